Background: an optimization exercise with open tools, aiming at small area. Do not read the settings as production practice.
RTL that was checked went through simulation tests only; none was proved equivalent to the original.
The runs stand in the order in which they began. Some may have run side by side, so a run need not build on the results above it, and the first need not be the original design.
Not every run is shown, and edits may drop behaviour that the tests do not exercise.
Only the layout flow was run in runs 5 and 6; the RTL was not checked for function there.
Power and IR drop assume default switching activity.

===== design/flow/design.v =====
`timescale 1ns/1ps
module uart_tx (output reg uart_txd,             
                output reg tx_done,              
                input wire clk,                  
                input wire rst_n,                
                input wire tx_enable,            
                input wire [7:0] uart_data_in);  
    parameter CLK_F    = 50_000_000;        
    parameter UART_BPS = 115200;            
    parameter CLK_GOAL = CLK_F / UART_BPS;  
    reg tx_enable_0;       
    reg tx_enable_1;       
    reg [31:0] clk_count;  
    reg [3:0] tx_count;    
    reg [7:0] tx_data;     
    reg tx_flag;           
    wire start_flag;  
    assign start_flag = (~tx_enable_1) & tx_enable_0;
    always @(posedge clk or negedge rst_n) begin
        if (!rst_n) begin
            tx_enable_0 <= 1'b0;
            tx_enable_1 <= 1'b0;
        end
        else begin
            tx_enable_0 <= tx_enable;
            tx_enable_1 <= tx_enable_0;
        end
    end
    always @(posedge clk or negedge rst_n) begin
        if (!rst_n) begin
            tx_flag <= 1'b0;
            tx_data <= 8'd0;
        end
        else begin
            if (start_flag) begin         
                tx_flag <= 1'b1;          
                tx_data <= uart_data_in;  
            end
            else if (tx_count == 4'd10) begin  
                tx_flag  <= 1'b0;              
                tx_data	 <= 8'd0;              
            end
            else begin
                tx_flag  <= tx_flag;
                tx_data	 <= tx_data;
            end
        end
    end
    always @(posedge clk or negedge rst_n) begin
        if (!rst_n) begin
            clk_count <= 32'd0;
            tx_count  <= 4'd0;
        end
        else if (tx_flag) begin                    
            if (clk_count < (CLK_GOAL - 1)) begin  
                clk_count <= clk_count + 1'b1;
                tx_count  <= tx_count;
            end
            else begin                         
                clk_count <= 32'd0;            
                tx_count  <= tx_count + 1'b1;  
            end
        end
        else begin  
            clk_count <= 32'd0;
            tx_count  <= 4'd0;
        end
    end
    always @(posedge clk or negedge rst_n) begin
        if (!rst_n) begin
            uart_txd <= 1'b1;
        end
        else if (tx_flag) begin  
            case (tx_count)      
                4'd0:
                uart_txd <= 1'b0;  
                4'd1:
                uart_txd <= tx_data[0];  
                4'd2:
                uart_txd <= tx_data[1];
                4'd3:
                uart_txd <= tx_data[2];
                4'd4:
                uart_txd <= tx_data[3];
                4'd5:
                uart_txd <= tx_data[4];
                4'd6:
                uart_txd <= tx_data[5];
                4'd7:
                uart_txd <= tx_data[6];
                4'd8:
                uart_txd <= tx_data[7];  
                default:
                uart_txd <= 1'b1;  
            endcase
        end
        else begin             
            uart_txd <= 1'b1;  
        end
    end
    always @(posedge clk or negedge rst_n) begin
        if (!rst_n) begin
            tx_done <= 1'b0;
        end
        else if (tx_count == 4'd10) begin  
            tx_done <= 1'b1;               
        end
        else begin
            tx_done <= 1'b0;
        end
    end
endmodule  
`timescale 1ns/1ps
module uart_rx (output reg [7:0] uart_data_out,  
                output reg uart_done,            
                input wire clk,                  
                input wire rst_n,                
                input wire uart_rxd);            
parameter CLK_F    = 50_000_000;        
parameter UART_BPS = 115200;            
parameter CLK_GOAL = CLK_F / UART_BPS;  
reg uart_rxd_1;        
reg [31:0] clk_count;  
reg [3:0] rx_count;    
reg [7:0] rx_data;     
reg rx_flag;           
wire start_flag;  
assign start_flag = uart_rxd_1 & (~uart_rxd);
always @(posedge clk or negedge rst_n) begin
    if (!rst_n) begin
        uart_rxd_1 <= 1'b1;
    end
    else begin
        uart_rxd_1 <= uart_rxd;
    end
end
always @(posedge clk or negedge rst_n) begin
    if (!rst_n) begin
        rx_flag <= 1'b0;
    end
    else begin
        if (start_flag) begin  
            rx_flag <= 1'b1;   
        end
        else if (rx_count == 4'd10) begin  
            rx_flag <= 1'b0;               
        end
        else begin
            rx_flag <= rx_flag;
        end
    end
end
always @(posedge clk or negedge rst_n) begin
    if (!rst_n) begin
        clk_count <= 32'd0;
        rx_count  <= 4'd0;
    end
    else if (rx_flag) begin                    
        if (clk_count < (CLK_GOAL - 1)) begin  
            clk_count <= clk_count + 1'b1;
            rx_count  <= rx_count;
        end
        else begin                         
            clk_count <= 32'd0;            
            rx_count  <= rx_count + 1'b1;  
        end
    end
    else begin  
        clk_count <= 32'd0;
        rx_count  <= 4'd0;
    end
end
always @(posedge clk or negedge rst_n) begin
    if (!rst_n) begin
        rx_data <= 8'd0;
    end
    else if (rx_flag) begin                     
        if (clk_count == (CLK_GOAL / 2)) begin  
            case (rx_count)
                4'd1:
                rx_data[0] <= uart_rxd;  
                4'd2:
                rx_data[1] <= uart_rxd;
                4'd3:
                rx_data[2] <= uart_rxd;
                4'd4:
                rx_data[3] <= uart_rxd;
                4'd5:
                rx_data[4] <= uart_rxd;
                4'd6:
                rx_data[5] <= uart_rxd;
                4'd7:
                rx_data[6] <= uart_rxd;
                4'd8:
                rx_data[7] <= uart_rxd;  
                default:
                rx_data <= rx_data;
            endcase
        end
        else begin  
            rx_data <= rx_data;
        end
    end
    else begin  
        rx_data <= 8'd0;
    end
end
always @(posedge clk or negedge rst_n) begin
    if (!rst_n) begin
        uart_data_out <= 8'd0;
        uart_done     <= 1'b0;
    end
    else if (rx_count == 4'd10) begin  
        uart_data_out <= rx_data;      
        uart_done     <= 1'b1;         
    end
    else begin
        uart_data_out <= uart_data_out;
        uart_done     <= 1'b0;
    end
end
endmodule  
`timescale 1ns/1ps
module data_in_64_to_8 (output reg [7:0] data_8,    
                        output reg tx_enable,       
                        input wire clk,             
                        input wire rst_n,           
                        input wire [63:0] data_64,  
                        input wire data_in_enable,  
                        input wire manual_start);   
reg [63:0] data;       
reg [3:0] state;       
reg data_in_enable_1;  
reg manual_start_1;    
wire start_flag;  
assign start_flag = (((~data_in_enable_1) & data_in_enable) || ((~manual_start_1) & manual_start));
always @(posedge clk or negedge rst_n) begin
    if (!rst_n) begin
        data_in_enable_1 <= 1'b0;
        manual_start_1   <= 1'b0;
    end
    else begin
        data_in_enable_1 <= data_in_enable;
        manual_start_1   <= manual_start;
    end
end
always @(posedge clk or negedge rst_n) begin
    if (!rst_n) begin
        state <= 4'd8;
        data  <= 64'd0;
    end
    else if (start_flag) begin   
        if (state > 4'd6) begin  
            state <= 4'd0;       
            data  <= data_64;    
        end
        else begin
            state <= state + 1'b1;  
            data  <= data;
        end
    end
    else begin  
        state <= state;
        data  <= data;
    end
end
always @(posedge clk or negedge rst_n) begin
    if (!rst_n) begin
        data_8 <= 8'd0;
    end
    else begin
        case (state)  
            4'd0:
            data_8 <= data[7:0];  
            4'd1:
            data_8 <= data[15:8];
            4'd2:
            data_8 <= data[23:16];
            4'd3:
            data_8 <= data[31:24];
            4'd4:
            data_8 <= data[39:32];
            4'd5:
            data_8 <= data[47:40];
            4'd6:
            data_8 <= data[55:48];
            4'd7:
            data_8 <= data[63:56];  
            default:
            data_8 <= 8'd0;
        endcase
    end
end
always @(posedge clk or negedge rst_n)  begin
    if (!rst_n) begin
        tx_enable <= 1'b0;
    end
    else if (start_flag) begin  
        tx_enable <= 1'b1;      
    end
    else begin
        tx_enable <= 1'b0;
    end
end
endmodule  
`timescale 1ns/1ps
module data_out_8_to_64 (output reg [63:0] data_64,    
                         output reg data_out_done,     
                         input wire clk,               
                         input wire rst_n,             
                         input wire [7:0] data_8,      
                         input wire data_out_enable);  
reg [7:0] data_in;      
reg [63:0] data_out;    
reg [3:0] state;        
reg data_out_enable_1;  
wire start_flag;  
assign start_flag = (~data_out_enable_1) & data_out_enable;
always @(posedge clk or negedge rst_n) begin
    if (!rst_n) begin
        data_out_enable_1 <= 1'b0;
    end
    else begin
        data_out_enable_1 <= data_out_enable;
    end
end
always @(posedge clk or negedge rst_n) begin
    if (!rst_n) begin
        state   <= 4'd8;
        data_in <= 8'd0;
    end
    else if (start_flag) begin   
        data_in <= data_8;       
        if (state > 4'd6) begin  
            state <= 4'd0;       
        end
        else begin
            state <= state + 1'b1;  
        end
    end
    else begin  
        state   <= state;
        data_in <= data_in;
    end
end
always @(posedge clk or negedge rst_n) begin
    if (!rst_n) begin
        data_out <= 64'd0;
    end
    else begin
        case (state)  
            4'd0:
            data_out[7:0] <= data_in;  
            4'd1:
            data_out[15:8] <= data_in;
            4'd2:
            data_out[23:16] <= data_in;
            4'd3:
            data_out[31:24] <= data_in;
            4'd4:
            data_out[39:32] <= data_in;
            4'd5:
            data_out[47:40] <= data_in;
            4'd6:
            data_out[55:48] <= data_in;
            4'd7:
            data_out[63:56] <= data_in;  
            default:
            data_out <= 64'd0;
        endcase
    end
end
always @(posedge clk or negedge rst_n) begin
    if (!rst_n) begin
        data_out_done <= 1'd0;
    end
    else if (state == 4'd7) begin  
        data_out_done <= 1'd1;     
    end
    else begin
        data_out_done <= 1'd0;
    end
end
always @(posedge clk or negedge rst_n) begin
    if (!rst_n) begin
        data_64 <= 64'd0;
    end
    else if (data_out_done == 1'd1) begin  
        data_64 <= data_out;               
    end
    else begin
        data_64 <= data_64;
    end
end
endmodule  
`timescale 1ns/1ps
module top_in (output wire uart_txd,       
               input wire clk,             
               input wire rst_n,           
               input wire [63:0] data_64,  
               input wire manual_start);   
    parameter CLK_F    = 50_000_000      ;
    parameter UART_BPS = 115200          ;
    parameter CLK_GOAL = CLK_F / UART_BPS;
    wire [7:0] data_8;  
    wire tx_done;       
    wire tx_enable;     
    data_in_64_to_8  u_data_in_64_to_8 (
    .clk                     (clk),
    .rst_n                   (rst_n),
    .data_64                 (data_64),
    .data_in_enable          (tx_done),
    .manual_start            (manual_start),
    .data_8                  (data_8),
    .tx_enable               (tx_enable)
    );
    uart_tx #(
    .CLK_F    (CLK_F),
    .UART_BPS (UART_BPS),
    .CLK_GOAL (CLK_F / UART_BPS))
    u_uart_tx (
    .clk                     (clk),
    .rst_n                   (rst_n),
    .tx_enable               (tx_enable),
    .uart_data_in            (data_8),
    .uart_txd                (uart_txd),
    .tx_done                 (tx_done)
    );
endmodule  
`timescale 1ns/1ps
module top_out (output wire [63:0] data_64,  
                output wire data_out_done,   
                input wire clk,              
                input wire rst_n,            
                input wire uart_rxd);        
parameter CLK_F    = 50_000_000      ;
parameter UART_BPS = 115200          ;
parameter CLK_GOAL = CLK_F / UART_BPS;
wire [7:0] uart_data_out;  
wire uart_done;            
uart_rx #(
.CLK_F    (CLK_F),
.UART_BPS (UART_BPS),
.CLK_GOAL (CLK_F / UART_BPS))
u_uart_rx (
.clk                     (clk),
.rst_n                   (rst_n),
.uart_rxd                (uart_rxd),
.uart_data_out           (uart_data_out),
.uart_done               (uart_done)
);
data_out_8_to_64  u_data_out_8_to_64 (
.clk                     (clk),
.rst_n                   (rst_n),
.data_8                  (uart_data_out),
.data_out_enable         (uart_done),
.data_64                 (data_64),
.data_out_done           (data_out_done)
);
endmodule  
`timescale 1ns/1ps
module top (output wire uart_txd,            
            output wire [63:0] data_out_64,  
            output wire data_out_done,       
            input wire clk,                  
            input wire rst_n,                
            input wire [63:0] data_in_64,    
            input wire manual_start,         
            input wire uart_rxd);            
    parameter CLK_F    = 50_000_000      ;
    parameter UART_BPS = 115200          ;
    parameter CLK_GOAL = CLK_F / UART_BPS;
    top_in #(
    .CLK_F    (CLK_F),
    .UART_BPS (UART_BPS),
    .CLK_GOAL (CLK_F / UART_BPS))
    u_top_in (
    .clk                     (clk),
    .rst_n                   (rst_n),
    .data_64                 (data_in_64),
    .manual_start            (manual_start),
    .uart_txd                (uart_txd)
    );
    top_out #(
    .CLK_F    (CLK_F),
    .UART_BPS (UART_BPS),
    .CLK_GOAL (CLK_F / UART_BPS))
    u_top_out (
    .clk                     (clk),
    .rst_n                   (rst_n),
    .uart_rxd                (uart_rxd),
    .data_64                 (data_out_64),
    .data_out_done           (data_out_done)
    );
endmodule  

===== design/flow/run.sh =====
#!/bin/bash
# synth_recipe.tcl (not shown) runs the flow's synth.tcl, then flattens the netlist and writes it again
# the make line also repeats each setting of config.mk as NAME=value (left out here)
make -C /OpenROAD-flow-scripts/flow DESIGN_CONFIG=/design/flow/config.mk WORK_HOME=/design/flow/orfs CLKGATE_MAP_FILE= SYNTH_SCRIPT=/design/flow/synth_recipe.tcl finish

===== design/flow/config.mk =====
export PLATFORM = sky130hd
export DESIGN_NAME = top
export DESIGN_NICKNAME = top
export VERILOG_FILES = /design/flow/design.v
export SDC_FILE = /design/flow/constraint.sdc
export NUM_CORES = 4
export LEC_CHECK = 0
export CAP_MARGIN = 20
export CORE_MARGIN = 2
export CORE_UTILIZATION = 40
export SLEW_MARGIN = 20

===== design/flow/constraint.sdc =====
create_clock -name core_clock -period 20.0 [get_ports {clk}]
set_input_delay 4.0000 -clock core_clock [delete_from_list [all_inputs] [get_ports {clk}]]
set_output_delay 4.0000 -clock core_clock [all_outputs]
set_load 0.01 [all_outputs]

==> results by group, run 1 <==
Setup path
  – Critical path's top delay family: buffers and inverters
  – Reg-to-reg endpoint: u_top_in.u_data_in_64_to_8.data[62]$_DFFE_PN0P_
  – Crit path cell chain: clkdlybuf4s50_1 > inv_1 > o22a_1 > inv_1 > o21ai_4 > buf_4 > mux2_2
  – R2R Setup Slk: 17.16 ns
  – CP arrival: 6.02 ns
  – CP max stage cell: buf_4
  – Critical Path Source Type: primary input
  – Most frequent CP cell: inv_1
  – Largest stage delay, worst path: 0.66 ns
  – Path length in cells of the critical path: 7
  – Worst setup EP type: flip-flop
  – Worst reg-to-reg path cell count: 6
  – CP Max Fanout: 64
  – Worst path bufs/invs: 4
  – CP Class: primary input to flip-flop
  – CP required: 20.38 ns
  – R2R Path Start: u_top_in.u_data_in_64_to_8.state[0]$_DFFE_PN0N_

Synthesis
  – Syn Std Cell Area: 0.0130 mm^2
  – Multiplexer share of the synthesized area: 13.1%
  – Top_reg_cell synth: dfrtp_1
  – XOR/XNOR Fraction of Synth Area: 1.01%
  – Post-synth EDFFs: 0
  – Adder-Cell Fraction of Synth Area: 2.03%
  – Async S/R FF share, synth: 100%
  – Syn_area_per_cell: 12.1 um^2
  – Synth Area in Compound Gates: 7.30%
  – YS warnings: 4
  – Main combinational cell family by area after synthesis: multiplexers
  – Synth Instances: 1075
  – Synth unique cells: 54
  – Register bit count reported by yosys: 325
  – Post-synthesis simple-gate area fraction: 11.3%
  – Post-synthesis sequential area ratio: 62.7%

Floorplan
  – Core Footprint: 0.0317 mm^2
  – Die width: 184 um
  – Core Rows: 65
  – Initial core utilization: 40.9%
  – Die Area: 0.0339 mm^2
  – Boundary pin count: 134
  – Die Ht: 184 um

Power
  – Worst vdd ir: 0.0532 mV
  – Gate power share: 22.5%
  – P_int: 1.31 mW
  – Pwr dens: 117 mW/mm^2
  – Sw frac: 30.0%
  – Seq pwr share: 44.6%
  – Power share of the clock group: 33.0%
  – Sw power: 0.560 mW
  – Leakage: 7.15 nW
  – Power Total: 1.87 mW

STA
  – Fmax: 177 MHz
  – Rel. slew slack: 33.1%
  – # setup viols final: 0
  – Minimum clock period: 5.64 ns
  – Worst-Margin Slew: 1.00 ns
  – Fin. Hold Viols: 0
  – Fin crit share: 28.2%
  – Max Slew Vio Count: 0
  – Clock skew: 0.0263 ns
  – Setup tns final: 0 ns
  – RSZ-0062 raised after global routing: false

Clock tree
  – CTS tree: built
  – Post-CTS Resized: 0
  – # clock sinks: 325
  – CTS root buf: clkbuf_16
  – Clock latency at the later pin of the worst-skew pair: 0.51 ns
  – CTS Hold Bufs: 0
  – H-tree Lvls: 2
  – Setup bufs post-CTS: 0
  – Clock-pin slew on the worst setup and hold paths: 0.06 ns
  – Clock Tree Buf Depth: 3
  – Total CTS buffers: 35

Global routing
  – Largest net degree at the start of global routing: 157
  – Initial antenna violation count: 0
  – First-pass GRT wire length: 44.6 mm
  – Global Route Usage Sum: 16.4%
  – Number of global-route vias before repair: 8256
  – Total global routing overflow: 0

Final layout
  – Multi-input logic area: 0.00470 mm^2
  – Area Growth Syn to Fin: 22.7%
  – Filler instances: 2832
  – Layout cell share with drive strength beyond 1: 16.9%
  – Fin area: 0.0159 mm^2
  – Ant diodes: 0
  – Final Net Count: 1330
  – Post-layout util: 50.2%
  – Seq. cell area: 0.00814 mm^2

Placed design
  – GPL Wtd Cong: 0.768
  – HPWL Detailed: 17.3 mm
  – I/O Buffers: 133
  – Placed cell areas: 0.0148 mm^2

Routing
  – DRC Markers: 0
  – 1st-iter DRT viols: 507
  – Vias/cell: 4.90
  – Vias: 8158
  – Drt pass-1 iters: 5
  – Routed WL: 26.6 mm
  – Drt wl/cell: 16.0 um
  – Final ANT Viol Nets: 0

Min path
  – Worst Hold Launch: u_top_in.u_data_in_64_to_8.tx_enable$_DFF_PN0_
  – Worst Hold End: u_top_in.u_uart_tx.tx_enable_0$_DFF_PN0_
  – Hold Path Depth: 0
  – Hold WC Path Type: flip-flop to flip-flop

Status
  – Status: complete, no violations

Run
  – Max_cap viols: 0
## cell families after synthesis
group	Yosys count
simple gates	326
flops	325
compound gates	155
mux	153
buf+inv	79
fa+ha+maj	21
xor+xnor	15
other cells	1
## cell usage in the layout (no fill, tap or decap), types with 9 or more instances in the layout
master           netlist  final
a22oi_1               10     10
ha_1                  21     21
nand3_1               17     17
nor2_1                34     34
a21oi_1               16     13
nor4_1                10     10
mux2i_1               15     15
inv_1                 24     24
o21ai_0               85     85
nand2_1              207    207
nand2b_1              12     12
nor3_1                11     11
clkbuf_16              0     37
xnor2_1                9      9
dfrtp_1              321    320
mux2_2               138    138
clkdlybuf4s50_1        0    132
clkbuf_1              31     13
conb_1                 1     46
## registers in the layout (all words and copies together), names as in the netlist, 4 cells and up
signal,cells
u_top_in.u_data_in_64_to_8.data,64
u_top_out.u_data_out_8_to_64.data_64,64
u_top_out.u_data_out_8_to_64.data_out,64
u_top_in.u_uart_tx.clk_count,32
u_top_out.u_uart_rx.clk_count,32
u_top_in.u_data_in_64_to_8.data_8,8
u_top_in.u_uart_tx.tx_data,8
u_top_out.u_data_out_8_to_64.data_in,8
u_top_out.u_uart_rx.rx_data,8
u_top_out.u_uart_rx.uart_data_out,8
u_top_in.u_data_in_64_to_8.state,4
u_top_in.u_uart_tx.tx_count,4
u_top_out.u_data_out_8_to_64.state,4
u_top_out.u_uart_rx.rx_count,4
## power groups by stage
stage               registers (mW)  logic (mW)  clock network, mW
CTS                          0.832       0.422              0.633
floorplan                    0.816       0.317                  0
global route                 0.845       0.473              0.666
detailed placement           0.843       0.419                  0
global placement             0.841       0.411                  0
finish                       0.832       0.420              0.616
## Yosys cell counts (2+ instances only)
library cell  count  area share [%]
buf_1            15            0.43
dfstp_2           4            0.81
a21oi_1          16            0.62
ha_1             21             2.0
buf_2             2           0.077
xnor2_1           9            0.61
and3_1            3            0.14
a22o_1            3            0.20
nand2_1         207             6.0
a222oi_1          6            0.46
and2_1            8            0.39
o22ai_1           5            0.24
nor4_4            2            0.33
o21ai_0          85             3.3
o31ai_1           2            0.12
or3_2             2            0.12
mux2i_1          15             1.2
a22oi_1          10            0.58
a21boi_0          3            0.17
nor4_1           10            0.48
nor3_2            2            0.15
nand4_1           3            0.14
and3_2            2            0.12
nor2b_1           5            0.24
nor4b_1           2            0.14
o211ai_1          5            0.29
mux2_2          138              12
nor2_1           34            0.98
nor3_1           11            0.42
xor2_1            6            0.41
a32oi_1           4            0.27
dfrtp_1         321              62
nand2b_1         12            0.58
a31oi_1           7            0.34
nand3_1          17            0.66
buf_4             7            0.41
clkbuf_1         31            0.90
inv_1            24            0.69
## worst max-delay path by stage
stage                                                       endpoint         start  slack (ns)
2_1_floorplan        u_top_in.u_data_in_64_to_8.data[10]$_DFFE_PN0P_  manual_start       14.85
3_3_place_gp              u_top_out.u_uart_rx.rx_data[3]$_DFFE_PN0P_         rst_n       13.81
3_5_place_dp              u_top_out.u_uart_rx.rx_data[3]$_DFFE_PN0P_         rst_n       13.77
4_1_cts          u_top_out.u_data_out_8_to_64.data_in[4]$_DFFE_PN0P_         rst_n       14.31
5_1_grt        u_top_out.u_data_out_8_to_64.data_out[34]$_DFFE_PN0N_         rst_n       14.01
6_report             u_top_in.u_data_in_64_to_8.data[62]$_DFFE_PN0P_  manual_start       14.36
## final cells by class
| class | count | area share (%) |
|---|---|---|
| clock buffer | 55 | 6.55 |
| clock inverter | 4 | 0.322 |
| inverter | 24 | 0.566 |
| multi-input combinational | 716 | 29.5 |
| sequential | 325 | 51.1 |
| tap | 402 | 3.16 |
| timing repair buffer | 139 | 8.75 |
## worst reg2reg max path, cell delays in order (launching register included)
cell	delay (ns)
dfrtp_1	0.45
inv_1	0.11
ha_1	0.73
nor3_2	0.17
o21ai_4	0.16
buf_4	0.66
mux2_2	0.47
## layer usage
layer / routed length, um / track usage [%] / part of all wire [%]
met5: 0 / 0 / 0
met1: 13300 / 25.0 / 50
met3: 1220 / 3.30 / 4.6
met4: 453 / 3.97 / 1.7
met2: 11600 / 24.0 / 44
## per-stage QoR
stage | instances | hold WS [ns] | setup slack (ns)
floorplan | 1120 | 0.331 | 14.85
global placement | 1606 | 0.333 | 13.81
detailed placement | 1606 | 0.335 | 13.77
CTS | 1665 | 0.361 | 14.31
global route | 1665 | 0.396 | 14.01
finish | 1665 | 0.361 | 14.36
==> run 2, diff against run 1 <==
==> design/flow/design.v (replaced) <==
`timescale 1ns/1ps
module top (output reg         uart_txd,
            output reg  [63:0] data_out_64,
            output reg         data_out_done,
            input  wire        clk,
            input  wire        rst_n,
            input  wire [63:0] data_in_64,
            input  wire        manual_start,
            input  wire        uart_rxd);
    parameter CLK_F    = 50_000_000;
    parameter UART_BPS = 115200;
    parameter CLK_GOAL = CLK_F / UART_BPS;     
    localparam [8:0] LAST   = CLK_GOAL - 1;
    localparam [8:0] SAMPLE = CLK_GOAL / 2;
    reg        ms_1;         
    reg  [2:0] t_state;      
    reg [63:0] t_word;       
    reg  [7:0] t_byte;       
    reg        t_en, t_en0, t_en1;
    reg        t_flag;
    reg  [8:0] t_clk;
    reg  [3:0] t_cnt;
    reg  [7:0] t_data;
    wire t_next  = (t_cnt == 4'd10 && t_clk == 9'd1) || (manual_start && !ms_1);
    wire t_start = t_en0 && !t_en1;
    always @(posedge clk or negedge rst_n)
        if (!rst_n) begin
            ms_1    <= 1'b0;
            t_state <= 3'd7;
            t_en    <= 1'b0;
            t_en0   <= 1'b0;
            t_en1   <= 1'b0;
            t_flag  <= 1'b0;
            t_clk   <= 9'd0;
            t_cnt   <= 4'd0;
            uart_txd <= 1'b1;
        end else begin
            ms_1  <= manual_start;
            t_en  <= t_next;
            t_en0 <= t_en;
            t_en1 <= t_en0;
            if (t_next)
                t_state <= t_state + 3'd1;
            if (t_start)
                t_flag <= 1'b1;
            else if (t_cnt == 4'd10)
                t_flag <= 1'b0;
            if (!t_flag) begin
                t_clk <= 9'd0;
                t_cnt <= 4'd0;
            end else if (t_clk != LAST) begin
                t_clk <= t_clk + 9'd1;
            end else begin
                t_clk <= 9'd0;
                t_cnt <= t_cnt + 4'd1;
            end
            if (!t_flag)
                uart_txd <= 1'b1;
            else case (t_cnt)
                4'd0: uart_txd <= 1'b0;
                4'd1: uart_txd <= t_data[0];
                4'd2: uart_txd <= t_data[1];
                4'd3: uart_txd <= t_data[2];
                4'd4: uart_txd <= t_data[3];
                4'd5: uart_txd <= t_data[4];
                4'd6: uart_txd <= t_data[5];
                4'd7: uart_txd <= t_data[6];
                4'd8: uart_txd <= t_data[7];
                default: uart_txd <= 1'b1;
            endcase
        end
    always @(posedge clk) begin
        if (t_next && t_state == 3'd7)
            t_word <= data_in_64;
        t_byte <= t_word[t_state*8 +: 8];
        if (t_start)
            t_data <= t_byte;
    end
    reg        rxd_1;
    reg        r_flag;
    reg  [8:0] r_clk;
    reg  [3:0] r_cnt;
    reg [63:0] r_shift;      
    reg  [3:0] r_state;      
    reg        done_1;       
    wire r_sample = r_clk == SAMPLE && r_cnt >= 4'd1 && r_cnt <= 4'd8;
    wire r_byte   = r_cnt == 4'd10 && r_clk == 9'd1;    
    always @(posedge clk or negedge rst_n)
        if (!rst_n) begin
            rxd_1   <= 1'b1;
            r_flag  <= 1'b0;
            r_clk   <= 9'd0;
            r_cnt   <= 4'd0;
            r_state <= 4'd8;
            data_out_done <= 1'b0;
            done_1  <= 1'b0;
            data_out_64 <= 64'd0;
        end else begin
            rxd_1 <= uart_rxd;
            if (rxd_1 && !uart_rxd)
                r_flag <= 1'b1;
            else if (r_cnt == 4'd10)
                r_flag <= 1'b0;
            if (!r_flag) begin
                r_clk <= 9'd0;
                r_cnt <= 4'd0;
            end else if (r_clk != LAST) begin
                r_clk <= r_clk + 9'd1;
            end else begin
                r_clk <= 9'd0;
                r_cnt <= r_cnt + 4'd1;
            end
            if (r_byte)
                r_state <= (r_state[3] || r_state[2:0] == 3'd7) ? 4'd0 : r_state + 4'd1;
            data_out_done <= r_state == 4'd7;
            done_1 <= data_out_done;
            if (data_out_done && !done_1)
                data_out_64 <= r_shift;
        end
    always @(posedge clk)
        if (r_sample)
            r_shift <= {uart_rxd, r_shift[63:1]};
endmodule
==> run 2 against run 1 <==
Net effect: still clean on timing, DRC and antenna; flip-flop and latch count shrank 74; count of clock-buffer cells in the layout shrank 21; non-clock buffer count decreased by 2; wire length shrank 39%; cell count is 40% lower; worst setup slack improved by 0.097 ns; clock power decreased by about 20%; register-to-register slack got worse by 0.06 ns; via count shrank 39%; die area shrank 28%; largest power group unchanged.
==> results by group, run 2 <==
Synthesis
  – YS warnings: 1
  – Post-synth EDFFs: 136
  – Syn_area_per_cell: 17.6 um^2
  – Synth Instances: 528
  – Post-synthesis sequential area ratio: 74.4%
  – Register bit count reported by yosys: 251
  – Top_reg_cell synth: edfxtp_1
  – Dominant cell type by area after synthesis: edfxtp_1
  – Synth unique cells: 43
  – Most frequent cell after synthesis: edfxtp_1
  – Async S/R FF share, synth: 42.6%
  – Commonest cells post-synth: 136 x edfxtp_1, 101 x dfrtp_1, 74 x mux2_2, 19 x a21oi_1
  – Synth area leaders: edfxtp_1 44%, dfrtp_1 27%, mux2_2 8.9%
  – Syn Std Cell Area: 0.00932 mm^2
  – Share of the synthesized area in the top cell type: 43.8%

STA
  – Fin crit share: 27.7%
  – Minimum clock period: 5.54 ns
  – Hold_ws: 0.354 ns
  – RSZ-0062 raised after global routing: false
  – # setup viols final: 0
  – Fin. Hold Viols: 0
  – Final WS setup: 14.46 ns
  – Setup tns final: 0 ns
  – Rel. slew slack: 42.9%
  – Clock skew: 0.0112 ns
  – Max Slew Vio Count: 0
  – Fmax: 180 MHz
  – Worst-Margin Slew: 0.857 ns

Global routing
  – Initial antenna violation count: 0
  – First-pass GRT wire length: 26.2 mm
  – Global Route Usage Sum: 13.3%
  – Total global routing overflow: 0
  – Number of global-route vias before repair: 5020
  – Largest net degree at the start of global routing: 77

Run
  – Max_cap viols: 0

Final layout
  – Ant diodes: 0
  – Commonest non-fill, non-tap cell in the layout: edfxtp_1
  – Filler instances: 1842
  – Post-layout util: 52.2%
  – Area Growth Syn to Fin: 27.6%
  – Layout cell share with drive strength beyond 1: 21.4%
  – Most frequent cells in the layout: 136 x edfxtp_1, 132 x clkdlybuf4s50_1, 101 x dfrtp_1
  – Final Net Count: 757
  – Biggest regs: data_out_64 (64), r_shift (64), t_word (64)

Clock tree
  – Clock latency at the later pin of the worst-skew pair: 0.51 ns
  – CTS Hold Bufs: 0
  – Setup bufs post-CTS: 0
  – Total CTS buffers: 27
  – Post-CTS Resized: 0
  – H-tree Lvls: 1
  – CTS root buf: clkbuf_16
  – CTS tree: built
  – Clock-pin slew on the worst setup and hold paths: 0.06 ns
  – # clock sinks: 251
  – Clock Tree Buf Depth: 3

Floorplan
  – Core Rows: 55
  – Boundary pin count: 134
  – Core Footprint: 0.0228 mm^2
  – Die Ht: 157 um
  – Initial core utilization: 40.9%
  – Die Area: 0.0245 mm^2
  – Die width: 157 um

Placed design
  – HPWL Detailed: 10.6 mm
  – GPL Wtd Cong: 0.740
  – Post-place setup slack: 14.08 ns
  – I/O Buffers: 133

Setup path
  – Crit path cell chain: clkdlybuf4s50_1
  – R2R Setup Slk: 17.10 ns
  – CP Class: flip-flop to output pin
  – Worst path bufs/invs: 1
  – CP max stage cell: clkdlybuf4s50_1
  – Critical Path Source Type: flip-flop
  – Worst setup EP type: output pin
  – Critical path's top delay family: buffers and inverters
  – CP Max Fanout: 1
  – CP required: 16.00 ns
  – Largest stage delay, worst path: 0.52 ns
  – CP arrival: 1.54 ns

Power
  – Pwr dens: 102 mW/mm^2
  – Worst vdd ir: 0.0580 mV
  – Leakage: 4.57 nW

Routing
  – Drt pass-1 iters: 4
  – 1st-iter DRT viols: 225
  – Routed WL: 16.2 mm
  – DRC Markers: 0
  – Final ANT Viol Nets: 0
  – Vias/cell: 4.93
  – Vias: 4954
  – Drt wl/cell: 16.1 um

Status
  – Status: complete, no violations

Min path
  – Hold WC Path Type: flip-flop to flip-flop
[run 2: cell types whose count changed in the layout (fill, tap and decap cells not counted), moves of 10 or more]
cell / before / now
mux4_2: 0 / 16
dfrtp_1: 320 / 101
mux2_2: 138 / 74
o21ai_0: 85 / 13
nor2_1: 34 / 11
nand2_1: 207 / 7
edfxtp_1: 0 / 136
nand2b_1: 12 / 2
clkbuf_1: 13 / 3
conb_1: 46 / 0
mux2i_1: 15 / 4
clkbuf_16: 37 / 27
[run 2: area by class of cell]
type / instances / area, um^2 / area share, %
multi-input combinational: 238 / 2240 / 18.9
sequential: 251 / 6930 / 58.3
clock buffer: 34 / 742 / 6.24
tap: 313 / 392 / 3.29
timing repair buffer: 137 / 1360 / 11.5
clock inverter: 15 / 154 / 1.29
inverter: 17 / 63.8 / 0.537
[run 2: path summary, 6_finish.rpt]
kind / from / cells past startpoint / end
worst min register to register: t_en$_DFF_PN0_ / 0 / t_en0$_DFF_PN0_
worst max register to register: t_clk[1]$_DFF_PN0_ / 6 / t_word[43]$_DFFE_PP_
max in group asynchronous: rst_n / 2 / data_out_64[51]$_DFFE_PN0P_
worst max-delay path: uart_txd$_DFF_PN1_ / 1 / uart_txd
worst min-delay path: t_en$_DFF_PN0_ / 0 / t_en0$_DFF_PN0_
min in group asynchronous: rst_n / 1 / data_out_64[17]$_DFFE_PN0P_
[run 2: power breakdown]
| group | internal (mW) | switching [mW] |
|---|---|---|
| registers | 0.580 | 0.0377 |
| logic | 0.0655 | 0.0324 |
| clock network | 0.300 | 0.193 |
[run 2: kinds of logic (layout without fill, tap and decap cells)]
kind of cell / count (synthesis) / in the layout / synth area share (%)
xor+xnor: 7 / 7 / 0.658
simple gates: 74 / 74 / 4.81
mux: 95 / 95 / 13.4
buf+inv: 39 / 203 / 1.80
flops: 251 / 251 / 74.4
compound gates: 45 / 45 / 2.74
fa+ha+maj: 17 / 17 / 2.28
[run 2: metal layers]
layer	share of wire (%)	GRT usage [%]
met1	47	18.6
met2	45	20.9
met3	6.1	3.18
met4	2.2	3.76
met5	0	0
[run 2: through the flow]
step                area, um^2  power, mW  instances
detailed placement       11000      0.730        956
global placement         11000      0.726        956
floorplan                 9320      0.692        528
global route             11900       1.26       1005
finish                   11900       1.21       1005
CTS                      11900       1.23       1005
==> run 3, diff against run 2 <==
--- a/design/flow/config.mk
+++ b/design/flow/config.mk
@@ -7,5 +7,6 @@
 export LEC_CHECK = 0
 export CAP_MARGIN = 20
 export CORE_MARGIN = 2
-export CORE_UTILIZATION = 40
+export CORE_UTILIZATION = 60
+export CTS_BUF_LIST = sky130_fd_sc_hd__clkbuf_2 sky130_fd_sc_hd__clkbuf_4
 export SLEW_MARGIN = 20
==> run 3 against run 2 <==
Net effect: still clean; sequential power barely moved; cell count fell by 5.9%; total power fell by 6.9%; non-clock buffer count did not move; synthesized area did not move; combinational power rose by 0.6%; clock skew rose by 0.027 ns; hold slack improved by 0.020 ns; flip-flop and latch count did not move; critical path depth did not move; critical endpoint unchanged; highest routed layer unchanged.
==> results by group, run 3 <==
Status
  – Status: complete, no violations

Setup path
  – Reg-to-reg endpoint: t_word[43]$_DFFE_PP_
  – R2R Setup Slk: 16.84 ns
  – CP max stage cell: dfstp_2
  – R2R Path Start: t_clk[1]$_DFF_PN0_
  – CP required: 16.00 ns
  – Critical Path Start: uart_txd$_DFF_PN1_
  – CP arrival: 1.71 ns
  – Path length in cells of the critical path: 1
  – Worst Setup EP: uart_txd
  – Worst setup EP type: output pin
  – Worst reg-to-reg path cell count: 6
  – CP Class: flip-flop to output pin
  – Critical path's top delay family: flip-flops
  – Worst path bufs/invs: 1
  – Crit path cell chain: clkdlybuf4s50_1
  – Critical Path Source Type: flip-flop
  – Largest stage delay, worst path: 0.52 ns
  – CP Max Fanout: 1

STA
  – # setup viols final: 0
  – Fmax: 175 MHz
  – Max Slew Vio Count: 0
  – Minimum clock period: 5.71 ns
  – Setup tns final: 0 ns
  – Rel. slew slack: 40.4%
  – Fin crit share: 28.5%
  – Clock skew: 0.0379 ns
  – Worst-Margin Slew: 0.894 ns
  – Fin. Hold Viols: 0
  – RSZ-0062 raised after global routing: false

Synthesis
  – Async S/R FF share, synth: 42.6%
  – Synth area leaders: edfxtp_1 44%, dfrtp_1 27%, mux2_2 8.9%
  – Commonest cells post-synth: 136 x edfxtp_1, 101 x dfrtp_1, 74 x mux2_2, 19 x a21oi_1
  – Top_reg_cell synth: edfxtp_1
  – YS warnings: 1
  – Post-synthesis sequential area ratio: 74.4%
  – Most frequent cell after synthesis: edfxtp_1
  – Register bit count reported by yosys: 251
  – Syn_area_per_cell: 17.6 um^2
  – Post-synth EDFFs: 136
  – Syn Std Cell Area: 0.00932 mm^2
  – Dominant cell type by area after synthesis: edfxtp_1
  – Share of the synthesized area in the top cell type: 43.8%
  – Synth Instances: 528
  – Synth unique cells: 43

Clock tree
  – Total CTS buffers: 61
  – Post-CTS Resized: 0
  – CTS Hold Bufs: 0
  – CTS root buf: clkbuf_4
  – # clock sinks: 251
  – Clock Tree Buf Depth: 3
  – Setup bufs post-CTS: 0
  – CTS tree: built
  – H-tree Lvls: 2
  – Clock latency at the later pin of the worst-skew pair: 0.68 ns
  – Clock-pin slew on the worst setup and hold paths: 0.07 ns

Routing
  – 1st-iter DRT viols: 339
  – DRC Markers: 0
  – Vias: 5176
  – Routed WL: 16.4 mm
  – Vias/cell: 5.47
  – Drt pass-1 iters: 4
  – Drt wl/cell: 17.4 um
  – Final ANT Viol Nets: 0

Global routing
  – M1 GR Usage: 28.4%
  – Total global routing overflow: 0
  – Global Route Usage Sum: 21.0%
  – Largest net degree at the start of global routing: 70
  – First-pass GRT wire length: 27.0 mm
  – Met2 Resource Use GR: 33.1%
  – Met3 usage: 6.44%
  – GR peak layer: met2
  – Initial antenna violation count: 1
  – Number of global-route vias before repair: 5506

Floorplan
  – Initial core utilization: 61.3%
  – Core Rows: 45
  – Die Ht: 129 um
  – Die Area: 0.0165 mm^2
  – Boundary pin count: 134
  – Core Footprint: 0.0152 mm^2
  – Die width: 129 um

Min path
  – Hold WC Path Type: flip-flop to flip-flop

Final layout
  – Area Growth Syn to Fin: 24.7%
  – Most frequent cells in the layout: 136 x edfxtp_1, 132 x clkdlybuf4s50_1, 101 x dfrtp_1
  – Layout cell share with drive strength beyond 1: 26.9%
  – Biggest regs: data_out_64 (64), r_shift (64), t_word (64)
  – Final Net Count: 791
  – Commonest non-fill, non-tap cell in the layout: edfxtp_1
  – Post-layout util: 76.4%
  – Filler instances: 924

Power
  – Leakage: 4.60 nW
  – Pwr dens: 96.8 mW/mm^2
  – Worst vdd ir: 0.0498 mV

Placed design
  – GPL Wtd Cong: 0.784
  – I/O Buffers: 133
  – HPWL Detailed: 10.5 mm

Run
  – Max_cap viols: 0
## run 3: kinds of logic after synthesis
group,synth area share (%)
DFF,74.4
AOI/OAI and AO/OA,2.74
buffers and inverters,1.80
and+or+nand+nor,4.81
xor gates and xnor gates,0.658
muxes,13.4
adders and majority gates,2.28
## run 3: power by group
part	switching [mW]	total, mW	internal (mW)
combinational	0.0331	0.0985	0.0654
clock	0.192	0.409	0.217
sequential	0.0377	0.618	0.580
## run 3: routing by layer
layer	share of wire [%]	vias to the layer above	wire (um)
met5	0	-	0
met4	1.8	0	294
li1	-	2389	-
met3	6.2	33	1010
met2	48	176	7940
met1	44	2578	7190
## run 3: area by class of cell
cell class / count / area (um^2) / area share, %
Sequential cell: 251 / 6930 / 59.6
Multi-Input combinational cell: 238 / 2240 / 19.3
Timing Repair Buffer: 137 / 1360 / 11.7
Clock buffer: 96 / 721 / 6.20
Tap cell: 188 / 235 / 2.02
Clock inverter: 17 / 63.8 / 0.549
Inverter: 17 / 63.8 / 0.549
Antenna cell: 2 / 5.00 / 0.0431
## run 3: through the flow
stage	cell area, um^2	hold WS (ns)	power, mW	std cells	setup slack [ns]
global placement	10800	0.355	0.725	831	13.81
finish	11600	0.374	1.13	946	14.29
detailed placement	10800	0.372	0.729	831	13.71
global route	11600	0.385	1.18	945	14.20
CTS	11600	0.382	1.14	944	14.24
floorplan	9320	0.331	0.692	528	7.97
## run 3: worst min-delay path by stage
stage,startpoint,endpoint,slack [ns],cells past startpoint
after floorplan,t_en$_DFF_PN0_,t_en0$_DFF_PN0_,0.33,0
after global placement,t_en0$_DFF_PN0_,t_en1$_DFF_PN0_,0.35,0
after detailed placement,t_en0$_DFF_PN0_,t_en1$_DFF_PN0_,0.37,0
after CTS,t_en0$_DFF_PN0_,t_en1$_DFF_PN0_,0.38,0
after global routing,t_en0$_DFF_PN0_,t_en1$_DFF_PN0_,0.39,0
final,t_en0$_DFF_PN0_,t_en1$_DFF_PN0_,0.37,0
==> run 4, diff against run 3 <==
--- a/design/flow/config.mk
+++ b/design/flow/config.mk
@@ -7,6 +7,6 @@
 export LEC_CHECK = 0
 export CAP_MARGIN = 20
 export CORE_MARGIN = 2
-export CORE_UTILIZATION = 60
-export CTS_BUF_LIST = sky130_fd_sc_hd__clkbuf_2 sky130_fd_sc_hd__clkbuf_4
+export CORE_UTILIZATION = 40
+export CTS_BUF_LIST = sky130_fd_sc_hd__clkbuf_4
 export SLEW_MARGIN = 20
==> run 4 against run 3 <==
Net effect: still clean; critical path depth unchanged; synthesized area unchanged; largest cell class unchanged; sequential power about the same; worst setup slack better by 0.048 ns; largest power group unchanged.
==> results by group, run 4 <==
Status
  – Status: complete, no violations

Synthesis
  – Share of the synthesized area in the top cell type: 43.8%
  – YS warnings: 1
  – Synth area leaders: edfxtp_1 44%, dfrtp_1 27%, mux2_2 8.9%
  – Register bit count reported by yosys: 251
  – Post-synthesis sequential area ratio: 74.4%
  – Most frequent cell after synthesis: edfxtp_1
  – Top_reg_cell synth: edfxtp_1
  – Synth Instances: 528
  – Syn_area_per_cell: 17.6 um^2
  – Post-synth EDFFs: 136
  – Async S/R FF share, synth: 42.6%
  – Dominant cell type by area after synthesis: edfxtp_1
  – Synth unique cells: 43
  – Commonest cells post-synth: 136 x edfxtp_1, 101 x dfrtp_1, 74 x mux2_2, 19 x a21oi_1
  – Syn Std Cell Area: 0.00932 mm^2

Power
  – Leakage: 4.74 nW
  – Pwr dens: 102 mW/mm^2
  – Seq pwr share: 50.2%
  – Gate power share: 8.0%
  – Power share of the clock group: 41.8%
  – Sw power: 0.269 mW
  – Sw frac: 21.9%
  – Power Total: 1.23 mW
  – P_int: 0.961 mW
  – Worst vdd ir: 0.0521 mV

Global routing
  – Largest net degree at the start of global routing: 77
  – First-pass GRT wire length: 26.9 mm
  – Initial antenna violation count: 0
  – Number of global-route vias before repair: 5429
  – Total global routing overflow: 0
  – Global Route Usage Sum: 14.0%

Final layout
  – Most frequent cells in the layout: 136 x edfxtp_1, 132 x clkdlybuf4s50_1, 111 x clkbuf_4
  – Commonest non-fill, non-tap cell in the layout: edfxtp_1
  – Layout cell share with drive strength beyond 1: 29.3%
  – Fin area: 0.0120 mm^2
  – Ant diodes: 0
  – Final Net Count: 799
  – Area Growth Syn to Fin: 29.0%
  – Biggest regs: data_out_64 (64), r_shift (64), t_word (64)

Placed design
  – HPWL Detailed: 10.6 mm
  – GPL Wtd Cong: 0.740
  – Post-place setup slack: 14.08 ns
  – I/O Buffers: 133
  – Placed cell areas: 0.0110 mm^2

Floorplan
  – Core Rows: 55
  – Die width: 157 um
  – Die Area: 0.0245 mm^2
  – Initial core utilization: 40.9%
  – Core Footprint: 0.0228 mm^2
  – Boundary pin count: 134
  – Die Ht: 157 um

Clock tree
  – Total CTS buffers: 68
  – H-tree Lvls: 3
  – Clock-pin slew on the worst setup and hold paths: 0.06 ns
  – Clock Tree Buf Depth: 3
  – Setup bufs post-CTS: 0
  – Clock latency at the later pin of the worst-skew pair: 0.65 ns
  – CTS Hold Bufs: 0
  – # clock sinks: 251
  – CTS root buf: clkbuf_4
  – CTS tree: built
  – Post-CTS Resized: 0

Setup path
  – CP Class: flip-flop to output pin
  – Reg-to-reg endpoint: t_word[54]$_DFFE_PP_
  – CP arrival: 1.66 ns
  – Critical Path Source Type: flip-flop
  – Crit path cell chain: clkdlybuf4s50_1
  – CP max stage cell: clkdlybuf4s50_1
  – CP required: 16.00 ns
  – Worst path bufs/invs: 1
  – CP Max Fanout: 1
  – Critical path's top delay family: buffers and inverters
  – Largest stage delay, worst path: 0.52 ns
  – R2R Path Start: t_clk[1]$_DFF_PN0_
  – R2R Setup Slk: 17.13 ns
  – Worst setup EP type: output pin
  – Worst reg-to-reg path cell count: 6

STA
  – Hold_ws: 0.356 ns
  – Setup tns final: 0 ns
  – Clock skew: 0.0364 ns
  – Worst-Margin Slew: 0.842 ns
  – Final WS setup: 14.34 ns
  – Fin crit share: 28.3%
  – Fmax: 177 MHz
  – Minimum clock period: 5.66 ns
  – Fin. Hold Viols: 0
  – RSZ-0062 raised after global routing: false
  – Max Slew Vio Count: 0
  – Rel. slew slack: 43.9%
  – # setup viols final: 0

Min path
  – Worst Hold Launch: t_en$_DFF_PN0_
  – Hold WC Path Type: flip-flop to flip-flop
  – Worst Hold End: t_en0$_DFF_PN0_
  – Hold Path Depth: 0

Routing
  – Drt pass-1 iters: 4
  – Vias: 5184
  – Final ANT Viol Nets: 0
  – DRC Markers: 0
  – 1st-iter DRT viols: 206
  – Routed WL: 16.6 mm
  – Vias/cell: 4.80
  – Drt wl/cell: 15.3 um

Run
  – Max_cap viols: 0
[run 4: cell counts after synthesis]
Identical to the previous run, type by type.
[run 4: how the worst max path moves through the flow]
stage | from | to | slack [ns] | cells past startpoint
5_1_grt | uart_txd$_DFF_PN1_ | uart_txd | 14.23 | 1
6_report | uart_txd$_DFF_PN1_ | uart_txd | 14.34 | 1
3_5_place_dp | manual_start | t_word[54]$_DFFE_PP_ | 14.08 | 4
4_1_cts | uart_txd$_DFF_PN1_ | uart_txd | 14.25 | 1
3_3_place_gp | manual_start | t_word[50]$_DFFE_PP_ | 14.15 | 4
2_1_floorplan | r_clk[1]$_DFF_PN0_ | r_shift[0]$_DFFE_PP_ | 7.97 | 4
[run 4: cell families after synthesis]
group                      after synthesis  synth area share (%)
DFF                                    251                  74.4
adders and majority gates               17                  2.28
xor gates and xnor gates                 7                 0.658
muxes                                   95                  13.4
AOI/OAI and AO/OA                       45                  2.74
buffers and inverters                   39                  1.80
and+or+nand+nor                         74                  4.81
[run 4: layout make-up]
cell class              count  area [um^2]
multi-input cells         238         2240
clock inverters            12          183
inverters                  17         63.8
clock buffers             111          833
repair buffers            138         1380
well taps                 313          392
fillers                  1873        10800
flip-flops and latches    251         6930
[run 4: routing by layer]
metal / up-vias / track usage, % / share of wire (%)
met3: 21 / 4.93 / 7.4
met1: 2577 / 17.8 / 45
met5: - / 0 / 0
li1: 2410 / - / -
met4: 0 / 6.77 / 1.8
met2: 176 / 21.4 / 45
[run 4: worst register-to-register path, cell delays in order (launching register included)]
cell and delay (ns):
dfrtp_1 0.42, inv_1 0.08, ha_1 0.16, nor4b_1 0.58, a32oi_1 0.43, nor2b_4 0.19
buf_4 0.61
[run 4: power by group through the flow]
stage,logic (mW),clock network [mW],registers (mW)
5_1_grt,0.110,0.563,0.624
6_report,0.0985,0.514,0.617
3_3_place_gp,0.0974,0,0.628
2_1_floorplan,0.0938,0,0.598
3_5_place_dp,0.0999,0,0.631
4_1_cts,0.101,0.536,0.620
[run 4: through the flow]
stage	std cells	util [%]
6_report	1080	52.8
5_1_grt	1080	52.8
4_1_cts	1079	52.7
3_5_place_dp	956	48.2
3_3_place_gp	956	48.2
2_1_floorplan	528	-
==> run 5, diff against run 4 <==
--- a/design/flow/design.v
+++ b/design/flow/design.v
@@ -1,6 +1,6 @@
 `timescale 1ns/1ps
 module top (output reg         uart_txd,
-            output reg  [63:0] data_out_64,
+            output wire [63:0] data_out_64,
             output reg         data_out_done,
             input  wire        clk,
             input  wire        rst_n,
@@ -10,8 +10,18 @@
     parameter CLK_F    = 50_000_000;
     parameter UART_BPS = 115200;
     parameter CLK_GOAL = CLK_F / UART_BPS;     
-    localparam [8:0] LAST   = CLK_GOAL - 1;
-    localparam [8:0] SAMPLE = CLK_GOAL / 2;
+    function [8:0] lfsr;
+        input integer n;
+        integer i;
+        begin
+            lfsr = 9'd0;
+            for (i = 0; i < n; i = i + 1)
+                lfsr = {lfsr[7:0], ~(lfsr[8] ^ lfsr[4])};
+        end
+    endfunction
+    localparam [8:0] ONE    = lfsr(1);
+    localparam [8:0] LAST   = lfsr(CLK_GOAL - 1);
+    localparam [8:0] SAMPLE = lfsr(CLK_GOAL / 2);
     reg        ms_1;         
     reg  [2:0] t_state;      
     reg [63:0] t_word;       
@@ -21,7 +31,7 @@
     reg  [8:0] t_clk;
     reg  [3:0] t_cnt;
     reg  [7:0] t_data;
-    wire t_next  = (t_cnt == 4'd10 && t_clk == 9'd1) || (manual_start && !ms_1);
+    wire t_next  = (t_cnt == 4'd10 && t_clk == ONE) || (manual_start && !ms_1);
     wire t_start = t_en0 && !t_en1;
     always @(posedge clk or negedge rst_n)
         if (!rst_n) begin
@@ -49,7 +59,7 @@
                 t_clk <= 9'd0;
                 t_cnt <= 4'd0;
             end else if (t_clk != LAST) begin
-                t_clk <= t_clk + 9'd1;
+                t_clk <= {t_clk[7:0], ~(t_clk[8] ^ t_clk[4])};
             end else begin
                 t_clk <= 9'd0;
                 t_cnt <= t_cnt + 4'd1;
@@ -81,10 +91,12 @@
     reg  [8:0] r_clk;
     reg  [3:0] r_cnt;
     reg [63:0] r_shift;      
+    reg [63:0] r_word;       
+    reg        r_valid;      
     reg  [3:0] r_state;      
     reg        done_1;       
     wire r_sample = r_clk == SAMPLE && r_cnt >= 4'd1 && r_cnt <= 4'd8;
-    wire r_byte   = r_cnt == 4'd10 && r_clk == 9'd1;    
+    wire r_byte   = r_cnt == 4'd10 && r_clk == ONE;    
     always @(posedge clk or negedge rst_n)
         if (!rst_n) begin
             rxd_1   <= 1'b1;
@@ -94,7 +106,7 @@
             r_state <= 4'd8;
             data_out_done <= 1'b0;
             done_1  <= 1'b0;
-            data_out_64 <= 64'd0;
+            r_valid <= 1'b0;
         end else begin
             rxd_1 <= uart_rxd;
             if (rxd_1 && !uart_rxd)
@@ -105,7 +117,7 @@
                 r_clk <= 9'd0;
                 r_cnt <= 4'd0;
             end else if (r_clk != LAST) begin
-                r_clk <= r_clk + 9'd1;
+                r_clk <= {r_clk[7:0], ~(r_clk[8] ^ r_clk[4])};
             end else begin
                 r_clk <= 9'd0;
                 r_cnt <= r_cnt + 4'd1;
@@ -115,9 +127,13 @@
             data_out_done <= r_state == 4'd7;
             done_1 <= data_out_done;
             if (data_out_done && !done_1)
-                data_out_64 <= r_shift;
+                r_valid <= 1'b1;
         end
-    always @(posedge clk)
+    always @(posedge clk) begin
         if (r_sample)
-            r_shift <= {uart_rxd, r_shift[63:1]};
+            r_shift <= {~uart_rxd, r_shift[63:1]};
+        if (data_out_done && !done_1)
+            r_word <= r_shift;
+    end
+    assign data_out_64 = ~r_word & {64{r_valid}};
 endmodule
==> design/flow/flow/run.sh (new file) <==
#!/bin/bash
# Own layout flow: the standard flow (standard synthesis unchanged), with the port
# buffers made from the smallest buffer and clock tree synthesis without dummy loads.
# Each step's full log is in orfs/logs/; standard.sh's own output goes to standard.log.
set -euo pipefail
CTS="-sink_clustering_enable -repair_clock_nets -dont_use_dummy_load"
if [[ -f flow/cts_args ]]; then CTS="$(cat flow/cts_args)"; fi
bash standard.sh \
  "BUFFER_PORTS_ARGS=-buffer_cell sky130_fd_sc_hd__buf_1" \
  "CTS_ARGS=$CTS" \
  finish > standard.log 2>&1
==> design/flow/flow/cts_args (new file) <==
-sink_clustering_enable -repair_clock_nets -dont_use_dummy_load -buf_list sky130_fd_sc_hd__clkbuf_8 -sink_clustering_size 16 -sink_clustering_max_diameter 50
==> design/flow/standard.sh (new file) <==
#!/bin/bash
# synth_recipe.tcl (not shown) runs the flow's synth.tcl, then flattens the netlist and writes it again
# the make line also repeats each setting of config.mk as NAME=value (left out here)
make -C /OpenROAD-flow-scripts/flow DESIGN_CONFIG=/design/flow/config.mk WORK_HOME=/design/flow/orfs CLKGATE_MAP_FILE= SYNTH_SCRIPT=/design/flow/synth_recipe.tcl "${@:-finish}"
--- a/design/flow/config.mk
+++ b/design/flow/config.mk
@@ -7,6 +7,5 @@
 export LEC_CHECK = 0
 export CAP_MARGIN = 20
 export CORE_MARGIN = 2
-export CORE_UTILIZATION = 40
-export CTS_BUF_LIST = sky130_fd_sc_hd__clkbuf_4
+export CORE_UTILIZATION = 60
 export SLEW_MARGIN = 20
removed: design/flow/run.sh
==> run 5 against run 4 <==
Net effect: cell count decreased by 24%; synthesized area decreased by 2.0%; clock power decreased by 53%; hold slack got worse by 0.0079 ns; total power decreased by 24%; combinational power decreased by 28%; still clean; fmax decreased by 4.0%; count of clock-buffer cells in the layout decreased by 89; via count decreased by 17%; sequential power about the same; largest cell class unchanged.
==> results by group, run 5 <==
Floorplan
  – Die Area: 0.0162 mm^2
  – Die width: 127 um
  – Core Rows: 45
  – Boundary pin count: 134
  – Initial core utilization: 60.7%
  – Core Footprint: 0.0150 mm^2
  – Die Ht: 127 um

Placed design
  – GPL Wtd Cong: 0.781
  – Post-place setup slack: 14.44 ns
  – I/O Buffers: 133
  – HPWL Detailed: 8.62 mm
  – Placed cell areas: 0.00984 mm^2

Routing
  – Drt pass-1 iters: 4
  – Drt wl/cell: 16.4 um
  – Final ANT Viol Nets: 0
  – Vias: 4302
  – Routed WL: 13.4 mm
  – DRC Markers: 0
  – 1st-iter DRT viols: 234
  – Vias/cell: 5.27

Synthesis
  – Synth area leaders: edfxtp_1 66%, dfrtp_1 10%, nor2b_1 4.6%
  – Synth Instances: 488
  – Post-synthesis sequential area ratio: 79.7%
  – Commonest cells post-synth: 200 x edfxtp_1, 67 x nor2b_1, 38 x dfrtp_1, 17 x nand2_1, 16 x mux4_2
  – Register bit count reported by yosys: 252
  – Most frequent cell after synthesis: edfxtp_1
  – Synth unique cells: 45
  – Post-synth EDFFs: 200
  – Share of the synthesized area in the top cell type: 65.8%
  – Syn_area_per_cell: 18.7 um^2
  – Syn Std Cell Area: 0.00913 mm^2
  – Async S/R FF share, synth: 17.5%
  – YS warnings: 1
  – Top_reg_cell synth: edfxtp_1
  – Dominant cell type by area after synthesis: edfxtp_1

STA
  – Final WS setup: 14.10 ns
  – Minimum clock period: 5.90 ns
  – Setup tns final: 0 ns
  – Max Slew Vio Count: 0
  – Clock skew: 0.0410 ns
  – Fin. Hold Viols: 0
  – Fin crit share: 29.5%
  – Rel. slew slack: 35.5%
  – RSZ-0062 raised after global routing: false
  – Fmax: 169 MHz
  – # setup viols final: 0
  – Worst-Margin Slew: 0.967 ns

Clock tree
  – Post-CTS Resized: 0
  – # clock sinks: 252
  – Total CTS buffers: 22
  – CTS root buf: clkbuf_8
  – H-tree Lvls: 1
  – Clock latency at the later pin of the worst-skew pair: 0.52 ns
  – Clock-pin slew on the worst setup and hold paths: 0.09 ns
  – Clock Tree Buf Depth: 3
  – CTS Hold Bufs: 0
  – Setup bufs post-CTS: 0
  – CTS tree: built

Setup path
  – Worst reg-to-reg path cell count: 4
  – CP Class: flip-flop to output pin
  – CP arrival: 1.90 ns
  – Largest stage delay, worst path: 0.61 ns
  – CP required: 16.00 ns
  – Crit path cell chain: buf_4 > nor2b_1 > buf_1
  – CP max stage cell: dfrtp_1
  – Worst setup EP type: output pin
  – Critical Path Source Type: flip-flop
  – CP Max Fanout: 47

Global routing
  – First-pass GRT wire length: 21.4 mm
  – Number of global-route vias before repair: 4284
  – Largest net degree at the start of global routing: 66
  – Initial antenna violation count: 0
  – Total global routing overflow: 0
  – Global Route Usage Sum: 16.8%

Final layout
  – Fin area: 0.0101 mm^2
  – Seq. cell area: 0.00727 mm^2
  – Multi-input logic area: 0.00176 mm^2
  – Ant diodes: 0
  – Area Growth Syn to Fin: 11.1%
  – Layout cell share with drive strength beyond 1: 10.7%
  – Final Net Count: 712
  – Filler instances: 1013
  – Commonest non-fill, non-tap cell in the layout: edfxtp_1
  – Most frequent cells in the layout: 200 x edfxtp_1, 132 x buf_1, 66 x nor2b_1
  – Biggest regs: r_shift (64), r_word (64), t_word (64)
  – Post-layout util: 67.5%

Status
  – Status: complete, no violations

Min path
  – Hold WC Path Type: flip-flop to flip-flop
  – Hold Path Depth: 0

Power
  – Pwr dens: 91.9 mW/mm^2
  – Worst vdd ir: 0.0708 mV
  – Leakage: 3.37 nW

Run
  – Max_cap viols: 0
run 5: final timing paths:
check | start | to | slack [ns]
min reg2reg | t_en0$_DFF_PN0_ | t_en1$_DFF_PN0_ | 0.35
max reg2reg | t_clk[4]$_DFF_PN0_ | t_word[63]$_DFFE_PP_ | 17.35
max | r_valid$_DFFE_PN0P_ | data_out_64[55] | 14.10
min | t_en0$_DFF_PN0_ | t_en1$_DFF_PN0_ | 0.35
min in group asynchronous | rst_n | r_valid$_DFFE_PN0P_ | 3.63
max in group asynchronous | rst_n | r_state[1]$_DFFE_PN0P_ | 15.72
run 5: final cells by class:
cell class / count / share of cell area [%]
multi-input combinational: 206 / 17.3
clock buffer: 22 / 2.99
inverter: 12 / 0.444
sequential: 252 / 71.7
tap: 188 / 2.32
timing repair buffer: 137 / 5.23
run 5: metal layers:
metal | up-vias | track usage, % | part of all wire [%]
met5 | - | 0 | 0
met4 | 0 | 5.11 | 1.7
met3 | 17 | 3.22 | 5.1
met2 | 123 | 27.0 | 48
met1 | 2085 | 24.0 | 45
li1 | 2077 | - | -
run 5: logic make-up (layout without fill, tap and decap cells):
| kind of cell | Yosys count | count (layout) | share of synthesized area (%) |
|---|---|---|---|
| buf+inv | 30 | 171 | 1.26 |
| fa+ha+maj | 13 | 13 | 1.78 |
| mux | 39 | 39 | 6.70 |
| simple gates | 141 | 141 | 9.35 |
| flops | 252 | 252 | 79.7 |
| compound gates | 11 | 11 | 1.06 |
| xor+xnor | 2 | 2 | 0.192 |
run 5: power by group:
part           leakage (nW)  internal [mW]  switching [mW]
Clock                 0.158         0.0984           0.144
Combinational         0.889         0.0498          0.0215
Sequential             2.32          0.591          0.0280
Total                  3.37          0.739           0.193
run 5: worst max-delay path, delay by kind of cell (launching register included):
family / cells / cell delay (ns)
DFF: 1 / 0.61
buffers and inverters: 2 / 0.55
and+or+nand+nor: 1 / 0.21
run 5: stage by stage:
step                cells  power (mW)  hold WS [ns]
finish                817       0.932         0.348
global placement      795       0.702         0.335
detailed placement    795       0.705         0.342
CTS                   817       0.947         0.348
floorplan             488       0.679         0.331
global route          817       0.975         0.360
==> run 6, diff against run 5 <==
==> design/flow/flow/cts_args (replaced) <==
-sink_clustering_enable -repair_clock_nets -dont_use_dummy_load -buf_list sky130_fd_sc_hd__clkbuf_4 -sink_clustering_size 10 -sink_clustering_max_diameter 40
==> run 6 against run 5 <==
Net effect: register-to-register slack got worse by 0.05 ns; wire length increased by 0.16%; total power decreased by 3.0%; hold slack better by 0.013 ns; combinational power about the same; clock power decreased by 12%; sequential share of layout area grew 0.48 points; first-iteration DRC count rose by 6.0%; cell count grew 1.2%; global-route usage up 0.18 points; fmax decreased by 2.2%; critical path type unchanged; largest cell class unchanged.
==> results by group, run 6 <==
STA
  – Fin. Hold Viols: 0
  – Rel. slew slack: 35.6%
  – Clock skew: 0.0337 ns
  – Setup tns final: 0 ns
  – Fmax: 166 MHz
  – RSZ-0062 raised after global routing: false
  – Max Slew Vio Count: 0
  – # setup viols final: 0
  – Worst-Margin Slew: 0.965 ns
  – Fin crit share: 30.2%
  – Minimum clock period: 6.04 ns

Synthesis
  – Share of the synthesized area in the top cell type: 65.8%
  – Register bit count reported by yosys: 252
  – Synth unique cells: 45
  – Synth area leaders: edfxtp_1 66%, dfrtp_1 10%, nor2b_1 4.6%
  – Dominant cell type by area after synthesis: edfxtp_1
  – Most frequent cell after synthesis: edfxtp_1
  – Async S/R FF share, synth: 17.5%
  – Syn_area_per_cell: 18.7 um^2
  – Post-synth EDFFs: 200
  – Commonest cells post-synth: 200 x edfxtp_1, 67 x nor2b_1, 38 x dfrtp_1, 17 x nand2_1, 16 x mux4_2
  – YS warnings: 1
  – Top_reg_cell synth: edfxtp_1
  – Post-synthesis sequential area ratio: 79.7%
  – Syn Std Cell Area: 0.00913 mm^2
  – Synth Instances: 488

Min path
  – Hold Path Depth: 0
  – Worst Hold End: t_en0$_DFF_PN0_
  – Hold WC Path Type: flip-flop to flip-flop
  – Worst Hold Launch: t_en$_DFF_PN0_

Routing
  – Final ANT Viol Nets: 0
  – DRC Markers: 0
  – 1st-iter DRT viols: 248
  – Vias/cell: 5.29
  – Routed WL: 13.4 mm
  – Drt pass-1 iters: 6
  – Vias: 4371
  – Drt wl/cell: 16.2 um

Status
  – Status: complete, no violations

Global routing
  – Number of global-route vias before repair: 4385
  – Largest net degree at the start of global routing: 66
  – Total global routing overflow: 0
  – Initial antenna violation count: 1
  – First-pass GRT wire length: 21.7 mm
  – Global Route Usage Sum: 17.0%

Clock tree
  – H-tree Lvls: 1
  – CTS Hold Bufs: 0
  – Setup bufs post-CTS: 0
  – CTS root buf: clkbuf_4
  – Clock latency at the later pin of the worst-skew pair: 0.65 ns
  – CTS tree: built
  – Total CTS buffers: 31
  – Post-CTS Resized: 0
  – # clock sinks: 252
  – Clock Tree Buf Depth: 3
  – Clock-pin slew on the worst setup and hold paths: 0.10 ns

Final layout
  – Layout cell share with drive strength beyond 1: 11.9%
  – Filler instances: 1026
  – Biggest regs: r_shift (64), r_word (64), t_word (64)
  – Seq. cell area: 0.00727 mm^2
  – Commonest non-fill, non-tap cell in the layout: edfxtp_1
  – Multi-input logic area: 0.00176 mm^2
  – Final Net Count: 721
  – Area Growth Syn to Fin: 10.3%
  – Most frequent cells in the layout: 200 x edfxtp_1, 132 x buf_1, 66 x nor2b_1

Setup path
  – R2R Path Start: t_clk[2]$_DFF_PN0_
  – Critical Path Source Type: flip-flop
  – CP Max Fanout: 47
  – Worst setup EP type: output pin
  – Worst reg-to-reg path cell count: 4
  – CP arrival: 2.04 ns
  – CP required: 16.00 ns
  – Reg-to-reg endpoint: t_word[50]$_DFFE_PP_
  – Critical Path Start: r_valid$_DFFE_PN0P_
  – CP Class: flip-flop to output pin
  – R2R Setup Slk: 17.30 ns

Placed design
  – HPWL Detailed: 8.62 mm
  – GPL Wtd Cong: 0.781
  – I/O Buffers: 133

Floorplan
  – Core Footprint: 0.0150 mm^2
  – Initial core utilization: 60.7%
  – Die Area: 0.0162 mm^2
  – Die width: 127 um
  – Boundary pin count: 134
  – Die Ht: 127 um
  – Core Rows: 45

Power
  – Worst vdd ir: 0.0784 mV
  – Leakage: 3.35 nW
  – Pwr dens: 89.7 mW/mm^2
  – Power Total: 0.904 mW

Run
  – Max_cap viols: 0
==> run 6: cell counts after synthesis <==
Identical to the previous run, type by type.
==> run 6: area by class of cell <==
class | instances | area share [%]
Sequential cell | 252 | 72.2
Multi-Input combinational cell | 206 | 17.4
Timing Repair Buffer | 137 | 5.27
Tap cell | 188 | 2.33
Clock buffer | 31 | 2.31
Inverter | 12 | 0.447
Antenna cell | 1 | 0.0248
==> run 6: critical path, stage by stage, from the launching register on <==
cell     delay (ns)
dfrtp_1        0.62
buf_4          0.38
nor2b_1        0.21
buf_1          0.17
==> run 6: where the power goes <==
part	internal (mW)	switching (mW)
combinational	0.0498	0.0215
sequential	0.591	0.0280
clock	0.0709	0.143
==> run 6: stage by stage <==
stage	cells	setup WS (ns)	hold slack [ns]	util [%]	cell area (um^2)
after global placement	795	14.51	0.335	65.5	9840
after floorplan	488	8.40	0.331	-	9130
after global routing	827	13.78	0.381	67.0	10100
final	827	13.96	0.361	67.0	10100
after CTS	826	13.91	0.366	67.0	10100
after detailed placement	795	14.44	0.342	65.5	9840
==> run 6: logic make-up (layout without fill, tap and decap cells) <==
group	count (synthesis)	after routing	synth area share, %
buffers and inverters	30	180	1.26
muxes	39	39	6.70
and+or+nand+nor	141	141	9.35
xor gates and xnor gates	2	2	0.192
other	0	1	0
AOI/OAI and AO/OA	11	11	1.06
adders and majority gates	13	13	1.78
DFF	252	252	79.7
==> run 6: how the worst max path moves through the flow <==
stage,endpoint,cells after the start
2_1_floorplan,r_shift[0]$_DFFE_PP_,4
3_3_place_gp,t_word[33]$_DFFE_PP_,5
3_5_place_dp,t_word[57]$_DFFE_PP_,5
4_1_cts,data_out_64[55],3
5_1_grt,data_out_64[30],3
6_report,data_out_64[55],3
==> run 6: routing by layer <==
metal / global-route usage [%] / share of wire, %
met4: 6.27 / 2.6
met5: 0 / 0
met1: 24.0 / 45
met2: 27.2 / 47
met3: 2.93 / 5.5
==> run 7, diff against run 6 <==
--- a/design/flow/design.v
+++ b/design/flow/design.v
@@ -23,34 +23,51 @@
     localparam [8:0] LAST   = lfsr(CLK_GOAL - 1);
     localparam [8:0] SAMPLE = lfsr(CLK_GOAL / 2);
     reg        ms_1;         
-    reg  [2:0] t_state;      
+    reg  [3:0] t_state;      
     reg [63:0] t_word;       
-    reg  [7:0] t_byte;       
-    reg        t_en, t_en0, t_en1;
+    reg        t_en, t_en0;  
+    reg        t_end;        
     reg        t_flag;
     reg  [8:0] t_clk;
     reg  [3:0] t_cnt;
     reg  [7:0] t_data;
-    wire t_next  = (t_cnt == 4'd10 && t_clk == ONE) || (manual_start && !ms_1);
-    wire t_start = t_en0 && !t_en1;
+    reg        t_txd;
+    wire [7:0] t_sel = {~t_state[2] &  t_state[3],
+                        ~t_state[1] &  t_state[2],
+                        ~t_state[0] &  t_state[1],
+                         t_state[3] &  t_state[0],
+                        ~t_state[3] &  t_state[2],
+                        ~t_state[2] &  t_state[1],
+                        ~t_state[1] &  t_state[0],
+                        ~t_state[3] & ~t_state[0]};
+    reg [7:0] t_byte;
+    integer k;
+    always @(*) begin
+        t_byte = 8'd0;
+        for (k = 0; k < 8; k = k + 1)
+            t_byte = t_byte | (t_word[k*8 +: 8] & {8{t_sel[k]}});
+    end
+    wire t_next  = t_end || (manual_start && !ms_1);
+    wire t_start = t_en && !t_en0;
     always @(posedge clk or negedge rst_n)
         if (!rst_n) begin
             ms_1    <= 1'b0;
-            t_state <= 3'd7;
+            t_state <= 4'b1000;
             t_en    <= 1'b0;
             t_en0   <= 1'b0;
-            t_en1   <= 1'b0;
+            t_end   <= 1'b0;
             t_flag  <= 1'b0;
             t_clk   <= 9'd0;
             t_cnt   <= 4'd0;
+            t_txd   <= 1'b1;
             uart_txd <= 1'b1;
         end else begin
             ms_1  <= manual_start;
             t_en  <= t_next;
             t_en0 <= t_en;
-            t_en1 <= t_en0;
+            t_end <= t_cnt == 4'd10 && t_clk == ONE;
             if (t_next)
-                t_state <= t_state + 3'd1;
+                t_state <= {t_state[2:0], ~t_state[3]};
             if (t_start)
                 t_flag <= 1'b1;
             else if (t_cnt == 4'd10)
@@ -65,24 +82,24 @@
                 t_cnt <= t_cnt + 4'd1;
             end
             if (!t_flag)
-                uart_txd <= 1'b1;
+                t_txd <= 1'b1;
             else case (t_cnt)
-                4'd0: uart_txd <= 1'b0;
-                4'd1: uart_txd <= t_data[0];
-                4'd2: uart_txd <= t_data[1];
-                4'd3: uart_txd <= t_data[2];
-                4'd4: uart_txd <= t_data[3];
-                4'd5: uart_txd <= t_data[4];
-                4'd6: uart_txd <= t_data[5];
-                4'd7: uart_txd <= t_data[6];
-                4'd8: uart_txd <= t_data[7];
-                default: uart_txd <= 1'b1;
+                4'd0: t_txd <= 1'b0;
+                4'd1: t_txd <= t_data[0];
+                4'd2: t_txd <= t_data[1];
+                4'd3: t_txd <= t_data[2];
+                4'd4: t_txd <= t_data[3];
+                4'd5: t_txd <= t_data[4];
+                4'd6: t_txd <= t_data[5];
+                4'd7: t_txd <= t_data[6];
+                4'd8: t_txd <= t_data[7];
+                default: t_txd <= 1'b1;
             endcase
+            uart_txd <= t_txd;
         end
     always @(posedge clk) begin
-        if (t_next && t_state == 3'd7)
+        if (t_next && t_sel[7])
             t_word <= data_in_64;
-        t_byte <= t_word[t_state*8 +: 8];
         if (t_start)
             t_data <= t_byte;
     end
@@ -92,11 +109,12 @@
     reg  [3:0] r_cnt;
     reg [63:0] r_shift;      
     reg [63:0] r_word;       
-    reg        r_valid;      
+    reg        r_none;       
     reg  [3:0] r_state;      
     reg        done_1;       
     wire r_sample = r_clk == SAMPLE && r_cnt >= 4'd1 && r_cnt <= 4'd8;
     wire r_byte   = r_cnt == 4'd10 && r_clk == ONE;    
+    wire r_load   = data_out_done && !done_1;
     always @(posedge clk or negedge rst_n)
         if (!rst_n) begin
             rxd_1   <= 1'b1;
@@ -106,7 +124,7 @@
             r_state <= 4'd8;
             data_out_done <= 1'b0;
             done_1  <= 1'b0;
-            r_valid <= 1'b0;
+            r_none  <= 1'b1;
         end else begin
             rxd_1 <= uart_rxd;
             if (rxd_1 && !uart_rxd)
@@ -126,14 +144,14 @@
                 r_state <= (r_state[3] || r_state[2:0] == 3'd7) ? 4'd0 : r_state + 4'd1;
             data_out_done <= r_state == 4'd7;
             done_1 <= data_out_done;
-            if (data_out_done && !done_1)
-                r_valid <= 1'b1;
+            if (r_load)
+                r_none <= 1'b0;
         end
     always @(posedge clk) begin
         if (r_sample)
             r_shift <= {~uart_rxd, r_shift[63:1]};
-        if (data_out_done && !done_1)
+        if (r_load)
             r_word <= r_shift;
     end
-    assign data_out_64 = ~r_word & {64{r_valid}};
+    assign data_out_64 = ~(r_word | {64{r_none}});
 endmodule
==> run 7 against run 6 <==
Net effect: sequential power increased by 0.6%; synthesized cell count increased by 7.6%; critical path depth decreased by 1; clock skew grew 0.018 ns; critical endpoint is now data_out_64[56]; core utilization up 0.60 points; hold slack improved by 0.0026 ns; largest power group unchanged; register-to-register slack better by 0.37 ns; die area fell by 3.1%.
==> results by group, run 7 <==
Synthesis
  – Synth Area in Compound Gates: 4.29%
  – Async S/R FF share, synth: 18.7%
  – Register bit count reported by yosys: 246
  – Top_reg_cell synth: edfxtp_1
  – Commonest cells post-synth: 200 x edfxtp_1, 67 x nor2_1, 40 x dfrtp_1, 18 x clkbuf_1, 18 x nor2b_1
  – Most frequent cell after synthesis: edfxtp_1
  – Adder-Cell Fraction of Synth Area: 1.56%
  – Dominant cell type by area after synthesis: edfxtp_1
  – Syn Std Cell Area: 0.00884 mm^2
  – XOR/XNOR Fraction of Synth Area: 0.198%
  – Synth Instances: 525
  – Share of the synthesized area in the top cell type: 67.9%
  – Synth area leaders: edfxtp_1 68%, dfrtp_1 11%, nor2_1 2.8%
  – Syn_area_per_cell: 16.8 um^2
  – Post-synthesis simple-gate area fraction: 9.23%
  – Synth unique cells: 44
  – Multiplexer share of the synthesized area: 2.08%
  – Main combinational cell family by area after synthesis: simple AND/OR/NAND/NOR gates
  – Post-synth EDFFs: 200
  – YS warnings: 1
  – Post-synthesis sequential area ratio: 81.0%

STA
  – Worst-Margin Slew: 0.808 ns
  – Hold_ws: 0.364 ns
  – Minimum clock period: 5.86 ns
  – Fmax: 171 MHz
  – Fin crit share: 29.3%
  – Max Slew Vio Count: 0
  – Setup tns final: 0 ns
  – Fin. Hold Viols: 0
  – Clock skew: 0.0519 ns
  – Rel. slew slack: 46.1%
  – Final WS setup: 14.14 ns
  – RSZ-0062 raised after global routing: false
  – # setup viols final: 0

Final layout
  – Filler instances: 1028
  – Most frequent cells in the layout: 200 x edfxtp_1, 132 x buf_1, 67 x nor2_1
  – Biggest regs: r_shift (64), r_word (64), t_word (64)
  – Commonest non-fill, non-tap cell in the layout: edfxtp_1
  – Final Net Count: 757
  – Layout cell share with drive strength beyond 1: 7.99%
  – Area Growth Syn to Fin: 10.7%
  – Multi-input logic area: 0.00155 mm^2
  – Ant diodes: 0
  – Fin area: 0.00979 mm^2
  – Seq. cell area: 0.00717 mm^2

Power
  – Leakage: 3.38 nW
  – Worst vdd ir: 0.0636 mV
  – Pwr dens: 96.4 mW/mm^2
  – Power Total: 0.944 mW

Routing
  – Vias/cell: 5.44
  – DR WL met2: 6.74 mm
  – 1st-iter DRT viols: 341
  – Vias: 4678
  – Met3 WL: 816 um
  – Drt pass-1 iters: 4
  – DRC Markers: 0
  – Top sig layer: met4
  – Met1 WL: 6.37 mm
  – Drt wl/cell: 16.5 um
  – Final ANT Viol Nets: 0
  – Routed WL: 14.2 mm

Floorplan
  – Die width: 125 um
  – Core Footprint: 0.0145 mm^2
  – Die Area: 0.0157 mm^2
  – Boundary pin count: 134
  – Die Ht: 125 um
  – Core Rows: 44
  – Initial core utilization: 61.1%

Clock tree
  – Post-CTS Resized: 0
  – Clock-pin slew on the worst setup and hold paths: 0.09 ns
  – # clock sinks: 246
  – Clock Tree Buf Depth: 3
  – CTS tree: built
  – CTS Hold Bufs: 0
  – Total CTS buffers: 34
  – Setup bufs post-CTS: 0
  – Clock latency at the later pin of the worst-skew pair: 0.60 ns
  – H-tree Lvls: 2
  – CTS root buf: clkbuf_4

Status
  – Status: complete, no violations

Global routing
  – First-pass GRT wire length: 23.2 mm
  – Largest net degree at the start of global routing: 66
  – Global Route Usage Sum: 18.6%
  – Number of global-route vias before repair: 4592
  – Total global routing overflow: 0
  – Initial antenna violation count: 0

Min path
  – Hold WC Path Type: flip-flop to flip-flop

Setup path
  – CP required: 16.00 ns
  – CP Max Fanout: 65
  – Critical Path Source Type: flip-flop
  – CP Class: flip-flop to output pin
  – Worst setup EP type: output pin
  – CP arrival: 1.86 ns

Placed design
  – GPL Wtd Cong: 0.831
  – Post-place setup slack: 14.42 ns
  – I/O Buffers: 133
  – HPWL Detailed: 8.92 mm
  – Placed cell areas: 0.00953 mm^2

Run
  – Max_cap viols: 0
==> run 7: report_power, final <==
group | switching, mW | total, mW | internal [mW]
clock | 0.142 | 0.221 | 0.0788
combinational | 0.0552 | 0.0998 | 0.0446
sequential | 0.0366 | 0.623 | 0.587
total | 0.234 | 0.944 | 0.710
==> run 7: layer usage <==
layer	track usage (%)	vias to the layer above
met5	0	-
li1	-	2258
met1	26.0	2249
met4	5.49	0
met2	29.6	146
met3	4.75	25
==> run 7: layout make-up <==
type | instances | share of cell area, %
Sequential cell | 246 | 73.2
Timing Repair Buffer | 136 | 5.37
Inverter | 17 | 0.652
Clock buffer | 34 | 2.61
Tap cell | 184 | 2.35
Multi-Input combinational cell | 243 | 15.8
==> run 7: cell families after synthesis <==
group | after synthesis
XOR/XNOR | 2
flip-flops | 246
AO/OA/AOI/OAI | 51
AND/OR/NAND/NOR | 161
adder cells (fa/ha/maj) | 11
multiplexers | 18
buffers and inverters | 36
==> run 7: through the flow <==
stage / instances / utilization (%)
floorplan: 525 / -
global placement: 826 / 65.8
detailed placement: 826 / 65.8
CTS: 860 / 67.6
global route: 860 / 67.6
finish: 860 / 67.6
==> run 7: path summary, 6_finish.rpt <==
path	from	end	slack (ns)	cells past startpoint
worst max-delay path	r_none$_DFFE_PN1P_	data_out_64[56]	14.14	2
worst min-delay path	t_txd$_DFF_PN1_	uart_txd$_DFF_PN1_	0.36	0
worst max register to register	t_state[3]$_DFFE_PN1P_	t_word[20]$_DFFE_PP_	17.67	3
worst min register to register	t_txd$_DFF_PN1_	uart_txd$_DFF_PN1_	0.36	0
max in group asynchronous	rst_n	t_end$_DFF_PN0_	16.17	1
min in group asynchronous	rst_n	t_state[0]$_DFFE_PN0P_	3.41	1
==> run 7: worst max-delay path, cell delays in order, from the launching register on <==
cell and delay (ns):
dfstp_4 0.95, nor2_1 0.13, buf_1 0.15
==> run 8, diff against run 7 <==
--- a/design/flow/design.v
+++ b/design/flow/design.v
@@ -54,17 +54,14 @@
             ms_1    <= 1'b0;
             t_state <= 4'b1000;
             t_en    <= 1'b0;
-            t_en0   <= 1'b0;
             t_end   <= 1'b0;
             t_flag  <= 1'b0;
-            t_clk   <= 9'd0;
             t_cnt   <= 4'd0;
             t_txd   <= 1'b1;
             uart_txd <= 1'b1;
         end else begin
             ms_1  <= manual_start;
             t_en  <= t_next;
-            t_en0 <= t_en;
             t_end <= t_cnt == 4'd10 && t_clk == ONE;
             if (t_next)
                 t_state <= {t_state[2:0], ~t_state[3]};
@@ -72,15 +69,10 @@
                 t_flag <= 1'b1;
             else if (t_cnt == 4'd10)
                 t_flag <= 1'b0;
-            if (!t_flag) begin
-                t_clk <= 9'd0;
+            if (!t_flag)
                 t_cnt <= 4'd0;
-            end else if (t_clk != LAST) begin
-                t_clk <= {t_clk[7:0], ~(t_clk[8] ^ t_clk[4])};
-            end else begin
-                t_clk <= 9'd0;
+            else if (t_clk == LAST)
                 t_cnt <= t_cnt + 4'd1;
-            end
             if (!t_flag)
                 t_txd <= 1'b1;
             else case (t_cnt)
@@ -98,6 +90,11 @@
             uart_txd <= t_txd;
         end
     always @(posedge clk) begin
+        t_en0 <= t_en;
+        if (!t_flag || t_clk == LAST)
+            t_clk <= 9'd0;
+        else
+            t_clk <= {t_clk[7:0], ~(t_clk[8] ^ t_clk[4])};
         if (t_next && t_sel[7])
             t_word <= data_in_64;
         if (t_start)
@@ -119,11 +116,9 @@
         if (!rst_n) begin
             rxd_1   <= 1'b1;
             r_flag  <= 1'b0;
-            r_clk   <= 9'd0;
             r_cnt   <= 4'd0;
             r_state <= 4'd8;
             data_out_done <= 1'b0;
-            done_1  <= 1'b0;
             r_none  <= 1'b1;
         end else begin
             rxd_1 <= uart_rxd;
@@ -131,23 +126,22 @@
                 r_flag <= 1'b1;
             else if (r_cnt == 4'd10)
                 r_flag <= 1'b0;
-            if (!r_flag) begin
-                r_clk <= 9'd0;
+            if (!r_flag)
                 r_cnt <= 4'd0;
-            end else if (r_clk != LAST) begin
-                r_clk <= {r_clk[7:0], ~(r_clk[8] ^ r_clk[4])};
-            end else begin
-                r_clk <= 9'd0;
+            else if (r_clk == LAST)
                 r_cnt <= r_cnt + 4'd1;
-            end
             if (r_byte)
                 r_state <= (r_state[3] || r_state[2:0] == 3'd7) ? 4'd0 : r_state + 4'd1;
             data_out_done <= r_state == 4'd7;
-            done_1 <= data_out_done;
             if (r_load)
                 r_none <= 1'b0;
         end
     always @(posedge clk) begin
+        done_1 <= data_out_done;
+        if (!r_flag || r_clk == LAST)
+            r_clk <= 9'd0;
+        else
+            r_clk <= {r_clk[7:0], ~(r_clk[8] ^ r_clk[4])};
         if (r_sample)
             r_shift <= {~uart_rxd, r_shift[63:1]};
         if (r_load)
==> design/flow/flow/cts_args (replaced) <==
-sink_clustering_enable -repair_clock_nets -dont_use_dummy_load -buf_list {sky130_fd_sc_hd__clkbuf_2 sky130_fd_sc_hd__clkbuf_4 sky130_fd_sc_hd__clkbuf_8} -sink_clustering_size 12 -sink_clustering_max_diameter 50
==> run 8 against run 7 <==
Net effect: still clean on timing, DRC and antenna; hold slack worse by 0.028 ns; sequential share of layout area down 1.3 points; clock skew down 0.024 ns; clock power up 19%; critical path depth unchanged; critical path type unchanged; highest routed layer unchanged.
==> results by group, run 8 <==
Status
  – Status: complete, no violations

Clock tree
  – # clock sinks: 246
  – Setup bufs post-CTS: 0
  – Total CTS buffers: 26
  – CTS Hold Bufs: 0
  – Post-CTS Resized: 0
  – H-tree Lvls: 1
  – CTS root buf: clkbuf_8
  – CTS tree: built
  – Clock-pin slew on the worst setup and hold paths: 0.07 ns
  – Clock Tree Buf Depth: 3
  – Clock latency at the later pin of the worst-skew pair: 0.53 ns

Routing
  – 1st-iter DRT viols: 304
  – Vias/cell: 5.42
  – Drt wl/cell: 17.1 um
  – Routed WL: 14.7 mm
  – DRC Markers: 0
  – Drt pass-1 iters: 4
  – Vias: 4651
  – Final ANT Viol Nets: 0

STA
  – Fin. Hold Viols: 0
  – Minimum clock period: 5.84 ns
  – Rel. slew slack: 44.2%
  – Final WS setup: 14.16 ns
  – Fmax: 171 MHz
  – # setup viols final: 0
  – Worst-Margin Slew: 0.837 ns
  – Fin crit share: 29.2%
  – Setup tns final: 0 ns
  – Max Slew Vio Count: 0
  – Hold_ws: 0.336 ns
  – RSZ-0062 raised after global routing: false
  – Clock skew: 0.0281 ns

Setup path
  – Reg-to-reg endpoint: t_word[48]$_DFFE_PP_
  – CP max stage cell: dfstp_4
  – Crit path cell chain: nor2_1 > buf_1
  – CP arrival: 1.84 ns
  – Worst reg-to-reg path cell count: 3
  – R2R Path Start: t_state[3]$_DFFE_PN1P_
  – Largest stage delay, worst path: 0.97 ns
  – CP Class: flip-flop to output pin
  – CP required: 16.00 ns
  – R2R Setup Slk: 17.25 ns
  – CP Max Fanout: 65
  – Worst setup EP type: output pin
  – Critical Path Source Type: flip-flop

Synthesis
  – Synth area leaders: edfxtp_1 69%, dfrtp_1 5.7%, dfxtp_1 4.6%
  – Syn_area_per_cell: 16.6 um^2
  – Async S/R FF share, synth: 10.6%
  – Dominant cell type by area after synthesis: edfxtp_1
  – Synth unique cells: 48
  – Commonest cells post-synth: 200 x edfxtp_1, 67 x nor2_1, 21 x nand2_1
  – Register bit count reported by yosys: 246
  – YS warnings: 1
  – Most frequent cell after synthesis: edfxtp_1
  – Share of the synthesized area in the top cell type: 68.6%
  – Post-synthesis sequential area ratio: 80.7%
  – Syn Std Cell Area: 0.00875 mm^2
  – Top_reg_cell synth: edfxtp_1
  – Post-synth EDFFs: 200
  – Synth Instances: 528

Placed design
  – Post-place setup slack: 14.00 ns
  – Placed cell areas: 0.00946 mm^2
  – I/O Buffers: 133
  – HPWL Detailed: 9.51 mm
  – # placed instances: 832
  – GPL Wtd Cong: 0.838

Power
  – Leakage: 3.33 nW
  – Worst vdd ir: 0.0522 mV
  – Pwr dens: 101 mW/mm^2
  – Power Total: 0.988 mW

Min path
  – Worst Hold Launch: t_txd$_DFF_PN1_
  – Hold Path Depth: 0
  – Worst Hold End: uart_txd$_DFF_PN1_
  – Hold WC Path Type: flip-flop to flip-flop

Final layout
  – Fin area: 0.00982 mm^2
  – Area Growth Syn to Fin: 12.2%
  – Layout cell share with drive strength beyond 1: 7.12%
  – Biggest regs: r_shift (64), r_word (64), t_word (64)
  – Ant diodes: 0
  – Layout Cells excl Fill: 858
  – Filler instances: 1005
  – Post-layout util: 68.4%
  – Commonest non-fill, non-tap cell in the layout: edfxtp_1
  – Most frequent cells in the layout: 200 x edfxtp_1, 133 x buf_1, 67 x nor2_1
  – Final Net Count: 755

Run
  – Max_cap viols: 0

Global routing
  – Initial antenna violation count: 0
  – Number of global-route vias before repair: 4614
  – Largest net degree at the start of global routing: 66
  – Global Route Usage Sum: 19.2%
  – Total global routing overflow: 0
  – First-pass GRT wire length: 23.6 mm

Floorplan
  – Die Area: 0.0156 mm^2
  – Initial core utilization: 60.9%
  – Die width: 125 um
  – Boundary pin count: 134
  – Core Footprint: 0.0144 mm^2
  – Die Ht: 125 um
  – Core Rows: 44
## run 8: cells by family after synthesis
kind of cell / count (synthesis) / synth area share, %
AOI/OAI and AO/OA: 46 / 3.85
and+or+nand+nor: 171 / 10.1
muxes: 18 / 2.10
buffers and inverters: 34 / 1.52
adders and majority gates: 11 / 1.57
DFF: 246 / 80.7
xor gates and xnor gates: 2 / 0.200
## run 8: cell type report
| cell class | instances | area [um^2] | area share (%) |
|---|---|---|---|
| Sequential cell | 246 | 7070 | 72.0 |
| Multi-Input combinational cell | 248 | 1570 | 16.0 |
| Tap cell | 184 | 230 | 2.34 |
| Timing Repair Buffer | 137 | 529 | 5.39 |
| Clock buffer | 26 | 358 | 3.64 |
| Inverter | 17 | 63.8 | 0.650 |
## run 8: routing by layer
layer	GRT usage [%]	routed length, um	vias to the layer above
met5	0	0	-
met4	6.35	254	0
met3	3.65	932	18
met2	29.4	6720	158
met1	28.3	6800	2251
li1	-	-	2224
## run 8: how the worst max path moves through the flow
stage                                 to  depth (start not counted)  slack, ns            startpoint
global placement    t_word[34]$_DFFE_PP_                          4      14.06          manual_start
global route             data_out_64[58]                          2      14.03    r_none$_DFFE_PN1P_
finish                   data_out_64[58]                          2      14.16    r_none$_DFFE_PN1P_
floorplan           r_shift[0]$_DFFE_PP_                          4       8.40  r_cnt[0]$_DFFE_PN0P_
detailed placement  t_word[42]$_DFFE_PP_                          4      14.00          manual_start
CTS                      data_out_64[58]                          2      13.81    r_none$_DFFE_PN1P_
## run 8: where the power goes
part           total (mW)  switching [mW]  internal [mW]
Combinational       0.105          0.0595         0.0458
Clock               0.262           0.147          0.115
Sequential          0.620          0.0330          0.587
Total               0.988           0.239          0.748
## run 8: worst max-delay path: cells and delay by family, from the launching register on
family | cells | cell delay (ns)
DFF | 1 | 0.97
and+or+nand+nor | 1 | 0.16
buffers and inverters | 1 | 0.16
==> run 9, diff against run 8 <==
==> design/flow/flow/cts_args (replaced) <==
-sink_clustering_enable -repair_clock_nets -dont_use_dummy_load -buf_list sky130_fd_sc_hd__clkbuf_4 -sink_clustering_size 10 -sink_clustering_max_diameter 40
==> run 9 against run 8 <==
Net effect: first-iteration DRC count grew 3.3%; critical endpoint unchanged; hold slack lost 0.0078 ns; total power shrank 3.6%; global-route usage grew 0.19 points; fmax shrank 1.7%; sequential share of layout area grew 0.68 points; flip-flop and latch count is the same; highest routed layer unchanged; via count grew 1.7%; wire length grew 0.86%; non-clock buffer count is the same; final area shrank 0.94%; largest cell class unchanged; critical path type unchanged; clock skew grew 0.029 ns.
==> results by group, run 9 <==
STA
  – Fin crit share: 29.7%
  – Setup tns final: 0 ns
  – Minimum clock period: 5.94 ns
  – Worst-Margin Slew: 0.831 ns
  – RSZ-0062 raised after global routing: false
  – Max Slew Vio Count: 0
  – Rel. slew slack: 44.6%
  – Clock skew: 0.0573 ns
  – Fmax: 168 MHz
  – Fin. Hold Viols: 0
  – # setup viols final: 0

Setup path
  – CP Class: flip-flop to output pin
  – CP Max Fanout: 65
  – Critical Path Source Type: flip-flop
  – CP arrival: 1.94 ns
  – Reg-to-reg endpoint: t_word[53]$_DFFE_PP_
  – Worst setup EP type: output pin
  – Worst reg-to-reg path cell count: 3
  – Critical Path Start: r_none$_DFFE_PN1P_
  – CP required: 16.00 ns
  – R2R Setup Slk: 17.24 ns
  – Worst Setup EP: data_out_64[58]
  – R2R Path Start: t_state[3]$_DFFE_PN1P_

Final layout
  – Biggest regs: r_shift (64), r_word (64), t_word (64)
  – Area Growth Syn to Fin: 11.2%
  – Final Net Count: 764
  – Commonest non-fill, non-tap cell in the layout: edfxtp_1
  – Layout cell share with drive strength beyond 1: 8.35%
  – Fin area: 0.00973 mm^2
  – Most frequent cells in the layout: 200 x edfxtp_1, 133 x buf_1, 67 x nor2_1

Clock tree
  – Total CTS buffers: 35
  – CTS tree: built
  – # clock sinks: 246
  – Clock latency at the later pin of the worst-skew pair: 0.62 ns
  – H-tree Lvls: 2
  – Clock Tree Buf Depth: 3
  – Post-CTS Resized: 0
  – Setup bufs post-CTS: 0
  – CTS Hold Bufs: 0
  – CTS root buf: clkbuf_4
  – Clock-pin slew on the worst setup and hold paths: 0.10 ns

Placed design
  – Placed cell areas: 0.00946 mm^2
  – HPWL Detailed: 9.51 mm
  – I/O Buffers: 133
  – GPL Wtd Cong: 0.838

Floorplan
  – Boundary pin count: 134
  – Die width: 125 um
  – Core Footprint: 0.0144 mm^2
  – Core Rows: 44
  – Die Area: 0.0156 mm^2
  – Initial core utilization: 60.9%
  – Die Ht: 125 um

Synthesis
  – Synth unique cells: 48
  – Syn Std Cell Area: 0.00875 mm^2
  – Async S/R FF share, synth: 10.6%
  – Most frequent cell after synthesis: edfxtp_1
  – Synth area leaders: edfxtp_1 69%, dfrtp_1 5.7%, dfxtp_1 4.6%
  – Share of the synthesized area in the top cell type: 68.6%
  – Top_reg_cell synth: edfxtp_1
  – Dominant cell type by area after synthesis: edfxtp_1
  – Register bit count reported by yosys: 246
  – Syn_area_per_cell: 16.6 um^2
  – Post-synthesis sequential area ratio: 80.7%
  – Post-synth EDFFs: 200
  – YS warnings: 1
  – Synth Instances: 528
  – Commonest cells post-synth: 200 x edfxtp_1, 67 x nor2_1, 21 x nand2_1

Power
  – P_int: 0.714 mW
  – Worst vdd ir: 0.0532 mV
  – Power Total: 0.952 mW
  – Seq pwr share: 65.1%
  – Sw frac: 25.0%
  – Gate power share: 11.0%
  – Pwr dens: 97.8 mW/mm^2
  – Power share of the clock group: 23.9%
  – Leakage: 3.30 nW
  – Sw power: 0.238 mW

Routing
  – Vias/cell: 5.45
  – Final ANT Viol Nets: 0
  – Vias: 4729
  – Drt pass-1 iters: 4
  – DRC Markers: 0
  – Routed WL: 14.8 mm
  – Drt wl/cell: 17.1 um
  – 1st-iter DRT viols: 314

Run
  – Max_cap viols: 0

Min path
  – Hold WC Path Type: flip-flop to flip-flop
  – Hold Path Depth: 0

Global routing
  – Initial antenna violation count: 1
  – Global Route Usage Sum: 19.4%
  – Total global routing overflow: 0
  – Largest net degree at the start of global routing: 66
  – Number of global-route vias before repair: 4670
  – First-pass GRT wire length: 23.6 mm

Status
  – Status: complete, no violations
==> run 9: critical path, stage by stage (launching register included) <==
cell	delay [ns]
dfstp_4	0.97
nor2_1	0.16
buf_1	0.16
==> run 9: metrics by stage <==
stage                     std cells  hold WS, ns  worst slack [ns]  utilization, %
after floorplan                 528        0.340              8.40               -
after global placement          832        0.346             14.06            65.8
after detailed placement        832        0.351             14.00            65.8
after CTS                       867        0.333             13.67            67.7
after global routing            868        0.324             13.89            67.7
final                           868        0.329             14.06            67.7
==> run 9: cell families after synthesis <==
logic type                 count (synthesis)  share of synthesized area [%]
adders and majority gates                 11                           1.57
buffers and inverters                     34                           1.52
DFF                                      246                           80.7
muxes                                     18                           2.10
AOI/OAI and AO/OA                         46                           3.85
and+or+nand+nor                          171                           10.1
xor gates and xnor gates                   2                          0.200
==> run 9: power by group through the flow <==
stage	Combinational [mW]	Clock [mW]	Sequential (mW)
finish	0.105	0.227	0.620
global route	0.116	0.257	0.624
CTS	0.105	0.238	0.620
detailed placement	0.104	0	0.631
global placement	0.102	0	0.630
floorplan	0.0870	0	0.610
==> run 9: area by class of cell <==
type                    count  area, um^2
diodes                      1        2.50
clock buffers              35         263
fillers                  1036        4640
inverters                  17        63.8
multi-input cells         248        1570
flip-flops and latches    246        7070
well taps                 184         230
repair buffers            137         529
==> run 9: how the worst min path moves through the flow <==
stage | slack (ns) | to | start
finish | 0.33 | uart_txd$_DFF_PN1_ | t_txd$_DFF_PN1_
global route | 0.32 | uart_txd$_DFF_PN1_ | t_txd$_DFF_PN1_
CTS | 0.33 | uart_txd$_DFF_PN1_ | t_txd$_DFF_PN1_
detailed placement | 0.35 | uart_txd$_DFF_PN1_ | t_txd$_DFF_PN1_
global placement | 0.35 | t_en0$_DFF_P_ | t_en$_DFF_PN0_
floorplan | 0.34 | t_en0$_DFF_P_ | t_en$_DFF_PN0_
==> run 9: metal layers <==
metal	global-route usage [%]	wire, um
met5	0	0
met4	6.48	296
met3	5.11	1000
met2	29.5	6750
met1	27.7	6780
==> run 10, diff against run 9 <==
==> design/flow/flow/cts_args (replaced) <==
-sink_clustering_enable -repair_clock_nets -dont_use_dummy_load -buf_list sky130_fd_sc_hd__clkbuf_4 -sink_clustering_size 12 -sink_clustering_max_diameter 35
--- a/design/flow/config.mk
+++ b/design/flow/config.mk
@@ -7,5 +7,5 @@
 export LEC_CHECK = 0
 export CAP_MARGIN = 20
 export CORE_MARGIN = 2
-export CORE_UTILIZATION = 60
+export CORE_UTILIZATION = 70
 export SLEW_MARGIN = 20
==> run 10 against run 9 <==
Net effect: fmax increased by 1.0%; flip-flop and latch count unchanged; cell count decreased by 2.0%; critical path type unchanged; clock skew decreased by 0.0028 ns; still clean on timing, DRC and antenna; combinational power about the same; sequential power about the same; register-to-register slack about the same; wire length decreased by 3.0%; worst setup slack improved by 0.059 ns; sequential share of layout area increased by 0.17 points; synthesized area unchanged.
==> results by group, run 10 <==
Status
  – Status: complete, no violations

Setup path
  – CP required: 16.00 ns
  – Path length in cells of the critical path: 2
  – R2R Setup Slk: 17.24 ns
  – CP arrival: 1.88 ns
  – CP max stage cell: dfstp_4
  – Crit path cell chain: nor2_1 > buf_1
  – Worst setup EP type: output pin
  – CP Max Fanout: 65
  – Critical path's top delay family: flip-flops
  – Worst reg-to-reg path cell count: 3
  – CP Class: flip-flop to output pin
  – Critical Path Source Type: flip-flop
  – Worst path bufs/invs: 1
  – Largest stage delay, worst path: 0.99 ns

Synthesis
  – Synth area leaders: edfxtp_1 69%, dfrtp_1 5.7%, dfxtp_1 4.6%
  – Share of the synthesized area in the top cell type: 68.6%
  – Post-synthesis sequential area ratio: 80.7%
  – Syn_area_per_cell: 16.6 um^2
  – Synth Instances: 528
  – Register bit count reported by yosys: 246
  – Top_reg_cell synth: edfxtp_1
  – Dominant cell type by area after synthesis: edfxtp_1
  – YS warnings: 1
  – Commonest cells post-synth: 200 x edfxtp_1, 67 x nor2_1, 21 x nand2_1
  – Post-synth EDFFs: 200
  – Most frequent cell after synthesis: edfxtp_1
  – Syn Std Cell Area: 0.00875 mm^2
  – Async S/R FF share, synth: 10.6%
  – Synth unique cells: 48

Routing
  – Drt pass-1 iters: 4
  – Final ANT Viol Nets: 0
  – Routed WL: 14.4 mm
  – Drt wl/cell: 16.9 um
  – Vias: 4732
  – Vias/cell: 5.56
  – 1st-iter DRT viols: 383
  – DRC Markers: 0

Final layout
  – Ant diodes: 0
  – Layout Cells excl Fill: 851
  – Most frequent cells in the layout: 200 x edfxtp_1, 133 x buf_1, 67 x nor2_1
  – Layout cell share with drive strength beyond 1: 8.35%
  – Fin area: 0.00971 mm^2
  – Final Net Count: 764
  – Biggest regs: r_shift (64), r_word (64), t_word (64)
  – Post-layout util: 80.2%
  – Commonest non-fill, non-tap cell in the layout: edfxtp_1
  – Area Growth Syn to Fin: 10.9%

Power
  – Power Total: 0.944 mW
  – Sw frac: 24.4%
  – Sw power: 0.230 mW
  – Seq pwr share: 65.5%
  – Worst vdd ir: 0.0664 mV
  – Power share of the clock group: 23.5%
  – P_int: 0.714 mW
  – Gate power share: 11.0%
  – Pwr dens: 97.2 mW/mm^2
  – Leakage: 3.30 nW

Clock tree
  – CTS root buf: clkbuf_4
  – H-tree Lvls: 2
  – Clock-pin slew on the worst setup and hold paths: 0.11 ns
  – Total CTS buffers: 35
  – Post-CTS Resized: 0
  – # clock sinks: 246
  – CTS Hold Bufs: 0
  – Clock Tree Buf Depth: 3
  – Setup bufs post-CTS: 0
  – Clock latency at the later pin of the worst-skew pair: 0.56 ns
  – CTS tree: built

Floorplan
  – Boundary pin count: 134
  – Initial core utilization: 72.3%
  – Die Ht: 116 um
  – Die width: 116 um
  – Die Area: 0.0134 mm^2
  – Core Footprint: 0.0121 mm^2
  – Core Rows: 40

STA
  – Clock skew: 0.0545 ns
  – RSZ-0062 raised after global routing: false
  – Setup tns final: 0 ns
  – Fin. Hold Viols: 0
  – Hold_ws: 0.337 ns
  – Max Slew Vio Count: 0
  – Worst-Margin Slew: 0.861 ns
  – # setup viols final: 0
  – Fin crit share: 29.4%
  – Fmax: 170 MHz
  – Final WS setup: 14.12 ns
  – Rel. slew slack: 42.6%
  – Minimum clock period: 5.88 ns

Min path
  – Hold WC Path Type: flip-flop to flip-flop
  – Hold Path Depth: 0

Global routing
  – First-pass GRT wire length: 22.3 mm
  – Total global routing overflow: 0
  – Initial antenna violation count: 0
  – Number of global-route vias before repair: 4549
  – Largest net degree at the start of global routing: 66
  – Global Route Usage Sum: 21.8%

Placed design
  – GPL Wtd Cong: 0.821
  – HPWL Detailed: 9.49 mm
  – # placed instances: 816
  – Post-place setup slack: 13.89 ns
  – I/O Buffers: 133
  – Placed cell areas: 0.00944 mm^2

Run
  – Max_cap viols: 0
run 10: routing by layer:
layer / up-vias / GRT usage, % / wire length (um)
met4: 0 / 7.14 / 221
met5: - / 0 / 0
li1: 2260 / - / -
met3: 18 / 4.86 / 1040
met2: 184 / 33.4 / 6900
met1: 2270 / 32.2 / 6230
run 10: path summary, 6_finish.rpt:
check / start / to
min in group asynchronous: rst_n / r_cnt[3]$_DFFE_PN0P_
max in group asynchronous: rst_n / r_state[3]$_DFFE_PN1P_
setup / recovery: r_none$_DFFE_PN1P_ / data_out_64[59]
hold / removal: t_en$_DFF_PN0_ / t_en0$_DFF_P_
setup reg to reg: t_state[3]$_DFFE_PN1P_ / t_word[53]$_DFFE_PP_
hold reg to reg: t_en$_DFF_PN0_ / t_en0$_DFF_P_
run 10: final cells by class:
type | instances | area, um^2
clock buffers | 35 | 263
flip-flops and latches | 246 | 7070
multi-input cells | 248 | 1570
inverters | 17 | 63.8
well taps | 168 | 210
fillers | 720 | 2400
repair buffers | 137 | 529
run 10: logic make-up after synthesis:
| family | synth area share [%] |
|---|---|
| XOR/XNOR | 0.200 |
| adder cells (fa/ha/maj) | 1.57 |
| AO/OA/AOI/OAI | 3.85 |
| AND/OR/NAND/NOR | 10.1 |
| buffers and inverters | 1.52 |
| multiplexers | 2.10 |
| flip-flops | 80.7 |
run 10: worst register-to-register path: cells and delay by family (launching register included):
kind	cells	cell delay [ns]
buffers and inverters	2	0.90
flip-flops	1	0.74
AND/OR/NAND/NOR	1	0.70
run 10: power groups by stage:
stage               clock (mW)  combinational, mW  sequential, mW
CTS                      0.230              0.105           0.618
detailed placement           0              0.104           0.630
floorplan                    0             0.0870           0.610
global placement             0             0.0997           0.628
finish                   0.222              0.104           0.618
global route             0.248              0.117           0.624
==> run 11, diff against run 10 <==
==> design/flow/flow/run.sh (replaced) <==
#!/bin/bash
# Own layout flow: the standard flow, with three changes:
#  - synthesis is the standard one, but ABC maps the logic with an area-oriented
#    script (flow/abc_area.script) instead of the speed script;
#  - the port buffers use the smallest buffer cell;
#  - clock tree synthesis inserts no dummy loads (options in flow/cts_args).
# standard.sh's output goes to standard.log; every step's full log is in orfs/logs/.
set -euo pipefail
WORK=$PWD
CTS="-sink_clustering_enable -repair_clock_nets -dont_use_dummy_load"
if [[ -f flow/cts_args ]]; then CTS="$(cat flow/cts_args)"; fi
cat > flow_synth.tcl <<EOT
proc abc {args} {
  set i [lsearch \$args -script]
  if {\$i >= 0} {
    set args [lreplace \$args [expr {\$i + 1}] [expr {\$i + 1}] $WORK/flow/abc_area.script]
  }
  yosys abc {*}\$args
}
source $WORK/synth_recipe.tcl
EOT
sed "s#SYNTH_SCRIPT=[^ ]*#SYNTH_SCRIPT=$WORK/flow_synth.tcl#" standard.sh > flow_standard.sh
grep -q "SYNTH_SCRIPT=$WORK/flow_synth.tcl" flow_standard.sh
bash flow_standard.sh \
  "BUFFER_PORTS_ARGS=-buffer_cell sky130_fd_sc_hd__buf_1" \
  "CTS_ARGS=$CTS" \
  finish > standard.log 2>&1
==> design/flow/flow/abc_area.script (new file) <==
&get -n
&st
&dch
&nf -R 1000
&st
&dch
&nf -R 1000
&put
==> design/flow/flow/cts_args (replaced) <==
-sink_clustering_enable -repair_clock_nets -dont_use_dummy_load -buf_list sky130_fd_sc_hd__clkbuf_4 -sink_clustering_size 10 -sink_clustering_max_diameter 40
--- a/design/flow/config.mk
+++ b/design/flow/config.mk
@@ -7,5 +7,5 @@
 export LEC_CHECK = 0
 export CAP_MARGIN = 20
 export CORE_MARGIN = 2
-export CORE_UTILIZATION = 70
+export CORE_UTILIZATION = 60
 export SLEW_MARGIN = 20
==> run 11 against run 10 <==
Net effect: still clean on timing, DRC and antenna; wire length decreased by 2.1%; synthesized area is 3.5% lower; clock power fell by 4%; synthesized cell count is 10% lower; hold slack improved by 0.028 ns; core utilization down 12 points; worst setup slack got worse by 0.034 ns; sequential power grew 2%; cell count is 3.2% lower; total power rose by 3.4%; register-to-register slack better by 0.12 ns; critical path type unchanged; largest power group unchanged.
==> results by group, run 11 <==
Clock tree
  – CTS root buf: clkbuf_4
  – CTS Hold Bufs: 0
  – H-tree Lvls: 1
  – Clock latency at the later pin of the worst-skew pair: 0.67 ns
  – Clock Tree Buf Depth: 3
  – CTS tree: built
  – Clock-pin slew on the worst setup and hold paths: 0.08 ns
  – Total CTS buffers: 31
  – Setup bufs post-CTS: 0
  – # clock sinks: 246
  – Post-CTS Resized: 0

Floorplan
  – Die Ht: 123 um
  – Die Area: 0.0150 mm^2
  – Core Footprint: 0.0138 mm^2
  – Die width: 123 um
  – Core Rows: 43
  – Initial core utilization: 61.1%
  – Boundary pin count: 134

Power
  – Leakage: 3.13 nW
  – Gate power share: 13.6%
  – Sw power: 0.248 mW
  – Sw frac: 25.4%
  – Seq pwr share: 64.6%
  – P_int: 0.728 mW
  – Pwr dens: 103 mW/mm^2
  – Power share of the clock group: 21.9%
  – Worst vdd ir: 0.0534 mV

Global routing
  – Total global routing overflow: 0
  – Global Route Usage Sum: 19.2%
  – Largest net degree at the start of global routing: 66
  – First-pass GRT wire length: 22.0 mm
  – Initial antenna violation count: 1
  – Number of global-route vias before repair: 4310

Placed design
  – # placed instances: 792
  – HPWL Detailed: 8.89 mm
  – GPL Wtd Cong: 0.783
  – I/O Buffers: 133

Routing
  – DRC Markers: 0
  – Final ANT Viol Nets: 0
  – Routed WL: 14.1 mm
  – Drt wl/cell: 17.1 um
  – 1st-iter DRT viols: 357
  – Vias: 4519
  – Vias/cell: 5.48
  – Drt pass-1 iters: 9

Synthesis
  – Share of the synthesized area in the top cell type: 71.1%
  – Synth area leaders: edfxtp_1 71%, dfrtp_1 5.9%, dfxtp_1 4.7%
  – Async S/R FF share, synth: 10.6%
  – YS warnings: 1
  – Syn Std Cell Area: 0.00845 mm^2
  – Post-synth EDFFs: 200
  – Register bit count reported by yosys: 246
  – Commonest cells post-synth: 200 x edfxtp_1, 74 x nor2_1, 20 x dfrtp_1, 20 x dfxtp_1, 19 x and2_0
  – Dominant cell type by area after synthesis: edfxtp_1
  – Synth unique cells: 38
  – Top_reg_cell synth: edfxtp_1
  – Synth Instances: 475
  – Most frequent cell after synthesis: edfxtp_1
  – Post-synthesis sequential area ratio: 83.6%
  – Syn_area_per_cell: 17.8 um^2

STA
  – Max Slew Vio Count: 0
  – # setup viols final: 0
  – RSZ-0062 raised after global routing: false
  – Clock skew: 0.0778 ns
  – Rel. slew slack: 36.3%
  – Fmax: 169 MHz
  – Fin. Hold Viols: 0
  – Fin crit share: 29.6%
  – Setup tns final: 0 ns
  – Minimum clock period: 5.91 ns
  – Worst-Margin Slew: 0.953 ns

Setup path
  – Crit path cell chain: nor2_1 > buf_1
  – CP Max Fanout: 65
  – CP Class: flip-flop to output pin
  – Worst setup EP type: output pin
  – Critical Path Source Type: flip-flop
  – CP required: 16.00 ns
  – Largest stage delay, worst path: 0.97 ns
  – CP max stage cell: dfstp_4
  – CP arrival: 1.91 ns
  – Worst reg-to-reg path cell count: 3

Min path
  – Hold WC Path Type: flip-flop to flip-flop
  – Hold Path Depth: 0

Final layout
  – Layout Cells excl Fill: 824
  – Commonest non-fill, non-tap cell in the layout: edfxtp_1
  – Multi-input logic area: 0.00137 mm^2
  – Filler instances: 986
  – Seq. cell area: 0.00707 mm^2
  – Most frequent cells in the layout: 200 x edfxtp_1, 133 x buf_1, 74 x nor2_1
  – Final Net Count: 724
  – Area Growth Syn to Fin: 12.0%
  – Biggest regs: r_shift (64), r_word (64), t_word (64)
  – Layout cell share with drive strength beyond 1: 6.84%

Status
  – Status: complete, no violations

Run
  – Max_cap viols: 0
run 11: cell types whose count changed after synthesis, sizes merged, moves of 8 or more:
cell and change:
nand2 -10, a222oi +12, mux2i -15, clkinv +10, nand3 +8, a22o +11
nand2b -10, clkbuf -13, and2 +13, inv -17, and3 -13
run 11: kinds of logic after synthesis:
group | synth area share (%)
and+or+nand+nor | 8.78
adders and majority gates | 1.63
xor gates and xnor gates | 0.104
buffers and inverters | 0.444
DFF | 83.6
AOI/OAI and AO/OA | 5.01
muxes | 0.400
run 11: worst max-delay path: cells and delay by family, from the launching register on:
kind | cells | cell delay, ns
flops | 1 | 0.97
buf+inv | 1 | 0.16
simple gates | 1 | 0.14
run 11: power groups by stage:
stage,Clock (mW),Sequential [mW],Combinational (mW)
2_1_floorplan,0,0.634,0.0898
3_3_place_gp,0,0.639,0.128
3_5_place_dp,0,0.641,0.133
4_1_cts,0.224,0.630,0.133
5_1_grt,0.243,0.636,0.149
6_report,0.214,0.630,0.132
run 11: stage by stage:
stage	power (mW)	area, um^2	utilization [%]	hold WS [ns]	worst slack (ns)
after floorplan	0.724	8450	-	0.340	8.33
after global placement	0.767	9220	66.7	0.346	14.41
after detailed placement	0.774	9220	66.7	0.347	14.31
after CTS	0.987	9460	68.4	0.366	13.61
after global routing	1.03	9460	68.4	0.371	13.93
final	0.976	9460	68.4	0.365	14.09
run 11: area by class of cell:
type | instances | area share (%)
sequential | 246 | 74.7
multi-input combinational | 219 | 14.4
timing repair buffer | 137 | 5.59
clock buffer | 31 | 2.46
tap | 180 | 2.38
inverter | 10 | 0.397
antenna | 1 | 0.0264
run 11: worst paths after layout:
path / from / endpoint / slack (ns)
worst min-delay path: t_en$_DFF_PN0_ / t_en0$_DFF_P_ / 0.36
worst min register to register: t_en$_DFF_PN0_ / t_en0$_DFF_P_ / 0.36
max in group asynchronous: rst_n / uart_txd$_DFF_PN1_ / 16.31
worst max register to register: t_state[3]$_DFFE_PN1P_ / t_word[63]$_DFFE_PP_ / 17.36
min in group asynchronous: rst_n / r_cnt[0]$_DFFE_PN0P_ / 3.31
worst max-delay path: r_none$_DFFE_PN1P_ / data_out_64[62] / 14.09
run 11: layer usage:
layer	wire length [um]	part of all wire (%)	up-vias	GRT usage (%)
met2	6370	45	156	28.6
met3	998	7.1	25	4.93
met4	256	1.8	0	5.53
met5	0	0	-	0
li1	-	-	2153	-
met1	6460	46	2185	28.6
==> run 12, diff against run 11 <==
--- a/design/flow/design.v
+++ b/design/flow/design.v
@@ -24,14 +24,14 @@
     localparam [8:0] SAMPLE = lfsr(CLK_GOAL / 2);
     reg        ms_1;         
     reg  [3:0] t_state;      
-    reg [63:0] t_word;       
-    reg        t_en, t_en0;  
-    reg        t_end;        
+    reg [63:8] t_word;       
+    reg        t_en;         
+    reg        t_end1, t_end;  
     reg        t_flag;
     reg  [8:0] t_clk;
     reg  [3:0] t_cnt;
     reg  [7:0] t_data;
-    reg        t_txd;
+    reg        t_txd, t_txd1;
     wire [7:0] t_sel = {~t_state[2] &  t_state[3],
                         ~t_state[1] &  t_state[2],
                         ~t_state[0] &  t_state[1],
@@ -43,26 +43,29 @@
     reg [7:0] t_byte;
     integer k;
     always @(*) begin
-        t_byte = 8'd0;
-        for (k = 0; k < 8; k = k + 1)
-            t_byte = t_byte | (t_word[k*8 +: 8] & {8{t_sel[k]}});
+        t_byte = data_in_64[7:0] & {8{t_sel[7]}};
+        for (k = 0; k < 7; k = k + 1)
+            t_byte = t_byte | (t_word[k*8+8 +: 8] & {8{t_sel[k]}});
     end
     wire t_next  = t_end || (manual_start && !ms_1);
-    wire t_start = t_en && !t_en0;
+    wire t_start = t_next && !t_en;
     always @(posedge clk or negedge rst_n)
         if (!rst_n) begin
             ms_1    <= 1'b0;
             t_state <= 4'b1000;
             t_en    <= 1'b0;
+            t_end1  <= 1'b0;
             t_end   <= 1'b0;
             t_flag  <= 1'b0;
             t_cnt   <= 4'd0;
             t_txd   <= 1'b1;
+            t_txd1  <= 1'b1;
             uart_txd <= 1'b1;
         end else begin
-            ms_1  <= manual_start;
-            t_en  <= t_next;
-            t_end <= t_cnt == 4'd10 && t_clk == ONE;
+            ms_1   <= manual_start;
+            t_en   <= t_next;
+            t_end1 <= t_cnt == 4'd10 && t_clk == ONE;
+            t_end  <= t_end1;
             if (t_next)
                 t_state <= {t_state[2:0], ~t_state[3]};
             if (t_start)
@@ -87,16 +90,16 @@
                 4'd8: t_txd <= t_data[7];
                 default: t_txd <= 1'b1;
             endcase
-            uart_txd <= t_txd;
+            t_txd1   <= t_txd;
+            uart_txd <= t_txd1;
         end
     always @(posedge clk) begin
-        t_en0 <= t_en;
         if (!t_flag || t_clk == LAST)
             t_clk <= 9'd0;
         else
             t_clk <= {t_clk[7:0], ~(t_clk[8] ^ t_clk[4])};
         if (t_next && t_sel[7])
-            t_word <= data_in_64;
+            t_word <= data_in_64[63:8];
         if (t_start)
             t_data <= t_byte;
     end
==> run 12 against run 11 <==
Net effect: final area fell by 2.6%; total power shrank 2.2%; register-to-register slack improved by 0.19 ns; first-iteration DRC count is 0.56% lower; non-clock buffer count shrank 1; sequential power shrank 3.2%; core utilization is 0.91 points higher; global-route usage is 0.27 points higher; critical path depth is the same.
==> results by group, run 12 <==
Status
  – Status: complete, no violations

STA
  – # setup viols final: 0
  – Final WS setup: 13.79 ns
  – Worst-Margin Slew: 1.04 ns
  – RSZ-0062 raised after global routing: false
  – Fin. Hold Viols: 0
  – Minimum clock period: 6.21 ns
  – Clock skew: 0.0591 ns
  – Setup tns final: 0 ns
  – Rel. slew slack: 30.4%
  – Hold_ws: 0.312 ns
  – Fin crit share: 31.1%
  – Max Slew Vio Count: 0
  – Fmax: 161 MHz

Clock tree
  – # clock sinks: 239
  – CTS root buf: clkbuf_4
  – H-tree Lvls: 2
  – CTS Hold Bufs: 0
  – Setup bufs post-CTS: 0
  – Total CTS buffers: 34
  – Clock latency at the later pin of the worst-skew pair: 0.62 ns
  – Clock-pin slew on the worst setup and hold paths: 0.09 ns
  – CTS tree: built
  – Clock Tree Buf Depth: 3
  – Post-CTS Resized: 0

Synthesis
  – Share of the synthesized area in the top cell type: 70.3%
  – Synth area leaders: edfxtp_1 70%, dfrtp_1 6.4%, dfxtp_1 4.6%
  – Top_reg_cell synth: edfxtp_1
  – Async S/R FF share, synth: 11.7%
  – Commonest cells post-synth: 192 x edfxtp_1, 73 x nor2_1, 21 x dfrtp_1, 19 x and2_0, 19 x dfxtp_1
  – Synth unique cells: 34
  – YS warnings: 1
  – Synth Instances: 465
  – Register bit count reported by yosys: 239
  – Post-synthesis sequential area ratio: 83.6%
  – Most frequent cell after synthesis: edfxtp_1
  – Post-synth EDFFs: 192
  – Syn_area_per_cell: 17.6 um^2
  – Dominant cell type by area after synthesis: edfxtp_1
  – Syn Std Cell Area: 0.00820 mm^2

Min path
  – Hold WC Path Type: flip-flop to flip-flop

Global routing
  – First-pass GRT wire length: 21.5 mm
  – Global Route Usage Sum: 19.5%
  – Number of global-route vias before repair: 4239
  – Total global routing overflow: 0
  – Largest net degree at the start of global routing: 66
  – Initial antenna violation count: 2

Final layout
  – Layout Cells excl Fill: 812
  – Layout cell share with drive strength beyond 1: 7.56%
  – Fin area: 0.00922 mm^2
  – Post-layout util: 69.3%
  – Commonest non-fill, non-tap cell in the layout: edfxtp_1
  – Biggest regs: r_shift (64), r_word (64), t_word (56)
  – Final Net Count: 716
  – Area Growth Syn to Fin: 12.5%
  – Most frequent cells in the layout: 192 x edfxtp_1, 132 x buf_1, 73 x nor2_1

Setup path
  – CP arrival: 2.21 ns
  – CP Class: flip-flop to output pin
  – Critical Path Source Type: flip-flop
  – Worst setup EP type: output pin
  – CP Max Fanout: 65
  – CP required: 16.00 ns

Placed design
  – GPL Wtd Cong: 0.782
  – Placed cell areas: 0.00896 mm^2
  – HPWL Detailed: 8.84 mm
  – # placed instances: 777
  – Post-place setup slack: 14.40 ns
  – I/O Buffers: 133

Routing
  – 1st-iter DRT viols: 355
  – Vias/cell: 5.36
  – Drt pass-1 iters: 6
  – DRC Markers: 0
  – Drt wl/cell: 16.9 um
  – Routed WL: 13.8 mm
  – Final ANT Viol Nets: 0
  – Vias: 4350

Power
  – Leakage: 3.05 nW
  – Power Total: 0.955 mW
  – Worst vdd ir: 0.0596 mV
  – Pwr dens: 104 mW/mm^2

Floorplan
  – Boundary pin count: 134
  – Core Footprint: 0.0133 mm^2
  – Core Rows: 42
  – Die width: 121 um
  – Initial core utilization: 61.7%
  – Die Area: 0.0146 mm^2
  – Die Ht: 121 um

Run
  – Max_cap viols: 0
-- run 12: cell count changes in the layout (fill, tap and decap cells not counted), moves of 3 or more --
cell and delta:
a22o_1 -7, edfxtp_1 -8, a22oi_1 +8, clkbuf_4 +3, a221oi_1 -3, nand2_1 +3
-- run 12: layer usage --
metal / up-vias / part of all wire [%] / GRT usage [%]
li1: 2105 / - / -
met1: 2070 / 46 / 28.6
met2: 160 / 45 / 28.5
met3: 15 / 7.3 / 5.78
met4: 0 / 1.3 / 6.47
met5: - / 0 / 0
-- run 12: worst paths after layout --
path,start,endpoint,slack [ns],cells after the start
setup / recovery,r_none$_DFFE_PN1P_,data_out_64[7],13.79,2
hold / removal,t_txd1$_DFF_PN1_,uart_txd$_DFF_PN1_,0.31,0
setup reg to reg,t_state[3]$_DFFE_PN1N_,t_word[42]$_DFFE_PP_,17.55,3
hold reg to reg,t_txd1$_DFF_PN1_,uart_txd$_DFF_PN1_,0.31,0
max in group asynchronous,rst_n,t_cnt[0]$_DFFE_PN0P_,15.99,1
min in group asynchronous,rst_n,data_out_done$_DFF_PN0_,3.44,1
-- run 12: kinds of logic after synthesis --
logic type | after synthesis | synth area share (%)
compound gates | 51 | 4.72
xor+xnor | 2 | 0.214
fa+ha+maj | 11 | 1.68
buf+inv | 10 | 0.458
flops | 239 | 83.6
mux | 3 | 0.412
simple gates | 149 | 8.90
-- run 12: worst max-delay path: stages (launching register included) --
cell	delay, ns
dfstp_2	1.21
nor2_1	0.16
buf_1	0.17
-- run 12: cell type report --
cell class	count	area, um^2
Fill cell	909	4080
Sequential cell	239	6860
Clock buffer	34	255
Antenna cell	1	2.50
Tap cell	176	220
Timing Repair Buffer	136	523
Inverter	10	37.5
Multi-Input combinational cell	216	1330
-- run 12: report_power, final --
part	total (mW)	internal [mW]	leakage, nW	switching, mW
Clock	0.222	0.0787	0.156	0.143
Sequential	0.610	0.582	2.14	0.0278
Combinational	0.123	0.0524	0.753	0.0702
==> run 13, diff against run 12 <==
==> design/flow/flow/cts_args (replaced) <==
-sink_clustering_enable -repair_clock_nets -dont_use_dummy_load -buf_list sky130_fd_sc_hd__clkbuf_8 -sink_clustering_size 20 -sink_clustering_max_diameter 80
==> run 13 against run 12 <==
Net effect: still clean on timing, DRC and antenna; final area fell by 0.56%; sequential power barely moved; global-route usage fell by 1.0 points; cell count fell by 2.5%; count of clock-buffer cells in the layout fell by 19; clock skew fell by 0.015 ns; sequential share of layout area rose by 0.42 points; register-to-register slack barely moved; combinational power barely moved; synthesized area did not move; flip-flop and latch count did not move; critical path type unchanged; largest power group unchanged.
==> results by group, run 13 <==
Placed design
  – HPWL Detailed: 8.84 mm
  – GPL Wtd Cong: 0.782
  – I/O Buffers: 133
  – Placed cell areas: 0.00896 mm^2

Clock tree
  – Clock-pin slew on the worst setup and hold paths: 0.12 ns
  – Clock Tree Buf Depth: 3
  – Clock latency at the later pin of the worst-skew pair: 0.50 ns
  – H-tree Lvls: 1
  – Post-CTS Resized: 0
  – Total CTS buffers: 15
  – # clock sinks: 239
  – Setup bufs post-CTS: 0
  – CTS root buf: clkbuf_8
  – CTS Hold Bufs: 0
  – CTS tree: built

Routing
  – DRC Markers: 0
  – Drt pass-1 iters: 5
  – Drt wl/cell: 17.0 um
  – Routed WL: 13.4 mm
  – Final ANT Viol Nets: 0
  – 1st-iter DRT viols: 323
  – Vias: 4315
  – Vias/cell: 5.45

Synthesis
  – Syn_area_per_cell: 17.6 um^2
  – Async S/R FF share, synth: 11.7%
  – Post-synth EDFFs: 192
  – Share of the synthesized area in the top cell type: 70.3%
  – Most frequent cell after synthesis: edfxtp_1
  – Top_reg_cell synth: edfxtp_1
  – YS warnings: 1
  – Synth unique cells: 34
  – Register bit count reported by yosys: 239
  – Synth area leaders: edfxtp_1 70%, dfrtp_1 6.4%, dfxtp_1 4.6%
  – Dominant cell type by area after synthesis: edfxtp_1
  – Post-synthesis sequential area ratio: 83.6%
  – Syn Std Cell Area: 0.00820 mm^2
  – Commonest cells post-synth: 192 x edfxtp_1, 73 x nor2_1, 21 x dfrtp_1, 19 x and2_0, 19 x dfxtp_1
  – Synth Instances: 465

Final layout
  – Fin area: 0.00917 mm^2
  – Ant diodes: 0
  – Filler instances: 910
  – Post-layout util: 69.0%
  – Area Growth Syn to Fin: 11.8%
  – Most frequent cells in the layout: 192 x edfxtp_1, 132 x buf_1, 73 x nor2_1
  – Seq. cell area: 0.00686 mm^2
  – Biggest regs: r_shift (64), r_word (64), t_word (56)
  – Layout cell share with drive strength beyond 1: 4.71%
  – Final Net Count: 697
  – Multi-input logic area: 0.00133 mm^2
  – Commonest non-fill, non-tap cell in the layout: edfxtp_1

Setup path
  – R2R Setup Slk: 17.56 ns
  – CP Class: flip-flop to output pin
  – Critical Path Source Type: flip-flop
  – CP arrival: 2.09 ns
  – CP required: 16.00 ns
  – Worst setup EP type: output pin
  – CP Max Fanout: 65

Floorplan
  – Initial core utilization: 61.7%
  – Boundary pin count: 134
  – Die Area: 0.0146 mm^2
  – Die width: 121 um
  – Core Rows: 42
  – Core Footprint: 0.0133 mm^2
  – Die Ht: 121 um

Power
  – Leakage: 3.00 nW
  – Power share of the clock group: 21.5%
  – Pwr dens: 102 mW/mm^2
  – Gate power share: 13.2%
  – Sw power: 0.230 mW
  – Sw frac: 24.7%
  – Worst vdd ir: 0.0864 mV
  – Seq pwr share: 65.4%
  – P_int: 0.703 mW

Status
  – Status: complete, no violations

Global routing
  – Global Route Usage Sum: 18.5%
  – Total global routing overflow: 0
  – First-pass GRT wire length: 20.9 mm
  – Initial antenna violation count: 1
  – Largest net degree at the start of global routing: 66
  – Number of global-route vias before repair: 4086

STA
  – Worst-Margin Slew: 1.06 ns
  – Clock skew: 0.0440 ns
  – RSZ-0062 raised after global routing: false
  – Rel. slew slack: 29.4%
  – Max Slew Vio Count: 0
  – # setup viols final: 0
  – Minimum clock period: 6.09 ns
  – Fin. Hold Viols: 0
  – Fin crit share: 30.5%
  – Fmax: 164 MHz
  – Setup tns final: 0 ns

Min path
  – Hold WC Path Type: flip-flop to flip-flop

Run
  – Max_cap viols: 0
## run 13: cell types whose count changed in the layout (fill, tap and decap cells not counted), sizes merged
cell and delta:
clkbuf -19, diode -1
## run 13: through the flow
stage	hold WS, ns	power, mW	instances	setup slack, ns
floorplan	0.331	0.698	465	12.85
global placement	0.344	0.739	777	14.49
detailed placement	0.338	0.745	777	14.40
CTS	0.355	0.941	792	13.87
global route	0.353	0.977	792	13.77
finish	0.357	0.933	792	13.91
## run 13: routing by layer
layer  up-vias  wire length, um  track usage (%)
met2       149             6000             28.2
li1       2054                -                -
met5         -                0                0
met3        20              925             2.87
met4         0              259             4.65
met1      2092             6260             28.6
## run 13: logic make-up (layout without fill, tap and decap cells)
logic type,after synthesis,count (layout),synth area share (%)
flip-flops,239,239,83.6
AND/OR/NAND/NOR,149,149,8.90
AO/OA/AOI/OAI,51,51,4.72
adder cells (fa/ha/maj),11,11,1.68
buffers and inverters,10,161,0.458
multiplexers,3,3,0.412
XOR/XNOR,2,2,0.214
## run 13: worst paths after layout
path,cells past startpoint,startpoint,endpoint
worst max-delay path,2,r_none$_DFFE_PN1P_,data_out_64[7]
worst min-delay path,0,t_txd$_DFF_PN1_,t_txd1$_DFF_PN1_
worst max register to register,5,r_clk[4]$_SDFF_PP0_,r_shift[50]$_DFFE_PP_
worst min register to register,0,t_txd$_DFF_PN1_,t_txd1$_DFF_PN1_
max in group asynchronous,1,rst_n,r_flag$_DFFE_PN0P_
min in group asynchronous,1,rst_n,r_cnt[0]$_DFFE_PN0P_
## run 13: power by group through the flow
stage	clock network [mW]	registers (mW)	logic, mW
CTS	0.207	0.610	0.125
global route	0.224	0.615	0.138
detailed placement	0	0.621	0.124
finish	0.200	0.610	0.123
global placement	0	0.619	0.120
floorplan	0	0.614	0.0842
## run 13: worst max-delay path: stages, from the launching register on
cell and delay (ns):
dfstp_2 1.23, nor2_1 0.16, buf_1 0.18
## run 13: final cells by class
type	instances	area share, %
repair buffers	136	5.70
inverters	10	0.409
flip-flops and latches	239	74.8
clock buffers	15	2.25
well taps	176	2.40
multi-input cells	216	14.5
==> run 14, diff against run 13 <==
--- a/design/flow/design.v
+++ b/design/flow/design.v
@@ -23,7 +23,7 @@
     localparam [8:0] LAST   = lfsr(CLK_GOAL - 1);
     localparam [8:0] SAMPLE = lfsr(CLK_GOAL / 2);
     reg        ms_1;         
-    reg  [3:0] t_state;      
+    reg  [2:0] t_state;      
     reg [63:8] t_word;       
     reg        t_en;         
     reg        t_end1, t_end;  
@@ -32,14 +32,7 @@
     reg  [3:0] t_cnt;
     reg  [7:0] t_data;
     reg        t_txd, t_txd1;
-    wire [7:0] t_sel = {~t_state[2] &  t_state[3],
-                        ~t_state[1] &  t_state[2],
-                        ~t_state[0] &  t_state[1],
-                         t_state[3] &  t_state[0],
-                        ~t_state[3] &  t_state[2],
-                        ~t_state[2] &  t_state[1],
-                        ~t_state[1] &  t_state[0],
-                        ~t_state[3] & ~t_state[0]};
+    wire [7:0] t_sel = 8'd1 << t_state;
     reg [7:0] t_byte;
     integer k;
     always @(*) begin
@@ -52,7 +45,7 @@
     always @(posedge clk or negedge rst_n)
         if (!rst_n) begin
             ms_1    <= 1'b0;
-            t_state <= 4'b1000;
+            t_state <= 3'd7;
             t_en    <= 1'b0;
             t_end1  <= 1'b0;
             t_end   <= 1'b0;
@@ -67,7 +60,7 @@
             t_end1 <= t_cnt == 4'd10 && t_clk == ONE;
             t_end  <= t_end1;
             if (t_next)
-                t_state <= {t_state[2:0], ~t_state[3]};
+                t_state <= t_state + 3'd1;
             if (t_start)
                 t_flag <= 1'b1;
             else if (t_cnt == 4'd10)
--- a/design/flow/flow/run.sh
+++ b/design/flow/flow/run.sh
@@ -1,7 +1,8 @@
 #!/bin/bash
-# Own layout flow: the standard flow, with three changes:
-#  - synthesis is the standard one, but ABC maps the logic with an area-oriented
-#    script (flow/abc_area.script) instead of the speed script;
+# Own layout flow: the standard flow, with these changes:
+#  - synthesis is the standard one (same script, same registers), except that
+#    half/full adders are not extracted before ABC and ABC maps the logic with
+#    an area-oriented script (flow/abc_area.script) instead of the speed script;
 #  - the port buffers use the smallest buffer cell;
 #  - clock tree synthesis inserts no dummy loads (options in flow/cts_args).
 # standard.sh's output goes to standard.log; every step's full log is in orfs/logs/.
@@ -10,6 +11,7 @@
 CTS="-sink_clustering_enable -repair_clock_nets -dont_use_dummy_load"
 if [[ -f flow/cts_args ]]; then CTS="$(cat flow/cts_args)"; fi
 cat > flow_synth.tcl <<EOT
+proc extract_fa {args} { puts "flow: adder extraction skipped" }
 proc abc {args} {
   set i [lsearch \$args -script]
   if {\$i >= 0} {
==> run 14 against run 13 <==
Net effect: still clean; clock power barely moved; critical path depth stayed put; combinational power is 16% lower; first-iteration DRC count is 25% higher; final area down 1.3%; synthesized area shrank 1.8%; largest power group unchanged; highest routed layer unchanged.
==> results by group, run 14 <==
Clock tree
  – CTS root buf: clkbuf_8
  – Clock-pin slew on the worst setup and hold paths: 0.11 ns
  – Setup bufs post-CTS: 0
  – Clock Tree Buf Depth: 3
  – Clock latency at the later pin of the worst-skew pair: 0.48 ns
  – H-tree Lvls: 1
  – CTS Hold Bufs: 0
  – Total CTS buffers: 15
  – CTS tree: built
  – # clock sinks: 238
  – Post-CTS Resized: 0

Setup path
  – Worst setup EP type: output pin
  – Critical Path Source Type: flip-flop
  – CP required: 16.00 ns
  – CP Max Fanout: 65
  – CP max stage cell: dfstp_4
  – Worst path bufs/invs: 1
  – Critical path's top delay family: flip-flops
  – CP Class: flip-flop to output pin
  – Largest stage delay, worst path: 0.97 ns
  – Crit path cell chain: nor2_1 > buf_1
  – CP arrival: 1.78 ns

Routing
  – Routed WL: 12.6 mm
  – Vias: 4210
  – 1st-iter DRT viols: 403
  – Met1 WL: 5.75 mm
  – DRC Markers: 0
  – Drt wl/cell: 16.0 um
  – Vias/cell: 5.36
  – Top sig layer: met4
  – DR WL met2: 5.83 mm
  – Drt pass-1 iters: 6
  – Met3 WL: 891 um
  – Final ANT Viol Nets: 0

Final layout
  – Ant diodes: 0
  – Seq. cell area: 0.00684 mm^2
  – Commonest non-fill, non-tap cell in the layout: edfxtp_1
  – Multi-input logic area: 0.00123 mm^2
  – Final Net Count: 679
  – Filler instances: 929
  – Layout cell share with drive strength beyond 1: 5.75%
  – Biggest regs: r_shift (64), r_word (64), t_word (56)
  – Area Growth Syn to Fin: 12.5%
  – Most frequent cells in the layout: 192 x edfxtp_1, 133 x buf_1, 79 x nor2_1

Floorplan
  – Core Rows: 42
  – Die width: 120 um
  – Boundary pin count: 134
  – Die Ht: 120 um
  – Core Footprint: 0.0132 mm^2
  – Die Area: 0.0144 mm^2
  – Initial core utilization: 61.0%

STA
  – # setup viols final: 0
  – Rel. slew slack: 46.0%
  – RSZ-0062 raised after global routing: false
  – Fin. Hold Viols: 0
  – Setup tns final: 0 ns
  – Fin crit share: 28.9%
  – Max Slew Vio Count: 0
  – Minimum clock period: 5.78 ns
  – Clock skew: 0.0127 ns
  – Fmax: 173 MHz
  – Worst-Margin Slew: 0.810 ns

Synthesis
  – Main combinational cell family by area after synthesis: simple AND/OR/NAND/NOR gates
  – Syn_area_per_cell: 17.7 um^2
  – Most frequent cell after synthesis: edfxtp_1
  – Post-synthesis simple-gate area fraction: 9.86%
  – Syn Std Cell Area: 0.00805 mm^2
  – Synth Area in Compound Gates: 4.59%
  – Post-synth EDFFs: 192
  – Dominant cell type by area after synthesis: edfxtp_1
  – Commonest cells post-synth: 192 x edfxtp_1, 79 x nor2_1, 21 x and2_0, 19 x dfxtp_1, 18 x dfrtp_1
  – XOR/XNOR Fraction of Synth Area: 0.435%
  – Multiplexer share of the synthesized area: 0%
  – Register bit count reported by yosys: 238
  – Synth unique cells: 37
  – Adder-Cell Fraction of Synth Area: 0%
  – YS warnings: 1
  – Synth Instances: 456
  – Synth area leaders: edfxtp_1 72%, dfrtp_1 5.6%, dfxtp_1 4.7%
  – Share of the synthesized area in the top cell type: 71.6%
  – Async S/R FF share, synth: 11.3%
  – Post-synthesis sequential area ratio: 84.9%
  – Top_reg_cell synth: edfxtp_1

Power
  – P_int: 0.695 mW
  – Sw power: 0.216 mW
  – Gate power share: 11.3%
  – Leakage: 2.92 nW
  – Worst vdd ir: 0.0634 mV
  – Power share of the clock group: 21.6%
  – Power Total: 0.911 mW
  – Seq pwr share: 67.1%
  – Sw frac: 23.8%
  – Pwr dens: 101 mW/mm^2

Global routing
  – Global Route Usage Sum: 17.7%
  – Total global routing overflow: 0
  – Initial antenna violation count: 0
  – First-pass GRT wire length: 19.9 mm
  – Number of global-route vias before repair: 3926
  – Largest net degree at the start of global routing: 66

Run
  – Max_cap viols: 0

Min path
  – Hold WC Path Type: flip-flop to flip-flop

Status
  – Status: complete, no violations

Placed design
  – HPWL Detailed: 8.11 mm
  – GPL Wtd Cong: 0.807
  – I/O Buffers: 133
run 14: final timing paths:
check / slack, ns / cells past startpoint / to / startpoint
worst min-delay path: 0.36 / 0 / t_txd1$_DFF_PN1_ / t_txd$_DFF_PN1_
worst max register to register: 17.44 / 3 / t_word[16]$_DFFE_PP_ / t_state[0]$_DFFE_PN1N_
worst max-delay path: 14.22 / 2 / data_out_64[56] / r_none$_DFFE_PN1P_
max in group asynchronous: 16.19 / 2 / rxd_1$_DFF_PN1_ / rst_n
min in group asynchronous: 3.50 / 2 / ms_1$_DFF_PN0_ / rst_n
worst min register to register: 0.36 / 0 / t_txd1$_DFF_PN1_ / t_txd$_DFF_PN1_
run 14: per-stage QoR:
stage | hold slack (ns) | std cells | area (um^2) | setup slack (ns) | utilization, %
after floorplan | 0.331 | 456 | 8050 | 12.86 | -
after global placement | 0.343 | 770 | 8830 | 14.36 | 66.9
after detailed placement | 0.347 | 770 | 8840 | 14.32 | 67.0
after CTS | 0.365 | 785 | 9040 | 13.83 | 68.6
after global routing | 0.374 | 785 | 9050 | 14.07 | 68.6
final | 0.363 | 785 | 9050 | 14.22 | 68.6
run 14: logic make-up after synthesis:
group                  count (synthesis)
AO/OA/AOI/OAI                         49
XOR/XNOR                               4
AND/OR/NAND/NOR                      160
flip-flops                           238
buffers and inverters                  5
run 14: final cells by class:
type,instances,share of cell area [%]
flip-flops and latches,238,75.5
repair buffers,138,5.93
well taps,176,2.43
clock buffers,15,2.28
inverters,5,0.207
multi-input cells,213,13.6
run 14: power groups by stage:
| stage | sequential (mW) | clock, mW | combinational (mW) |
|---|---|---|---|
| floorplan | 0.613 | 0 | 0.0683 |
| global placement | 0.618 | 0 | 0.101 |
| detailed placement | 0.620 | 0 | 0.103 |
| CTS | 0.610 | 0.206 | 0.103 |
| global route | 0.617 | 0.222 | 0.116 |
| finish | 0.611 | 0.197 | 0.103 |
run 14: routing by layer:
layer	vias to the layer above	track usage, %
li1	2034	-
met1	2001	27.1
met3	11	2.90
met4	0	4.41
met5	-	0
met2	164	27.3
==> run 15, diff against run 14 <==
--- a/design/flow/config.mk
+++ b/design/flow/config.mk
@@ -7,5 +7,5 @@
 export LEC_CHECK = 0
 export CAP_MARGIN = 20
 export CORE_MARGIN = 2
-export CORE_UTILIZATION = 60
+export CORE_UTILIZATION = 80
 export SLEW_MARGIN = 20
==> run 15 against run 14 <==
Net effect: count of clock-buffer cells in the layout unchanged; final area down 0.66%; die area down 24%; via count up 11%; sequential share of layout area up 0.46 points; critical path type unchanged; global-route usage up 11 points; core utilization up 23 points.
==> results by group, run 15 <==
Status
  – Status: complete, no violations

Power
  – Worst vdd ir: 0.0993 mV
  – Pwr dens: 103 mW/mm^2
  – Leakage: 2.92 nW

STA
  – RSZ-0062 raised after global routing: false
  – Minimum clock period: 6.17 ns
  – Max Slew Vio Count: 0
  – Setup tns final: 0 ns
  – Final WS setup: 13.83 ns
  – Clock skew: 0.0207 ns
  – Rel. slew slack: 26.0%
  – Fmax: 162 MHz
  – Worst-Margin Slew: 1.10 ns
  – Hold_ws: 0.369 ns
  – Fin crit share: 30.9%
  – Fin. Hold Viols: 0
  – # setup viols final: 0

Floorplan
  – Initial core utilization: 82.3%
  – Core Rows: 36
  – Die Area: 0.0109 mm^2
  – Die width: 104 um
  – Core Footprint: 0.00977 mm^2
  – Die Ht: 104 um
  – Boundary pin count: 134

Clock tree
  – CTS root buf: clkbuf_8
  – # clock sinks: 238
  – Setup bufs post-CTS: 0
  – Clock Tree Buf Depth: 3
  – Clock latency at the later pin of the worst-skew pair: 0.50 ns
  – Total CTS buffers: 15
  – Clock-pin slew on the worst setup and hold paths: 0.12 ns
  – CTS Hold Bufs: 0
  – H-tree Lvls: 1
  – CTS tree: built
  – Post-CTS Resized: 0

Setup path
  – CP arrival: 2.17 ns
  – CP Max Fanout: 65
  – Worst Setup EP: data_out_64[28]
  – CP required: 16.00 ns
  – R2R Path Start: t_state[0]$_DFFE_PN1N_
  – R2R Setup Slk: 17.63 ns
  – Critical Path Source Type: flip-flop
  – Worst setup EP type: output pin
  – Critical Path Start: r_none$_DFFE_PN1P_
  – Reg-to-reg endpoint: t_word[21]$_DFFE_PP_
  – Worst reg-to-reg path cell count: 3
  – CP Class: flip-flop to output pin

Final layout
  – Fin area: 0.00899 mm^2
  – Area Growth Syn to Fin: 11.7%
  – Layout cell share with drive strength beyond 1: 5.57%
  – Most frequent cells in the layout: 192 x edfxtp_1, 133 x buf_1, 79 x nor2_1
  – Final Net Count: 680
  – Ant diodes: 0
  – Post-layout util: 92.0%
  – Biggest regs: r_shift (64), r_word (64), t_word (56)
  – Commonest non-fill, non-tap cell in the layout: edfxtp_1
  – Filler instances: 307

Routing
  – Vias: 4674
  – Drt wl/cell: 20.7 um
  – Drt pass-1 iters: 7
  – Final ANT Viol Nets: 0
  – 1st-iter DRT viols: 550
  – Routed WL: 15.4 mm
  – DRC Markers: 0
  – Vias/cell: 6.29

Placed design
  – HPWL Detailed: 10.2 mm
  – GPL Wtd Cong: 0.812
  – Post-place setup slack: 14.40 ns
  – Placed cell areas: 0.00878 mm^2
  – I/O Buffers: 133

Synthesis
  – Syn Std Cell Area: 0.00805 mm^2
  – Post-synthesis sequential area ratio: 84.9%
  – Top_reg_cell synth: edfxtp_1
  – Dominant cell type by area after synthesis: edfxtp_1
  – Register bit count reported by yosys: 238
  – Synth area leaders: edfxtp_1 72%, dfrtp_1 5.6%, dfxtp_1 4.7%
  – YS warnings: 1
  – Share of the synthesized area in the top cell type: 71.6%
  – Async S/R FF share, synth: 11.3%
  – Synth Instances: 456
  – Syn_area_per_cell: 17.7 um^2
  – Synth unique cells: 37
  – Commonest cells post-synth: 192 x edfxtp_1, 79 x nor2_1, 21 x and2_0, 19 x dfxtp_1, 18 x dfrtp_1
  – Post-synth EDFFs: 192
  – Most frequent cell after synthesis: edfxtp_1

Global routing
  – First-pass GRT wire length: 23.9 mm
  – GR peak layer: met2
  – M1 GR Usage: 37.9%
  – Largest net degree at the start of global routing: 66
  – Met2 Resource Use GR: 49.0%
  – Met3 usage: 5.14%
  – Total global routing overflow: 0
  – Number of global-route vias before repair: 4579
  – Initial antenna violation count: 0
  – Global Route Usage Sum: 28.8%

Min path
  – Hold WC Path Type: flip-flop to flip-flop

Run
  – Max_cap viols: 0
==> run 15: cell counts after synthesis <==
Identical to the previous run, type by type.
==> run 15: cell type report <==
class	instances	area [um^2]	area share (%)
sequential	238	6830	76.0
clock buffer	15	206	2.30
multi-input combinational	213	1220	13.6
timing repair buffer	139	544	6.05
inverter	5	18.8	0.209
tap	133	166	1.85
==> run 15: report_power, final <==
| part | leakage [nW] | internal (mW) | switching, mW |
|---|---|---|---|
| clock | 0.108 | 0.0684 | 0.129 |
| sequential | 2.12 | 0.581 | 0.0386 |
| combinational | 0.686 | 0.0461 | 0.0609 |
==> run 15: worst min path at each step <==
| stage | from | to | depth (start not counted) |
|---|---|---|---|
| after floorplan | t_end1$_DFF_PN0_ | t_end$_DFF_PN0_ | 0 |
| after detailed placement | t_txd1$_DFF_PN1_ | uart_txd$_DFF_PN1_ | 0 |
| final | t_txd$_DFF_PN1_ | t_txd1$_DFF_PN1_ | 0 |
| after global placement | t_end1$_DFF_PN0_ | t_end$_DFF_PN0_ | 0 |
| after global routing | t_txd$_DFF_PN1_ | t_txd1$_DFF_PN1_ | 0 |
| after CTS | t_txd$_DFF_PN1_ | t_txd1$_DFF_PN1_ | 0 |
==> run 15: per-layer routing <==
layer,vias to the layer above,part of all wire (%)
li1,2039,-
met3,46,8.9
met4,0,3.2
met5,-,0
met2,360,52
met1,2229,36
==> run 15: logic make-up (layout without fill, tap and decap cells) <==
group	count (synthesis)	after routing	synth area share, %
AO/OA/AOI/OAI	49	49	4.59
XOR/XNOR	4	4	0.435
buffers and inverters	5	159	0.233
flip-flops	238	238	84.9
AND/OR/NAND/NOR	160	160	9.86
==> run 15: stage by stage <==
step	cells	power (mW)
floorplan	456	0.682
global placement	728	0.715
detailed placement	728	0.730
CTS	743	0.921
global route	743	0.953
finish	743	0.924
==> run 15: worst max-delay path, stage by stage (launching register included) <==
cell and delay (ns):
dfstp_2 1.28, nor2_1 0.16, buf_1 0.20
==> run 16, diff against run 15 <==
==> design/flow/flow/cts_args (replaced) <==
-sink_clustering_enable -repair_clock_nets -dont_use_dummy_load -buf_list sky130_fd_sc_hd__clkbuf_8 -root_buf sky130_fd_sc_hd__clkbuf_4 -tree_buf sky130_fd_sc_hd__clkbuf_4 -sink_clustering_size 20 -sink_clustering_max_diameter 80
--- a/design/flow/config.mk
+++ b/design/flow/config.mk
@@ -7,5 +7,5 @@
 export LEC_CHECK = 0
 export CAP_MARGIN = 20
 export CORE_MARGIN = 2
-export CORE_UTILIZATION = 80
+export CORE_UTILIZATION = 60
 export SLEW_MARGIN = 20
==> run 16 against run 15 <==
Net effect: synthesized area unchanged; sequential share of layout area decreased by 0.33 points; combinational power decreased by 4%; fmax increased by 5.3%; count of clock-buffer cells in the layout unchanged; critical path type unchanged; largest cell class unchanged.
==> results by group, run 16 <==
Synthesis
  – Share of the synthesized area in the top cell type: 71.6%
  – YS warnings: 1
  – Post-synth EDFFs: 192
  – Most frequent cell after synthesis: edfxtp_1
  – Synth Instances: 456
  – Register bit count reported by yosys: 238
  – Top_reg_cell synth: edfxtp_1
  – Synth unique cells: 37
  – Syn Std Cell Area: 0.00805 mm^2
  – Dominant cell type by area after synthesis: edfxtp_1
  – Synth area leaders: edfxtp_1 72%, dfrtp_1 5.6%, dfxtp_1 4.7%
  – Commonest cells post-synth: 192 x edfxtp_1, 79 x nor2_1, 21 x and2_0, 19 x dfxtp_1, 18 x dfrtp_1
  – Syn_area_per_cell: 17.7 um^2
  – Async S/R FF share, synth: 11.3%
  – Post-synthesis sequential area ratio: 84.9%

Routing
  – Drt wl/cell: 16.0 um
  – DRC Markers: 0
  – Drt pass-1 iters: 5
  – Final ANT Viol Nets: 0
  – Routed WL: 12.6 mm
  – Vias/cell: 5.39
  – 1st-iter DRT viols: 465
  – Vias: 4234

Final layout
  – Biggest regs: r_shift (64), r_word (64), t_word (56)
  – Layout cell share with drive strength beyond 1: 5.75%
  – Most frequent cells in the layout: 192 x edfxtp_1, 133 x buf_1, 79 x nor2_1
  – Fin area: 0.00903 mm^2
  – Area Growth Syn to Fin: 12.2%
  – Layout Cells excl Fill: 786
  – Final Net Count: 679
  – Post-layout util: 68.5%
  – Commonest non-fill, non-tap cell in the layout: edfxtp_1
  – Filler instances: 934

STA
  – Clock skew: 0.0155 ns
  – Minimum clock period: 5.86 ns
  – Setup tns final: 0 ns
  – Max Slew Vio Count: 0
  – Rel. slew slack: 44.8%
  – Final WS setup: 14.14 ns
  – Fin. Hold Viols: 0
  – Fmax: 171 MHz
  – Hold_ws: 0.363 ns
  – # setup viols final: 0
  – Worst-Margin Slew: 0.827 ns
  – Fin crit share: 29.3%
  – RSZ-0062 raised after global routing: false

Global routing
  – Global Route Usage Sum: 17.7%
  – Number of global-route vias before repair: 3932
  – Largest net degree at the start of global routing: 66
  – Initial antenna violation count: 1
  – Total global routing overflow: 0
  – First-pass GRT wire length: 19.9 mm

Floorplan
  – Initial core utilization: 61.0%
  – Die Ht: 120 um
  – Die width: 120 um
  – Die Area: 0.0144 mm^2
  – Core Rows: 42
  – Boundary pin count: 134
  – Core Footprint: 0.0132 mm^2

Setup path
  – Critical Path Start: r_none$_DFFE_PN1P_
  – Path length in cells of the critical path: 2
  – Worst setup EP type: output pin
  – CP Class: flip-flop to output pin
  – CP required: 16.00 ns
  – Crit path cell chain: nor2_1 > buf_1
  – CP max stage cell: dfstp_4
  – R2R Path Start: t_state[0]$_DFFE_PN1N_
  – Worst Setup EP: data_out_64[56]
  – CP Max Fanout: 65
  – Critical Path Source Type: flip-flop
  – R2R Setup Slk: 17.44 ns
  – Largest stage delay, worst path: 0.97 ns
  – Critical path's top delay family: flip-flops
  – CP arrival: 1.86 ns
  – Reg-to-reg endpoint: t_word[16]$_DFFE_PP_
  – Worst reg-to-reg path cell count: 3
  – Worst path bufs/invs: 1

Clock tree
  – # clock sinks: 238
  – CTS tree: built
  – Setup bufs post-CTS: 0
  – Post-CTS Resized: 0
  – CTS Hold Bufs: 0
  – Clock latency at the later pin of the worst-skew pair: 0.56 ns
  – Clock-pin slew on the worst setup and hold paths: 0.11 ns
  – CTS root buf: clkbuf_4
  – Total CTS buffers: 15
  – Clock Tree Buf Depth: 3
  – H-tree Lvls: 1

Placed design
  – # placed instances: 770
  – I/O Buffers: 133
  – Post-place setup slack: 14.32 ns
  – HPWL Detailed: 8.11 mm
  – Placed cell areas: 0.00884 mm^2
  – GPL Wtd Cong: 0.807

Power
  – Leakage: 2.91 nW
  – Pwr dens: 99.9 mW/mm^2
  – Power Total: 0.903 mW
  – Worst vdd ir: 0.0629 mV

Min path
  – Hold WC Path Type: flip-flop to flip-flop
  – Hold Path Depth: 0

Status
  – Status: complete, no violations

Run
  – Max_cap viols: 0
run 16: cells by family after synthesis:
group,synth area share (%)
AO/OA/AOI/OAI,4.59
XOR/XNOR,0.435
buffers and inverters,0.233
flip-flops,84.9
AND/OR/NAND/NOR,9.86
run 16: area by class of cell:
cell class / instances / area [um^2] / share of cell area [%]
diodes: 1 / 2.50 / 0.0277
clock buffers: 15 / 188 / 2.08
inverters: 5 / 18.8 / 0.208
multi-input cells: 213 / 1230 / 13.6
flip-flops and latches: 238 / 6840 / 75.7
well taps: 176 / 220 / 2.44
repair buffers: 138 / 537 / 5.94
run 16: worst min-delay path by stage:
stage / startpoint / endpoint
floorplan: t_end1$_DFF_PN0_ / t_end$_DFF_PN0_
global placement: t_end1$_DFF_PN0_ / t_end$_DFF_PN0_
detailed placement: t_end1$_DFF_PN0_ / t_end$_DFF_PN0_
CTS: t_txd$_DFF_PN1_ / t_txd1$_DFF_PN1_
global route: t_txd$_DFF_PN1_ / t_txd1$_DFF_PN1_
finish: t_txd$_DFF_PN1_ / t_txd1$_DFF_PN1_
run 16: routing by layer:
metal / track usage [%] / vias up / wire [um]
met5: 0 / - / 0
met4: 4.26 / 0 / 153
met3: 2.90 / 17 / 892
met2: 27.4 / 163 / 5770
met1: 27.1 / 2017 / 5760
li1: - / 2037 / -
run 16: power breakdown:
part / internal [mW] / switching, mW / total [mW]
Sequential: 0.580 / 0.0308 / 0.611
Clock: 0.0613 / 0.127 / 0.189
Combinational: 0.0457 / 0.0571 / 0.103
==> run 17, diff against run 16 <==
--- a/design/flow/design.v
+++ b/design/flow/design.v
@@ -29,7 +29,7 @@
     reg        t_end1, t_end;  
     reg        t_flag;
     reg  [8:0] t_clk;
-    reg  [3:0] t_cnt;
+    reg  [3:0] t_cnt;        
     reg  [7:0] t_data;
     reg        t_txd, t_txd1;
     wire [7:0] t_sel = 8'd1 << t_state;
@@ -50,39 +50,31 @@
             t_end1  <= 1'b0;
             t_end   <= 1'b0;
             t_flag  <= 1'b0;
-            t_cnt   <= 4'd0;
+            t_cnt   <= 4'd15;
             t_txd   <= 1'b1;
             t_txd1  <= 1'b1;
             uart_txd <= 1'b1;
         end else begin
             ms_1   <= manual_start;
             t_en   <= t_next;
-            t_end1 <= t_cnt == 4'd10 && t_clk == ONE;
+            t_end1 <= t_cnt == 4'd9 && t_clk == ONE;
             t_end  <= t_end1;
             if (t_next)
                 t_state <= t_state + 3'd1;
             if (t_start)
                 t_flag <= 1'b1;
-            else if (t_cnt == 4'd10)
+            else if (t_cnt == 4'd9)
                 t_flag <= 1'b0;
             if (!t_flag)
-                t_cnt <= 4'd0;
+                t_cnt <= 4'd15;
             else if (t_clk == LAST)
                 t_cnt <= t_cnt + 4'd1;
             if (!t_flag)
                 t_txd <= 1'b1;
-            else case (t_cnt)
-                4'd0: t_txd <= 1'b0;
-                4'd1: t_txd <= t_data[0];
-                4'd2: t_txd <= t_data[1];
-                4'd3: t_txd <= t_data[2];
-                4'd4: t_txd <= t_data[3];
-                4'd5: t_txd <= t_data[4];
-                4'd6: t_txd <= t_data[5];
-                4'd7: t_txd <= t_data[6];
-                4'd8: t_txd <= t_data[7];
-                default: t_txd <= 1'b1;
-            endcase
+            else if (!t_cnt[3])
+                t_txd <= t_data[t_cnt[2:0]];
+            else
+                t_txd <= t_cnt != 4'd15;
             t_txd1   <= t_txd;
             uart_txd <= t_txd1;
         end
@@ -99,20 +91,20 @@
     reg        rxd_1;
     reg        r_flag;
     reg  [8:0] r_clk;
-    reg  [3:0] r_cnt;
+    reg  [3:0] r_cnt;        
     reg [63:0] r_shift;      
     reg [63:0] r_word;       
     reg        r_none;       
     reg  [3:0] r_state;      
     reg        done_1;       
-    wire r_sample = r_clk == SAMPLE && r_cnt >= 4'd1 && r_cnt <= 4'd8;
-    wire r_byte   = r_cnt == 4'd10 && r_clk == ONE;    
+    wire r_sample = r_clk == SAMPLE && !r_cnt[3];
+    wire r_byte   = r_cnt == 4'd9 && r_clk == ONE;    
     wire r_load   = data_out_done && !done_1;
     always @(posedge clk or negedge rst_n)
         if (!rst_n) begin
             rxd_1   <= 1'b1;
             r_flag  <= 1'b0;
-            r_cnt   <= 4'd0;
+            r_cnt   <= 4'd15;
             r_state <= 4'd8;
             data_out_done <= 1'b0;
             r_none  <= 1'b1;
@@ -120,10 +112,10 @@
             rxd_1 <= uart_rxd;
             if (rxd_1 && !uart_rxd)
                 r_flag <= 1'b1;
-            else if (r_cnt == 4'd10)
+            else if (r_cnt == 4'd9)
                 r_flag <= 1'b0;
             if (!r_flag)
-                r_cnt <= 4'd0;
+                r_cnt <= 4'd15;
             else if (r_clk == LAST)
                 r_cnt <= r_cnt + 4'd1;
             if (r_byte)
==> run 17 against run 16 <==
Net effect: final area fell by 0.18%; via count shrank 1.1%; synthesized area decreased by 0.20%; still clean; sequential share of layout area is 0.25 points higher; cell count shrank 0.38%; clock power is essentially flat; flip-flop and latch count stayed put; synthesized cell count shrank 0.66%; count of clock-buffer cells in the layout did not move; first-iteration DRC count decreased by 26%; core utilization is 0.15 points higher.
==> results by group, run 17 <==
Synthesis
  – Commonest cells post-synth: 192 x edfxtp_1, 81 x nor2_1, 19 x dfxtp_1, 17 x dfstp_2
  – Synth unique cells: 37
  – Syn_area_per_cell: 17.7 um^2
  – Post-synthesis sequential area ratio: 85.2%
  – Synth area leaders: edfxtp_1 72%, dfstp_2 5.6%, dfxtp_1 4.7%
  – Register bit count reported by yosys: 238
  – YS warnings: 1
  – Post-synth EDFFs: 192
  – Syn Std Cell Area: 0.00803 mm^2
  – Dominant cell type by area after synthesis: edfxtp_1
  – Most frequent cell after synthesis: edfxtp_1
  – Top_reg_cell synth: edfxtp_1
  – Synth Instances: 453
  – Share of the synthesized area in the top cell type: 71.8%
  – Async S/R FF share, synth: 11.3%

Min path
  – Worst Hold End: t_end$_DFF_PN0_
  – Worst Hold Launch: t_end1$_DFF_PN0_
  – Hold Path Depth: 0
  – Hold WC Path Type: flip-flop to flip-flop

Final layout
  – Final Net Count: 677
  – Commonest non-fill, non-tap cell in the layout: edfxtp_1
  – Most frequent cells in the layout: 192 x edfxtp_1, 133 x buf_1, 81 x nor2_1
  – Fin area: 0.00902 mm^2
  – Area Growth Syn to Fin: 12.3%
  – Biggest regs: r_shift (64), r_word (64), t_word (56)
  – Filler instances: 932
  – Layout cell share with drive strength beyond 1: 7.08%
  – Ant diodes: 0

Setup path
  – CP Max Fanout: 65
  – CP Class: flip-flop to output pin
  – CP arrival: 1.85 ns
  – R2R Setup Slk: 17.69 ns
  – Critical Path Source Type: flip-flop
  – R2R Path Start: t_state[0]$_DFFE_PN1N_
  – Worst reg-to-reg path cell count: 3
  – CP required: 16.00 ns
  – Worst setup EP type: output pin
  – Reg-to-reg endpoint: t_word[11]$_DFFE_PP_

Clock tree
  – H-tree Lvls: 1
  – Setup bufs post-CTS: 0
  – Total CTS buffers: 15
  – Clock Tree Buf Depth: 3
  – CTS Hold Bufs: 0
  – CTS tree: built
  – CTS root buf: clkbuf_4
  – # clock sinks: 238
  – Clock latency at the later pin of the worst-skew pair: 0.57 ns
  – Post-CTS Resized: 0
  – Clock-pin slew on the worst setup and hold paths: 0.11 ns

Routing
  – Routed WL: 12.4 mm
  – DRC Markers: 0
  – Drt wl/cell: 15.8 um
  – Drt pass-1 iters: 5
  – Vias: 4189
  – 1st-iter DRT viols: 342
  – Final ANT Viol Nets: 0
  – Vias/cell: 5.35

Global routing
  – Met3 usage: 2.95%
  – Initial antenna violation count: 0
  – Global Route Usage Sum: 17.2%
  – First-pass GRT wire length: 19.5 mm
  – Total global routing overflow: 0
  – GR peak layer: met1
  – Number of global-route vias before repair: 3786
  – Largest net degree at the start of global routing: 66
  – Met2 Resource Use GR: 25.8%
  – M1 GR Usage: 27.3%

Power
  – P_int: 0.697 mW
  – Power Total: 0.912 mW
  – Gate power share: 11.8%
  – Leakage: 2.94 nW
  – Power share of the clock group: 20.6%
  – Worst vdd ir: 0.0780 mV
  – Sw power: 0.216 mW
  – Sw frac: 23.6%
  – Pwr dens: 101 mW/mm^2
  – Seq pwr share: 67.6%

STA
  – Fmax: 171 MHz
  – Fin. Hold Viols: 0
  – # setup viols final: 0
  – Final WS setup: 14.15 ns
  – Clock skew: 0.0226 ns
  – Fin crit share: 29.3%
  – Max Slew Vio Count: 0
  – Rel. slew slack: 45.7%
  – RSZ-0062 raised after global routing: false
  – Minimum clock period: 5.85 ns
  – Worst-Margin Slew: 0.814 ns
  – Hold_ws: 0.363 ns
  – Setup tns final: 0 ns

Floorplan
  – Die Ht: 120 um
  – Die width: 120 um
  – Core Rows: 42
  – Core Footprint: 0.0131 mm^2
  – Initial core utilization: 61.1%
  – Die Area: 0.0143 mm^2
  – Boundary pin count: 134

Placed design
  – I/O Buffers: 133
  – GPL Wtd Cong: 0.782
  – Placed cell areas: 0.00883 mm^2
  – Post-place setup slack: 14.38 ns
  – HPWL Detailed: 7.94 mm

Status
  – Status: complete, no violations

Run
  – Max_cap viols: 0
## run 17: cell families (layout without fill, tap and decap cells)
family / after synthesis / count (layout) / share of synthesized area [%]
xor gates and xnor gates: 6 / 6 / 0.654
AOI/OAI and AO/OA: 45 / 45 / 4.30
buffers and inverters: 6 / 160 / 0.280
and+or+nand+nor: 158 / 158 / 9.58
DFF: 238 / 238 / 85.2
## run 17: routing by layer
layer / part of all wire (%) / up-vias / wire length, um
met4: 1.2 / 0 / 148
met3: 7.0 / 15 / 860
met2: 45 / 145 / 5550
met1: 47 / 1998 / 5810
li1: - / 2031 / -
met5: 0 / - / 0
## run 17: metrics by stage
stage          util (%)  cells
6_report           68.6    783
5_1_grt            68.6    783
3_3_place_gp       67.1    768
3_5_place_dp       67.2    768
2_1_floorplan         -    453
4_1_cts            68.6    783
## run 17: how the worst max path moves through the flow
stage / end / slack [ns] / depth (start not counted) / from
6_report: data_out_64[37] / 14.15 / 2 / r_none$_DFFE_PN1P_
5_1_grt: data_out_64[57] / 14.01 / 2 / r_none$_DFFE_PN1P_
3_3_place_gp: data_out_64[41] / 14.53 / 2 / r_none$_DFFE_PN1P_
3_5_place_dp: data_out_64[37] / 14.38 / 2 / r_none$_DFFE_PN1P_
2_1_floorplan: t_word[10]$_DFFE_PP_ / 12.86 / 2 / manual_start
4_1_cts: data_out_64[37] / 13.75 / 2 / r_none$_DFFE_PN1P_
## run 17: critical path: stages (launching register included)
cell	delay, ns
dfstp_4	1.00
nor2_1	0.12
buf_1	0.15
## run 17: power by group through the flow
stage	clock network, mW	registers [mW]	logic [mW]
after floorplan	0	0.618	0.0743
after global placement	0	0.624	0.106
after detailed placement	0	0.627	0.109
after CTS	0.196	0.616	0.110
after global routing	0.214	0.623	0.121
final	0.188	0.616	0.108
## run 17: layout make-up
class | count | area, um^2 | share of cell area (%)
Clock buffer | 15 | 188 | 2.08
Inverter | 6 | 22.5 | 0.250
Multi-Input combinational cell | 209 | 1200 | 13.3
Sequential cell | 238 | 6850 | 75.9
Tap cell | 176 | 220 | 2.44
Timing Repair Buffer | 139 | 544 | 6.03
==> run 18, diff against run 17 <==
==> design/flow/flow/cts_args (replaced) <==
-sink_clustering_enable -repair_clock_nets -dont_use_dummy_load -buf_list sky130_fd_sc_hd__clkbuf_8 -root_buf sky130_fd_sc_hd__clkbuf_4 -tree_buf sky130_fd_sc_hd__clkbuf_4 -sink_clustering_size 22 -sink_clustering_max_diameter 60
--- a/design/flow/config.mk
+++ b/design/flow/config.mk
@@ -7,5 +7,5 @@
 export LEC_CHECK = 0
 export CAP_MARGIN = 20
 export CORE_MARGIN = 2
-export CORE_UTILIZATION = 60
+export CORE_UTILIZATION = 70
 export SLEW_MARGIN = 20
==> run 18 against run 17 <==
Net effect: still clean on timing, DRC and antenna; non-clock buffer count is 2 lower; combinational power hardly changed; synthesized area stayed put; critical path depth stayed put; final area is 0.61% lower; flip-flop and latch count stayed put; via count is 0.93% higher; clock power hardly changed; largest power group unchanged.
==> results by group, run 18 <==
Synthesis
  – YS warnings: 1
  – Post-synthesis sequential area ratio: 85.2%
  – Synth area leaders: edfxtp_1 72%, dfstp_2 5.6%, dfxtp_1 4.7%
  – Syn_area_per_cell: 17.7 um^2
  – Top_reg_cell synth: edfxtp_1
  – Synth Instances: 453
  – Syn Std Cell Area: 0.00803 mm^2
  – Share of the synthesized area in the top cell type: 71.8%
  – Most frequent cell after synthesis: edfxtp_1
  – Commonest cells post-synth: 192 x edfxtp_1, 81 x nor2_1, 19 x dfxtp_1, 17 x dfstp_2
  – Synth unique cells: 37
  – Register bit count reported by yosys: 238
  – Dominant cell type by area after synthesis: edfxtp_1
  – Async S/R FF share, synth: 11.3%
  – Post-synth EDFFs: 192

Final layout
  – Ant diodes: 0
  – Most frequent cells in the layout: 192 x edfxtp_1, 133 x buf_1, 81 x nor2_1
  – Biggest regs: r_shift (64), r_word (64), t_word (56)
  – Final Net Count: 675
  – Area Growth Syn to Fin: 11.6%
  – Post-layout util: 79.2%
  – Commonest non-fill, non-tap cell in the layout: edfxtp_1
  – Layout cell share with drive strength beyond 1: 6.94%

STA
  – Clock skew: 0.0468 ns
  – RSZ-0062 raised after global routing: false
  – Max Slew Vio Count: 0
  – Fin. Hold Viols: 0
  – Final WS setup: 13.85 ns
  – Fmax: 163 MHz
  – Fin crit share: 30.8%
  – Hold_ws: 0.337 ns
  – Setup tns final: 0 ns
  – Minimum clock period: 6.15 ns
  – Worst-Margin Slew: 1.05 ns
  – Rel. slew slack: 29.9%
  – # setup viols final: 0

Routing
  – 1st-iter DRT viols: 360
  – DRC Markers: 0
  – Final ANT Viol Nets: 0
  – Drt pass-1 iters: 5
  – Drt wl/cell: 16.5 um
  – Vias: 4228
  – Vias/cell: 5.65
  – Routed WL: 12.3 mm

Floorplan
  – Die Ht: 111 um
  – Die Area: 0.0123 mm^2
  – Initial core utilization: 71.0%
  – Die width: 111 um
  – Boundary pin count: 134
  – Core Footprint: 0.0113 mm^2
  – Core Rows: 39

Setup path
  – CP Max Fanout: 65
  – CP arrival: 2.15 ns
  – Critical Path Source Type: flip-flop
  – CP required: 16.00 ns
  – CP Class: flip-flop to output pin
  – Worst setup EP type: output pin

Placed design
  – Post-place setup slack: 14.44 ns
  – GPL Wtd Cong: 0.773
  – HPWL Detailed: 8.18 mm
  – I/O Buffers: 133

Global routing
  – Initial antenna violation count: 0
  – First-pass GRT wire length: 19.5 mm
  – Met3 usage: 3.83%
  – M1 GR Usage: 28.6%
  – Largest net degree at the start of global routing: 66
  – Total global routing overflow: 0
  – GR peak layer: met2
  – Met2 Resource Use GR: 32.6%
  – Number of global-route vias before repair: 4047
  – Global Route Usage Sum: 19.9%

Status
  – Status: complete, no violations

Clock tree
  – Clock-pin slew on the worst setup and hold paths: 0.12 ns
  – CTS tree: built
  – Total CTS buffers: 15
  – H-tree Lvls: 1
  – CTS Hold Bufs: 0
  – Post-CTS Resized: 0
  – Clock Tree Buf Depth: 3
  – # clock sinks: 238
  – Clock latency at the later pin of the worst-skew pair: 0.57 ns
  – Setup bufs post-CTS: 0
  – CTS root buf: clkbuf_4

Power
  – Worst vdd ir: 0.0925 mV
  – Leakage: 2.93 nW
  – Pwr dens: 101 mW/mm^2
  – Power Total: 0.908 mW

Min path
  – Hold WC Path Type: flip-flop to flip-flop

Run
  – Max_cap viols: 0
run 18: cell counts after synthesis:
Identical to the previous run, type by type.
run 18: worst paths after layout:
| path | from | to | slack [ns] | cells past startpoint |
|---|---|---|---|---|
| min | t_txd1$_DFF_PN1_ | uart_txd$_DFF_PN1_ | 0.34 | 0 |
| min in group asynchronous | rst_n | r_flag$_DFFE_PN0P_ | 3.41 | 2 |
| max in group asynchronous | rst_n | t_state[0]$_DFFE_PN1N_ | 16.22 | 2 |
| max | r_none$_DFFE_PN1P_ | data_out_64[36] | 13.85 | 2 |
| max reg2reg | t_state[0]$_DFFE_PN1N_ | t_word[40]$_DFFE_PP_ | 17.76 | 3 |
| min reg2reg | t_txd1$_DFF_PN1_ | uart_txd$_DFF_PN1_ | 0.34 | 0 |
run 18: area by class of cell:
class / count / area, um^2
Sequential cell: 238 / 6840
Fill cell: 638 / 2360
Multi-Input combinational cell: 209 / 1200
Timing Repair Buffer: 137 / 529
Clock buffer: 15 / 188
Tap cell: 143 / 179
Inverter: 6 / 22.5
run 18: logic make-up (layout without fill, tap and decap cells):
logic type,count (synthesis),count (layout),share of synthesized area [%]
AOI/OAI and AO/OA,45,45,4.30
and+or+nand+nor,158,158,9.58
xor gates and xnor gates,6,6,0.654
buffers and inverters,6,158,0.280
DFF,238,238,85.2
run 18: per-layer routing:
| layer | vias to the layer above | routed length, um | part of all wire, % |
|---|---|---|---|
| li1 | 2023 | - | - |
| met1 | 2021 | 5380 | 44 |
| met2 | 164 | 5910 | 48 |
| met3 | 20 | 845 | 6.9 |
| met4 | 0 | 176 | 1.4 |
| met5 | - | 0 | 0 |
run 18: power breakdown:
part	internal [mW]	leakage (nW)	switching (mW)
Combinational	0.0494	0.634	0.0555
Sequential	0.585	2.19	0.0332
Clock	0.0613	0.100	0.124
run 18: through the flow:
stage	area [um^2]	std cells
final	8960	748
after floorplan	8030	453
after global placement	8760	733
after global routing	8960	748
after detailed placement	8760	733
after CTS	8950	748
run 18: worst max-delay path, stage by stage, from the launching register on:
cell and delay (ns):
dfstp_2 1.24, nor2_1 0.14, buf_1 0.17
==> run 19, diff against run 18 <==
==> design/flow/config.mk (replaced) <==
export PLATFORM = sky130hd
export DESIGN_NAME = top
export DESIGN_NICKNAME = top
export VERILOG_FILES = /design/flow/design.v
export SDC_FILE = /design/flow/constraint.sdc
export NUM_CORES = 4
export LEC_CHECK = 0
export CAP_MARGIN = 0
export CORE_MARGIN = 2
export CORE_UTILIZATION = 70
export SLEW_MARGIN = 0
==> run 19 against run 18 <==
Net effect: core utilization fell by 0.13 points; global-route usage stayed put; sequential share of layout area grew 0.13 points; non-clock buffer count unchanged; clock power hardly changed; sequential power about the same; cell count stayed put; count of clock-buffer cells in the layout unchanged; synthesized area unchanged; flip-flop and latch count unchanged; wire length is essentially flat; critical endpoint unchanged; largest power group unchanged; highest routed layer unchanged.
==> results by group, run 19 <==
Floorplan
  – Boundary pin count: 134
  – Core Footprint: 0.0113 mm^2
  – Die Area: 0.0123 mm^2
  – Die Ht: 111 um
  – Core Rows: 39
  – Die width: 111 um
  – Initial core utilization: 71.0%

Final layout
  – Most frequent cells in the layout: 192 x edfxtp_1, 133 x buf_1, 81 x nor2_1
  – Area Growth Syn to Fin: 11.4%
  – Final Net Count: 675
  – Ant diodes: 0
  – Biggest regs: r_shift (64), r_word (64), t_word (56)
  – Layout cell share with drive strength beyond 1: 6.45%
  – Commonest non-fill, non-tap cell in the layout: edfxtp_1
  – Layout Cells excl Fill: 748

Synthesis
  – Commonest cells post-synth: 192 x edfxtp_1, 81 x nor2_1, 19 x dfxtp_1, 17 x dfstp_2
  – Share of the synthesized area in the top cell type: 71.8%
  – Top_reg_cell synth: edfxtp_1
  – Register bit count reported by yosys: 238
  – Syn_area_per_cell: 17.7 um^2
  – Synth unique cells: 37
  – Synth area leaders: edfxtp_1 72%, dfstp_2 5.6%, dfxtp_1 4.7%
  – Post-synthesis sequential area ratio: 85.2%
  – Post-synth EDFFs: 192
  – Synth Instances: 453
  – Syn Std Cell Area: 0.00803 mm^2
  – Most frequent cell after synthesis: edfxtp_1
  – YS warnings: 1
  – Async S/R FF share, synth: 11.3%
  – Dominant cell type by area after synthesis: edfxtp_1

Global routing
  – Total global routing overflow: 0
  – Global Route Usage Sum: 19.9%
  – Largest net degree at the start of global routing: 66
  – Number of global-route vias before repair: 4047
  – First-pass GRT wire length: 19.5 mm
  – Initial antenna violation count: 0

Routing
  – 1st-iter DRT viols: 354
  – Vias/cell: 5.67
  – Routed WL: 12.3 mm
  – Drt wl/cell: 16.5 um
  – Vias: 4244
  – Drt pass-1 iters: 6
  – DRC Markers: 0
  – Final ANT Viol Nets: 0

Setup path
  – CP Class: flip-flop to output pin
  – Worst path bufs/invs: 1
  – Critical path's top delay family: flip-flops
  – Largest stage delay, worst path: 1.23 ns
  – Critical Path Source Type: flip-flop
  – R2R Setup Slk: 17.76 ns
  – CP arrival: 2.14 ns
  – Crit path cell chain: nor2_1 > buf_1
  – CP required: 16.00 ns
  – CP Max Fanout: 65
  – CP max stage cell: dfstp_2
  – Worst setup EP type: output pin

STA
  – Rel. slew slack: 17.5%
  – Fin crit share: 30.7%
  – Max Slew Vio Count: 0
  – Clock skew: 0.0461 ns
  – Fin. Hold Viols: 0
  – Setup tns final: 0 ns
  – Minimum clock period: 6.14 ns
  – Worst-Margin Slew: 1.23 ns
  – # setup viols final: 0
  – Fmax: 163 MHz
  – RSZ-0062 raised after global routing: false

Clock tree
  – Setup bufs post-CTS: 0
  – Clock-pin slew on the worst setup and hold paths: 0.12 ns
  – CTS tree: built
  – CTS Hold Bufs: 0
  – # clock sinks: 238
  – Post-CTS Resized: 0
  – CTS root buf: clkbuf_4
  – Clock latency at the later pin of the worst-skew pair: 0.56 ns
  – Clock Tree Buf Depth: 3
  – Total CTS buffers: 15
  – H-tree Lvls: 1

Placed design
  – GPL Wtd Cong: 0.773
  – I/O Buffers: 133
  – # placed instances: 733
  – HPWL Detailed: 8.18 mm

Run
  – Max_cap viols: 0

Power
  – Pwr dens: 101 mW/mm^2
  – Leakage: 2.92 nW
  – Power Total: 0.906 mW
  – Worst vdd ir: 0.0925 mV

Status
  – Status: complete, no violations

Min path
  – Hold WC Path Type: flip-flop to flip-flop
-- run 19: cell count changes in the layout (fill, tap and decap cells not counted) --
cell,previous run,this run
nor3b_1,2,5
nor3b_2,3,0
-- run 19: worst paths after layout --
check | startpoint | end | depth (start not counted)
max | r_none$_DFFE_PN1P_ | data_out_64[36] | 2
min | t_txd1$_DFF_PN1_ | uart_txd$_DFF_PN1_ | 0
max reg2reg | t_state[0]$_DFFE_PN1N_ | t_data[6]$_DFFE_PP_ | 3
min reg2reg | t_txd1$_DFF_PN1_ | uart_txd$_DFF_PN1_ | 0
max in group asynchronous | rst_n | t_state[2]$_DFFE_PN1N_ | 2
min in group asynchronous | rst_n | r_flag$_DFFE_PN0P_ | 2
-- run 19: area by class of cell --
cell class                      instances  area, um^2
Sequential cell                       238        6840
Fill cell                             640        2370
Clock buffer                           15         188
Inverter                                6        22.5
Tap cell                              143         179
Multi-Input combinational cell        209        1190
Timing Repair Buffer                  137         529
-- run 19: report_power, final --
group / internal [mW] / total, mW / switching, mW
Combinational: 0.0486 / 0.104 / 0.0551
Clock: 0.0613 / 0.185 / 0.124
Sequential: 0.585 / 0.617 / 0.0324
-- run 19: metal layers --
metal | vias up | global-route usage, % | share of wire [%]
li1 | 2025 | - | -
met1 | 2035 | 28.6 | 43
met2 | 164 | 32.6 | 48
met3 | 20 | 3.83 | 6.9
met4 | 0 | 4.69 | 1.4
met5 | - | 0 | 0
-- run 19: cells by family (layout without fill, tap and decap cells) --
| group | Yosys count | count (layout) | synth area share [%] |
|---|---|---|---|
| and+or+nand+nor | 158 | 158 | 9.58 |
| DFF | 238 | 238 | 85.2 |
| AOI/OAI and AO/OA | 45 | 45 | 4.30 |
| xor gates and xnor gates | 6 | 6 | 0.654 |
| buffers and inverters | 6 | 158 | 0.280 |
-- run 19: per-stage QoR --
step / utilization (%) / setup WS [ns] / instance area (um^2) / hold WS (ns)
floorplan: - / 12.86 / 8030 / 0.331
global placement: 77.4 / 14.49 / 8760 / 0.335
detailed placement: 77.4 / 14.44 / 8760 / 0.344
CTS: 79.0 / 13.80 / 8950 / 0.340
global route: 79.0 / 13.67 / 8950 / 0.338
finish: 79.0 / 13.86 / 8950 / 0.340
-- run 19: worst reg2reg max path, stage by stage (launching register included) --
cell	delay, ns
dfstp_2	0.64
nor3b_1	1.01
a222oi_1	0.29
nand3_1	0.18

[afterwards: timing with drivers on the ports]
No port has a modelled driver above. Below, the same layouts with a new extraction and two added sets of constraints.
Step 1 sets driving cells, clkbuf_16 on the clock port and buf_2 on the other inputs (assumed; they add their load-dependent delay and slew).
Step 2, shift: input delay + t, output delay - t, t = (earliest + latest rising clock arrival at the registers) / 2. This alone moves slack from input paths to output paths.
a / b / c = no drivers / after step 1 / after step 2; a / b = the first two.
run | t, ns | setup WS [ns] | worst setup path at the end | clock arrival spread, ns | worst register clock-pin slew, ns
run 1 | 0.546 | 14.361 / 14.389 / 13.843 | input to register | 0.026 / 0.026 | 0.06 / 0.06
run 2 | 0.552 | 14.458 / 14.414 / 14.095 | input to register | 0.016 / 0.016 | 0.06 / 0.06
run 3 | 0.695 | 14.291 / 14.253 / 13.720 | input to register | 0.039 / 0.039 | 0.08 / 0.08
run 4 | 0.657 | 14.338 / 14.303 / 14.073 | input to register | 0.049 / 0.049 | 0.07 / 0.07
run 5 | 0.532 | 14.100 / 14.064 / 14.459 | input to register | 0.041 / 0.041 | 0.09 / 0.09
run 6 | 0.662 | 13.964 / 13.933 / 14.442 | input to register | 0.034 / 0.034 | 0.11 / 0.11
run 7 | 0.607 | 14.141 / 14.108 / 14.424 | input to register | 0.054 / 0.053 | 0.10 / 0.10
run 8 | 0.556 | 14.161 / 14.122 / 13.973 | input to register | 0.031 / 0.031 | 0.08 / 0.08
run 9 | 0.620 | 14.061 / 14.025 / 13.988 | input to register | 0.062 / 0.062 | 0.11 / 0.11
run 10 | 0.575 | 14.121 / 14.087 / 13.882 | input to register | 0.063 / 0.063 | 0.11 / 0.11
run 11 | 0.666 | 14.086 / 14.049 / 14.417 | input to register | 0.081 / 0.081 | 0.11 / 0.11
run 12 | 0.623 | 13.786 / 13.753 / 14.362 | input to register | 0.075 / 0.075 | 0.11 / 0.11
run 13 | 0.516 | 13.909 / 13.875 / 14.377 | input to register | 0.045 / 0.045 | 0.12 / 0.12
run 14 | 0.512 | 14.222 / 14.184 / 14.342 | input to register | 0.013 / 0.013 | 0.12 / 0.12
run 15 | 0.526 | 13.828 / 13.789 / 14.315 | register to output | 0.021 / 0.021 | 0.12 / 0.12
run 16 | 0.589 | 14.137 / 14.102 / 14.345 | input to register | 0.016 / 0.016 | 0.12 / 0.12
run 17 | 0.589 | 14.145 / 14.112 / 14.556 | input to register | 0.025 / 0.025 | 0.11 / 0.11
run 18 | 0.571 | 13.849 / 13.820 / 14.390 | register to output | 0.047 / 0.047 | 0.12 / 0.12
run 19 | 0.570 | 13.858 / 13.829 / 14.399 | register to output | 0.048 / 0.048 | 0.12 / 0.12
After both steps setup and hold are still met in every run listed. The setup slack of run 3, which loses most, moves by -0.038 ns with the drivers and by -0.571 ns with both steps.
